This design comes from an exercise in tuning for a short achievable clock period and few clock cycles on the open sky130 flow, not from production work.
Function was checked by simulation only, so behaviour that the tests miss may differ from the original.
Runs are listed by start time; runs that overlapped did not see each other's results, and the first one shown may already differ from the original design.
The series may have gaps, and a smaller design here may also do less where the tests do not look.
No driver is modelled on the clock port, so clocking that relies on it looks cheaper here than on a real chip.
Power figures rest on the tool's default switching activity, not on a simulated workload.

[run.sh]
#!/bin/bash
# synth_recipe.tcl (not shown) runs the flow's synth.tcl, then flattens the netlist and writes it again
# the make line also repeats each setting of config.mk as NAME=value (left out here)
make -C /OpenROAD-flow-scripts/flow DESIGN_CONFIG=/design/flow/config.mk WORK_HOME=/design/flow/orfs CLKGATE_MAP_FILE= SYNTH_SCRIPT=/design/flow/synth_recipe.tcl finish
[config.mk]
export PLATFORM = sky130hd
export DESIGN_NAME = SCPU
export DESIGN_NICKNAME = SCPU
export VERILOG_FILES = /design/flow/design.v
export SDC_FILE = /design/flow/constraint.sdc
export NUM_CORES = 8
export LEC_CHECK = 0
export CAP_MARGIN = 20
export CORE_MARGIN = 2
export CORE_UTILIZATION = 25
export PLACE_DENSITY = 0.4
export SETUP_SLACK_MARGIN = 0.5
export SLEW_MARGIN = 20
[constraint.sdc]
create_clock -name core_clock -period 15.0 [get_ports {clk}]
set_input_delay 3.0000 -clock core_clock [delete_from_list [all_inputs] [get_ports {clk}]]
set_output_delay 3.0000 -clock core_clock [all_outputs]
set_load 0.01 [all_outputs]
[design.v]
module SCPU (
    input        clk,       
    input        reset,     
    input [31:0] inst_in,   
    input [31:0] Data_in,   
    output        mem_w,      
    output [31:0] PC_out,     
    output [31:0] Addr_out,   
    output [31:0] Data_out,   
    input [4:0] reg_sel,   
    output [31:0] reg_data,   
    output [2:0] DMType_out,
    output MemRead_out
);
  wire        MemWrite;
  wire        MemRead;
  wire        RegWrite;   
  wire [ 5:0] EXTOp;   
  wire [ 4:0] ALUOp;   
  wire [ 2:0] NPCOp;   
  wire [ 1:0] WDSel;   
  wire [ 1:0] GPRSel;   
  wire        ALUSrc;   
  wire        Zero;   
  wire [31:0] NPC;   
  wire [ 4:0] rs1;   
  wire [ 4:0] rs2;   
  wire [ 4:0] rd;   
  wire [ 6:0] Op;   
  wire [ 6:0] Funct7;   
  wire [ 2:0] Funct3;   
  wire [11:0] Imm12;   
  wire [31:0] Imm32;   
  wire [19:0] IMM;   
  wire [ 4:0] A3;   
  reg  [31:0] WD;   
  wire [31:0] RD1, RD2;   
  wire [31:0] B;   
  wire [ 2:0] DMType;
  wire [ 4:0] iimm_shamt;
  wire [11:0] iimm, simm, bimm;
  wire [19:0] uimm, jimm;
  wire [31:0] immout;
  wire [31:0] aluout;
  assign B = (ALUSrc) ? immout : RD2;
  wire Stall;
  reg [31:0] ALU_A;   
  reg [31:0] ALU_B;
  reg [31:0] ALU_RD2;
  reg IF_ID_valid;
  reg IF_Flush;
  reg [31:0] IF_ID_PC, IF_ID_Inst;
  always @(posedge clk) begin
    if (reset) begin
      IF_ID_valid <= 0;
      IF_ID_Inst <= 32'h00000013;
    end else if (Stall) begin
      IF_ID_PC   <= IF_ID_PC;
      IF_ID_Inst <= IF_ID_Inst;
    end else if (IF_Flush) begin
      IF_ID_PC   <= 32'hffffffff;   
      IF_ID_Inst <= 32'h00000013;
    end else begin
      IF_ID_valid <= 1;
      IF_ID_PC <= PC_out;
      IF_ID_Inst <= inst_in;
    end
  end
  assign iimm_shamt = IF_ID_Inst[24:20];
  assign iimm = IF_ID_Inst[31:20];
  assign simm = {IF_ID_Inst[31:25], IF_ID_Inst[11:7]};
  assign bimm = {IF_ID_Inst[31], IF_ID_Inst[7], IF_ID_Inst[30:25], IF_ID_Inst[11:8]};
  assign uimm = IF_ID_Inst[31:12];
  assign jimm = {IF_ID_Inst[31], IF_ID_Inst[19:12], IF_ID_Inst[20], IF_ID_Inst[30:21]};
  assign Op = IF_ID_Inst[6:0];   
  assign Funct7 = IF_ID_Inst[31:25];   
  assign Funct3 = IF_ID_Inst[14:12];   
  assign rs1 = IF_ID_Inst[19:15];   
  assign rs2 = IF_ID_Inst[24:20];   
  assign rd = IF_ID_Inst[11:7];   
  assign Imm12 = IF_ID_Inst[31:20];   
  assign IMM = IF_ID_Inst[31:12];   
  reg ID_EX_valid;
  reg [31:0] ID_EX_PC, ID_EX_RD1, ID_EX_RD2, ID_EX_Imm, ID_EX_Inst;
  reg [4:0] ID_EX_rs1, ID_EX_rs2, ID_EX_rd;
  reg [4:0] ID_EX_ALUOp;
  reg [2:0] ID_EX_NPCOp;
  reg ID_EX_ALUSrc, ID_EX_RegWrite, ID_EX_MemWrite, ID_EX_MemRead;
  reg [1:0] ID_EX_WDSel;
  reg [2:0] ID_EX_DMType;
  always @(posedge clk) begin
    if (reset) begin
      ID_EX_valid <= 0;
      ID_EX_NPCOp <= 3'b000;   
      ID_EX_PC <= 0;
      ID_EX_RegWrite <= 0;
      ID_EX_MemWrite <= 0;
      ID_EX_MemRead <= 0;
      ID_EX_rd <= 0;
    end   
    else if (Stall) begin
      ID_EX_Inst <= 32'h00000013;
      ID_EX_PC <= 32'hffffffff;
      ID_EX_NPCOp <= 3'b000;   
      ID_EX_MemRead <= 0;
      ID_EX_ALUOp <= 0;
      ID_EX_RegWrite <= 0;
      ID_EX_DMType <= 0;
      ID_EX_MemWrite <= 0;
      ID_EX_rd <= 0;
      ID_EX_rs1 <= 0;
      ID_EX_rs2 <= 0;
      ID_EX_WDSel <= 0;
    end else begin   
      ID_EX_Inst <= IF_ID_Inst;
      ID_EX_valid <= IF_ID_valid;
      ID_EX_PC <= IF_ID_PC;   
      ID_EX_RD1 <= RD1;
      ID_EX_RD2 <= RD2;
      ID_EX_Imm <= immout;
      ID_EX_rs1 <= rs1;
      ID_EX_rs2 <= rs2;
      ID_EX_rd <= rd;
      ID_EX_ALUOp <= ALUOp;
      ID_EX_ALUSrc <= ALUSrc;
      ID_EX_RegWrite <= RegWrite;
      ID_EX_WDSel <= WDSel;
      ID_EX_DMType <= DMType;
      ID_EX_MemWrite <= MemWrite;
      ID_EX_NPCOp <= NPCOp;
      ID_EX_MemRead <= MemRead;
    end
  end
  reg EX_MEM_valid;
  reg [31:0] EX_MEM_ALUResult, EX_MEM_RD2, EX_MEM_PC, EX_MEM_Inst;
  reg [4:0] EX_MEM_rd;
  reg EX_MEM_RegWrite, EX_MEM_MemWrite, EX_MEM_MemRead;
  reg [2:0] EX_MEM_NPCOp;
  reg [1:0] EX_MEM_WDSel;
  reg [2:0] EX_MEM_DMType;
  always @(posedge clk) begin
    if (reset) begin
      EX_MEM_valid <= 0;
      EX_MEM_RegWrite <= 0;
      EX_MEM_MemWrite <= 0;
      EX_MEM_MemRead <= 0;
      EX_MEM_rd <= 0;
    end
    else if (0) begin
      EX_MEM_Inst <= 32'h00000013;
      EX_MEM_PC   <= 32'hffffffff;
    end else begin
      EX_MEM_Inst <= ID_EX_Inst;
      EX_MEM_valid <= ID_EX_valid;
      EX_MEM_PC <= ID_EX_PC;   
      EX_MEM_ALUResult <= (ID_EX_WDSel == 2'b10) ? ID_EX_PC + 32'd4 : aluout;
      EX_MEM_NPCOp <= NPCOp;
      EX_MEM_RD2 <= ALU_RD2;   
      EX_MEM_rd <= ID_EX_rd;
      EX_MEM_RegWrite <= ID_EX_RegWrite;
      EX_MEM_MemWrite <= ID_EX_MemWrite;
      EX_MEM_WDSel <= ID_EX_WDSel;
      EX_MEM_DMType <= ID_EX_DMType;
      EX_MEM_MemRead <= ID_EX_MemRead;
    end
  end
  reg MEM_WB_valid;
  reg [31:0] MEM_WB_MemData, MEM_WB_ALUResult, MEM_WB_PC, MEM_WB_RD2, MEM_WB_Inst;
  reg [4:0] MEM_WB_rd;
  reg MEM_WB_RegWrite, MEM_WB_MemWrite, MEM_WB_MemRead;
  reg [1:0] MEM_WB_WDSel;
  always @(posedge clk) begin
    if (reset) begin
      MEM_WB_valid <= 0;
      MEM_WB_RegWrite <= 0;
      MEM_WB_MemRead <= 0;
      MEM_WB_rd <= 0;
    end
    else begin
      MEM_WB_Inst <= EX_MEM_Inst;
      MEM_WB_PC <= EX_MEM_PC;
      MEM_WB_valid <= EX_MEM_valid;
      MEM_WB_MemData <= Data_in;  
      MEM_WB_ALUResult <= EX_MEM_ALUResult;
      MEM_WB_rd <= EX_MEM_rd;
      MEM_WB_RD2 <= EX_MEM_RD2;
      MEM_WB_RegWrite <= EX_MEM_RegWrite;
      MEM_WB_WDSel <= EX_MEM_WDSel;
      MEM_WB_MemWrite <= EX_MEM_MemWrite;
      MEM_WB_MemRead <= EX_MEM_MemRead;
    end
  end
  ctrl U_ctrl (
      .Op(Op),
      .Funct7(Funct7),
      .Funct3(Funct3),
      .Zero(Zero),
      .RegWrite(RegWrite),
      .MemWrite(MemWrite),
      .EXTOp(EXTOp),
      .ALUOp(ALUOp),
      .NPCOp(NPCOp),
      .ALUSrc(ALUSrc),
      .GPRSel(GPRSel),
      .WDSel(WDSel),
      .DMType(DMType),
      .MemRead(MemRead)
  );
  PC U_PC (
      .clk(clk),
      .rst(reset),
      .NPC(NPC),
      .PC(PC_out),
      .Stall(Stall)
  );
  reg [31:0] True_PC_for_next;
  reg [2:0] True_NPCOp;
  wire Can_Branch;
  always @* begin
    case (NPCOp)
      3'b100, 3'b010: begin
        True_PC_for_next <= IF_ID_PC;
        True_NPCOp <= NPCOp;
      end
      3'b001: begin
        if (Can_Branch == 1) begin
          True_PC_for_next <= IF_ID_PC;
          True_NPCOp <= NPCOp;
        end else begin
          True_PC_for_next <= PC_out;
          True_NPCOp <= 3'b000;
        end
      end
      default: begin
        True_PC_for_next <= PC_out;
        True_NPCOp <= 3'b000;
      end
    endcase
  end
  reg  [31:0] RD1_For_Jalr;
  wire [31:0] jalr_next = RD1_For_Jalr + immout;
  always @* begin
    case (NPCOp)
      3'b100: IF_Flush = 1'b1;
      3'b010: IF_Flush = 1'b1;
      3'b001: begin
        if (Can_Branch == 1) IF_Flush = 1'b1;
        else IF_Flush = 1'b0;
      end
      default:   IF_Flush = 1'b0;
    endcase
  end
  NPC U_NPC (
      .PC(True_PC_for_next),
      .NPCOp(True_NPCOp),
      .IMM(immout),
      .aluout(jalr_next),
      .NPC(NPC)
  );
  EXT U_EXT (
      .iimm_shamt(iimm_shamt),
      .iimm(iimm),
      .simm(simm),
      .bimm(bimm),
      .uimm(uimm),
      .jimm(jimm),
      .EXTOp(EXTOp),
      .immout(immout)
  );
  RF U_RF (
      .clk(clk),
      .rst(reset),
      .RFWr(MEM_WB_RegWrite),
      .A1(rs1),
      .A2(rs2),
      .A3(MEM_WB_rd),
      .WD(WD),   
      .RD1(RD1),
      .RD2(RD2),
      .reg_sel(reg_sel),
      .reg_data(reg_data)
  );
  always @(*) begin
    if (ID_EX_ALUSrc) ALU_B = ID_EX_Imm;
    else ALU_B = ALU_RD2;
  end
  alu U_alu (
      .A(ALU_A),
      .B(ALU_B),   
      .ALUOp(ID_EX_ALUOp),
      .C(aluout),
      .Zero(Zero),
      .PC(ID_EX_PC)
  );
  reg  [31:0] ALU_A_Btype;
  reg  [31:0] ALU_B_Btype;
  reg [31:0] ALU_RD2_Btype;
  always @(*) begin
    if (ALUSrc) ALU_B_Btype = immout;
    else ALU_B_Btype = ALU_RD2_Btype;
  end
  wire [31:0] not_used;
  alu U_alu_Btype (
      .A(ALU_A_Btype),
      .B(ALU_B_Btype),
      .ALUOp(ALUOp),
      .C(not_used),
      .Zero(Can_Branch),
      .PC(IF_ID_PC)
  );
  assign Addr_out = EX_MEM_ALUResult;  
  assign Data_out = EX_MEM_RD2;      
  assign mem_w = EX_MEM_MemWrite;    
  assign DMType_out = EX_MEM_DMType;
  assign MemRead_out = EX_MEM_MemRead;
  always @* begin
    case (MEM_WB_WDSel)
      2'b00: WD = MEM_WB_ALUResult;
      2'b01: WD = MEM_WB_MemData;
      2'b10:  WD = MEM_WB_PC + 4;
      default:        WD = 32'hffffffff;
    endcase
  end
  wire [3:0] ForwardA;
  wire [3:0] ForwardB;
  Forward_unit U_Forward_unit (
      .ID_EX_rs1(ID_EX_rs1),
      .ID_EX_rs2(ID_EX_rs2),
      .EX_MEM_rd(EX_MEM_rd),
      .MEM_WB_rd(MEM_WB_rd),
      .EX_MEM_RegWrite(EX_MEM_RegWrite),
      .MEM_WB_RegWrite(MEM_WB_RegWrite),
      .NPCOp(NPCOp),
      .rs1(rs1),
      .rs2(rs2),
      .ForwardA(ForwardA),
      .ForwardB(ForwardB),
      .EX_MEM_MemRead(EX_MEM_MemRead),
      .MEM_WB_MemRead(MEM_WB_MemRead)
  );
  Hazard_detection U_Hazard_Detection (
      .ID_EX_MemRead (ID_EX_MemRead),
      .EX_MEM_MemRead(EX_MEM_MemRead),
      .ID_EX_RegWrite(ID_EX_RegWrite),
      .rs1           (rs1),
      .rs2           (rs2),
      .ID_EX_rd      (ID_EX_rd),
      .EX_MEM_rd     (EX_MEM_rd),
      .Stall         (Stall),
      .NPCOp         (NPCOp)
  );
  always @(*) begin
    case (ForwardA[1:0])
      2'b00: ALU_A <= ID_EX_RD1;
      2'b01: ALU_A <= WD;
      2'b10: ALU_A <= EX_MEM_ALUResult;
      default ALU_A <= ID_EX_RD1;
    endcase
    case (ForwardB[1:0])
      2'b00: ALU_RD2 <= ID_EX_RD2;
      2'b01: ALU_RD2 <= WD;
      2'b10: ALU_RD2 <= EX_MEM_ALUResult;
      default ALU_RD2 <= ID_EX_RD2;
    endcase
  end
  always @(*) begin
    case (ForwardA[3:2])
      2'b00:   ALU_A_Btype = RD1;
      2'b01:   ALU_A_Btype = MEM_WB_MemData;
      2'b10:   ALU_A_Btype = EX_MEM_ALUResult;
      default: ALU_A_Btype = RD1;
    endcase
    case (ForwardB[3:2])
      2'b00:   ALU_RD2_Btype = RD2;
      2'b01:   ALU_RD2_Btype = MEM_WB_MemData;
      2'b10:   ALU_RD2_Btype = EX_MEM_ALUResult;
      default: ALU_RD2_Btype = RD2;
    endcase
  end
  always @(*) begin
    case (ForwardA[3:2])
      2'b00:   RD1_For_Jalr = RD1;
      2'b01:   RD1_For_Jalr = WD;
      2'b10:   RD1_For_Jalr = EX_MEM_ALUResult;
      default: RD1_For_Jalr = RD1;
    endcase
  end
endmodule
module ctrl (
    Op,
    Funct7,
    Funct3,
    Zero,
    RegWrite,
    MemWrite,
    EXTOp,
    ALUOp,
    NPCOp,
    ALUSrc,
    GPRSel,
    WDSel,
    DMType,
    MemRead
);
  input [6:0] Op;   
  input [6:0] Funct7;   
  input [2:0] Funct3;   
  input Zero;
  output RegWrite;   
  output MemWrite;   
  output [5:0] EXTOp;   
  output [4:0] ALUOp;   
  output [2:0] NPCOp;   
  output ALUSrc;   
  output [2:0] DMType;
  output [1:0] GPRSel;   
  output [1:0] WDSel;   
  output MemRead;
  wire is_rtype = (Op == 7'b0110011);
  wire is_itype_l = (Op == 7'b0000011);   
  wire is_itype_r = (Op == 7'b0010011);   
  wire is_stype = (Op == 7'b0100011);
  wire is_sbtype = (Op == 7'b1100011);
  wire is_jal = (Op == 7'b1101111);
  wire is_jalr = (Op == 7'b1100111);
  wire is_lui = (Op == 7'b0110111);
  wire is_auipc = (Op == 7'b0010111);
  wire is_add = is_rtype & (Funct3 == 3'b000) & (Funct7 == 7'b0000000);
  wire is_sub = is_rtype & (Funct3 == 3'b000) & (Funct7 == 7'b0100000);
  wire is_or = is_rtype & (Funct3 == 3'b110) & (Funct7 == 7'b0000000);
  wire is_and = is_rtype & (Funct3 == 3'b111) & (Funct7 == 7'b0000000);
  wire is_xor = is_rtype & (Funct3 == 3'b100) & (Funct7 == 7'b0000000);
  wire is_sll = is_rtype & (Funct3 == 3'b001) & (Funct7 == 7'b0000000);
  wire is_slt = is_rtype & (Funct3 == 3'b010) & (Funct7 == 7'b0000000);
  wire is_sltu = is_rtype & (Funct3 == 3'b011) & (Funct7 == 7'b0000000);
  wire is_sra = is_rtype & (Funct3 == 3'b101) & (Funct7 == 7'b0100000);
  wire is_srl = is_rtype & (Funct3 == 3'b101) & (Funct7 == 7'b0000000);
  wire is_lw = is_itype_l & (Funct3 == 3'b010);
  wire is_lb = is_itype_l & (Funct3 == 3'b000);
  wire is_lh = is_itype_l & (Funct3 == 3'b001);
  wire is_lbu = is_itype_l & (Funct3 == 3'b100);
  wire is_lhu = is_itype_l & (Funct3 == 3'b101);
  wire is_addi = is_itype_r & (Funct3 == 3'b000);
  wire is_ori = is_itype_r & (Funct3 == 3'b110);
  wire is_andi = is_itype_r & (Funct3 == 3'b111);
  wire is_xori = is_itype_r & (Funct3 == 3'b100);
  wire is_slli = is_itype_r & (Funct3 == 3'b001) & (Funct7 == 7'b0000000);
  wire is_slti = is_itype_r & (Funct3 == 3'b010);
  wire is_sltiu = is_itype_r & (Funct3 == 3'b011);
  wire is_srai = is_itype_r & (Funct3 == 3'b101) & (Funct7 == 7'b0100000);
  wire is_srli = is_itype_r & (Funct3 == 3'b101) & (Funct7 == 7'b0000000);
  wire is_sw = is_stype & (Funct3 == 3'b010);
  wire is_sb = is_stype & (Funct3 == 3'b000);
  wire is_sh = is_stype & (Funct3 == 3'b001);
  wire is_beq = is_sbtype & (Funct3 == 3'b000);
  wire is_blt = is_sbtype & (Funct3 == 3'b100);
  wire is_bltu = is_sbtype & (Funct3 == 3'b110);
  wire is_bne = is_sbtype & (Funct3 == 3'b001);
  wire is_bge = is_sbtype & (Funct3 == 3'b101);
  wire is_bgeu = is_sbtype & (Funct3 == 3'b111);
  assign RegWrite = is_rtype | is_itype_r | is_jalr | is_jal | is_lui | is_auipc | is_itype_l;
  assign MemWrite = is_stype;
  assign ALUSrc = is_itype_r | is_stype | is_jal | is_jalr | is_itype_l | is_lui | is_auipc;
  assign EXTOp[5] = is_slli | is_srli | is_srai;
  assign EXTOp[4] = is_itype_l | is_addi | is_ori | is_andi | is_xori | is_jalr | is_slti | is_sltiu;
  assign EXTOp[3] = is_stype;
  assign EXTOp[2] = is_sbtype && Zero;
  assign EXTOp[1] = is_lui | is_auipc;
  assign EXTOp[0] = is_jal;
  assign WDSel[0] = is_itype_l;
  assign WDSel[1] = is_jal | is_jalr;
  assign NPCOp[0] = is_sbtype;
  assign NPCOp[1] = is_jal;
  assign NPCOp[2] = is_jalr;
  assign ALUOp[0] = is_itype_l | is_stype | is_addi | is_ori | is_add | is_or | is_lui | is_slli | is_sll | is_sltu | is_sltiu | is_jalr | is_bne | is_bge | is_bgeu | is_sra | is_srai;
  assign ALUOp[1] = is_jalr | is_itype_l | is_stype | is_add | is_addi | is_and | is_andi | is_auipc | is_slli | is_sll | is_slt | is_sltu | is_slti | is_sltiu | is_blt | is_bge;
  assign ALUOp[2] = is_andi | is_and | is_ori | is_or | is_sub | is_xori | is_xor | is_slli | is_sll | is_blt | is_bne | is_bge | is_beq;
  assign ALUOp[3] = is_andi | is_and | is_ori | is_or | is_xori | is_xor | is_slli | is_sll | is_slt | is_sltu | is_slti | is_sltiu | is_bltu | is_bgeu;
  assign ALUOp[4] = is_sra | is_srl | is_srai | is_srli;
  assign DMType[0] = is_lh | is_sh | is_sb | is_lb;
  assign DMType[1] = is_lhu | is_sb | is_lb;
  assign DMType[2] = is_lbu;
  assign MemRead = is_itype_l;
endmodule
module EXT (
    input [4:0] iimm_shamt,
    input [11:0] iimm,   
    input [11:0] simm,   
    input [11:0] bimm,   
    input [19:0] uimm,
    input [19:0] jimm,
    input [5:0] EXTOp,
    output reg [31:0] immout
);
  always @(*)
    case (EXTOp)
      6'b100000: immout = {27'b0, iimm_shamt[4:0]};
      6'b010000: immout = {{20{iimm[11]}}, iimm[11:0]};
      6'b001000: immout = {{20{simm[11]}}, simm[11:0]};
      6'b000100: immout = {{19{bimm[11]}}, bimm[11:0], 1'b0};
      6'b000010: immout = {uimm[19:0], 12'b0};
      6'b000001: immout = {{11{jimm[19]}}, jimm[19:0], 1'b0};
      default: immout = 32'h0;
    endcase
endmodule
module Forward_unit (
    input  [4:0] ID_EX_rs1,         
    input  [4:0] ID_EX_rs2,         
    input  [4:0] EX_MEM_rd,         
    input  [4:0] MEM_WB_rd,         
    input        EX_MEM_RegWrite,   
    input        MEM_WB_RegWrite,   
    input EX_MEM_MemRead,
    input MEM_WB_MemRead,
    input  [2:0] NPCOp,
    input  [4:0] rs1,
    input [4:0] rs2,
    output [3:0] ForwardA,
    output [3:0] ForwardB
);
  wire EX_MEM_ForwardA = (EX_MEM_rd != 0) && (EX_MEM_rd == ID_EX_rs1) && EX_MEM_RegWrite && (!EX_MEM_MemRead);
  wire MEM_WB_ForwardA = (MEM_WB_rd != 0) && (MEM_WB_rd == ID_EX_rs1) && (MEM_WB_RegWrite || MEM_WB_MemRead) && !EX_MEM_ForwardA;
  wire ID_EX_ForwardA = (EX_MEM_rd != 0) && (EX_MEM_rd == rs1) && (EX_MEM_RegWrite) && (!EX_MEM_MemRead) && (NPCOp == 3'b001 || NPCOp == 3'b100);
  wire ID_MEM_ForwardA = (MEM_WB_rd != 0) && (MEM_WB_rd == rs1) && MEM_WB_MemRead && (NPCOp == 3'b001 || NPCOp == 3'b100) && !ID_EX_ForwardA;
  wire EX_MEM_ForwardB = (EX_MEM_rd != 0) && (EX_MEM_rd == ID_EX_rs2) && EX_MEM_RegWrite;
  wire MEM_WB_ForwardB = (MEM_WB_rd != 0) && (MEM_WB_rd == ID_EX_rs2) && (MEM_WB_RegWrite || MEM_WB_MemRead) && !EX_MEM_ForwardB;
  wire ID_EX_ForwardB = (EX_MEM_rd != 0) && (EX_MEM_rd == rs2) && (EX_MEM_RegWrite) && (!EX_MEM_MemRead) && (NPCOp == 3'b001 || NPCOp == 3'b100);
  wire ID_MEM_ForwardB = (MEM_WB_rd != 0) && (MEM_WB_rd == rs2) && MEM_WB_MemRead && (NPCOp == 3'b001 || NPCOp == 3'b100) && !ID_EX_ForwardB;
  assign ForwardA = {ID_EX_ForwardA, ID_MEM_ForwardA, EX_MEM_ForwardA, MEM_WB_ForwardA};
  assign ForwardB = {ID_EX_ForwardB, ID_MEM_ForwardB, EX_MEM_ForwardB, MEM_WB_ForwardB};
endmodule
module Hazard_detection (
    input            ID_EX_MemRead,
    input            EX_MEM_MemRead,
    input            ID_EX_RegWrite,
    input      [4:0] rs1,
    input      [4:0] rs2,
    input      [4:0] ID_EX_rd,
    input      [4:0] EX_MEM_rd,
    input      [2:0] NPCOp,
    output reg       Stall
);
  always @(*) begin
    Stall = 1'b0;   
    if (ID_EX_MemRead && (ID_EX_rd != 5'd0) && ((ID_EX_rd == rs1) || (ID_EX_rd == rs2))) begin
      Stall = 1'b1;
    end
    if ((NPCOp == 3'b001 || NPCOp == 3'b100) &&
      ID_EX_RegWrite && (ID_EX_rd != 5'd0) &&
      ((ID_EX_rd == rs1) || (ID_EX_rd == rs2))) begin
      Stall = 1'b1;
    end
    if (EX_MEM_MemRead && (EX_MEM_rd != 5'd0) && ((EX_MEM_rd == rs1) || (EX_MEM_rd == rs2))) begin
      Stall = 1'b1;
    end
  end
endmodule
module NPC(PC, NPCOp, IMM, NPC,aluout);   
   input  [31:0] PC;         
   input  [2:0]  NPCOp;      
   input  [31:0] IMM;        
	input [31:0] aluout;
   output reg [31:0] NPC;    
   wire [31:0] PCPLUS4;
   assign PCPLUS4 = PC + 4;  
   always @(*) begin
      case (NPCOp)
          3'b000:  NPC = PCPLUS4;
          3'b001: NPC = PC+IMM;
          3'b010:   NPC = PC+IMM;
		  3'b100:	NPC =aluout;
          default:     NPC = PCPLUS4;
      endcase
   end  
endmodule
module PC (
    clk,
    rst,
    NPC,
    PC,
    Stall
);
  input clk;
  input rst;
  input [31:0] NPC;
  input Stall;
  output reg [31:0] PC;
  always @(posedge clk, posedge rst)
    if (rst) PC <= 32'h0000_0000;
    else if (Stall == 0) PC <= NPC;
endmodule
module RF (
    input         clk,
    input         rst,
    input         RFWr,
    input  [ 4:0] A1,
    A2,
    A3,
    input  [31:0] WD,
    output [31:0] RD1,
    RD2,
    input  [ 4:0] reg_sel,
    output [31:0] reg_data
);
  reg [31:0] rf[31:0];
  integer i;
  always @(posedge clk, posedge rst)
    if (rst) begin   
      for (i = 1; i < 32; i = i + 1) rf[i] <= 0;   
    end else if (RFWr && A3) begin
      rf[A3] <= WD;
    end
  assign RD1 = (A1 == 0) ? 32'b0 : (RFWr && A1 == A3) ? WD : rf[A1];
  assign RD2 = (A2 == 0) ? 32'b0 : (RFWr && A2 == A3) ? WD : rf[A2];
  assign reg_data = (reg_sel != 0) ? rf[reg_sel] : 0;
endmodule
module alu (
    A,
    B,
    ALUOp,
    C,
    Zero,
    PC
);
  input signed [31:0] A, B;
  input [4:0] ALUOp;
  input [31:0] PC;
  output reg signed [31:0] C;
  output Zero;
  integer    i;
  always @(*) begin
    case (ALUOp)
      5'b00000: C = A;
      5'b00001: C = B;
      5'b00010: C = PC + B;
      5'b00011: C = A + B;
      5'b00100: C = A - B;
      5'b00101: C = {31'b0, (A == B)};
      5'b00110: C = {31'b0, (A >= B)};
      5'b00111: C = {31'b0, (A < B)};
      5'b01000: C = {31'b0, ($unsigned(A) >= $unsigned(B))};
      5'b01001: C = {31'b0, ($unsigned(A) < $unsigned(B))};
      5'b01010: C = {31'b0, (A < B)};
      5'b01011: C = {31'b0, ($unsigned(A) < $unsigned(B))};
      5'b01100: C = A ^ B;
      5'b01101: C = A | B;
      5'b01110: C = A & B;
      5'b01111: C = A << B[4:0];
      5'b10000: C = A >> B[4:0];
      5'b10001: C = A >>> B[4:0];
      default: C = 32'b0;
    endcase
  end   
  assign Zero = (C == 32'b0);
endmodule
==> metrics.csv, run 1 <==
metric,value,unit
RSZ-0062 raised after global routing,false,
Worst path most repeated cell,buf_4,
fill count,39749,
# DRC,0,
dpl cells,16968,
Max Clock Freq,70.6,MHz
final WL,748000,µm
Setup Viol. Count Final,0,
register-to-register setup slack,0.83,ns
Crit-path slowest cell,a21oi_1,
register area share after synthesis,0.398,
Main synth FF type,dfrtp_1,
die height,621,µm
H-tree levels,4,
grt ovf,0,
"EDFF count, synth",348,
Avg WL per Cell,42.9,µm
DRT Pass-1 Iters,15,
leakage,50.2,nW
Sink Count,1459,
Worst Max-Slew Pin Slew,1.38,ns
HPWL Detailed,507000,µm
Async SR Flop Fraction,0.702,
Via-to-Cell Ratio,6.56,
CP Buf/Inv Count,12,
number of routed nets with antenna violations,0,
CP required,15.77,ns
"delay-heaviest family, CP",compound AO/OA/AOI/OAI gates,
die width,621,µm
vias in the first global route,104282,
CTS tree,done,
Ports,204,
Slew headroom,0.0781,
TritonCTS Buffers,180,
Post-Syn Area,95100,µm²
Syn-to-layout area delta,26.0,%
CP endpoint kind,flip-flop,
CP Launch Type,flip-flop,
"CTS clk-pin slew, worst paths",0.06,ns
Synth Register Bits,1459,
HP Class,reg2reg,
max incr delay on CP,0.91,ns
clk root buf,clkbuf_16,
max-capacitance violation count,0,
net count reported at finish,12478,
setup TNS,0,ns
latest clock arrival within the worst-skew pair,0.98,ns
peak supply drop,83.2,µV
Crit Path Class,reg2reg,
count of non-filler cells in the finished layout,17424,
first-iteration detailed-routing DRC count,21757,
final hold vios,0,
Initial Utilization,0.251,
CP max FO,15,
cts hold-fix bufs,0,
first-pass GRT wire length,982000,µm
pin count of the biggest net entering global routing,163,
Unique masters post-synth,107,
Avg Synthesized Cell Area,8.36,µm²
worst setup skew after layout,0.132,ns
area of the die,385000,µm²
Clock Tree Buf Depth,4,
gr usage total,0.374,
status,"complete, no violations",
fin crit period,14.17,ns
total vias in the final route,114314,
Worst EP arrival,14.94,ns
pwr dens,105,nW/µm²
Final Slew Violations,0,
core area,379000,µm²
# rows,226,
share of post-route cells with drive strength above 1,0.179,
Post-Syn Instances,11371,
Yosys warnings,8,
PortBufs,203,
Final Cycle Share,0.945,
initial antenna violation count,111,
total power,12.6,mW
gpl congestion,1.04,
-- cell usage in the layout (no fill, tap or decap), drive strengths merged, types with 101 or more instances in the layout --
master and count:
a22o 201, nor3 178, nand2 1529, nor2 750
edfxtp 348, nand4 252, xnor2 101, a221oi 251
buf 1422, ha 228, clkdlybuf4s50 202, mux2i 128
a21oi 509, and3 366, inv 264, a22oi 663
clkbuf 253, dfrtp 1024, nand3 480, o21ai 1313
-- through the flow --
| stage | utilization | hold slack (ns) | area (µm²) | worst slack [ns] |
|---|---|---|---|---|
| floorplan | - | 0.400 | 95100 | -9.24 |
| global placement | 0.295 | 0.401 | 112000 | -0.527 |
| detailed placement | 0.295 | 0.405 | 112000 | -0.181 |
| CTS | 0.312 | 0.415 | 118000 | 0.485 |
| global route | 0.316 | 0.415 | 120000 | 0.466 |
| finish | 0.316 | 0.417 | 120000 | 0.831 |
-- cells by family (layout without fill, tap and decap cells) --
logic type / after synthesis / in the layout / synth area share
multiplexers: 172 / 172 / 0.0192
AO/OA/AOI/OAI: 3964 / 3964 / 0.280
AND/OR/NAND/NOR: 4112 / 4113 / 0.206
XOR/XNOR: 168 / 168 / 0.0156
flip-flops: 1459 / 1459 / 0.398
buffers and inverters: 1262 / 2209 / 0.0506
other: 0 / 89 / 0
adder cells (fa/ha/maj): 234 / 234 / 0.0313
-- layout make-up --
type | instances | area, µm² | share of cell area
sequential | 1459 | 37800 | 0.316
inverter | 257 | 975 | 0.00813
timing repair buffer | 1624 | 13500 | 0.113
tap | 5016 | 6280 | 0.0524
antenna | 89 | 223 | 0.00186
clock inverter | 75 | 902 | 0.00753
clock buffer | 253 | 5210 | 0.0435
multi-input combinational | 8651 | 54900 | 0.458
-- state kept, by name (all words and copies together) (netlist names), 32 cells and up --
| name | flops |
|---|---|
| MEM_WB_PC | 32 |
| ID_EX_PC | 32 |
| EX_MEM_PC | 32 |
| MEM_WB_ALUResult | 32 |
| ID_EX_RD1 | 32 |
| U_PC.PC | 32 |
| IF_ID_Inst | 32 |
| MEM_WB_MemData | 32 |
| IF_ID_PC | 32 |
| EX_MEM_ALUResult | 32 |
| ID_EX_Imm | 32 |
| ID_EX_RD2 | 32 |
| U_RF.rf | 992 |
| EX_MEM_RD2 | 32 |
-- layer usage --
metal / up-vias / routed length, µm / GRT usage
li1: 44484 / - / -
met1: 56546 / 296000 / 0.485
met2: 10167 / 295000 / 0.517
met3: 3055 / 93300 / 0.135
met4: 62 / 63500 / 0.248
met5: - / 577 / 0.000631
-- where the power goes --
group          switching, mW  internal [mW]
combinational           2.23           1.15
clock                   2.05           2.69
sequential             0.249           4.23
total                   4.53           8.07
-- cells in the mapped netlist, types with 39 or more instances --
| library cell | number | area [µm²] |
|---|---|---|
| mux2i_1 | 127 | 1270 |
| nand4_1 | 251 | 1570 |
| nor4_1 | 82 | 513 |
| a31oi_1 | 77 | 482 |
| nand2_1 | 1527 | 5730 |
| a22oi_1 | 662 | 4970 |
| clkbuf_1 | 888 | 3330 |
| nor2b_1 | 69 | 432 |
| and2_1 | 45 | 282 |
| xor2_1 | 66 | 578 |
| xnor2_1 | 101 | 885 |
| nand2b_1 | 96 | 601 |
| and3_1 | 366 | 2290 |
| or3_1 | 53 | 332 |
| o211ai_1 | 96 | 721 |
| nand3_1 | 480 | 2400 |
| a22o_1 | 201 | 1760 |
| a221oi_1 | 250 | 2190 |
| nor3_1 | 178 | 891 |
| a2111oi_0 | 94 | 823 |
| dfxtp_1 | 87 | 1740 |
| dfrtp_1 | 1024 | 25600 |
| buf_2 | 40 | 200 |
| a21oi_1 | 508 | 2540 |
| or4_1 | 61 | 458 |
| ha_1 | 228 | 2850 |
| inv_1 | 253 | 950 |
| o21ai_0 | 1303 | 6520 |
| a211oi_1 | 86 | 646 |
| edfxtp_1 | 348 | 10500 |
| nor2_1 | 750 | 2820 |
| buf_1 | 71 | 267 |
| a222oi_1 | 73 | 731 |
| o22ai_1 | 60 | 375 |
| mux2_2 | 39 | 439 |
| a21o_1 | 77 | 578 |
-- timing repair --
action / in CTS / in global routing
pin swaps: 8 / 74
gates resized for setup: 57 / 197
gates cloned: 1 / 0
buffers inserted: 3 / 30
setup endpoints to repair: 10 / 16
-- path summary, 6_finish.rpt --
path                            startpoint             end  cells past startpoint
setup / recovery           EX_MEM_RegWrite     U_PC.PC[31]                     63
setup reg to reg           EX_MEM_RegWrite     U_PC.PC[31]                     63
min in group asynchronous            reset      U_PC.PC[2]                      2
max in group asynchronous            reset  U_RF.rf[1][13]                      6
hold reg to reg               EX_MEM_PC[3]    MEM_WB_PC[3]                      0
hold / removal                EX_MEM_PC[3]    MEM_WB_PC[3]                      0
Testbench counts, summed over its fixed seeds: cycles 86,218.
==> inputs of run 2 (changes only) <==
==> design.v (replaced) <==
module SCPU (
    input        clk,       
    input        reset,     
    input [31:0] inst_in,   
    input [31:0] Data_in,   
    output        mem_w,      
    output [31:0] PC_out,     
    output [31:0] Addr_out,   
    output [31:0] Data_out,   
    input [4:0] reg_sel,   
    output [31:0] reg_data,   
    output [2:0] DMType_out,
    output MemRead_out
);
  reg        v;    
  reg [31:0] pc;   
  reg [31:0] ir;
  wire [4:0] op = ir[6:2];
  wire [2:0] f3 = ir[14:12];
  wire [4:0] rs1 = ir[19:15];
  wire [4:0] rs2 = ir[24:20];
  wire [4:0] rd = ir[11:7];
  wire is_lui   = (op == 5'b01101);
  wire is_auipc = (op == 5'b00101);
  wire is_jal   = (op == 5'b11011);
  wire is_jalr  = (op == 5'b11001);
  wire is_br    = (op == 5'b11000);
  wire is_ld    = (op == 5'b00000);
  wire is_st    = (op == 5'b01000);
  wire is_opi   = (op == 5'b00100);
  wire is_op    = (op == 5'b01100);
  wire [31:0] imm_i = {{20{ir[31]}}, ir[31:20]};
  wire [31:0] imm_s = {{20{ir[31]}}, ir[31:25], ir[11:7]};
  wire [31:0] imm_b = {{19{ir[31]}}, ir[31], ir[7], ir[30:25], ir[11:8], 1'b0};
  wire [31:0] imm_u = {ir[31:12], 12'b0};
  wire [31:0] imm_j = {{11{ir[31]}}, ir[31], ir[19:12], ir[20], ir[30:21], 1'b0};
  wire [31:0] rv1, rv2;
  wire        rf_we;
  wire [31:0] rf_wd;
  RF U_RF (
      .clk(clk),
      .rst(reset),
      .we(rf_we),
      .A1(rs1),
      .A2(rs2),
      .A3(rd),
      .WD(rf_wd),
      .RD1(rv1),
      .RD2(rv2),
      .reg_sel(reg_sel),
      .reg_data(reg_data)
  );
  wire [31:0] alu_b = is_op ? rv2 : imm_i;
  wire [31:0] alu_c;
  alu U_alu (
      .A(rv1),
      .B(alu_b),
      .f3(f3),
      .sub(is_op & ir[30]),
      .sra(ir[30]),
      .C(alu_c)
  );
  wire [31:0] pc4 = pc + 32'd4;
  wire [31:0] result = is_lui ? imm_u :
                       is_auipc ? pc + imm_u :
                       (is_jal | is_jalr) ? pc4 :
                       is_ld ? Data_in : alu_c;
  assign rf_we = v & (rd != 5'd0) & ~is_br & ~is_st;
  assign rf_wd = result;
  wire br_eq  = (rv1 == rv2);
  wire br_lt  = {~rv1[31], rv1[30:0]} < {~rv2[31], rv2[30:0]};
  wire br_ltu = rv1 < rv2;
  reg  br_c;
  always @(*) begin
    case ({f3[2], f3[1]})
      2'b00:   br_c = br_eq;
      2'b10:   br_c = br_lt;
      default: br_c = br_ltu;
    endcase
  end
  wire taken = is_jal | (is_br & (br_c ^ f3[0]));
  wire [31:0] tgt_pc = pc + (is_jal ? imm_j : imm_b);
  wire [31:0] tgt_jalr = (rv1 + imm_i) & ~32'd1;
  wire [31:0] npc = is_jalr ? tgt_jalr : taken ? tgt_pc : pc4;
  assign PC_out = v ? npc : pc;
  always @(posedge clk, posedge reset)
    if (reset) begin
      v  <= 1'b0;
      pc <= 32'b0;
    end else begin
      v  <= 1'b1;
      pc <= PC_out;
    end
  always @(posedge clk) ir <= inst_in;
  assign Addr_out = rv1 + (is_st ? imm_s : imm_i);
  assign Data_out = rv2;
  assign mem_w = v & is_st;
  assign MemRead_out = v & is_ld;
  assign DMType_out = f3[2] ? {~f3[0], f3[0], 1'b0} :
                      f3[1] ? 3'b000 : {1'b0, ~f3[0], 1'b1};
endmodule
module RF (
    input         clk,
    input         rst,
    input         we,
    input  [ 4:0] A1,
    input  [ 4:0] A2,
    input  [ 4:0] A3,
    input  [31:0] WD,
    output [31:0] RD1,
    output [31:0] RD2,
    input  [ 4:0] reg_sel,
    output [31:0] reg_data
);
  reg  [31:0] rf[1:31];
  wire [31:0] rv[0:31];
  assign rv[0] = 32'b0;
  genvar g;
  generate
    for (g = 1; g < 32; g = g + 1) begin : gr
      always @(posedge clk, posedge rst)
        if (rst) rf[g] <= 32'b0;
        else if (we && A3 == g) rf[g] <= WD;
      assign rv[g] = rf[g];
    end
  endgenerate
  assign RD1 = rv[A1];
  assign RD2 = rv[A2];
  assign reg_data = rv[reg_sel];
endmodule
module alu (
    input  [31:0] A,
    input  [31:0] B,
    input  [ 2:0] f3,
    input         sub,    
    input         sra,    
    output reg [31:0] C
);
  wire [31:0] sum = sub ? A - B : A + B;
  wire lt  = {~A[31], A[30:0]} < {~B[31], B[30:0]};
  wire ltu = A < B;
  wire signed [32:0] sx = {sra & A[31], A};
  wire [32:0] sr = sx >>> B[4:0];
  always @(*) begin
    case (f3)
      3'd0: C = sum;
      3'd1: C = A << B[4:0];
      3'd2: C = {31'b0, lt};
      3'd3: C = {31'b0, ltu};
      3'd4: C = A ^ B;
      3'd5: C = sr[31:0];
      3'd6: C = A | B;
      default: C = A & B;
    endcase
  end
endmodule
==> metrics.csv, run 2 <==
metric,value,unit,change
Initial Utilization,0.252,,+0.000521
PortBufs,201,,-0.99%
gpl congestion,1.02,,-1.9%
TritonCTS Buffers,144,,-20%
footprint of the multi-input gates,45700,µm²,-17%
"EDFF count, synth",0,,-100%
Unique masters post-synth,105,,-1.9%
Setup Viol. Count Final,0,,unchanged
R2R depth,24,,-62%
peak supply drop,83.8,µV,+0.74%
pin count of the biggest net entering global routing,140,,-14%
count of non-filler cells in the finished layout,12667,,-27%
net count reported at finish,8853,,-29%
share of post-route cells with drive strength above 1,0.158,,-0.0209
"most common cell after layout, fill and taps aside",dfrtp_1,,
Worst Max-Slew Pin Slew,1.34,ns,-0.0478 ns
# DRC,0,,unchanged
dominant cell type by area after synthesis,dfrtp_1,,
clk root buf,clkbuf_16,,
most frequent cells in the layout,"dfrtp_1, nand2_1, a22oi_1",,
Ports,204,,unchanged
max-capacitance violation count,0,,unchanged
Avg WL per Cell,46.5,µm,+8.4%
gr usage total,0.374,,about the same
die width,551,µm,-11%
Slew headroom,0.108,,+0.0297
max reg flops,992,,unchanged
total vias in the final route,86694,,-24%
leakage,36.9,nW,-27%
CTS resizes,0,,-100%
final WL,589000,µm,-21%
Final Cycle Share,0.853,,-0.0912
fill count,31517,,-21%
total power,12.6,mW,+0.23%
cts hold-fix bufs,0,,unchanged
register area share after synthesis,0.351,,-0.0466
vias in the first global route,79391,,-24%
fin crit period,12.80,ns,-1.37 ns
Main synth FF type,dfrtp_1,,
Max Clock Freq,78.1,MHz,+11%
Synth Register Bits,1055,,-28%
die height,551,µm,-11%
Synth top area share,0.343,,+0.0736
Post-Syn Area,74800,µm²,-21%
pwr dens,144,nW/µm²,+37%
setup bufs post-CTS,0,,-3
CP endpoint kind,output port,,
CP required,12.00,ns,-3.77 ns
CTS tree,done,,
CP Launch Type,flip-flop,,
Yosys warnings,4,,-4
dpl cells,12348,,-27%
"CTS clk-pin slew, worst paths",0.05,ns,about the same
Worst EP arrival,9.80,ns,-5.14 ns
area of the die,303000,µm²,-21%
largest cells by area after synthesis,"dfrtp_1, a22oi_1, mux2_2, o21ai_0, nand2_1",,
hold path depth,2,,+2
"count leader, synth",dfrtp_1,,
grt ovf,0,,unchanged
initial antenna violation count,77,,-31%
# rows,200,,-12%
first-iteration detailed-routing DRC count,15145,,-30%
core area,297000,µm²,-22%
status,"complete, no violations",,
Reg area,26300,µm²,-31%
Async SR Flop Fraction,0.972,,+0.270
HP Class,reg2reg,,
Avg Synthesized Cell Area,8.65,µm²,+3.4%
Clock Tree Buf Depth,4,,unchanged
most flop-heavy register,U_RF.rf,,
Via-to-Cell Ratio,6.84,,+4.3%
HPWL Detailed,382000,µm,-25%
Sink Count,1055,,-28%
CP max FO,24,,+9
number of routed nets with antenna violations,0,,unchanged
worst setup skew after layout,0.123,ns,-0.00973 ns
first-pass GRT wire length,770000,µm,-22%
Crit Path Class,reg2out,,
largest registers,"U_RF.rf (992), pc (32), ir (30)",,
Syn-to-layout area delta,17.1,%,
latest clock arrival within the worst-skew pair,0.90,ns,-0.08 ns
Post-synth top cells,"dfrtp_1, nand2_1, a22oi_1",,
H-tree levels,4,,unchanged
final hold vios,0,,unchanged
Post-Syn Instances,8645,,-24%
DRT Pass-1 Iters,10,,-5
RSZ-0062 raised after global routing,false,,
Final Slew Violations,0,,unchanged
==> run 2: changes by cell type after synthesis, sizes merged, moves of 73 or more <==
cell | before | now
mux2i | 128 | 52
a21oi | 509 | 344
nand2 | 1528 | 889
o21ai | 1313 | 817
nor2 | 750 | 384
mux2 | 40 | 484
edfxtp | 348 | 0
inv | 255 | 168
a22oi | 663 | 795
a221oi | 251 | 178
nand3 | 480 | 310
nand4 | 252 | 171
clkbuf | 889 | 687
==> run 2: power by group <==
group | switching (mW) | internal (mW)
Sequential | 1.23 | 3.59
Combinational | 2.73 | 1.49
Clock | 1.49 | 2.10
==> run 2: final timing paths <==
path	start	end	slack, ns
min in group asynchronous	reset	U_RF.rf[29][12]	2.51
worst min-delay path	U_RF.rf[21][3]	U_RF.rf[21][3]	0.54
worst min register to register	U_RF.rf[21][3]	U_RF.rf[21][3]	0.54
worst max-delay path	ir[19]	PC_out[21]	2.20
worst max register to register	ir[23]	U_RF.rf[4][31]	4.98
max in group asynchronous	reset	U_RF.rf[4][31]	9.54
==> run 2: kinds of logic after synthesis <==
kind of cell,after synthesis,share of synthesized area
AO/OA/AOI/OAI,2971,0.276
XOR/XNOR,149,0.0175
adder cells (fa/ha/maj),223,0.0379
buffers and inverters,992,0.0542
flip-flops,1055,0.351
multiplexers,539,0.0808
other,1,0.0000502
AND/OR/NAND/NOR,2715,0.183
==> run 2: per-layer routing <==
metal,vias to the layer above,wire length [µm],GRT usage
met2,7942,236000,0.525
met1,43253,223000,0.459
met5,-,708,0.00938
met3,2559,75000,0.144
li1,32891,-,-
met4,49,54000,0.281
==> run 2: per-stage QoR <==
| step | area [µm²] | hold WS, ns | TNS, ns | setup WS [ns] | utilization |
|---|---|---|---|---|---|
| final | 87600 | 0.543 | 0 | 2.20 | 0.295 |
| after global routing | 87400 | 0.563 | 0 | 2.23 | 0.294 |
| after CTS | 87300 | 0.534 | 0 | 2.49 | 0.294 |
| after detailed placement | 82600 | 0.521 | 0 | 3.37 | 0.278 |
| after global placement | 82600 | 0.509 | 0 | 3.34 | 0.278 |
| after floorplan | 74800 | 0.477 | -2181.12 | -2.13 | - |
==> run 2: area by class of cell <==
class | instances | area share
clock buffer | 202 | 0.0478
timing repair buffer | 590 | 0.0585
antenna | 71 | 0.00203
tap | 3939 | 0.0563
sequential | 1055 | 0.300
multi-input combinational | 6598 | 0.522
clock inverter | 42 | 0.00596
inverter | 170 | 0.00733
==> run 2: worst max-delay path: stages, from the launching register on <==
cell,delay [ns]
dfxtp_2,0.79
buf_4,0.44
nand2_1,0.61
nor2_4,0.90
buf_4,0.72
a22oi_1,0.15
and4_1,0.32
nand3_1,0.22
buf_4,0.42
ha_1,0.23
a21o_1,0.11
a21o_1,0.11
a2111oi_0,0.09
o31a_1,0.30
o21ai_0,0.78
nand2_1,0.24
a21oi_1,0.23
o31a_2,0.59
buf_4,0.41
nand2_1,0.09
o211ai_1,0.12
o211ai_1,0.11
o21ai_0,0.24
clkdlybuf4s50_1,0.63
Testbench counts for the RTL of run 2, summed over its fixed seeds: cycles 49,715.
==> inputs of run 3 (changes only) <==
==> design.v (replaced) <==
module SCPU (
    input        clk,       
    input        reset,     
    input [31:0] inst_in,   
    input [31:0] Data_in,   
    output        mem_w,      
    output [31:0] PC_out,     
    output [31:0] Addr_out,   
    output [31:0] Data_out,   
    input [4:0] reg_sel,   
    output [31:0] reg_data,   
    output [2:0] DMType_out,
    output MemRead_out
);
  reg        v;       
  reg [11:0] pc0;     
  reg [11:0] pc0n;    
  reg [11:0] ppc;     
  reg        pv;      
  reg [31:0] ir0;
  reg lui0, auipc0, jal0, jalr0, br0, ld0, st0, op0, wr0, sub0, sra0;
  reg [2:0] dm0;
  reg [31:0] imma0, immm0, immc0, immu0;
  reg [31:0] o0a, o0b;   
  reg [31:0] ir1;
  reg lui1, auipc1, jal1, jalr1, br1, ld1, st1, op1, wr1, sub1, sra1;
  reg [2:0] dm1;
  reg [31:0] imma1, immm1, immu1;
  reg [31:0] o1a, o1b;   
  reg [11:0] s1;      
  reg [11:0] s1n;     
  reg        j1;      
  reg [11:0] t1;      
  reg        pok;     
  reg        fa, fb;  
  reg        bp1;     
  wire [11:0] pc4 = pc0n;
  wire [11:0] pc2 = s1n;
  wire [31:0] link0 = {17'd0, pc0n == 12'd0, pc0n, 2'b00};   
  wire [31:0] link1 = {17'd0, s1n == 12'd0, s1n, 2'b00};
  wire [11:0] npc;
  wire [31:0] alu0;
  alu U_alu0 (.A(o0a), .B(o0b), .f3(ir0[14:12]), .sub(sub0), .sra(sra0), .C(alu0));
  wire c0;
  NPC U_br0 (.a(o0a), .b(o0b), .f3(ir0[14:12]), .cond(c0));
  wire taken0 = br0 & c0;
  wire [31:0] res0 = lui0 ? immu0 :
                     auipc0 ? {18'd0, pc0, 2'b00} + immu0 :
                     (jal0 | jalr0) ? link0 :
                     ld0 ? Data_in : alu0;
  wire we0 = v & wr0;
  wire ex1 = v & pok & (j1 ? (jal0 | taken0) : ~(jal0 | taken0));
  wire [31:0] a1 = fa ? res0 : o1a;
  wire [31:0] b1 = fb ? res0 : o1b;
  wire [31:0] alu1;
  alu U_alu1 (.A(a1), .B(b1), .f3(ir1[14:12]), .sub(sub1), .sra(sra1), .C(alu1));
  wire c1;
  NPC U_br1 (.a(o1a), .b(o1b), .f3(ir1[14:12]), .cond(c1));
  wire c1f;   
  NPC U_br1f (.a(a1), .b(b1), .f3(ir1[14:12]), .cond(c1f));
  reg  [1:0] bpc[0:15];
  reg [15:0] bpv;   
  wire [3:0] bpi = s1[3:0];
  wire [1:0] bps = bpv[bpi] ? bpc[bpi] : {ir1[31], 1'b0};
  wire pred1 = bps[1];
  wire taken1 = br1 & (bp1 ? pred1 : c1);
  wire mis = ex1 & bp1 & (c1f != pred1);
  wire bpu = ex1 & bp1;   
  wire [1:0] bpn = c1f ? ((bps == 2'b11) ? 2'b11 : (bps == 2'b10) ? 2'b11 : (bps == 2'b01) ? 2'b10 : 2'b01) :
                         ((bps == 2'b00) ? 2'b00 : (bps == 2'b01) ? 2'b00 : (bps == 2'b10) ? 2'b01 : 2'b10);
  always @(posedge clk, posedge reset)
    if (reset) bpv <= 16'd0;
    else if (bpu) bpv[bpi] <= 1'b1;
  always @(posedge clk)
    if (bpu) bpc[bpi] <= bpn;
  wire [31:0] res1 = lui1 ? immu1 :
                     auipc1 ? {18'd0, s1, 2'b00} + immu1 :
                     (jal1 | jalr1) ? link1 :
                     ld1 ? Data_in : alu1;
  wire we1 = ex1 & wr1;
  wire [11:0] tgt0 = pc0 + immc0[13:2];
  wire [11:0] tgt1 = t1;
  wire [13:0] jt0s = o0a[13:0] + imma0[13:0];
  wire [13:0] jt1s = o1a[13:0] + imma1[13:0];
  wire [11:0] jt0 = jt0s[13:2];
  wire [11:0] jt1 = jt1s[13:2];
  wire [11:0] npc0 = jalr0 ? jt0 : (jal0 | taken0) ? tgt0 : pc4;
  wire [11:0] npc1 = jalr1 ? jt1 : (jal1 | taken1) ? tgt1 : pc2;
  assign npc = ~v ? pc0 : ex1 ? npc1 : npc0;
  assign PC_out = {18'd0, npc, 2'b00};
  wire mem0 = ld0 | st0;
  assign Addr_out = mem0 ? o0a + immm0 : o1a + immm1;
  assign Data_out = mem0 ? o0b : o1b;
  assign mem_w = v & (st0 | (st1 & ex1));
  assign MemRead_out = v & (ld0 | (ld1 & ex1));
  assign DMType_out = mem0 ? dm0 : dm1;
  wire n_lui0, n_auipc0, n_jal0, n_jalr0, n_br0, n_ld0, n_st0, n_op0, n_u10, n_u20, n_wr0;
  wire n_sub0, n_sra0;
  wire [2:0] n_dm0;
  wire [31:0] n_imma0, n_immm0, n_immc0, n_immu0;
  ctrl U_ctrl0 (
      .ir(inst_in), .is_lui(n_lui0), .is_auipc(n_auipc0), .is_jal(n_jal0), .is_jalr(n_jalr0),
      .is_br(n_br0), .is_ld(n_ld0), .is_st(n_st0), .is_op(n_op0), .use1(n_u10), .use2(n_u20),
      .wr(n_wr0), .sub(n_sub0), .sra(n_sra0), .dmtype(n_dm0),
      .imm_a(n_imma0), .imm_m(n_immm0), .imm_c(n_immc0), .imm_u(n_immu0)
  );
  wire [31:0] nword;
  wire [11:0] nspc, ntgt;
  wire        njmp;
  wire        hit;
  PC U_IS (
      .clk(clk), .rst(reset),
      .we(v & pv), .wpc(ppc), .spc(pc0), .wdat(ir0),
      .rpc(npc), .rdat(nword), .rspc(nspc),
      .rjmp(njmp), .rtgt(ntgt), .hit(hit)
  );
  wire n_lui1, n_auipc1, n_jal1, n_jalr1, n_br1, n_ld1, n_st1, n_op1, n_u11, n_u21, n_wr1;
  wire n_sub1, n_sra1;
  wire [2:0] n_dm1;
  wire [31:0] n_imma1, n_immm1, n_immc1, n_immu1;
  ctrl U_ctrl1 (
      .ir(nword), .is_lui(n_lui1), .is_auipc(n_auipc1), .is_jal(n_jal1), .is_jalr(n_jalr1),
      .is_br(n_br1), .is_ld(n_ld1), .is_st(n_st1), .is_op(n_op1), .use1(n_u11), .use2(n_u21),
      .wr(n_wr1), .sub(n_sub1), .sra(n_sra1), .dmtype(n_dm1),
      .imm_a(n_imma1), .imm_m(n_immm1), .imm_c(n_immc1), .imm_u(n_immu1)
  );
  wire n_fa = n_wr0 & n_u11 & (inst_in[11:7] == nword[19:15]);
  wire n_fb = n_wr0 & n_u21 & (inst_in[11:7] == nword[24:20]);
  wire n_dep = n_fa | n_fb;
  wire n_mem0 = n_ld0 | n_st0;
  wire n_mem1 = n_ld1 | n_st1;
  wire n_pok = hit & ~n_jalr0 & ~(n_mem0 & n_mem1) & ~(n_dep & (n_mem1 | n_jalr1));
  wire [31:0] r0a, r0b, r1a, r1b;
  RF U_RF (
      .clk(clk), .rst(reset),
      .we0(we0), .wa0(ir0[11:7]), .wd0(res0),
      .we1(we1), .wa1(ir1[11:7]), .wd1(res1),
      .ra0(inst_in[19:15]), .ra1(inst_in[24:20]), .ra2(nword[19:15]), .ra3(nword[24:20]),
      .rd0(r0a), .rd1(r0b), .rd2(r1a), .rd3(r1b),
      .reg_sel(reg_sel), .reg_data(reg_data)
  );
  wire [31:0] n0a, n0b, n1a, n1b;
  Forward_unit U_F0a (.ra(inst_in[19:15]), .rfv(r0a), .we0(we0), .wa0(ir0[11:7]), .wd0(res0),
                      .we1(we1), .wa1(ir1[11:7]), .wd1(res1), .v(n0a));
  Forward_unit U_F0b (.ra(inst_in[24:20]), .rfv(r0b), .we0(we0), .wa0(ir0[11:7]), .wd0(res0),
                      .we1(we1), .wa1(ir1[11:7]), .wd1(res1), .v(n0b));
  Forward_unit U_F1a (.ra(nword[19:15]), .rfv(r1a), .we0(we0), .wa0(ir0[11:7]), .wd0(res0),
                      .we1(we1), .wa1(ir1[11:7]), .wd1(res1), .v(n1a));
  Forward_unit U_F1b (.ra(nword[24:20]), .rfv(r1b), .we0(we0), .wa0(ir0[11:7]), .wd0(res0),
                      .we1(we1), .wa1(ir1[11:7]), .wd1(res1), .v(n1b));
  wire [11:0] pcn = mis ? (c1f ? tgt1 : pc2) : npc;   
  always @(posedge clk, posedge reset)
    if (reset) begin
      v   <= 1'b0;
      pc0 <= 12'd0;
      pc0n <= 12'd1;
      pv  <= 1'b0;
      pok <= 1'b0;
    end else begin
      v   <= ~mis;
      pc0 <= pcn;
      pc0n <= pcn + 12'd1;
      pok <= n_pok;
      if (v) pv <= 1'b1;
    end
  always @(posedge clk) begin
    if (v) ppc <= ex1 ? s1 : pc0;
    ir0 <= inst_in;
    {lui0, auipc0, jal0, jalr0, br0, ld0, st0, op0, wr0, sub0, sra0} <=
        {n_lui0, n_auipc0, n_jal0, n_jalr0, n_br0, n_ld0, n_st0, n_op0, n_wr0, n_sub0, n_sra0};
    dm0 <= n_dm0;
    imma0 <= n_imma0;
    immm0 <= n_immm0;
    immc0 <= n_immc0;
    immu0 <= n_immu0;
    o0a <= n0a;
    o0b <= n_u20 ? n0b : n_imma0;
    ir1 <= nword;
    {lui1, auipc1, jal1, jalr1, br1, ld1, st1, op1, wr1, sub1, sra1} <=
        {n_lui1, n_auipc1, n_jal1, n_jalr1, n_br1, n_ld1, n_st1, n_op1, n_wr1, n_sub1, n_sra1};
    dm1 <= n_dm1;
    imma1 <= n_imma1;
    immm1 <= n_immm1;
    immu1 <= n_immu1;
    o1a <= n1a;
    o1b <= n_u21 ? n1b : n_imma1;
    s1 <= nspc;
    s1n <= nspc + 12'd1;
    j1 <= njmp;
    t1 <= ntgt;
    fa <= n_fa;
    fb <= n_fb;
    bp1 <= n_dep & n_br1;
  end
endmodule
module ctrl (
    input  [31:0] ir,
    output        is_lui,
    output        is_auipc,
    output        is_jal,
    output        is_jalr,
    output        is_br,
    output        is_ld,
    output        is_st,
    output        is_op,     
    output        use1,      
    output        use2,      
    output        wr,        
    output        sub,       
    output        sra,       
    output [ 2:0] dmtype,    
    output [31:0] imm_a,     
    output [31:0] imm_m,     
    output [31:0] imm_c,     
    output [31:0] imm_u      
);
  wire [4:0] op = ir[6:2];
  wire [2:0] f3 = ir[14:12];
  assign is_lui   = (op == 5'b01101);
  assign is_auipc = (op == 5'b00101);
  assign is_jal   = (op == 5'b11011);
  assign is_jalr  = (op == 5'b11001);
  assign is_br    = (op == 5'b11000);
  assign is_ld    = (op == 5'b00000);
  assign is_st    = (op == 5'b01000);
  assign is_op    = (op == 5'b01100);
  wire   is_opi   = (op == 5'b00100);
  assign use1 = is_op | is_opi | is_ld | is_st | is_br | is_jalr;
  assign use2 = is_op | is_st | is_br;
  assign wr = ~is_br & ~is_st & (ir[11:7] != 5'd0);
  assign sub = is_op & ir[30];
  assign sra = ir[30];
  assign dmtype = f3[2] ? {~f3[0], f3[0], 1'b0} : f3[1] ? 3'b000 : {1'b0, ~f3[0], 1'b1};
  wire [31:0] imm_i = {{20{ir[31]}}, ir[31:20]};
  wire [31:0] imm_s = {{20{ir[31]}}, ir[31:25], ir[11:7]};
  wire [31:0] imm_b = {{19{ir[31]}}, ir[31], ir[7], ir[30:25], ir[11:8], 1'b0};
  wire [31:0] imm_j = {{11{ir[31]}}, ir[31], ir[19:12], ir[20], ir[30:21], 1'b0};
  assign imm_a = imm_i;
  assign imm_m = is_st ? imm_s : imm_i;
  assign imm_c = is_jal ? imm_j : imm_b;
  assign imm_u = {ir[31:12], 12'b0};
endmodule
module Forward_unit (
    input  [ 4:0] ra,
    input  [31:0] rfv,    
    input         we0,
    input  [ 4:0] wa0,
    input  [31:0] wd0,
    input         we1,
    input  [ 4:0] wa1,
    input  [31:0] wd1,
    output [31:0] v
);
  assign v = (we1 && wa1 == ra) ? wd1 : (we0 && wa0 == ra) ? wd0 : rfv;
endmodule
module NPC (
    input  [31:0] a,
    input  [31:0] b,
    input  [ 2:0] f3,
    output        cond
);
  wire eq  = (a == b);
  wire lt  = {~a[31], a[30:0]} < {~b[31], b[30:0]};
  wire ltu = a < b;
  reg  c;
  always @(*) begin
    case (f3[2:1])
      2'b00:   c = eq;
      2'b10:   c = lt;
      default: c = ltu;
    endcase
  end
  assign cond = c ^ f3[0];
endmodule
module PC #(
    parameter IW = 6   
) (
    input             clk,
    input             rst,
    input             we,
    input      [11:0] wpc,    
    input      [11:0] spc,    
    input      [31:0] wdat,
    input      [11:0] rpc,    
    output     [31:0] rdat,   
    output     [11:0] rspc,   
    output            rjmp,   
    output     [11:0] rtgt,   
    output            hit
);
  localparam N = 1 << IW;
  localparam TW = 12 - IW;   
  reg [N-1:0] cv;
  reg [TW-1:0] ctag[0:N-1];
  reg [11:0] cspc[0:N-1];
  reg [N-1:0] cjmp;
  reg [11:0] ctgt[0:N-1];
  reg [31:0] cdat[0:N-1];
  wire [IW-1:0] widx = wpc[IW-1:0];
  wire is_jal = (wdat[6:2] == 5'b11011);
  wire [31:0] imm_b = {{19{wdat[31]}}, wdat[31], wdat[7], wdat[30:25], wdat[11:8], 1'b0};
  wire [31:0] imm_j = {{11{wdat[31]}}, wdat[31], wdat[19:12], wdat[20], wdat[30:21], 1'b0};
  wire [31:0] imm = is_jal ? imm_j : imm_b;
  wire [11:0] tgt = spc + imm[13:2];
  always @(posedge clk, posedge rst)
    if (rst) cv <= {N{1'b0}};
    else if (we) cv[widx] <= 1'b1;
  always @(posedge clk)
    if (we) begin
      ctag[widx] <= wpc[11:IW];
      cspc[widx] <= spc;
      cjmp[widx] <= (spc != wpc + 12'd1);
      ctgt[widx] <= tgt;
      cdat[widx] <= wdat;
    end
  wire [IW-1:0] ridx = rpc[IW-1:0];
  assign rdat = cdat[ridx];
  assign rspc = cspc[ridx];
  assign rjmp = cjmp[ridx];
  assign rtgt = ctgt[ridx];
  assign hit = cv[ridx] && (ctag[ridx] == rpc[11:IW]);
endmodule
module RF (
    input         clk,
    input         rst,
    input         we0,
    input  [ 4:0] wa0,
    input  [31:0] wd0,
    input         we1,
    input  [ 4:0] wa1,
    input  [31:0] wd1,
    input  [ 4:0] ra0,
    input  [ 4:0] ra1,
    input  [ 4:0] ra2,
    input  [ 4:0] ra3,
    output [31:0] rd0,
    output [31:0] rd1,
    output [31:0] rd2,
    output [31:0] rd3,
    input  [ 4:0] reg_sel,
    output [31:0] reg_data
);
  reg  [31:0] rf[1:31];
  wire [31:0] rv[0:31];
  assign rv[0] = 32'b0;
  genvar g;
  generate
    for (g = 1; g < 32; g = g + 1) begin : gr
      always @(posedge clk, posedge rst)
        if (rst) rf[g] <= 32'b0;
        else if (we1 && wa1 == g) rf[g] <= wd1;
        else if (we0 && wa0 == g) rf[g] <= wd0;
      assign rv[g] = rf[g];
    end
  endgenerate
  assign rd0 = rv[ra0];
  assign rd1 = rv[ra1];
  assign rd2 = rv[ra2];
  assign rd3 = rv[ra3];
  assign reg_data = rv[reg_sel];
endmodule
module alu (
    input  [31:0] A,
    input  [31:0] B,
    input  [ 2:0] f3,
    input         sub,    
    input         sra,    
    output reg [31:0] C
);
  wire [31:0] sum = sub ? A - B : A + B;
  wire lt  = {~A[31], A[30:0]} < {~B[31], B[30:0]};
  wire ltu = A < B;
  wire signed [32:0] sx = {sra & A[31], A};
  wire [32:0] sr = sx >>> B[4:0];
  always @(*) begin
    case (f3)
      3'd0: C = sum;
      3'd1: C = A << B[4:0];
      3'd2: C = {31'b0, lt};
      3'd3: C = {31'b0, ltu};
      3'd4: C = A ^ B;
      3'd5: C = sr[31:0];
      3'd6: C = A | B;
      default: C = A & B;
    endcase
  end
endmodule
==> flow/run.sh (new file) <==
#!/bin/bash
# Own layout flow: the standard flow (standard.sh), with the standard synthesis
# unchanged, and then a layout that works harder on timing:
#  - the port buffers are plain buffers (buf_4) that the resizer may size freely
#    (MATCH_CELL_FOOTPRINT=0 lets it swap to any equivalent cell);
#  - setup repair aims at a margin below the design's clock period, on the worst
#    endpoints (TNS_END_PERCENT), so the achieved period comes out shorter;
#  - after clock tree synthesis, flow/post_cts.tcl runs one more repair pass over all
#    endpoints that miss the margin.
# The clock period, the constraints and the clock tree are the design's.
# Each tool's output is in the ORFS logs (orfs/logs/...); make's in log_*.txt here.
set -uo pipefail
bash standard.sh synth > log_synth.txt 2>&1 || exit 1
bash standard.sh \
  MATCH_CELL_FOOTPRINT=0 \
  "BUFFER_PORTS_ARGS=-buffer_cell sky130_fd_sc_hd__buf_4" \
  SETUP_SLACK_MARGIN=8 \
  TNS_END_PERCENT=5 \
  POST_CTS_TCL=$(pwd)/flow/post_cts.tcl \
  finish > log_layout.txt 2>&1 || exit 1
==> flow/post_cts.tcl (new file) <==
# Sourced by ORFS's cts.tcl after its own setup repair (POST_CTS_TCL): one more
# setup repair pass over all endpoints that miss the margin, then legalize.
log_cmd repair_timing -setup -setup_margin 7 -repair_tns 100 -max_iterations 3000 -verbose
detailed_placement
check_placement -verbose
log_cmd estimate_parasitics -placement
report_worst_slack -max
==> standard.sh (new file) <==
#!/bin/bash
# synth_recipe.tcl (not shown) runs the flow's synth.tcl, then flattens the netlist and writes it again
# the make line also repeats each setting of config.mk as NAME=value (left out here)
make -C /OpenROAD-flow-scripts/flow DESIGN_CONFIG=/design/flow/config.mk WORK_HOME=/design/flow/orfs CLKGATE_MAP_FILE= SYNTH_SCRIPT=/design/flow/synth_recipe.tcl "${@:-finish}"
--- a/config.mk
+++ b/config.mk
@@ -7,7 +7,6 @@
 export LEC_CHECK = 0
 export CAP_MARGIN = 20
 export CORE_MARGIN = 2
-export CORE_UTILIZATION = 25
-export PLACE_DENSITY = 0.4
-export SETUP_SLACK_MARGIN = 0.5
+export CORE_UTILIZATION = 40
+export PLACE_DENSITY = 0.6
 export SLEW_MARGIN = 20
removed: run.sh
==> metrics.csv, run 3 <==
metric,value,unit,change
die width,819,µm,+49%
Synth top area share,0.446,,+0.103
status,did not finish,,
Initial Utilization,0.401,,+0.150
Yosys warnings,6,,+2
pin count of the biggest net entering global routing,134,,
Avg Synthesized Cell Area,12.6,µm²,+46%
# rows,299,,+50%
"EDFF count, synth",3948,,+3948
gpl congestion,1.13,,+11%
dominant cell type by area after synthesis,edfxtp_1,,
"count leader, synth",edfxtp_1,,
Post-Syn Instances,21071,,+140%
Log Error,[ERROR GRT-0232] Routing congestion too high. Check the congestion heatmap in the GUI.,,
grt ovf,1,,
Post-Syn Area,266000,µm²,+260%
failing step,global routing,,
largest cells by area after synthesis,"edfxtp_1, dfrtp_1, mux4_2, a22oi_1, nand2_1",,
Synth Register Bits,5310,,+400%
register area share after synthesis,0.569,,+0.218
gr usage total,0.495,,
Ports,204,,unchanged
Sink Count,5310,,+400%
Unique masters post-synth,114,,+8.6%
post-place setup slack,2.70,ns,-0.670 ns
PortBufs,181,,-10%
HPWL Detailed,925000,µm,+140%
Post-synth top cells,"edfxtp_1, nand2_1, nor2_1",,
Async SR Flop Fraction,0.207,,-0.765
Main synth FF type,edfxtp_1,,
die height,819,µm,+49%
[run 3: how the worst min path moves through the flow]
stage          cells after the start     from      end  slack [ns]
3_3_place_gp                       1   bpv[9]   bpv[9]        0.43
3_5_place_dp                       1   bpv[6]   bpv[6]        0.44
2_1_floorplan                      1  bpv[10]  bpv[10]        0.42
[run 3: through the flow]
step | setup TNS [ns] | area [µm²] | hold WS (ns) | std cells
2_1_floorplan | -3472.08 | 266000 | 0.423 | 21090
3_5_place_dp | 0 | 281000 | 0.439 | 29267
3_3_place_gp | 0 | 281000 | 0.434 | 29259
[run 3: kinds of logic after synthesis]
kind of cell,count (synthesis),synth area share
other,1,0.0000141
XOR/XNOR,216,0.00711
AND/OR/NAND/NOR,4587,0.0781
buffers and inverters,2199,0.0353
adder cells (fa/ha/maj),358,0.0171
AO/OA/AOI/OAI,6667,0.177
flip-flops,5310,0.569
multiplexers,1733,0.117
[run 3: layer usage]
metal  GRT usage  overflow
met1       0.564         1
met2       0.612         0
met3       0.332         0
met4       0.407         0
met5       0.201         0
Testbench counts for the RTL of run 3, summed over its fixed seeds: cycles 29,069.
==> inputs of run 4 (changes only) <==
--- a/design.v
+++ b/design.v
@@ -14,7 +14,6 @@
 );
   reg        v;       
   reg [11:0] pc0;     
-  reg [11:0] pc0n;    
   reg [11:0] ppc;     
   reg        pv;      
   reg [31:0] ir0;
@@ -22,11 +21,13 @@
   reg [2:0] dm0;
   reg [31:0] imma0, immm0, immc0, immu0;
   reg [31:0] o0a, o0b;   
+  reg [31:0] o0c, o0d, o0m, o0s;
   reg [31:0] ir1;
   reg lui1, auipc1, jal1, jalr1, br1, ld1, st1, op1, wr1, sub1, sra1;
   reg [2:0] dm1;
   reg [31:0] imma1, immm1, immu1;
   reg [31:0] o1a, o1b;   
+  reg [31:0] o1c, o1d, o1m, o1s;
   reg [11:0] s1;      
   reg [11:0] s1n;     
   reg        j1;      
@@ -34,6 +35,7 @@
   reg        pok;     
   reg        fa, fb;  
   reg        bp1;     
+  reg  [11:0] pc0n;   
   wire [11:0] pc4 = pc0n;
   wire [11:0] pc2 = s1n;
   wire [31:0] link0 = {17'd0, pc0n == 12'd0, pc0n, 2'b00};   
@@ -42,31 +44,33 @@
   wire [31:0] alu0;
   alu U_alu0 (.A(o0a), .B(o0b), .f3(ir0[14:12]), .sub(sub0), .sra(sra0), .C(alu0));
   wire c0;
-  NPC U_br0 (.a(o0a), .b(o0b), .f3(ir0[14:12]), .cond(c0));
+  NPC U_br0 (.a(o0c), .b(o0d), .f3(ir0[14:12]), .cond(c0));
   wire taken0 = br0 & c0;
   wire [31:0] res0 = lui0 ? immu0 :
                      auipc0 ? {18'd0, pc0, 2'b00} + immu0 :
                      (jal0 | jalr0) ? link0 :
                      ld0 ? Data_in : alu0;
   wire we0 = v & wr0;
-  wire ex1 = v & pok & (j1 ? (jal0 | taken0) : ~(jal0 | taken0));
+  wire ex1_0 = v & pok & (j1 ? jal0 : ~jal0);
+  wire ex1_1 = v & pok & (j1 ? (jal0 | br0) : ~(jal0 | br0));
+  wire ex1 = c0 ? ex1_1 : ex1_0;
   wire [31:0] a1 = fa ? res0 : o1a;
   wire [31:0] b1 = fb ? res0 : o1b;
   wire [31:0] alu1;
   alu U_alu1 (.A(a1), .B(b1), .f3(ir1[14:12]), .sub(sub1), .sra(sra1), .C(alu1));
   wire c1;
-  NPC U_br1 (.a(o1a), .b(o1b), .f3(ir1[14:12]), .cond(c1));
+  NPC U_br1 (.a(o1c), .b(o1d), .f3(ir1[14:12]), .cond(c1));
   wire c1f;   
   NPC U_br1f (.a(a1), .b(b1), .f3(ir1[14:12]), .cond(c1f));
   reg  [1:0] bpc[0:15];
   reg [15:0] bpv;   
+  reg  [1:0] bps;   
   wire [3:0] bpi = s1[3:0];
-  wire [1:0] bps = bpv[bpi] ? bpc[bpi] : {ir1[31], 1'b0};
   wire pred1 = bps[1];
-  wire taken1 = br1 & (bp1 ? pred1 : c1);
-  wire mis = ex1 & bp1 & (c1f != pred1);
-  wire bpu = ex1 & bp1;   
-  wire [1:0] bpn = c1f ? ((bps == 2'b11) ? 2'b11 : (bps == 2'b10) ? 2'b11 : (bps == 2'b01) ? 2'b10 : 2'b01) :
+  wire c1x = bp1 ? c1f : c1;   
+  wire mis = ex1 & br1 & (c1x != pred1);
+  wire bpu = ex1 & br1;   
+  wire [1:0] bpn = c1x ? ((bps == 2'b11) ? 2'b11 : (bps == 2'b10) ? 2'b11 : (bps == 2'b01) ? 2'b10 : 2'b01) :
                          ((bps == 2'b00) ? 2'b00 : (bps == 2'b01) ? 2'b00 : (bps == 2'b10) ? 2'b01 : 2'b10);
   always @(posedge clk, posedge reset)
     if (reset) bpv <= 16'd0;
@@ -77,22 +81,41 @@
                      auipc1 ? {18'd0, s1, 2'b00} + immu1 :
                      (jal1 | jalr1) ? link1 :
                      ld1 ? Data_in : alu1;
-  wire we1 = ex1 & wr1;
+  wire we1 = c0 ? ex1_1 & wr1 : ex1_0 & wr1;
   wire [11:0] tgt0 = pc0 + immc0[13:2];
   wire [11:0] tgt1 = t1;
-  wire [13:0] jt0s = o0a[13:0] + imma0[13:0];
-  wire [13:0] jt1s = o1a[13:0] + imma1[13:0];
+  wire [13:0] jt0s = o0c[13:0] + imma0[13:0];
+  wire [13:0] jt1s = o1c[13:0] + imma1[13:0];
   wire [11:0] jt0 = jt0s[13:2];
   wire [11:0] jt1 = jt1s[13:2];
-  wire [11:0] npc0 = jalr0 ? jt0 : (jal0 | taken0) ? tgt0 : pc4;
-  wire [11:0] npc1 = jalr1 ? jt1 : (jal1 | taken1) ? tgt1 : pc2;
-  assign npc = ~v ? pc0 : ex1 ? npc1 : npc0;
+  wire [11:0] npc0_0 = jalr0 ? jt0 : jal0 ? tgt0 : pc4;
+  wire [11:0] npc0_1 = jalr0 ? jt0 : (jal0 | br0) ? tgt0 : pc4;
+  wire [11:0] npc1 = jalr1 ? jt1 : (jal1 | (br1 & pred1)) ? tgt1 : pc2;
+  wire [11:0] npc_0 = ~v ? pc0 : ex1_0 ? npc1 : npc0_0;
+  wire [11:0] npc_1 = ~v ? pc0 : ex1_1 ? npc1 : npc0_1;
+  assign npc = c0 ? npc_1 : npc_0;
+  wire [11:0] jt0p, tgt0p, pc4p, jt1p, t1p, s1p;
+  inc12 U_i0 (.a(jt0), .y(jt0p));
+  inc12 U_i1 (.a(tgt0), .y(tgt0p));
+  inc12 U_i2 (.a(pc0n), .y(pc4p));
+  inc12 U_i3 (.a(jt1), .y(jt1p));
+  inc12 U_i4 (.a(t1), .y(t1p));
+  inc12 U_i5 (.a(s1n), .y(s1p));
+  wire [11:0] npc0p_0 = jalr0 ? jt0p : jal0 ? tgt0p : pc4p;
+  wire [11:0] npc0p_1 = jalr0 ? jt0p : (jal0 | br0) ? tgt0p : pc4p;
+  wire [11:0] npc1p = jalr1 ? jt1p : (jal1 | (br1 & pred1)) ? t1p : s1p;
+  wire [11:0] npcp_0 = ~v ? pc0n : ex1_0 ? npc1p : npc0p_0;
+  wire [11:0] npcp_1 = ~v ? pc0n : ex1_1 ? npc1p : npc0p_1;
+  wire [11:0] npcp = c0 ? npcp_1 : npcp_0;
   assign PC_out = {18'd0, npc, 2'b00};
   wire mem0 = ld0 | st0;
-  assign Addr_out = mem0 ? o0a + immm0 : o1a + immm1;
-  assign Data_out = mem0 ? o0b : o1b;
-  assign mem_w = v & (st0 | (st1 & ex1));
-  assign MemRead_out = v & (ld0 | (ld1 & ex1));
+  wire [31:0] ad0, ad1;
+  agu U_agu0 (.base(o0m), .off(immm0), .addr(ad0));
+  agu U_agu1 (.base(o1m), .off(immm1), .addr(ad1));
+  assign Addr_out = mem0 ? ad0 : ad1;
+  assign Data_out = mem0 ? o0s : o1s;
+  assign mem_w = c0 ? v & (st0 | (st1 & ex1_1)) : v & (st0 | (st1 & ex1_0));
+  assign MemRead_out = c0 ? v & (ld0 | (ld1 & ex1_1)) : v & (ld0 | (ld1 & ex1_0));
   assign DMType_out = mem0 ? dm0 : dm1;
   wire n_lui0, n_auipc0, n_jal0, n_jalr0, n_br0, n_ld0, n_st0, n_op0, n_u10, n_u20, n_wr0;
   wire n_sub0, n_sra0;
@@ -104,16 +127,20 @@
       .wr(n_wr0), .sub(n_sub0), .sra(n_sra0), .dmtype(n_dm0),
       .imm_a(n_imma0), .imm_m(n_immm0), .imm_c(n_immc0), .imm_u(n_immu0)
   );
-  wire [31:0] nword;
-  wire [11:0] nspc, ntgt;
-  wire        njmp;
-  wire        hit;
+  wire [31:0] nword_0, nword_1;
+  wire [11:0] nspc_0, nspc_1, ntgt_0, ntgt_1;
+  wire        njmp_0, njmp_1, hit_0, hit_1;
   PC U_IS (
       .clk(clk), .rst(reset),
       .we(v & pv), .wpc(ppc), .spc(pc0), .wdat(ir0),
-      .rpc(npc), .rdat(nword), .rspc(nspc),
-      .rjmp(njmp), .rtgt(ntgt), .hit(hit)
+      .rpc0(npc_0), .rdat0(nword_0), .rspc0(nspc_0), .rjmp0(njmp_0), .rtgt0(ntgt_0), .hit0(hit_0),
+      .rpc1(npc_1), .rdat1(nword_1), .rspc1(nspc_1), .rjmp1(njmp_1), .rtgt1(ntgt_1), .hit1(hit_1)
   );
+  wire [31:0] nword = c0 ? nword_1 : nword_0;
+  wire [11:0] nspc = c0 ? nspc_1 : nspc_0;
+  wire [11:0] ntgt = c0 ? ntgt_1 : ntgt_0;
+  wire        njmp = c0 ? njmp_1 : njmp_0;
+  wire        hit = c0 ? hit_1 : hit_0;
   wire n_lui1, n_auipc1, n_jal1, n_jalr1, n_br1, n_ld1, n_st1, n_op1, n_u11, n_u21, n_wr1;
   wire n_sub1, n_sra1;
   wire [2:0] n_dm1;
@@ -148,7 +175,8 @@
                       .we1(we1), .wa1(ir1[11:7]), .wd1(res1), .v(n1a));
   Forward_unit U_F1b (.ra(nword[24:20]), .rfv(r1b), .we0(we0), .wa0(ir0[11:7]), .wd0(res0),
                       .we1(we1), .wa1(ir1[11:7]), .wd1(res1), .v(n1b));
-  wire [11:0] pcn = mis ? (c1f ? tgt1 : pc2) : npc;   
+  wire [11:0] pcn = mis ? (c1x ? tgt1 : pc2) : npc;   
+  wire [11:0] pcnp = mis ? (c1x ? t1p : s1p) : npcp;   
   always @(posedge clk, posedge reset)
     if (reset) begin
       v   <= 1'b0;
@@ -159,7 +187,7 @@
     end else begin
       v   <= ~mis;
       pc0 <= pcn;
-      pc0n <= pcn + 12'd1;
+      pc0n <= pcnp;
       pok <= n_pok;
       if (v) pv <= 1'b1;
     end
@@ -175,6 +203,10 @@
     immu0 <= n_immu0;
     o0a <= n0a;
     o0b <= n_u20 ? n0b : n_imma0;
+    o0c <= (n_br0 | n_jalr0) ? n0a : 32'd0;
+    o0d <= n_br0 ? n0b : 32'd0;
+    o0m <= (n_ld0 | n_st0) ? n0a : 32'd0;
+    o0s <= n_st0 ? n0b : 32'd0;
     ir1 <= nword;
     {lui1, auipc1, jal1, jalr1, br1, ld1, st1, op1, wr1, sub1, sra1} <=
         {n_lui1, n_auipc1, n_jal1, n_jalr1, n_br1, n_ld1, n_st1, n_op1, n_wr1, n_sub1, n_sra1};
@@ -184,7 +216,13 @@
     immu1 <= n_immu1;
     o1a <= n1a;
     o1b <= n_u21 ? n1b : n_imma1;
+    o1c <= (n_br1 | n_jalr1) ? n1a : 32'd0;
+    o1d <= n_br1 ? n1b : 32'd0;
+    o1m <= (n_ld1 | n_st1) ? n1a : 32'd0;
+    o1s <= n_st1 ? n1b : 32'd0;
     s1 <= nspc;
+    bps <= (bpu && nspc[3:0] == bpi) ? bpn :
+           bpv[nspc[3:0]] ? bpc[nspc[3:0]] : {nword[31], 1'b0};
     s1n <= nspc + 12'd1;
     j1 <= njmp;
     t1 <= ntgt;
@@ -240,6 +278,13 @@
   assign imm_c = is_jal ? imm_j : imm_b;
   assign imm_u = {ir[31:12], 12'b0};
 endmodule
+module agu (
+    input  [31:0] base,
+    input  [31:0] off,
+    output [31:0] addr
+);
+  assign addr = base + off;
+endmodule
 module Forward_unit (
     input  [ 4:0] ra,
     input  [31:0] rfv,    
@@ -253,6 +298,13 @@
 );
   assign v = (we1 && wa1 == ra) ? wd1 : (we0 && wa0 == ra) ? wd0 : rfv;
 endmodule
+module Hazard_detection (
+    input  [32*32-1:0] rv,    
+    input  [ 4:0]      sel,
+    output [31:0]      q
+);
+  assign q = rv[32*sel +: 32];
+endmodule
 module NPC (
     input  [31:0] a,
     input  [31:0] b,
@@ -272,6 +324,12 @@
   end
   assign cond = c ^ f3[0];
 endmodule
+module inc12 (
+    input  [11:0] a,
+    output [11:0] y
+);
+  assign y = a + 12'd1;
+endmodule
 module PC #(
     parameter IW = 6   
 ) (
@@ -281,12 +339,18 @@
     input      [11:0] wpc,    
     input      [11:0] spc,    
     input      [31:0] wdat,
-    input      [11:0] rpc,    
-    output     [31:0] rdat,   
-    output     [11:0] rspc,   
-    output            rjmp,   
-    output     [11:0] rtgt,   
-    output            hit
+    input      [11:0] rpc0,    
+    output     [31:0] rdat0,   
+    output     [11:0] rspc0,   
+    output            rjmp0,   
+    output     [11:0] rtgt0,   
+    output            hit0,
+    input      [11:0] rpc1,
+    output     [31:0] rdat1,
+    output     [11:0] rspc1,
+    output            rjmp1,
+    output     [11:0] rtgt1,
+    output            hit1
 );
   localparam N = 1 << IW;
   localparam TW = 12 - IW;   
@@ -313,12 +377,18 @@
       ctgt[widx] <= tgt;
       cdat[widx] <= wdat;
     end
-  wire [IW-1:0] ridx = rpc[IW-1:0];
-  assign rdat = cdat[ridx];
-  assign rspc = cspc[ridx];
-  assign rjmp = cjmp[ridx];
-  assign rtgt = ctgt[ridx];
-  assign hit = cv[ridx] && (ctag[ridx] == rpc[11:IW]);
+  wire [IW-1:0] ridx0 = rpc0[IW-1:0];
+  assign rdat0 = cdat[ridx0];
+  assign rspc0 = cspc[ridx0];
+  assign rjmp0 = cjmp[ridx0];
+  assign rtgt0 = ctgt[ridx0];
+  assign hit0 = cv[ridx0] && (ctag[ridx0] == rpc0[11:IW]);
+  wire [IW-1:0] ridx1 = rpc1[IW-1:0];
+  assign rdat1 = cdat[ridx1];
+  assign rspc1 = cspc[ridx1];
+  assign rjmp1 = cjmp[ridx1];
+  assign rtgt1 = ctgt[ridx1];
+  assign hit1 = cv[ridx1] && (ctag[ridx1] == rpc1[11:IW]);
 endmodule
 module RF (
     input         clk,
@@ -341,8 +411,8 @@
     output [31:0] reg_data
 );
   reg  [31:0] rf[1:31];
-  wire [31:0] rv[0:31];
-  assign rv[0] = 32'b0;
+  wire [32*32-1:0] rv;   
+  assign rv[31:0] = 32'b0;
   genvar g;
   generate
     for (g = 1; g < 32; g = g + 1) begin : gr
@@ -350,14 +420,14 @@
         if (rst) rf[g] <= 32'b0;
         else if (we1 && wa1 == g) rf[g] <= wd1;
         else if (we0 && wa0 == g) rf[g] <= wd0;
-      assign rv[g] = rf[g];
+      assign rv[32*g+31:32*g] = rf[g];
     end
   endgenerate
-  assign rd0 = rv[ra0];
-  assign rd1 = rv[ra1];
-  assign rd2 = rv[ra2];
-  assign rd3 = rv[ra3];
-  assign reg_data = rv[reg_sel];
+  Hazard_detection U_r0 (.rv(rv), .sel(ra0), .q(rd0));
+  Hazard_detection U_r1 (.rv(rv), .sel(ra1), .q(rd1));
+  Hazard_detection U_r2 (.rv(rv), .sel(ra2), .q(rd2));
+  Hazard_detection U_r3 (.rv(rv), .sel(ra3), .q(rd3));
+  Hazard_detection U_rd (.rv(rv), .sel(reg_sel), .q(reg_data));
 endmodule
 module alu (
     input  [31:0] A,
--- a/flow/run.sh
+++ b/flow/run.sh
@@ -7,14 +7,27 @@
 #    endpoints (TNS_END_PERCENT), so the achieved period comes out shorter;
 #  - after clock tree synthesis, flow/post_cts.tcl runs one more repair pass over all
 #    endpoints that miss the margin.
+# If global routing finds the layout too congested, the layout is redone from the
+# floorplan with a lower utilization.
 # The clock period, the constraints and the clock tree are the design's.
 # Each tool's output is in the ORFS logs (orfs/logs/...); make's in log_*.txt here.
 set -uo pipefail
 bash standard.sh synth > log_synth.txt 2>&1 || exit 1
-bash standard.sh \
-  MATCH_CELL_FOOTPRINT=0 \
-  "BUFFER_PORTS_ARGS=-buffer_cell sky130_fd_sc_hd__buf_4" \
-  SETUP_SLACK_MARGIN=8 \
-  TNS_END_PERCENT=5 \
-  POST_CTS_TCL=$(pwd)/flow/post_cts.tcl \
-  finish > log_layout.txt 2>&1 || exit 1
+common=(
+  MATCH_CELL_FOOTPRINT=0
+  "BUFFER_PORTS_ARGS=-buffer_cell sky130_fd_sc_hd__buf_4"
+  SETUP_SLACK_MARGIN=8
+  TNS_END_PERCENT=5
+  POST_CTS_TCL=$(pwd)/flow/post_cts.tcl
+)
+if bash standard.sh "${common[@]}" finish > log_layout.txt 2>&1; then
+  exit 0
+fi
+res=orfs/results/sky130hd/SCPU/base
+if [[ -f $res/5_1_grt.odb || ! -f $res/4_1_cts.odb ]]; then
+  exit 1  # failed elsewhere than in global routing
+fi
+mkdir -p logs_try1
+cp -r orfs/logs logs_try1/ 2>/dev/null
+rm -f $res/2_* $res/3_* $res/4_* $res/5_* $res/6_* $res/route.guide
+bash standard.sh "${common[@]}" CORE_UTILIZATION=28 PLACE_DENSITY=0.48 finish > log_layout2.txt 2>&1 || exit 1
--- a/config.mk
+++ b/config.mk
@@ -7,6 +7,7 @@
 export LEC_CHECK = 0
 export CAP_MARGIN = 20
 export CORE_MARGIN = 2
-export CORE_UTILIZATION = 40
-export PLACE_DENSITY = 0.6
+export CORE_UTILIZATION = 35
+export PLACE_DENSITY = 0.55
 export SLEW_MARGIN = 20
+export SYNTH_HIERARCHICAL = 1
==> metrics.csv, run 4 <==
metric,value,unit,change
status,"complete, no violations",,
# DRC,0,,
Worst Max-Slew Pin Slew,1.45,ns,
count of non-filler cells in the finished layout,40963,,
initial antenna violation count,204,,
Crit Path Class,in2out,,
latest clock arrival within the worst-skew pair,1.15,ns,
Post-Syn Area,341000,µm²,+28%
net count reported at finish,27675,,
area of the die,982000,µm²,
largest registers,"U_IS.cdat (1920), U_RF.rf (992)",,
gr usage total,0.329,,
Post-Syn Instances,27367,,+30%
share of post-route cells with drive strength above 1,0.255,,
most flop-heavy register,U_IS.cdat,,
final hold vios,0,,
max reg flops,1920,,
CP required,12.00,ns,
Sink Count,5705,,+7.4%
core area,972000,µm²,
final WL,1690000,µm,
DRT Pass-1 Iters,10,,
dpl cells,38629,,+32%
Final Slew Violations,0,,
Syn-to-layout area delta,16.3,%,
worst setup skew after layout,0.154,ns,
"most common cell after layout, fill and taps aside",edfxtp_1,,
total vias in the final route,285124,,
grt ovf,0,,
Via-to-Cell Ratio,6.96,,
first-pass GRT wire length,2250000,µm,
Setup Viol. Count Final,0,,
Avg WL per Cell,41.3,µm,
vias in the first global route,263072,,
CP Launch Type,input pin,,
Avg Synthesized Cell Area,12.5,µm²,-1.3%
PortBufs,181,,unchanged
Worst EP arrival,5.03,ns,
pin count of the biggest net entering global routing,181,,
first-iteration detailed-routing DRC count,51753,,
CTS tree,done,,
max-capacitance violation count,0,,
"CTS clk-pin slew, worst paths",0.06,ns,
Yosys warnings,12,,+6
# rows,362,,+21%
Initial Utilization,0.351,,-0.0504
RSZ-0062 raised after global routing,true,,
Slew headroom,0.0342,,
Max Clock Freq,125,MHz,
most frequent cells in the layout,"edfxtp_1, mux2i_1, mux4_2",,
die height,991,µm,+21%
CP endpoint kind,output port,,
CP max FO,30,,
HP Class,reg2reg,,
HPWL Detailed,957000,µm,+3.5%
Ports,204,,unchanged
Final Cycle Share,0.535,,
fin crit period,8.03,ns,
number of routed nets with antenna violations,0,,
gpl congestion,0.980,,-13%
die width,991,µm,+21%
## run 4: routing by layer
metal	global-route usage	vias up	wire (µm)
li1	-	107603	-
met1	0.414	144237	594000
met2	0.461	26165	692000
met3	0.117	7047	239000
met4	0.249	72	164000
met5	0.00359	-	1010
## run 4: cell type report
type / count / area [µm²]
Fill cell: 89724 / 575000
Multi-Input combinational cell: 18514 / 176000
Sequential cell: 5705 / 159000
Timing Repair Buffer: 1792 / 20500
Clock buffer: 877 / 18500
Tap cell: 12922 / 16200
Clock inverter: 293 / 2970
Inverter: 463 / 1950
Antenna cell: 393 / 983
Timing Repair inverter: 4 / 33.8
## run 4: metrics by stage
step / hold slack (ns) / setup slack [ns] / TNS, ns / instance area [µm²] / util
floorplan: 0.427 / -1.67 / -1653.00 / 342000 / -
global route: 0.469 / 7.00 / 0 / 396000 / 0.408
finish: 0.456 / 6.97 / 0 / 396000 / 0.408
detailed placement: 0.444 / 3.56 / 0 / 355000 / 0.365
global placement: 0.438 / 3.56 / 0 / 355000 / 0.365
## run 4: final timing paths
kind | startpoint | end | slack, ns | depth (start not counted)
max in group asynchronous | reset | U_RF.rf[20][28] | 9.88 | 5
min in group asynchronous | reset | U_RF.rf[8][8] | 2.10 | 2
setup / recovery | reg_sel[0] | reg_data[19] | 6.97 | 10
hold / removal | bpv[13] | bpv[13] | 0.46 | 1
setup reg to reg | pc0[0] | o1b[9] | 7.03 | 21
hold reg to reg | bpv[13] | bpv[13] | 0.46 | 1
## run 4: critical path: stages
cell and delay [ns]:
buf_4 0.14, nor2b_4 0.16, buf_12 0.20, buf_12 0.17, buf_12 0.31, a22o_1 0.21
nor3_1 0.06, a31oi_1 0.20, nand3_1 0.26, buf_4 0.25
Testbench counts for the RTL of run 4, summed over its fixed seeds: cycles 29,276.
Power of run 4 is not shown: the default activity estimate is doubtful for this run.
==> inputs of run 5 (changes only) <==
--- a/design.v
+++ b/design.v
@@ -35,6 +35,7 @@
   reg        pok;     
   reg        fa, fb;  
   reg        bp1;     
+  reg        alu0s, alu1s;   
   reg  [11:0] pc0n;   
   wire [11:0] pc4 = pc0n;
   wire [11:0] pc2 = s1n;
@@ -46,16 +47,16 @@
   wire c0;
   NPC U_br0 (.a(o0c), .b(o0d), .f3(ir0[14:12]), .cond(c0));
   wire taken0 = br0 & c0;
-  wire [31:0] res0 = lui0 ? immu0 :
-                     auipc0 ? {18'd0, pc0, 2'b00} + immu0 :
-                     (jal0 | jalr0) ? link0 :
-                     ld0 ? Data_in : alu0;
+  wire [31:0] oth0 = lui0 ? immu0 : auipc0 ? {18'd0, pc0, 2'b00} + immu0 : link0;
+  wire [31:0] res0;
+  mux32 U_res0 (.s(alu0s), .a(alu0), .b(ld0 ? Data_in : oth0), .y(res0));
   wire we0 = v & wr0;
   wire ex1_0 = v & pok & (j1 ? jal0 : ~jal0);
   wire ex1_1 = v & pok & (j1 ? (jal0 | br0) : ~(jal0 | br0));
   wire ex1 = c0 ? ex1_1 : ex1_0;
-  wire [31:0] a1 = fa ? res0 : o1a;
-  wire [31:0] b1 = fb ? res0 : o1b;
+  wire [31:0] a1, b1;
+  mux32 U_a1 (.s(fa), .a(res0), .b(o1a), .y(a1));
+  mux32 U_b1 (.s(fb), .a(res0), .b(o1b), .y(b1));
   wire [31:0] alu1;
   alu U_alu1 (.A(a1), .B(b1), .f3(ir1[14:12]), .sub(sub1), .sra(sra1), .C(alu1));
   wire c1;
@@ -77,10 +78,9 @@
     else if (bpu) bpv[bpi] <= 1'b1;
   always @(posedge clk)
     if (bpu) bpc[bpi] <= bpn;
-  wire [31:0] res1 = lui1 ? immu1 :
-                     auipc1 ? {18'd0, s1, 2'b00} + immu1 :
-                     (jal1 | jalr1) ? link1 :
-                     ld1 ? Data_in : alu1;
+  wire [31:0] oth1 = lui1 ? immu1 : auipc1 ? {18'd0, s1, 2'b00} + immu1 : link1;
+  wire [31:0] res1;
+  mux32 U_res1 (.s(alu1s), .a(alu1), .b(ld1 ? Data_in : oth1), .y(res1));
   wire we1 = c0 ? ex1_1 & wr1 : ex1_0 & wr1;
   wire [11:0] tgt0 = pc0 + immc0[13:2];
   wire [11:0] tgt1 = t1;
@@ -88,11 +88,19 @@
   wire [13:0] jt1s = o1c[13:0] + imma1[13:0];
   wire [11:0] jt0 = jt0s[13:2];
   wire [11:0] jt1 = jt1s[13:2];
-  wire [11:0] npc0_0 = jalr0 ? jt0 : jal0 ? tgt0 : pc4;
-  wire [11:0] npc0_1 = jalr0 ? jt0 : (jal0 | br0) ? tgt0 : pc4;
-  wire [11:0] npc1 = jalr1 ? jt1 : (jal1 | (br1 & pred1)) ? tgt1 : pc2;
-  wire [11:0] npc_0 = ~v ? pc0 : ex1_0 ? npc1 : npc0_0;
-  wire [11:0] npc_1 = ~v ? pc0 : ex1_1 ? npc1 : npc0_1;
+  wire [11:0] npc_0, npc_1, lpc_0, lpc_1;
+  npcsel U_npc (
+      .v(v), .pc0(pc0), .ex1_0(ex1_0), .ex1_1(ex1_1),
+      .jalr0(jalr0), .jal0(jal0), .br0(br0), .jt0(jt0), .tgt0(tgt0), .pc4(pc4),
+      .jalr1(jalr1), .jal1(jal1), .br1(br1), .pred1(pred1), .jt1(jt1), .tgt1(tgt1), .pc2(pc2),
+      .npc_0(npc_0), .npc_1(npc_1)
+  );
+  npcsel U_lpc (
+      .v(v), .pc0(pc0), .ex1_0(ex1_0), .ex1_1(ex1_1),
+      .jalr0(jalr0), .jal0(jal0), .br0(br0), .jt0(jt0), .tgt0(tgt0), .pc4(pc4),
+      .jalr1(jalr1), .jal1(jal1), .br1(br1), .pred1(pred1), .jt1(jt1), .tgt1(tgt1), .pc2(pc2),
+      .npc_0(lpc_0), .npc_1(lpc_1)
+  );
   assign npc = c0 ? npc_1 : npc_0;
   wire [11:0] jt0p, tgt0p, pc4p, jt1p, t1p, s1p;
   inc12 U_i0 (.a(jt0), .y(jt0p));
@@ -133,8 +141,8 @@
   PC U_IS (
       .clk(clk), .rst(reset),
       .we(v & pv), .wpc(ppc), .spc(pc0), .wdat(ir0),
-      .rpc0(npc_0), .rdat0(nword_0), .rspc0(nspc_0), .rjmp0(njmp_0), .rtgt0(ntgt_0), .hit0(hit_0),
-      .rpc1(npc_1), .rdat1(nword_1), .rspc1(nspc_1), .rjmp1(njmp_1), .rtgt1(ntgt_1), .hit1(hit_1)
+      .rpc0(lpc_0), .rdat0(nword_0), .rspc0(nspc_0), .rjmp0(njmp_0), .rtgt0(ntgt_0), .hit0(hit_0),
+      .rpc1(lpc_1), .rdat1(nword_1), .rspc1(nspc_1), .rjmp1(njmp_1), .rtgt1(ntgt_1), .hit1(hit_1)
   );
   wire [31:0] nword = c0 ? nword_1 : nword_0;
   wire [11:0] nspc = c0 ? nspc_1 : nspc_0;
@@ -229,6 +237,8 @@
     fa <= n_fa;
     fb <= n_fb;
     bp1 <= n_dep & n_br1;
+    alu0s <= ~(n_lui0 | n_auipc0 | n_jal0 | n_jalr0 | n_ld0);
+    alu1s <= ~(n_lui1 | n_auipc1 | n_jal1 | n_jalr1 | n_ld1);
   end
 endmodule
 module ctrl (
@@ -298,6 +308,14 @@
 );
   assign v = (we1 && wa1 == ra) ? wd1 : (we0 && wa0 == ra) ? wd0 : rfv;
 endmodule
+module mux32 (
+    input         s,
+    input  [31:0] a,
+    input  [31:0] b,
+    output [31:0] y
+);
+  assign y = s ? a : b;
+endmodule
 module Hazard_detection (
     input  [32*32-1:0] rv,    
     input  [ 4:0]      sel,
@@ -330,8 +348,35 @@
 );
   assign y = a + 12'd1;
 endmodule
+module npcsel (
+    input         v,
+    input  [11:0] pc0,
+    input         ex1_0,
+    input         ex1_1,
+    input         jalr0,
+    input         jal0,
+    input         br0,
+    input  [11:0] jt0,
+    input  [11:0] tgt0,
+    input  [11:0] pc4,
+    input         jalr1,
+    input         jal1,
+    input         br1,
+    input         pred1,
+    input  [11:0] jt1,
+    input  [11:0] tgt1,
+    input  [11:0] pc2,
+    output [11:0] npc_0,
+    output [11:0] npc_1
+);
+  wire [11:0] n0_0 = jalr0 ? jt0 : jal0 ? tgt0 : pc4;
+  wire [11:0] n0_1 = jalr0 ? jt0 : (jal0 | br0) ? tgt0 : pc4;
+  wire [11:0] n1 = jalr1 ? jt1 : (jal1 | (br1 & pred1)) ? tgt1 : pc2;
+  assign npc_0 = ~v ? pc0 : ex1_0 ? n1 : n0_0;
+  assign npc_1 = ~v ? pc0 : ex1_1 ? n1 : n0_1;
+endmodule
 module PC #(
-    parameter IW = 6   
+    parameter IW = 5   
 ) (
     input             clk,
     input             rst,
--- a/flow/run.sh
+++ b/flow/run.sh
@@ -4,9 +4,7 @@
 #  - the port buffers are plain buffers (buf_4) that the resizer may size freely
 #    (MATCH_CELL_FOOTPRINT=0 lets it swap to any equivalent cell);
 #  - setup repair aims at a margin below the design's clock period, on the worst
-#    endpoints (TNS_END_PERCENT), so the achieved period comes out shorter;
-#  - after clock tree synthesis, flow/post_cts.tcl runs one more repair pass over all
-#    endpoints that miss the margin.
+#    endpoints (TNS_END_PERCENT), so the achieved period comes out shorter.
 # If global routing finds the layout too congested, the layout is redone from the
 # floorplan with a lower utilization.
 # The clock period, the constraints and the clock tree are the design's.
@@ -18,7 +16,6 @@
   "BUFFER_PORTS_ARGS=-buffer_cell sky130_fd_sc_hd__buf_4"
   SETUP_SLACK_MARGIN=8
   TNS_END_PERCENT=5
-  POST_CTS_TCL=$(pwd)/flow/post_cts.tcl
 )
 if bash standard.sh "${common[@]}" finish > log_layout.txt 2>&1; then
   exit 0
--- a/config.mk
+++ b/config.mk
@@ -6,6 +6,8 @@
 export NUM_CORES = 8
 export LEC_CHECK = 0
 export CAP_MARGIN = 20
+export CELL_PAD_IN_SITES_DETAIL_PLACEMENT = 1
+export CELL_PAD_IN_SITES_GLOBAL_PLACEMENT = 2
 export CORE_MARGIN = 2
 export CORE_UTILIZATION = 35
 export PLACE_DENSITY = 0.55
removed: flow/post_cts.tcl
==> metrics.csv, run 5 <==
metric,value,unit,change
status,failed layout checks,,
SO Viols,"max-capacitance violations, max-slew violations",,
R2R depth,24,,+14%
max-capacitance violation count,5,,+5
grt ovf,0,,unchanged
DRT Pass-1 Iters,6,,-4
CTS tree,done,,
die height,851,µm,-14%
first-iteration detailed-routing DRC count,28794,,-44%
gr usage total,0.413,,+0.0841
"most common cell after layout, fill and taps aside",mux2i_1,,
CP max FO,17,,-43%
worst setup skew after layout,0.117,ns,-0.0361 ns
Slew headroom,-2.17,,-2.20
worst setup path start,reg_sel[2],,
most flop-heavy register,U_RF.rf,,
hold path depth,1,,unchanged
# rows,311,,-14%
WP depth,10,,unchanged
Max Used Layer,met5,,
final hold vios,0,,unchanged
Clock Tree Buf Depth,4,,
Crit Path Class,in2out,,
most frequent cells in the layout,"mux2i_1, nand2_1, edfxtp_1",,
Max Clock Freq,124,MHz,-0.47%
Post-Syn Area,251000,µm²,-26%
"delay-heaviest family, CP",buffers and inverters,,
area of the die,725000,µm²,-26%
total vias in the final route,226852,,-20%
max incr delay on CP,0.27,ns,-0.04 ns
vias in the first global route,220833,,-16%
"Critical Path, Cell by Cell",buf_16 -> nor2b_4 -> buf_12 -> buf_12 -> buf_16 -> a22o_1 -> nor3_1 -> a31oi_1 -> nand3_2 -> buf_4,,
Hold Crit Start,bpv[4],,
Crit-path slowest cell,a31oi_1,,
first-pass GRT wire length,2060000,µm,-8.4%
Post-Syn Instances,23588,,-14%
"CTS clk-pin slew, worst paths",0.06,ns,about the same
# DRC,0,,unchanged
RSZ-0062 raised after global routing,true,,
number of routed nets with antenna violations,0,,unchanged
clk root buf,clkbuf_16,,
Worst Max-Slew Pin Slew,4.70,ns,+3.25 ns
metal1 wirelength,627000,µm,+5.5%
register-to-register setup slack,7.10,ns,+0.07 ns
Yosys warnings,12,,unchanged
HPWL Detailed,930000,µm,-2.8%
Avg Synthesized Cell Area,10.7,µm²,-15%
Routed met2 length,680000,µm,-1.7%
H-tree levels,5,,
initial antenna violation count,209,,+2.5%
latest clock arrival within the worst-skew pair,1.17,ns,+0.02 ns
Via-to-Cell Ratio,6.78,,-2.7%
TritonCTS Buffers,460,,
Setup Viol. Count Final,0,,unchanged
Ports,204,,unchanged
core area,716000,µm²,-26%
CP endpoint kind,output port,,
HP Class,reg2reg,,
net count reported at finish,23650,,-15%
CP Buf/Inv Count,5,,unchanged
Worst EP arrival,5.07,ns,+0.04 ns
PortBufs,181,,unchanged
Initial Utilization,0.351,,about the same
max reg flops,992,,-48%
largest registers,"U_RF.rf (992), U_IS.cdat (960)",,
fin crit period,8.07,ns,+0.0382 ns
Final Cycle Share,0.538,,+0.00255
CP Launch Type,input pin,,
Sink Count,3755,,-34%
Final Slew Violations,15,,+15
WHS,0.456,ns,-0.000229 ns
Avg WL per Cell,47.1,µm,+14%
pin count of the biggest net entering global routing,140,,-23%
r2r startpoint,o0a[1],,
gpl congestion,0.913,,-6.8%
share of post-route cells with drive strength above 1,0.214,,-0.0418
final WL,1580000,µm,-6.8%
CP required,12.00,ns,about the same
met3 routed WL,131000,µm,-45%
die width,851,µm,-14%
Syn-to-layout area delta,15.7,%,
run 5: what timing repair did:
action	4_1_cts	5_1_grt
cloned	91	38
pin swaps	186	117
hold buffers	0	0
endpoints found under the setup margin	1596	1520
setup buffers	289	129
endpoints found under the hold margin	0	0
resized for setup	1184	336
run 5: path summary, 6_finish.rpt:
path | end
max | reg_data[2]
min | bpv[4]
max reg2reg | o0b[1]
min reg2reg | bpv[4]
max in group asynchronous | U_RF.rf[5][29]
min in group asynchronous | U_IS.cv[28]
run 5: routing by layer:
layer / GRT usage / up-vias
met4: 0.291 / 52
met3: 0.0779 / 3416
met1: 0.537 / 121056
met5: 0.000197 / -
li1: - / 89717
met2: 0.619 / 12611
run 5: through the flow:
stage          utilization  std cells  TNS (ns)  setup slack, ns  instance area (µm²)
5_1_grt              0.406      33414         0             7.01               291000
3_5_place_dp         0.363      31658         0             3.61               260000
3_3_place_gp         0.363      31656         0             3.70               260000
4_1_cts              0.399      32901         0             7.02               286000
2_1_floorplan            -      23788  -1653.00            -1.67               252000
6_report             0.406      33481         0             6.93               291000
run 5: layout make-up:
class / count / area (µm²)
Clock inverter: 236 / 2670
Clock buffer: 627 / 12900
Multi-Input combinational cell: 17096 / 144000
Inverter: 401 / 1620
Fill cell: 76358 / 426000
Antenna cell: 409 / 1020
Timing Repair Buffer: 1411 / 15600
Tap cell: 9546 / 11900
Sequential cell: 3755 / 101000
Testbench counts for the RTL of run 5, summed over its fixed seeds: cycles 29,704.
Power of run 5 is not shown: the default activity estimate is doubtful for this run.
==> inputs of run 6 (changes only) <==
--- a/design.v
+++ b/design.v
@@ -376,7 +376,7 @@
   assign npc_1 = ~v ? pc0 : ex1_1 ? n1 : n0_1;
 endmodule
 module PC #(
-    parameter IW = 5   
+    parameter IW = 6   
 ) (
     input             clk,
     input             rst,
--- a/flow/run.sh
+++ b/flow/run.sh
@@ -4,7 +4,9 @@
 #  - the port buffers are plain buffers (buf_4) that the resizer may size freely
 #    (MATCH_CELL_FOOTPRINT=0 lets it swap to any equivalent cell);
 #  - setup repair aims at a margin below the design's clock period, on the worst
-#    endpoints (TNS_END_PERCENT), so the achieved period comes out shorter.
+#    endpoints (TNS_END_PERCENT), so the achieved period comes out shorter;
+#  - after global routing, flow/post_grt.tcl fixes any max slew / capacitance
+#    violation that the timing repair left.
 # If global routing finds the layout too congested, the layout is redone from the
 # floorplan with a lower utilization.
 # The clock period, the constraints and the clock tree are the design's.
@@ -16,6 +18,7 @@
   "BUFFER_PORTS_ARGS=-buffer_cell sky130_fd_sc_hd__buf_4"
   SETUP_SLACK_MARGIN=8
   TNS_END_PERCENT=5
+  POST_GLOBAL_ROUTE_TCL=$(pwd)/flow/post_grt.tcl
 )
 if bash standard.sh "${common[@]}" finish > log_layout.txt 2>&1; then
   exit 0
==> flow/post_grt.tcl (new file) <==
# Sourced by ORFS's global_route.tcl at its end (POST_GLOBAL_ROUTE_TCL). The setup
# repair there can leave max slew / max capacitance violations; fix them, keeping the
# global routing up to date as global_route.tcl does for its own repairs.
puts "Repair max slew and capacitance left after the timing repair..."
log_cmd global_route -start_incremental
repair_design_helper
log_cmd detailed_placement
log_cmd global_route -end_incremental
log_cmd estimate_parasitics -global_routing
report_check_types -max_slew -max_cap -violators
report_worst_slack -max
==> metrics.csv, run 6 <==
metric,value,unit,change
total vias in the final route,279145,,+23%
CP max FO,7,,-10
Final Cycle Share,0.548,,+0.0103
Ports,204,,unchanged
Worst path most repeated cell,nor3_4,,
met2 GRT Util,0.594,,-0.0249
most flop-heavy register,U_IS.cdat,,
fin crit period,8.22,ns,+0.154 ns
GR peak layer,met2,,
Post-Syn Area,342000,µm²,+36%
die width,992,µm,+17%
TritonCTS Buffers,708,,+54%
worst setup path start,o0b[0],,
initial antenna violation count,267,,+28%
PortBufs,181,,unchanged
HP Class,reg2reg,,
Post-Syn Instances,27332,,+16%
H-tree levels,6,,+1
HPWL Detailed,1150000,µm,+24%
Avg WL per Cell,48.0,µm,+2.0%
core area,972000,µm²,+36%
cts hold-fix bufs,0,,unchanged
largest registers,"U_IS.cdat (1920), U_RF.rf (992)",,
worst setup skew after layout,0.104,ns,-0.0137 ns
gpl congestion,0.902,,-1.2%
number of routed nets with antenna violations,0,,unchanged
setup bufs post-CTS,444,,+54%
max-capacitance violation count,0,,-5
"CTS clk-pin slew, worst paths",0.06,ns,about the same
CTS resizes,1321,,+12%
Yosys warnings,12,,unchanged
Slew headroom,0.0943,,+2.26
gr usage total,0.387,,-0.0259
Final Slew Violations,0,,-15
"most common cell after layout, fill and taps aside",edfxtp_1,,
setup TNS,0,ns,unchanged
CP endpoint kind,flip-flop,,
Setup Viol. Count Final,0,,unchanged
met1 usage,0.487,,-0.0500
max reg flops,1920,,+94%
Clock Tree Buf Depth,5,,+1
CP Launch Type,flip-flop,,
most frequent cells in the layout,"edfxtp_1, mux2i_1, mux4_2",,
Worst EP arrival,9.12,ns,+4.05 ns
Max Clock Freq,122,MHz,-1.9%
Avg Synthesized Cell Area,12.5,µm²,+17%
CTS tree,done,,
die height,992,µm,+17%
Crit-path slowest cell,o32a_1,,
Crit Path Class,reg2reg,,
first-pass GRT wire length,2590000,µm,+26%
area of the die,984000,µm²,+36%
grt ovf,0,,unchanged
net count reported at finish,27819,,+18%
vias in the first global route,273660,,+24%
M3 GR Usage,0.0777,,-0.000241
Worst Max-Slew Pin Slew,1.36,ns,-3.34 ns
final hold vios,0,,unchanged
Initial Utilization,0.351,,+0.000622
pin count of the biggest net entering global routing,132,,-5.7%
Syn-to-layout area delta,16.7,%,
max incr delay on CP,0.48,ns,+0.21 ns
# rows,362,,+16%
clk root buf,clkbuf_16,,
# DRC,0,,unchanged
Sink Count,5707,,+52%
share of post-route cells with drive strength above 1,0.251,,+0.0374
status,"complete, no violations",,
r2r startpoint,o0b[0],,
latest clock arrival within the worst-skew pair,1.15,ns,-0.02 ns
DRT Pass-1 Iters,8,,+2
first-iteration detailed-routing DRC count,35579,,+24%
Via-to-Cell Ratio,6.73,,-0.67%
CP required,15.90,ns,+3.90 ns
Hold Crit Start,bpv[15],,
final WL,1990000,µm,+26%
==> run 6: final cells by class <==
| cell class | instances | area [µm²] |
|---|---|---|
| clock inverters | 329 | 3390 |
| flip-flops and latches | 5707 | 159000 |
| diodes | 701 | 1750 |
| repair buffers | 1892 | 22400 |
| repair inverters | 3 | 33.8 |
| well taps | 12922 | 16200 |
| clock buffers | 942 | 19300 |
| multi-input cells | 18599 | 175000 |
| fillers | 99577 | 574000 |
| inverters | 381 | 1530 |
==> run 6: final timing paths <==
path | to | slack, ns | depth (start not counted)
worst max-delay path | U_RF.rf[8][0] | 6.78 | 34
worst min-delay path | bpv[15] | 0.46 | 1
worst max register to register | U_RF.rf[8][0] | 6.78 | 34
worst min register to register | bpv[15] | 0.46 | 1
max in group asynchronous | U_RF.rf[14][25] | 9.84 | 6
min in group asynchronous | pc0[10] | 2.11 | 2
==> run 6: metrics by stage <==
stage	utilization	hold WS, ns	cells	cell area [µm²]	setup slack [ns]
CTS	0.403	0.458	40552	392000	6.59
floorplan	-	0.427	27532	342000	-1.67
finish	0.410	0.458	41476	399000	6.78
global placement	0.366	0.438	38681	356000	3.93
detailed placement	0.366	0.444	38697	356000	4.11
==> run 6: layer usage <==
metal	vias up	share of wire
met4	46	0.088
met3	4542	0.083
met5	-	0.00015
li1	108181	-
met1	150495	0.38
met2	15881	0.45
==> run 6: critical path: cells and delay by family (launching register included) <==
kind / cells / cell delay, ns
simple gates: 5 / 0.86
fa+ha+maj: 4 / 1.11
buf+inv: 7 / 1.27
flops: 1 / 0.36
compound gates: 15 / 3.26
mux: 3 / 1.10
Testbench counts for the RTL of run 6, summed over its fixed seeds: cycles 29,276.
Power of run 6 is not shown: the default activity estimate is doubtful for this run.
==> inputs of run 7 (changes only) <==
--- a/config.mk
+++ b/config.mk
@@ -6,8 +6,6 @@
 export NUM_CORES = 8
 export LEC_CHECK = 0
 export CAP_MARGIN = 20
-export CELL_PAD_IN_SITES_DETAIL_PLACEMENT = 1
-export CELL_PAD_IN_SITES_GLOBAL_PLACEMENT = 2
 export CORE_MARGIN = 2
 export CORE_UTILIZATION = 35
 export PLACE_DENSITY = 0.55
==> metrics.csv, run 7 <==
metric,value,unit,change
status,"complete, no violations",,
Clock Tree Buf Depth,5,,unchanged
CP max FO,25,,+18
CP required,12.00,ns,-3.90 ns
CP endpoint kind,output port,,
fill count,89931,,-9.7%
register-to-register setup slack,7.00,ns,+0.22 ns
Max Clock Freq,123,MHz,+1.3%
H-tree levels,6,,unchanged
gpl congestion,1.02,,+13%
Post-Syn Instances,27332,,unchanged
largest registers,"U_IS.cdat (1920), U_RF.rf (992)",,
die height,992,µm,unchanged
setup bufs post-CTS,256,,-42%
Final Cycle Share,0.541,,-0.00704
first-pass GRT wire length,2250000,µm,-13%
final worst slack,6.88,ns,+0.106 ns
"CTS clk-pin slew, worst paths",0.05,ns,about the same
share of post-route cells with drive strength above 1,0.235,,-0.0158
Avg Synthesized Cell Area,12.5,µm²,unchanged
Final Slew Violations,0,,unchanged
placed cell area,354000,µm²,-0.43%
# DRC,0,,unchanged
pin count of the biggest net entering global routing,143,,+8.3%
Final Cell Area,390000,µm²,-2.3%
post-place setup slack,4.67,ns,+0.563 ns
Initial Utilization,0.351,,unchanged
latest clock arrival within the worst-skew pair,1.21,ns,+0.06 ns
worst setup skew after layout,0.196,ns,+0.0927 ns
PortBufs,181,,unchanged
HPWL Detailed,951000,µm,-18%
Post-Syn Area,342000,µm²,unchanged
CTS tree,done,,
DRT Pass-1 Iters,10,,+2
Worst EP arrival,5.12,ns,-4.00 ns
most flop-heavy register,U_IS.cdat,,
worst setup path start,reg_sel[3],,
Avg WL per Cell,41.6,µm,-13%
dpl cells,38568,,-0.33%
fin crit period,8.12,ns,-0.106 ns
CTS resizes,975,,-26%
net count reported at finish,27388,,-1.5%
first-iteration detailed-routing DRC count,52268,,+47%
final WL,1690000,µm,-15%
Via-to-Cell Ratio,6.99,,+3.9%
gr usage total,0.329,,-0.0582
Crit Path Class,in2out,,
die width,992,µm,unchanged
r2r startpoint,o1c[2],,
R2R depth,26,,-24%
WHS,0.452,ns,-0.00662 ns
max-capacitance violation count,0,,unchanged
Setup Viol. Count Final,0,,unchanged
count of non-filler cells in the finished layout,40706,,-1.9%
core area,972000,µm²,unchanged
number of routed nets with antenna violations,0,,unchanged
vias in the first global route,262689,,-4.0%
Sink Count,5707,,unchanged
Slew headroom,0.0758,,-0.0184
total vias in the final route,284572,,+1.9%
most frequent cells in the layout,"edfxtp_1, mux2i_1, mux4_2",,
"most common cell after layout, fill and taps aside",edfxtp_1,,
CP Capture Point,reg_data[3],,
Worst Max-Slew Pin Slew,1.39,ns,+0.0276 ns
final hold vios,0,,unchanged
cts hold-fix bufs,0,,unchanged
grt ovf,0,,unchanged
CP Launch Type,input pin,,
initial antenna violation count,225,,-16%
Syn-to-layout area delta,14.1,%,
Ports,204,,unchanged
clk root buf,clkbuf_16,,
max reg flops,1920,,unchanged
HP Class,reg2reg,,
# rows,362,,unchanged
worst reg2reg path endpoint,o1b[14],,
area of the die,984000,µm²,unchanged
Yosys warnings,12,,unchanged
TritonCTS Buffers,676,,-4.5%
[run 7: worst min path at each step]
stage | cells after the start | start | endpoint | slack (ns)
floorplan | 1 | bpv[10] | bpv[10] | 0.43
global placement | 1 | bpv[3] | bpv[3] | 0.44
detailed placement | 1 | bpv[2] | bpv[2] | 0.44
CTS | 1 | bpv[2] | bpv[2] | 0.46
finish | 1 | bpv[11] | bpv[11] | 0.45
[run 7: layout make-up]
cell class / instances / area (µm²) / share of cell area
multi-input cells: 18591 / 174000 / 0.446
diodes: 420 / 1050 / 0.00270
inverters: 381 / 1500 / 0.00385
clock inverters: 299 / 2860 / 0.00733
repair buffers: 1504 / 16300 / 0.0419
flip-flops and latches: 5707 / 159000 / 0.409
well taps: 12922 / 16200 / 0.0415
clock buffers: 882 / 18500 / 0.0475
[run 7: worst max-delay path, cell delays in order]
cell and delay [ns]:
buf_4 0.14, or2_4 0.42, buf_12 0.50, nor3_1 0.14
a31oi_1 0.25, nand3_2 0.34, buf_4 0.28
[run 7: per-stage QoR]
stage                util  setup TNS, ns
detailed placement  0.364              0
CTS                 0.396              0
floorplan               -       -1653.00
finish              0.401              0
global placement    0.364              0
[run 7: routing by layer]
metal | vias up | share of wire | GRT usage
li1 | 106978 | - | -
met1 | 143395 | 0.35 | 0.411
met2 | 26796 | 0.40 | 0.453
met3 | 7323 | 0.15 | 0.135
met4 | 80 | 0.095 | 0.244
met5 | - | 0.00054 | 0.00222
Power of run 7 is not shown: the default activity estimate is doubtful for this run.
==> inputs of run 8 (changes only) <==
--- a/design.v
+++ b/design.v
@@ -20,12 +20,14 @@
   reg lui0, auipc0, jal0, jalr0, br0, ld0, st0, op0, wr0, sub0, sra0;
   reg [2:0] dm0;
   reg [31:0] imma0, immm0, immc0, immu0;
+  reg [13:0] imma0p;   
   reg [31:0] o0a, o0b;   
   reg [31:0] o0c, o0d, o0m, o0s;
   reg [31:0] ir1;
   reg lui1, auipc1, jal1, jalr1, br1, ld1, st1, op1, wr1, sub1, sra1;
   reg [2:0] dm1;
   reg [31:0] imma1, immm1, immu1;
+  reg [13:0] imma1p;
   reg [31:0] o1a, o1b;   
   reg [31:0] o1c, o1d, o1m, o1s;
   reg [11:0] s1;      
@@ -48,15 +50,19 @@
   NPC U_br0 (.a(o0c), .b(o0d), .f3(ir0[14:12]), .cond(c0));
   wire taken0 = br0 & c0;
   wire [31:0] oth0 = lui0 ? immu0 : auipc0 ? {18'd0, pc0, 2'b00} + immu0 : link0;
+  wire [31:0] oth0l = ld0 ? Data_in : oth0;   
   wire [31:0] res0;
-  mux32 U_res0 (.s(alu0s), .a(alu0), .b(ld0 ? Data_in : oth0), .y(res0));
+  mux32 U_res0 (.s(alu0s), .a(alu0), .b(oth0l), .y(res0));
   wire we0 = v & wr0;
   wire ex1_0 = v & pok & (j1 ? jal0 : ~jal0);
   wire ex1_1 = v & pok & (j1 ? (jal0 | br0) : ~(jal0 | br0));
   wire ex1 = c0 ? ex1_1 : ex1_0;
   wire [31:0] a1, b1;
-  mux32 U_a1 (.s(fa), .a(res0), .b(o1a), .y(a1));
-  mux32 U_b1 (.s(fb), .a(res0), .b(o1b), .y(b1));
+  wire [31:0] a1o, b1o;
+  mux32 U_a1o (.s(fa), .a(oth0l), .b(o1a), .y(a1o));
+  mux32 U_b1o (.s(fb), .a(oth0l), .b(o1b), .y(b1o));
+  mux32 U_a1 (.s(fa & alu0s), .a(alu0), .b(a1o), .y(a1));
+  mux32 U_b1 (.s(fb & alu0s), .a(alu0), .b(b1o), .y(b1));
   wire [31:0] alu1;
   alu U_alu1 (.A(a1), .B(b1), .f3(ir1[14:12]), .sub(sub1), .sra(sra1), .C(alu1));
   wire c1;
@@ -79,13 +85,19 @@
   always @(posedge clk)
     if (bpu) bpc[bpi] <= bpn;
   wire [31:0] oth1 = lui1 ? immu1 : auipc1 ? {18'd0, s1, 2'b00} + immu1 : link1;
+  wire [31:0] oth1l = ld1 ? Data_in : oth1;
   wire [31:0] res1;
-  mux32 U_res1 (.s(alu1s), .a(alu1), .b(ld1 ? Data_in : oth1), .y(res1));
+  mux32 U_res1 (.s(alu1s), .a(alu1), .b(oth1l), .y(res1));
   wire we1 = c0 ? ex1_1 & wr1 : ex1_0 & wr1;
-  wire [11:0] tgt0 = pc0 + immc0[13:2];
+  wire [11:0] tgt0, tgt0p;
+  add12 U_t0 (.a(pc0), .b(immc0[13:2]), .y(tgt0));
+  add12 U_t0p (.a(pc0n), .b(immc0[13:2]), .y(tgt0p));   
   wire [11:0] tgt1 = t1;
-  wire [13:0] jt0s = o0c[13:0] + imma0[13:0];
-  wire [13:0] jt1s = o1c[13:0] + imma1[13:0];
+  wire [13:0] jt0s, jt1s, jt0ps, jt1ps;
+  add14 U_j0 (.a(o0c[13:0]), .b(imma0[13:0]), .y(jt0s));
+  add14 U_j1 (.a(o1c[13:0]), .b(imma1[13:0]), .y(jt1s));
+  add14 U_j0p (.a(o0c[13:0]), .b(imma0p[13:0]), .y(jt0ps));   
+  add14 U_j1p (.a(o1c[13:0]), .b(imma1p[13:0]), .y(jt1ps));
   wire [11:0] jt0 = jt0s[13:2];
   wire [11:0] jt1 = jt1s[13:2];
   wire [11:0] npc_0, npc_1, lpc_0, lpc_1;
@@ -102,11 +114,10 @@
       .npc_0(lpc_0), .npc_1(lpc_1)
   );
   assign npc = c0 ? npc_1 : npc_0;
-  wire [11:0] jt0p, tgt0p, pc4p, jt1p, t1p, s1p;
-  inc12 U_i0 (.a(jt0), .y(jt0p));
-  inc12 U_i1 (.a(tgt0), .y(tgt0p));
+  wire [11:0] pc4p, t1p, s1p;
+  wire [11:0] jt0p = jt0ps[13:2];
+  wire [11:0] jt1p = jt1ps[13:2];
   inc12 U_i2 (.a(pc0n), .y(pc4p));
-  inc12 U_i3 (.a(jt1), .y(jt1p));
   inc12 U_i4 (.a(t1), .y(t1p));
   inc12 U_i5 (.a(s1n), .y(s1p));
   wire [11:0] npc0p_0 = jalr0 ? jt0p : jal0 ? tgt0p : pc4p;
@@ -136,16 +147,19 @@
       .imm_a(n_imma0), .imm_m(n_immm0), .imm_c(n_immc0), .imm_u(n_immu0)
   );
   wire [31:0] nword_0, nword_1;
-  wire [11:0] nspc_0, nspc_1, ntgt_0, ntgt_1;
+  wire [11:0] nspc_0, nspc_1, nspn_0, nspn_1, ntgt_0, ntgt_1;
   wire        njmp_0, njmp_1, hit_0, hit_1;
   PC U_IS (
       .clk(clk), .rst(reset),
       .we(v & pv), .wpc(ppc), .spc(pc0), .wdat(ir0),
-      .rpc0(lpc_0), .rdat0(nword_0), .rspc0(nspc_0), .rjmp0(njmp_0), .rtgt0(ntgt_0), .hit0(hit_0),
-      .rpc1(lpc_1), .rdat1(nword_1), .rspc1(nspc_1), .rjmp1(njmp_1), .rtgt1(ntgt_1), .hit1(hit_1)
+      .rpc0(lpc_0), .rdat0(nword_0), .rspc0(nspc_0), .rspn0(nspn_0), .rjmp0(njmp_0), .rtgt0(ntgt_0),
+      .hit0(hit_0),
+      .rpc1(lpc_1), .rdat1(nword_1), .rspc1(nspc_1), .rspn1(nspn_1), .rjmp1(njmp_1), .rtgt1(ntgt_1),
+      .hit1(hit_1)
   );
   wire [31:0] nword = c0 ? nword_1 : nword_0;
   wire [11:0] nspc = c0 ? nspc_1 : nspc_0;
+  wire [11:0] nspn = c0 ? nspn_1 : nspn_0;
   wire [11:0] ntgt = c0 ? ntgt_1 : ntgt_0;
   wire        njmp = c0 ? njmp_1 : njmp_0;
   wire        hit = c0 ? hit_1 : hit_0;
@@ -169,20 +183,24 @@
   RF U_RF (
       .clk(clk), .rst(reset),
       .we0(we0), .wa0(ir0[11:7]), .wd0(res0),
-      .we1(we1), .wa1(ir1[11:7]), .wd1(res1),
+      .we1(we1), .wa1(ir1[11:7]), .alu1s(alu1s), .alu1(alu1), .oth1(oth1l),
       .ra0(inst_in[19:15]), .ra1(inst_in[24:20]), .ra2(nword[19:15]), .ra3(nword[24:20]),
       .rd0(r0a), .rd1(r0b), .rd2(r1a), .rd3(r1b),
       .reg_sel(reg_sel), .reg_data(reg_data)
   );
   wire [31:0] n0a, n0b, n1a, n1b;
   Forward_unit U_F0a (.ra(inst_in[19:15]), .rfv(r0a), .we0(we0), .wa0(ir0[11:7]), .wd0(res0),
-                      .we1(we1), .wa1(ir1[11:7]), .wd1(res1), .v(n0a));
+                      .we1(we1), .wa1(ir1[11:7]), .alu1s(alu1s), .alu1(alu1), .oth1(oth1l),
+                      .v(n0a));
   Forward_unit U_F0b (.ra(inst_in[24:20]), .rfv(r0b), .we0(we0), .wa0(ir0[11:7]), .wd0(res0),
-                      .we1(we1), .wa1(ir1[11:7]), .wd1(res1), .v(n0b));
+                      .we1(we1), .wa1(ir1[11:7]), .alu1s(alu1s), .alu1(alu1), .oth1(oth1l),
+                      .v(n0b));
   Forward_unit U_F1a (.ra(nword[19:15]), .rfv(r1a), .we0(we0), .wa0(ir0[11:7]), .wd0(res0),
-                      .we1(we1), .wa1(ir1[11:7]), .wd1(res1), .v(n1a));
+                      .we1(we1), .wa1(ir1[11:7]), .alu1s(alu1s), .alu1(alu1), .oth1(oth1l),
+                      .v(n1a));
   Forward_unit U_F1b (.ra(nword[24:20]), .rfv(r1b), .we0(we0), .wa0(ir0[11:7]), .wd0(res0),
-                      .we1(we1), .wa1(ir1[11:7]), .wd1(res1), .v(n1b));
+                      .we1(we1), .wa1(ir1[11:7]), .alu1s(alu1s), .alu1(alu1), .oth1(oth1l),
+                      .v(n1b));
   wire [11:0] pcn = mis ? (c1x ? tgt1 : pc2) : npc;   
   wire [11:0] pcnp = mis ? (c1x ? t1p : s1p) : npcp;   
   always @(posedge clk, posedge reset)
@@ -206,6 +224,7 @@
         {n_lui0, n_auipc0, n_jal0, n_jalr0, n_br0, n_ld0, n_st0, n_op0, n_wr0, n_sub0, n_sra0};
     dm0 <= n_dm0;
     imma0 <= n_imma0;
+    imma0p <= n_imma0[13:0] + 14'd4;
     immm0 <= n_immm0;
     immc0 <= n_immc0;
     immu0 <= n_immu0;
@@ -220,6 +239,7 @@
         {n_lui1, n_auipc1, n_jal1, n_jalr1, n_br1, n_ld1, n_st1, n_op1, n_wr1, n_sub1, n_sra1};
     dm1 <= n_dm1;
     imma1 <= n_imma1;
+    imma1p <= n_imma1[13:0] + 14'd4;
     immm1 <= n_immm1;
     immu1 <= n_immu1;
     o1a <= n1a;
@@ -231,7 +251,7 @@
     s1 <= nspc;
     bps <= (bpu && nspc[3:0] == bpi) ? bpn :
            bpv[nspc[3:0]] ? bpc[nspc[3:0]] : {nword[31], 1'b0};
-    s1n <= nspc + 12'd1;
+    s1n <= nspn;
     j1 <= njmp;
     t1 <= ntgt;
     fa <= n_fa;
@@ -303,10 +323,14 @@
     input  [31:0] wd0,
     input         we1,
     input  [ 4:0] wa1,
-    input  [31:0] wd1,
+    input         alu1s,
+    input  [31:0] alu1,
+    input  [31:0] oth1,
     output [31:0] v
 );
-  assign v = (we1 && wa1 == ra) ? wd1 : (we0 && wa0 == ra) ? wd0 : rfv;
+  wire m1 = we1 && wa1 == ra;
+  wire [31:0] vo = m1 ? oth1 : (we0 && wa0 == ra) ? wd0 : rfv;
+  assign v = (m1 && alu1s) ? alu1 : vo;
 endmodule
 module mux32 (
     input         s,
@@ -375,6 +399,20 @@
   assign npc_0 = ~v ? pc0 : ex1_0 ? n1 : n0_0;
   assign npc_1 = ~v ? pc0 : ex1_1 ? n1 : n0_1;
 endmodule
+module add12 (
+    input  [11:0] a,
+    input  [11:0] b,
+    output [11:0] y
+);
+  assign y = a + b;
+endmodule
+module add14 (
+    input  [13:0] a,
+    input  [13:0] b,
+    output [13:0] y
+);
+  assign y = a + b;
+endmodule
 module PC #(
     parameter IW = 6   
 ) (
@@ -387,12 +425,14 @@
     input      [11:0] rpc0,    
     output     [31:0] rdat0,   
     output     [11:0] rspc0,   
+    output     [11:0] rspn0,   
     output            rjmp0,   
     output     [11:0] rtgt0,   
     output            hit0,
     input      [11:0] rpc1,
     output     [31:0] rdat1,
     output     [11:0] rspc1,
+    output     [11:0] rspn1,
     output            rjmp1,
     output     [11:0] rtgt1,
     output            hit1
@@ -402,6 +442,7 @@
   reg [N-1:0] cv;
   reg [TW-1:0] ctag[0:N-1];
   reg [11:0] cspc[0:N-1];
+  reg [11:0] cspn[0:N-1];
   reg [N-1:0] cjmp;
   reg [11:0] ctgt[0:N-1];
   reg [31:0] cdat[0:N-1];
@@ -418,6 +459,7 @@
     if (we) begin
       ctag[widx] <= wpc[11:IW];
       cspc[widx] <= spc;
+      cspn[widx] <= spc + 12'd1;
       cjmp[widx] <= (spc != wpc + 12'd1);
       ctgt[widx] <= tgt;
       cdat[widx] <= wdat;
@@ -425,12 +467,14 @@
   wire [IW-1:0] ridx0 = rpc0[IW-1:0];
   assign rdat0 = cdat[ridx0];
   assign rspc0 = cspc[ridx0];
+  assign rspn0 = cspn[ridx0];
   assign rjmp0 = cjmp[ridx0];
   assign rtgt0 = ctgt[ridx0];
   assign hit0 = cv[ridx0] && (ctag[ridx0] == rpc0[11:IW]);
   wire [IW-1:0] ridx1 = rpc1[IW-1:0];
   assign rdat1 = cdat[ridx1];
   assign rspc1 = cspc[ridx1];
+  assign rspn1 = cspn[ridx1];
   assign rjmp1 = cjmp[ridx1];
   assign rtgt1 = ctgt[ridx1];
   assign hit1 = cv[ridx1] && (ctag[ridx1] == rpc1[11:IW]);
@@ -443,7 +487,9 @@
     input  [31:0] wd0,
     input         we1,
     input  [ 4:0] wa1,
-    input  [31:0] wd1,
+    input         alu1s,   
+    input  [31:0] alu1,
+    input  [31:0] oth1,
     input  [ 4:0] ra0,
     input  [ 4:0] ra1,
     input  [ 4:0] ra2,
@@ -463,7 +509,8 @@
     for (g = 1; g < 32; g = g + 1) begin : gr
       always @(posedge clk, posedge rst)
         if (rst) rf[g] <= 32'b0;
-        else if (we1 && wa1 == g) rf[g] <= wd1;
+        else if (we1 && wa1 == g && alu1s) rf[g] <= alu1;
+        else if (we1 && wa1 == g) rf[g] <= oth1;
         else if (we0 && wa0 == g) rf[g] <= wd0;
       assign rv[32*g+31:32*g] = rf[g];
     end
==> metrics.csv, run 8 <==
metric,value,unit,change
status,"complete, no violations",,
clk root buf,clkbuf_16,,
Ports,204,,unchanged
final WL,1850000,µm,+9.5%
# DRC,0,,unchanged
area of the die,1100000,µm²,+12%
CP max FO,18,,-28%
net count reported at finish,29256,,+6.8%
setup bufs post-CTS,372,,+45%
Yosys warnings,12,,unchanged
fill count,99844,,+11%
# rows,383,,+5.8%
WHS,0.453,ns,+0.00123 ns
Syn-to-layout area delta,14.5,%,
Sink Count,6499,,+14%
final hold vios,0,,unchanged
number of routed nets with antenna violations,0,,unchanged
Final Cycle Share,0.535,,-0.00587
TritonCTS Buffers,725,,+7.2%
gr usage total,0.324,,-0.00478
die height,1050,µm,+5.7%
worst setup skew after layout,0.114,ns,-0.0825 ns
"most common cell after layout, fill and taps aside",edfxtp_1,,
pin count of the biggest net entering global routing,152,,+6.3%
CP endpoint kind,output port,,
Final Cell Area,437000,µm²,+12%
grt ovf,0,,unchanged
PortBufs,181,,unchanged
Crit-path slowest cell,clkbuf_16,,
Via-to-Cell Ratio,6.95,,-0.62%
initial antenna violation count,204,,-9.3%
"Critical Path, Cell by Cell",buf_16 -> buf_16 -> clkbuf_16 -> mux2i_1 -> a22o_1 -> nor3_1 -> a31oi_1 -> nand3_4 -> buf_4,,
latest clock arrival within the worst-skew pair,1.14,ns,-0.07 ns
placed cell area,396000,µm²,+12%
vias in the first global route,285530,,+8.7%
HP Class,reg2reg,,
HPWL Detailed,1050000,µm,+11%
first-iteration detailed-routing DRC count,54587,,+4.4%
total vias in the final route,305356,,+7.3%
first-pass GRT wire length,2470000,µm,+9.9%
Post-Syn Instances,29091,,+6.4%
Max Clock Freq,125,MHz,+1.1%
max-capacitance violation count,0,,unchanged
CTS resizes,1317,,+35%
footprint of the multi-input gates,190000,µm²,+9.0%
Worst path most repeated cell,buf_16,,
core area,1090000,µm²,+12%
max incr delay on CP,0.29,ns,-0.21 ns
gpl congestion,0.996,,-2.0%
Clock Tree Buf Depth,5,,unchanged
die width,1050,µm,+5.7%
CP required,12.00,ns,about the same
Final Slew Violations,0,,unchanged
H-tree levels,6,,unchanged
cts hold-fix bufs,0,,unchanged
Avg WL per Cell,42.2,µm,+1.4%
fin crit period,8.03,ns,-0.0880 ns
Final Util,0.402,,+0.000907
"CTS clk-pin slew, worst paths",0.05,ns,about the same
Worst Max-Slew Pin Slew,1.42,ns,+0.0367 ns
CP Launch Type,input pin,,
DRT Pass-1 Iters,13,,+3
max reg flops,1920,,unchanged
Slew headroom,0.0514,,-0.0245
Initial Utilization,0.351,,-0.000390
Setup Viol. Count Final,0,,unchanged
most flop-heavy register,U_IS.cdat,,
share of post-route cells with drive strength above 1,0.261,,+0.0255
Avg Synthesized Cell Area,13.1,µm²,+4.9%
largest registers,"U_IS.cdat (1920), U_RF.rf (992)",,
Worst EP arrival,5.03,ns,-0.09 ns
most frequent cells in the layout,"edfxtp_1, mux4_2, mux2i_1",,
Reg area,183000,µm²,+15%
Post-Syn Area,382000,µm²,+12%
CTS tree,done,,
Crit Path Class,in2out,,
[run 8: path summary, 6_finish.rpt]
| kind | from | endpoint | slack, ns | cells after the start |
|---|---|---|---|---|
| setup / recovery | reg_sel[1] | reg_data[12] | 6.97 | 9 |
| max in group asynchronous | reset | U_RF.rf[14][7] | 9.83 | 5 |
| hold reg to reg | bpv[13] | bpv[13] | 0.45 | 1 |
| hold / removal | bpv[13] | bpv[13] | 0.45 | 1 |
| min in group asynchronous | reset | U_IS.cv[62] | 2.34 | 3 |
| setup reg to reg | imma0p[0] | o1c[7] | 7.25 | 29 |
[run 8: metrics by stage]
stage	setup slack (ns)	TNS, ns	instances
floorplan	-1.67	-1653.00	29291
finish	6.97	0	43953
global placement	4.44	0	41740
CTS	7.17	0	43571
detailed placement	4.79	0	41745
[run 8: worst max-delay path: cells and delay by family]
family                 cells  cell delay (ns)
AND/OR/NAND/NOR            2             0.58
AO/OA/AOI/OAI              2             0.38
buffers and inverters      4             0.88
multiplexers               1             0.12
[run 8: cell type report]
cell class              count  share of cell area
clock buffers             964              0.0454
clock inverters           331             0.00741
repair inverters            1           0.0000258
multi-input cells       19400               0.434
diodes                    262             0.00150
flip-flops and latches   6499               0.419
inverters                 372             0.00339
well taps               14437              0.0413
repair buffers           1687              0.0482
[run 8: per-layer routing]
| metal | track usage | up-vias | part of all wire |
|---|---|---|---|
| met5 | 0.00827 | - | 0.00066 |
| met4 | 0.228 | 85 | 0.087 |
| met3 | 0.120 | 7048 | 0.15 |
| met2 | 0.450 | 27316 | 0.41 |
| met1 | 0.415 | 156165 | 0.36 |
| li1 | - | 114742 | - |
Testbench counts for the RTL of run 8, summed over its fixed seeds: cycles 29,276.
Power of run 8 is not shown: the default activity estimate is doubtful for this run.
==> inputs of run 9 (changes only) <==
--- a/design.v
+++ b/design.v
@@ -147,19 +147,16 @@
       .imm_a(n_imma0), .imm_m(n_immm0), .imm_c(n_immc0), .imm_u(n_immu0)
   );
   wire [31:0] nword_0, nword_1;
-  wire [11:0] nspc_0, nspc_1, nspn_0, nspn_1, ntgt_0, ntgt_1;
+  wire [11:0] nspc_0, nspc_1, ntgt_0, ntgt_1;
   wire        njmp_0, njmp_1, hit_0, hit_1;
   PC U_IS (
       .clk(clk), .rst(reset),
       .we(v & pv), .wpc(ppc), .spc(pc0), .wdat(ir0),
-      .rpc0(lpc_0), .rdat0(nword_0), .rspc0(nspc_0), .rspn0(nspn_0), .rjmp0(njmp_0), .rtgt0(ntgt_0),
-      .hit0(hit_0),
-      .rpc1(lpc_1), .rdat1(nword_1), .rspc1(nspc_1), .rspn1(nspn_1), .rjmp1(njmp_1), .rtgt1(ntgt_1),
-      .hit1(hit_1)
+      .rpc0(lpc_0), .rdat0(nword_0), .rspc0(nspc_0), .rjmp0(njmp_0), .rtgt0(ntgt_0), .hit0(hit_0),
+      .rpc1(lpc_1), .rdat1(nword_1), .rspc1(nspc_1), .rjmp1(njmp_1), .rtgt1(ntgt_1), .hit1(hit_1)
   );
   wire [31:0] nword = c0 ? nword_1 : nword_0;
   wire [11:0] nspc = c0 ? nspc_1 : nspc_0;
-  wire [11:0] nspn = c0 ? nspn_1 : nspn_0;
   wire [11:0] ntgt = c0 ? ntgt_1 : ntgt_0;
   wire        njmp = c0 ? njmp_1 : njmp_0;
   wire        hit = c0 ? hit_1 : hit_0;
@@ -251,7 +248,7 @@
     s1 <= nspc;
     bps <= (bpu && nspc[3:0] == bpi) ? bpn :
            bpv[nspc[3:0]] ? bpc[nspc[3:0]] : {nword[31], 1'b0};
-    s1n <= nspn;
+    s1n <= nspc + 12'd1;
     j1 <= njmp;
     t1 <= ntgt;
     fa <= n_fa;
@@ -425,14 +422,12 @@
     input      [11:0] rpc0,    
     output     [31:0] rdat0,   
     output     [11:0] rspc0,   
-    output     [11:0] rspn0,   
     output            rjmp0,   
     output     [11:0] rtgt0,   
     output            hit0,
     input      [11:0] rpc1,
     output     [31:0] rdat1,
     output     [11:0] rspc1,
-    output     [11:0] rspn1,
     output            rjmp1,
     output     [11:0] rtgt1,
     output            hit1
@@ -442,7 +437,6 @@
   reg [N-1:0] cv;
   reg [TW-1:0] ctag[0:N-1];
   reg [11:0] cspc[0:N-1];
-  reg [11:0] cspn[0:N-1];
   reg [N-1:0] cjmp;
   reg [11:0] ctgt[0:N-1];
   reg [31:0] cdat[0:N-1];
@@ -459,7 +453,6 @@
     if (we) begin
       ctag[widx] <= wpc[11:IW];
       cspc[widx] <= spc;
-      cspn[widx] <= spc + 12'd1;
       cjmp[widx] <= (spc != wpc + 12'd1);
       ctgt[widx] <= tgt;
       cdat[widx] <= wdat;
@@ -467,14 +460,12 @@
   wire [IW-1:0] ridx0 = rpc0[IW-1:0];
   assign rdat0 = cdat[ridx0];
   assign rspc0 = cspc[ridx0];
-  assign rspn0 = cspn[ridx0];
   assign rjmp0 = cjmp[ridx0];
   assign rtgt0 = ctgt[ridx0];
   assign hit0 = cv[ridx0] && (ctag[ridx0] == rpc0[11:IW]);
   wire [IW-1:0] ridx1 = rpc1[IW-1:0];
   assign rdat1 = cdat[ridx1];
   assign rspc1 = cspc[ridx1];
-  assign rspn1 = cspn[ridx1];
   assign rjmp1 = cjmp[ridx1];
   assign rtgt1 = ctgt[ridx1];
   assign hit1 = cv[ridx1] && (ctag[ridx1] == rpc1[11:IW]);
==> metrics.csv, run 9 <==
metric,value,unit,change
status,"complete, no violations",,
CP endpoint kind,flip-flop,,
"most common cell after layout, fill and taps aside",edfxtp_1,,
Final Util,0.401,,-0.00102
Yosys warnings,12,,unchanged
Setup Viol. Count Final,0,,unchanged
Sink Count,5731,,-12%
R2R depth,22,,-24%
core area,988000,µm²,-9.2%
DRT Pass-1 Iters,12,,-1
CP Launch Type,flip-flop,,
final WL,1720000,µm,-7.2%
# rows,365,,-4.7%
share of post-route cells with drive strength above 1,0.246,,-0.0146
grt ovf,0,,unchanged
clk root buf,clkbuf_16,,
PortBufs,181,,unchanged
vias in the first global route,264078,,-7.5%
Max Clock Freq,123,MHz,-1.6%
dpl cells,39179,,-6.1%
pin count of the biggest net entering global routing,196,,+29%
gr usage total,0.329,,+0.00520
worst setup skew after layout,0.121,ns,+0.00661 ns
Ports,204,,unchanged
most frequent cells in the layout,"edfxtp_1, mux2i_1, mux4_2",,
fin crit period,8.16,ns,+0.129 ns
final hold vios,0,,unchanged
max-capacitance violation count,0,,unchanged
CTS resizes,1207,,-8.4%
Final Slew Violations,0,,unchanged
Hold Crit Start,bpv[1],,
max reg flops,1920,,unchanged
largest registers,"U_IS.cdat (1920), U_RF.rf (992)",,
Final Cycle Share,0.544,,+0.00860
r2r startpoint,o1c[2],,
# DRC,0,,unchanged
area of the die,999000,µm²,-9.1%
latest clock arrival within the worst-skew pair,1.15,ns,about the same
HPWL Detailed,978000,µm,-7.0%
Slew headroom,0.0667,,+0.0153
CP required,16.03,ns,+4.03 ns
Worst Max-Slew Pin Slew,1.40,ns,-0.0230 ns
gpl congestion,0.991,,-0.50%
H-tree levels,6,,unchanged
WHS,0.454,ns,+0.000570 ns
Worst EP arrival,9.18,ns,+4.15 ns
net count reported at finish,27732,,-5.2%
Syn-to-layout area delta,14.1,%,
CTS tree,done,,
end of the worst hold path,bpv[1],,
die height,999,µm,-4.7%
count of non-filler cells in the finished layout,41150,,-6.4%
Post-Syn Area,347000,µm²,-9.1%
Via-to-Cell Ratio,6.96,,+0.21%
setup bufs post-CTS,283,,-24%
Avg Synthesized Cell Area,12.5,µm²,-4.5%
Initial Utilization,0.351,,about the same
register-to-register setup slack,6.84,ns,-0.41 ns
Clock Tree Buf Depth,5,,unchanged
hold path depth,1,,unchanged
first-iteration detailed-routing DRC count,51862,,-5.0%
worst reg2reg path endpoint,o1c[1],,
first-pass GRT wire length,2280000,µm,-7.8%
Avg WL per Cell,41.8,µm,-0.88%
cts hold-fix bufs,0,,unchanged
die width,999,µm,-4.7%
TritonCTS Buffers,667,,-8.0%
total vias in the final route,286493,,-6.2%
"CTS clk-pin slew, worst paths",0.06,ns,about the same
CP max FO,36,,+18
Crit Path Class,reg2reg,,
HP Class,reg2reg,,
Post-Syn Instances,27691,,-4.8%
number of routed nets with antenna violations,0,,unchanged
initial antenna violation count,248,,+22%
most flop-heavy register,U_IS.cdat,,
run 9: routing by layer:
metal  share of wire  up-vias  routed length (µm)  global-route usage
met4           0.090       68              154000               0.239
met2            0.41    26201              699000               0.455
met3            0.15     7031              258000               0.129
met5         0.00035        -                 606             0.00241
met1            0.35   145094              610000               0.416
li1                -   108099                   -                   -
run 9: critical path, stage by stage (launching register included):
cell and delay [ns]:
dfxtp_1 0.43, ha_1 0.44, nor2b_1 0.17, nor2_1 0.07, xnor2_1 0.45, nand2b_1 0.20
nand3_1 0.15, a31oi_4 0.29, buf_4 0.16, clkbuf_16 0.22, buf_8 0.36, mux4_2 0.38
mux4_2 0.53, mux4_2 0.47, mux2_4 0.47, nand2b_4 0.70, buf_6 0.54, a21oi_1 0.10
a31oi_1 0.30, nand3_2 0.38, o21ai_1 0.36, a31oi_4 0.25, nor2b_1 0.23
run 9: worst max path at each step:
stage	startpoint	endpoint	slack [ns]	cells after the start
after floorplan	reset	U_RF.rf[10][0]	-1.67	1
after global placement	o0c[0]	o1b[1]	4.74	22
after detailed placement	o0b[4]	o0b[0]	4.66	27
after CTS	reg_sel[2]	reg_data[12]	7.04	10
final	o1c[2]	o1c[1]	6.84	22
run 9: layout make-up:
cell class	count	area [µm²]
Antenna cell	285	713
Clock buffer	865	18200
Clock inverter	295	2920
Fill cell	91394	592000
Inverter	384	1540
Multi-Input combinational cell	18873	177000
Sequential cell	5731	160000
Tap cell	13212	16500
Timing Repair Buffer	1504	18600
Timing Repair inverter	1	11.3
run 9: stage by stage:
step / setup WS (ns) / setup TNS [ns] / cell area (µm²)
floorplan: -1.67 / -1653.00 / 348000
global placement: 4.74 / 0 / 360000
detailed placement: 4.66 / 0 / 360000
CTS: 7.04 / 0 / 392000
finish: 6.84 / 0 / 396000
Testbench counts for the RTL of run 9, summed over its fixed seeds: cycles 29,276.
Power of run 9 is not shown: the default activity estimate is doubtful for this run.
==> inputs of run 10 (changes only) <==
--- a/config.mk
+++ b/config.mk
@@ -5,9 +5,9 @@
 export SDC_FILE = /design/flow/constraint.sdc
 export NUM_CORES = 8
 export LEC_CHECK = 0
-export CAP_MARGIN = 20
+export CAP_MARGIN = 40
 export CORE_MARGIN = 2
 export CORE_UTILIZATION = 35
 export PLACE_DENSITY = 0.55
-export SLEW_MARGIN = 20
+export SLEW_MARGIN = 40
 export SYNTH_HIERARCHICAL = 1
==> metrics.csv, run 10 <==
metric,value,unit,change
Post-Syn Area,347000,µm²,unchanged
Final Slew Violations,0,,unchanged
vias in the first global route,266294,,+0.84%
max-capacitance violation count,0,,unchanged
die height,999,µm,unchanged
Clock Tree Buf Depth,5,,unchanged
number of routed nets with antenna violations,0,,unchanged
fin crit period,8.06,ns,-0.0955 ns
Ports,204,,unchanged
CP required,12.00,ns,-4.03 ns
hold path depth,1,,unchanged
CP Buf/Inv Count,4,,unchanged
TritonCTS Buffers,668,,+0.15%
final hold vios,0,,unchanged
PortBufs,181,,unchanged
die width,999,µm,unchanged
"most common cell after layout, fill and taps aside",edfxtp_1,,
Worst Max-Slew Pin Slew,1.17,ns,-0.232 ns
gr usage total,0.332,,+0.00274
# rows,365,,unchanged
CTS tree,done,,
Crit-path slowest cell,a31oi_1,,
worst setup path start,reg_sel[1],,
HP Class,reg2reg,,
Setup Viol. Count Final,0,,unchanged
final WL,1730000,µm,+0.72%
Final Util,0.407,,+0.00575
Syn-to-layout area delta,15.8,%,
Yosys warnings,12,,unchanged
max incr delay on CP,0.34,ns,-0.36 ns
"CTS clk-pin slew, worst paths",0.06,ns,about the same
Slew headroom,0.221,,+0.155
core area,988000,µm²,unchanged
largest registers,"U_IS.cdat (1920), U_RF.rf (992)",,
CTS resizes,1292,,+7.0%
net count reported at finish,27955,,+0.80%
Final Cycle Share,0.538,,-0.00636
status,"complete, no violations",,
first-iteration detailed-routing DRC count,50423,,-2.8%
area of the die,999000,µm²,unchanged
"delay-heaviest family, CP",buffers and inverters,,
share of post-route cells with drive strength above 1,0.257,,+0.0112
pin count of the biggest net entering global routing,135,,-31%
first-pass GRT wire length,2300000,µm,+0.71%
grt ovf,0,,unchanged
max reg flops,1920,,unchanged
setup bufs post-CTS,342,,+21%
H-tree levels,6,,unchanged
r2r startpoint,o0c[1],,
DRT Pass-1 Iters,13,,+1
Post-Syn Instances,27691,,unchanged
WP depth,8,,-64%
most flop-heavy register,U_IS.cdat,,
worst setup skew after layout,0.118,ns,-0.00228 ns
Initial Utilization,0.351,,unchanged
Max Clock Freq,124,MHz,+1.2%
"Critical Path, Cell by Cell",buf_16 -> clkbuf_16 -> buf_12 -> mux2i_1 -> a22oi_1 -> a31oi_1 -> nand3_2 -> buf_4,,
clk root buf,clkbuf_16,,
Avg Synthesized Cell Area,12.5,µm²,unchanged
Via-to-Cell Ratio,6.95,,-0.15%
CP Launch Type,input pin,,
most frequent cells in the layout,"edfxtp_1, mux2i_1, mux4_2",,
total vias in the final route,288227,,+0.61%
CP max FO,42,,+17%
Worst EP arrival,5.06,ns,-4.12 ns
gpl congestion,0.991,,unchanged
latest clock arrival within the worst-skew pair,1.13,ns,-0.02 ns
initial antenna violation count,240,,-3.2%
Hold Crit Start,bpv[1],,
R2R depth,26,,+18%
CP endpoint kind,output port,,
HPWL Detailed,996000,µm,+1.9%
Crit Path Class,in2out,,
# DRC,0,,unchanged
Avg WL per Cell,41.8,µm,about the same
Sink Count,5731,,unchanged
cts hold-fix bufs,0,,unchanged
## run 10: area by class of cell
| cell class | count | area [µm²] |
|---|---|---|
| Tap cell | 13212 | 16500 |
| Timing Repair Buffer | 1731 | 23200 |
| Timing Repair inverter | 1 | 11.3 |
| Clock inverter | 301 | 2790 |
| Inverter | 384 | 1540 |
| Multi-Input combinational cell | 18868 | 178000 |
| Antenna cell | 360 | 901 |
| Fill cell | 91042 | 586000 |
| Sequential cell | 5731 | 160000 |
| Clock buffer | 873 | 18200 |
## run 10: final timing paths
kind | endpoint | slack [ns]
max reg2reg | o1b[3] | 7.17
min | bpv[1] | 0.46
max in group asynchronous | U_RF.rf[26][31] | 10.02
min reg2reg | bpv[1] | 0.46
max | reg_data[5] | 6.94
min in group asynchronous | pv | 1.96
## run 10: stage by stage
stage | setup WS (ns) | setup TNS [ns] | cells | hold slack [ns] | instance area (µm²)
3_3_place_gp | 4.74 | 0 | 39177 | 0.437 | 360000
4_1_cts | 7.12 | 0 | 40916 | 0.457 | 396000
2_1_floorplan | -1.67 | -1653.00 | 27891 | 0.427 | 348000
3_5_place_dp | 5.15 | 0 | 39242 | 0.443 | 362000
6_report | 6.94 | 0 | 41461 | 0.456 | 402000
## run 10: per-layer routing
metal	global-route usage	share of wire	up-vias
li1	-	-	108659
met1	0.415	0.35	146025
met2	0.458	0.41	26313
met3	0.138	0.15	7130
met4	0.244	0.090	100
met5	0.00515	0.00081	-
Power of run 10 is not shown: the default activity estimate is doubtful for this run.

-- port drivers added, routing unchanged --
In the flow no input, the clock included, has a driving cell. The finished layouts below were timed again as built, in two steps.
Step 1 assumes that a clkbuf_16 drives the clock port and a buf_2 every other input.
Step 2 also shifts input and output timing later by t, the mid clock arrival at the registers, as if the neighbouring blocks saw the same clock.
a / b / c = ideal / step 1 / step 2; a / b = the first two.
run | t, ns | slack for setup (ns) | worst register clock-pin slew, ns
run 1 | 1.018 | 0.831 / 0.831 / 0.831 | 0.07 / 0.07
run 2 | 0.950 | 2.200 / 2.089 / 3.039 | 0.07 / 0.07
run 4 | 1.267 | 6.970 / 6.548 / 5.970 | 0.07 / 0.07
run 5 | 1.265 | 6.932 / 6.581 / 6.281 | 0.08 / 0.08
run 6 | 1.279 | 6.777 / 6.529 / 6.281 | 0.07 / 0.07
run 7 | 1.288 | 6.883 / 6.557 / 6.093 | 0.08 / 0.08
run 8 | 1.261 | 6.971 / 6.447 / 6.223 | 0.09 / 0.09
run 9 | 1.256 | 6.842 / 6.354 / 6.284 | 0.08 / 0.08
run 10 | 1.236 | 6.937 / 6.657 / 6.256 | 0.08 / 0.08
The setup slack of run 4, which loses most, moves by -0.422 ns with the drivers and by -1.000 ns with both steps.
